From an optimization exercise on the open Yosys and OpenROAD flow, aimed at small area and a short achievable clock period; shortcuts taken in it are not production practice.
RTL that was checked went through simulation tests only; none was proved equivalent to the original.
The runs stand in the order in which they began. Some may have run side by side, so a run need not build on the results above it, and the first need not be the original design.
Some runs may be left out. An edit can pass the tests and still lose a function that they never use.
Only the layout flow was run in runs 2 to 9, 15, 16, 22, 27 and 28; the RTL was not checked for function there.
No activity file was given, so power comes from the tool's default toggle rates.

==> design/flow/design.v <==
module ALU(
           input[63:0] A,
	   input[63:0] B,   
           input[3:0] OPERATION, 
           output[63:0] Out,  
	   output Z  
    );
    reg [63:0] Result;
    assign Out = Result;  
    assign Z = (Result == 64'd0);
    always @(A or B or OPERATION)
    begin
        case(OPERATION)
        	4'b0000:  
           		Result = A & B ; 
        	4'b0001:  
          		Result = A | B ;
        	4'b0010:  
           		Result = A + B;
        	4'b0110:  
           		Result = A-B;
        	4'b0111:  
           		Result = B;
         	4'b1100:  
			Result = ~(A | B);
		4'b0101 : 
			Result = -A-B;
          	default: Result = A + B ; 
        endcase
    end
endmodule
module ALU_top(
    input             clk,
    input      [63:0] A,
    input      [63:0] B,
    input      [3:0]  OPERATION,
    output reg [63:0] Out,
    output reg        Z
);
    reg [63:0] a_q, b_q;
    reg [3:0]  op_q;
    wire [63:0] alu_out;
    wire        alu_z;
    always @(posedge clk) begin
        a_q  <= A;
        b_q  <= B;
        op_q <= OPERATION;
        Out  <= alu_out;
        Z    <= alu_z;
    end
    ALU alu(.A(a_q), .B(b_q), .OPERATION(op_q), .Out(alu_out), .Z(alu_z));
endmodule
==> design/flow/run.sh <==
#!/bin/bash
# synth_recipe.tcl (not shown) runs the flow's synth.tcl, then flattens the netlist and writes it again
# the make line also repeats each setting of config.mk as NAME=value (left out here)
make -C /OpenROAD-flow-scripts/flow DESIGN_CONFIG=/design/flow/config.mk WORK_HOME=/design/flow/orfs CLKGATE_MAP_FILE= SYNTH_SCRIPT=/design/flow/synth_recipe.tcl finish
==> design/flow/config.mk <==
export PLATFORM = sky130hd
export DESIGN_NAME = ALU_top
export DESIGN_NICKNAME = ALU_top
export VERILOG_FILES = /design/flow/design.v
export SDC_FILE = /design/flow/constraint.sdc
export NUM_CORES = 4
export LEC_CHECK = 0
export CAP_MARGIN = 20
export CORE_MARGIN = 2
export CORE_UTILIZATION = 40
export SLEW_MARGIN = 20
==> design/flow/constraint.sdc <==
create_clock -name core_clock -period 6.5 [get_ports {clk}]
set_input_delay 1.3000 -clock core_clock [delete_from_list [all_inputs] [get_ports {clk}]]
set_output_delay 1.3000 -clock core_clock [all_outputs]
set_load 0.01 [all_outputs]
==> impl_metrics.py, run 1 <==
metrics = {
    "status": {
        "outcome": "timing/DRC/antenna clean",
    },
    "cells_and_area": {
        "drive_above_1_share_pct": 5.08,
        "nNetsFinal": 2915,
        "fin_area_um2": 21700,
        "layoutNonFillerInstCount": 3138,
        "post-route-util_pct": 47.7,
        "area_growth_pct": 18.0,
        "diodes": 0,
    },
    "route": {
        "viasPerCell": 6.17,
        "drt_wl_total_um": 79800,
        "post-route-drc-count": 0,
        "drt.antenna.violating_nets": 0,
        "dr.first_iter.drc_count": 2077,
        "routedWlPerCell_um": 25.4,
        "first_pass_iters": 6,
        "vias": 19400,
    },
    "synth": {
        "synth_edf_count": 0,
        "ys_seq_area_share_pct": 21.5,
        "ys_types": 81,
        "async_flop_share_pct": 0,
        "yosysWarnings": 2,
        "syn_inst": 2393,
        "synth_area_um2": 18400,
        "synth_top_flop_cell": "dfxtp_1",
        "avgSynthCellArea_um2": 7.67,
        "syn-num-nets": 2783,
        "ys_seq_elements": 197,
    },
    "clock_network": {
        "clockBufferDepth": 2,
        "numCtsBuffers": 17,
        "cts_hold_buf": 0,
        "h-tree-depth": 4,
        "cts_root_buf": "clkbuf_16",
        "clock_latency_ns": 0.52,
        "clkTransAtPathRegs_ns": 0.08,
        "cts_tree": "yes",
        "cts_num_sinks": 197,
    },
    "die": {
        "die_area_um2": 47600,
        "die_x_um": 218,
        "ios": 198,
        "core_area_um2": 45400,
        "die_height_um": 218,
        "start_util_pct": 40.5,
        "row_count": 78,
    },
    "power_and_ir_drop": {
        "cellPowerDensity_nw_per_um2": 221,
        "p_int_mw": 2.89,
        "seq_power_share_pct": 30.6,
        "p_sw_mw": 1.90,
        "peakVddDrop_v": 0.000209,
        "leakagePower_nw": 9.18,
        "switching_share_pct": 39.6,
        "pwr-share-clk_pct": 24.9,
        "p_comb_share_pct": 44.5,
    },
    "sta": {
        "setup_violations": 0,
        "fin_crit_ns": 6.21,
        "fmax_mhz": 161,
        "setup_ws_ns": 0.292,
        "drv_slew": 0,
        "finalHoldViolCount": 0,
        "rsz0062_at_grt": "false",
        "fin_skew_ns": 0.0190,
        "fin_tns_setup_ns": 0,
        "slew_headroom_pct": 28.4,
        "tightest_slew_ns": 1.07,
        "min_period_over_period_pct": 95.5,
    },
    "worst_setup_path": {
        "crit_start": "b_q[10]",
        "crit_path_max_incr_delay_ns": 0.59,
        "rr_startpoint": "b_q[10]",
        "end_kind": "register",
        "critPathMaxFanout": 9,
        "required_ns": 6.93,
        "critPathLaunchType": "register",
        "arrival_ns": 6.64,
        "criticalPathCategory": "register to register",
        "crit_chain": "or4_1 > nor4_1 > and3_2 > and3_1 > and3_2 > a31oi_1 > xnor2_1 > ha_1 > a21oi_1 > o21ai_0 > nor3_1 > o21ai_0 > and2_1 > o21a_1 > mux2_2 > o211ai_1 > nor4_2 > and4_1 > nand4_1 > nor4_2",
        "slowest_stage": "nor4_2",
    },
    "global_routing": {
        "antenna_found_initial": 3,
        "grtUsageTotal_pct": 33.0,
        "grt_max_degree": 46,
        "grt_pass1_vias": 18400,
        "grt-ovfl-total": 0,
        "grt_pass1_wl_um": 117000,
    },
    "job": {
        "cap_viol_max_count": 0,
    },
    "placed_design": {
        "dpl.hpwl_um": 64300,
        "dp_cells": 3106,
        "port_buffers": 197,
        "place_worst_setup_slack_ns": -0.131,
        "routabilityCongestion": 1.01,
        "placed_area_um2": 21000,
    },
    "worst_hold_path": {
        "worstHoldStart": "b_q[12]",
        "hold_path.class": "register to register",
    },
}
-- final timing paths --
path | to | slack (ns) | cells after the start
setup / recovery | Z | 0.29 | 20
hold / removal | Out[12] | 0.68 | 2
setup reg to reg | Z | 0.29 | 20
hold reg to reg | Out[12] | 0.68 | 2
-- placed cells by master (no fill, tap or decap), drive strengths merged, types with 9 or more instances in the layout --
| master | instances |
|---|---|
| nand3 | 50 |
| nor4 | 28 |
| inv | 168 |
| xor2 | 33 |
| a211oi | 16 |
| nor2b | 17 |
| and2 | 21 |
| clkbuf | 22 |
| o211ai | 33 |
| a221oi | 26 |
| or2 | 10 |
| a31oi | 33 |
| a21oi | 208 |
| or3 | 17 |
| o31ai | 21 |
| o21a | 21 |
| o22ai | 13 |
| dfxtp | 197 |
| o2111ai | 16 |
| clkdlybuf4s50 | 197 |
| mux2i | 12 |
| nand2b | 14 |
| nand4 | 68 |
| a211o | 10 |
| a221o | 11 |
| o21ai | 148 |
| buf | 51 |
| or4 | 9 |
| a22oi | 41 |
| nor3 | 42 |
| o221ai | 18 |
| a21o | 61 |
| nand2 | 227 |
| xnor2 | 113 |
| nor2 | 148 |
| and3 | 22 |
| ha | 255 |
| o21bai | 17 |
-- per-stage QoR --
stage / power, mW / hold slack [ns]
6_report: 4.79 / 0.678
2_1_floorplan: 2.67 / 0.521
4_1_cts: 4.76 / 0.661
5_1_grt: 5.00 / 0.718
3_5_place_dp: 3.55 / 0.650
3_3_place_gp: 3.56 / 0.633
-- critical path, delay by kind of cell, from the launching register on --
family | cells | cell delay (ns)
xor+xnor | 1 | 0.14
simple gates | 11 | 3.74
fa+ha+maj | 1 | 0.42
flops | 1 | 0.34
mux | 1 | 0.26
compound gates | 6 | 1.22
-- power by group through the flow --
stage               sequential, mW  clock, mW  combinational, mW
global placement              1.49          0               2.06
CTS                           1.46       1.23               2.07
finish                        1.47       1.19               2.13
global route                  1.48       1.26               2.27
floorplan                     1.50          0               1.17
detailed placement            1.49          0               2.06
-- area by class of cell --
cell class	instances	area, um2
flip-flops and latches	197	3940
repair buffers	248	2370
clock inverters	10	165
well taps	600	751
fillers	4557	23700
clock buffers	22	484
inverters	165	619
multi-input cells	1896	13300
-- sequential cells by signal, indices dropped and copies added, names as in the netlist --
signal / count
a_q: 64
Out: 64
b_q: 64
op_q: 4
Z: 1
-- cells by family after synthesis --
logic type	share of synthesized area, %
AOI/OAI and AO/OA	28.1
and+or+nand+nor	18.8
buffers and inverters	6.29
adders and majority gates	17.6
DFF	21.5
xor gates and xnor gates	6.97
muxes	0.838
-- repair_timing --
item | CTS | global route
cloned | 0 | 0
gates resized for setup | 1 | 12
endpoints found under the setup margin | 1 | 1
buffers inserted | 0 | 0
pin swaps | 0 | 0
-- synthesized netlist by cell type (18+ instances only) --
cell / count / area share (%)
a21o_1: 61 / 2.5
a21oi_1: 205 / 5.6
a221oi_1: 22 / 1.0
a22oi_1: 41 / 1.7
a31oi_1: 33 / 1.1
and2_1: 21 / 0.72
and3_1: 22 / 0.75
clkbuf_1: 111 / 2.3
dfxtp_1: 197 / 21
ha_1: 255 / 17
inv_1: 165 / 3.4
nand2_1: 227 / 4.6
nand3_1: 50 / 1.4
nand4_1: 68 / 2.3
nor2_1: 148 / 3.0
nor3_1: 42 / 1.1
nor4_1: 27 / 0.92
o211ai_1: 33 / 1.3
o21a_1: 21 / 0.86
o21ai_0: 147 / 4.0
o221ai_1: 18 / 0.86
o31ai_1: 21 / 0.86
xnor2_1: 113 / 5.4
xor2_1: 33 / 1.6
-- metal layers --
layer  part of all wire (%)  track usage [%]
met1                     45             45.4
met2                     43             50.3
met3                    8.5             6.29
met4                    3.7             13.4
met5                  0.028                0
==> inputs of run 2 (changes only) <==
==> design/flow/design.v (replaced) <==
module ALU_pre #(parameter K = 4) (
    input  [63:0]       A,
    input  [63:0]       B,
    input  [3:0]        OPERATION,
    output [63:0]       S,       
    output [64/K-2:0]   G        
);
    localparam NB = 64 / K;
    wire op_and  = (OPERATION == 4'b0000);
    wire op_or   = (OPERATION == 4'b0001);
    wire op_pass = (OPERATION == 4'b0111);
    wire op_nor  = (OPERATION == 4'b1100);
    wire op_sub  = (OPERATION == 4'b0110);
    wire op_neg  = (OPERATION == 4'b0101);
    wire logic_op = op_and | op_or | op_pass | op_nor;
    wire [63:0] L = ({64{op_and}}  & (A & B))
                  | ({64{op_or}}   & (A | B))
                  | ({64{op_pass}} & B)
                  | ({64{op_nor}}  & ~(A | B));
    wire [63:0] An = A ^ B ^ 64'd1;
    wire [63:0] Bn = {~(A[62:1] | B[62:1]), ~(A[0] & B[0]), 1'b0};
    wire [63:0] X = logic_op ? L : (op_neg ? An : A);
    wire [63:0] Y = logic_op ? 64'd0 : (op_neg ? Bn : (op_sub ? ~B : B));
    wire cin = op_sub | op_neg;
    genvar j;
    generate
        for (j = 0; j < NB; j = j + 1) begin : blk
            wire [K:0] sum;
            if (j == 0) begin : b0
                assign sum = X[K-1:0] + Y[K-1:0] + cin;
            end else begin : bj
                assign sum = X[j*K +: K] + Y[j*K +: K];
            end
            assign S[j*K +: K] = sum[K-1:0];
            if (j < NB - 1) begin : g
                assign G[j] = sum[K];
            end
        end
    endgenerate
endmodule
module ALU_post #(parameter K = 4) (
    input  [63:0]       S,
    input  [64/K-2:0]   G,
    output [63:0]       Out,
    output              Z
);
    localparam NB = 64 / K;
    wire [NB-1:0] P, Zb;
    wire [NB-1:0] c;    
    genvar j, l;
    generate
        for (j = 0; j < NB; j = j + 1) begin : bp
            assign P[j]  = &S[j*K +: K];
            assign Zb[j] = ~|S[j*K +: K];
        end
    endgenerate
    localparam LV = (NB <= 2) ? 1 : $clog2(NB - 1) + 1;
    wire [NB-2:0] gg [0:LV];
    wire [NB-2:0] pp [0:LV];
    assign gg[0] = G;
    assign pp[0] = P[NB-2:0];
    generate
        for (l = 0; l < LV; l = l + 1) begin : lvl
            for (j = 0; j < NB - 1; j = j + 1) begin : node
                if (j >= (1 << l)) begin : comb
                    assign gg[l+1][j] = gg[l][j] | (pp[l][j] & gg[l][j - (1 << l)]);
                    assign pp[l+1][j] = pp[l][j] & pp[l][j - (1 << l)];
                end else begin : pass
                    assign gg[l+1][j] = gg[l][j];
                    assign pp[l+1][j] = pp[l][j];
                end
            end
        end
    endgenerate
    assign c = {gg[LV], 1'b0};
    wire [NB-1:0] zblk;
    generate
        for (j = 0; j < NB; j = j + 1) begin : inc
            assign Out[j*K +: K] = S[j*K +: K] + c[j];
            assign zblk[j] = c[j] ? P[j] : Zb[j];
        end
    endgenerate
    assign Z = &zblk;
endmodule
module ALU_top(
    input             clk,
    input      [63:0] A,
    input      [63:0] B,
    input      [3:0]  OPERATION,
    output reg [63:0] Out,
    output reg        Z
);
    localparam K = 4;
    wire [63:0]     s_d;
    wire [64/K-2:0] g_d;
    reg  [63:0]     s_q;
    reg  [64/K-2:0] g_q;
    wire [63:0]     alu_out;
    wire            alu_z;
    ALU_pre  #(.K(K)) pre (.A(A), .B(B), .OPERATION(OPERATION), .S(s_d), .G(g_d));
    ALU_post #(.K(K)) post(.S(s_q), .G(g_q), .Out(alu_out), .Z(alu_z));
    always @(posedge clk) begin
        s_q <= s_d;
        g_q <= g_d;
        Out <= alu_out;
        Z   <= alu_z;
    end
endmodule
==> run 2 against run 1 <==
Net effect: still clean; total power is 14% lower; routed wire length down 53%; cell area shrank 28%; sequential share of layout area up 0.22 points; critical endpoint is now g_q[9]; highest routed layer unchanged.
==> impl_metrics.py, run 2 <==
metrics = {
    "power_and_ir_drop": {
        "p_total_mw": 4.10,
        "leakagePower_nw": 7.25,
        "cellPowerDensity_nw_per_um2": 262,
        "peakVddDrop_v": 0.000196,
    },
    "clock_network": {
        "post_cts_buffers": 0,
        "cts_tree": "yes",
        "numCtsBuffers": 17,
        "cts_root_buf": "clkbuf_16",
        "cts_hold_buf": 0,
        "h-tree-depth": 4,
        "clockBufferDepth": 2,
        "clkTransAtPathRegs_ns": 0.07,
        "clock_latency_ns": 0.44,
        "cts_num_sinks": 144,
        "cts_resized": 0,
    },
    "sta": {
        "setup_violations": 0,
        "fin_crit_ns": 4.49,
        "drv_slew": 0,
        "tightest_slew_ns": 0.909,
        "slew_headroom_pct": 39.2,
        "hold_ws_ns": 0.356,
        "finalHoldViolCount": 0,
        "fin_tns_setup_ns": 0,
        "setup_ws_ns": 2.01,
        "fmax_mhz": 223,
        "min_period_over_period_pct": 69.0,
        "rsz0062_at_grt": "false",
        "fin_skew_ns": 0.0128,
    },
    "placed_design": {
        "routabilityCongestion": 0.848,
        "place_worst_setup_slack_ns": 1.58,
        "port_buffers": 197,
        "dpl.hpwl_um": 27300,
    },
    "synth": {
        "async_flop_share_pct": 0,
        "synth_edf_count": 0,
        "ys_seq_area_share_pct": 22.7,
        "yosys-top-cells-count": "ha_1, inv_1, nor2_1",
        "synth_area_leader_cell": "dfxtp_1",
        "ys_seq_elements": 144,
        "ys_types": 65,
        "syn-num-nets": 1947,
        "syn_inst": 1577,
        "avgSynthCellArea_um2": 8.06,
        "synth_area_leaders": "dfxtp_1, ha_1, xnor2_1",
        "synth_most_common_cell": "ha_1",
        "synth_top_flop_cell": "dfxtp_1",
        "synth_area_um2": 12700,
        "netlist.area_leader.share_pct": 22.7,
        "yosysWarnings": 2,
    },
    "worst_setup_path": {
        "r2r-end": "Z",
        "slowest_stage": "or2_4",
        "crit_path_max_incr_delay_ns": 0.66,
        "arrival_ns": 4.81,
        "critPathLaunchType": "input pin",
        "required_ns": 6.83,
        "end_kind": "register",
        "crit_chain": "clkdlybuf4s50_1 > nor2b_1 > and3_2 > or2_4 > buf_4 > a21oi_1 > ha_1 > fa_1 > a21o_1 > a21o_1",
        "crit_top_cell": "a21o_1",
        "rr_startpoint": "s_q[6]",
        "critical-path-top-delay-family": "simple AND/OR/NAND/NOR gates",
        "ff2ff_path_depth": 8,
        "cp.buffers_inverters": 2,
        "critPathMaxFanout": 63,
        "rrSetupSlack_ns": 3.43,
        "criticalPathCategory": "input pin to register",
    },
    "cells_and_area": {
        "drive_above_1_share_pct": 4.21,
        "reg_top3": "Out (64), s_q (64), g_q (15)",
        "final_cell_mix": "ha_1, clkdlybuf4s50_1, inv_1",
        "post-route-util_pct": 49.9,
        "area_growth_pct": 23.2,
        "nNetsFinal": 2092,
        "mostFrequentLayoutCell": "ha_1",
    },
    "die": {
        "die_x_um": 182,
        "die_area_um2": 33200,
        "die_height_um": 182,
        "row_count": 65,
        "start_util_pct": 40.5,
        "ios": 198,
        "core_area_um2": 31400,
    },
    "route": {
        "routedWlPerCell_um": 17.4,
        "first_pass_iters": 5,
        "drt.antenna.violating_nets": 0,
        "dr.first_iter.drc_count": 771,
        "post-route-drc-count": 0,
        "drt_wl_total_um": 37200,
        "viasPerCell": 5.33,
        "vias": 11400,
    },
    "job": {
        "cap_viol_max_count": 0,
    },
    "worst_hold_path": {
        "hold_path.class": "register to register",
        "worstHoldStart": "s_q[1]",
        "hold_depth": 0,
        "worstHoldEndpoint": "Out[1]",
    },
    "global_routing": {
        "grt_max_degree": 108,
        "grt_pass1_vias": 11100,
        "antenna_found_initial": 6,
        "grt-ovfl-total": 0,
        "grt_pass1_wl_um": 59500,
        "grtUsageTotal_pct": 22.6,
    },
    "status": {
        "outcome": "timing/DRC/antenna clean",
    },
}
## run 2: cell count changes after synthesis, moves of 47 or more
| cell | change |
|---|---|
| clkbuf_1 | -47 |
| nand2_1 | -97 |
| nand4_1 | -62 |
| dfxtp_1 | -53 |
| o21ai_0 | -127 |
| a21oi_1 | -55 |
## run 2: how the worst max path moves through the flow
| stage | startpoint | endpoint | cells after the start |
|---|---|---|---|
| 3_5_place_dp | OPERATION[2] | g_q[9] | 10 |
| 6_report | OPERATION[2] | g_q[9] | 10 |
| 4_1_cts | OPERATION[2] | g_q[9] | 10 |
| 5_1_grt | OPERATION[3] | g_q[3] | 13 |
| 2_1_floorplan | OPERATION[1] | g_q[10] | 14 |
| 3_3_place_gp | OPERATION[2] | g_q[9] | 10 |
## run 2: cell families (layout without fill, tap and decap cells)
family	count (synthesis)	after routing	share of synthesized area (%)
simple gates	439	439	16.7
fa+ha+maj	237	237	24.3
flops	144	144	22.7
buf+inv	266	424	7.98
other cells	0	3	0
mux	6	6	0.483
compound gates	358	358	19.1
xor+xnor	127	127	8.76
## run 2: layer usage
layer,vias to the layer above,track usage [%],share of wire [%]
met5,-,0,0.10
met4,6,5.42,1.2
met3,33,4.55,6.7
met2,306,37.7,46
met1,5339,29.8,46
li1,5717,-,-
## run 2: power breakdown
group	total [mW]	internal, mW	switching [mW]
combinational	1.63	0.871	0.758
clock	0.976	0.540	0.436
sequential	1.50	1.26	0.238
## run 2: final cells by class
type | count | area [um2]
clock inverters | 14 | 145
well taps | 402 | 503
fillers | 3015 | 15700
clock buffers | 18 | 429
multi-input cells | 1167 | 8850
diodes | 3 | 7.51
repair buffers | 212 | 2160
inverters | 180 | 676
flip-flops and latches | 144 | 2880
## run 2: per-stage QoR
step | cell area, um2 | cells
final | 15700 | 2140
after global routing | 15600 | 2138
after CTS | 15600 | 2137
after detailed placement | 15100 | 2105
after global placement | 15100 | 2105
after floorplan | 12700 | 1577
==> inputs of run 3 (changes only) <==
--- a/design/flow/design.v
+++ b/design/flow/design.v
@@ -24,14 +24,19 @@
     wire cin = op_sub | op_neg;
-    genvar j;
+    wire [63:0] p = X ^ Y;
+    wire [63:0] g = X & Y;
+    genvar j, i;
     generate
         for (j = 0; j < NB; j = j + 1) begin : blk
-            wire [K:0] sum;
+            wire [K:0] c;    
             if (j == 0) begin : b0
-                assign sum = X[K-1:0] + Y[K-1:0] + cin;
+                assign c[0] = cin;
             end else begin : bj
-                assign sum = X[j*K +: K] + Y[j*K +: K];
+                assign c[0] = 1'b0;
             end
-            assign S[j*K +: K] = sum[K-1:0];
-            if (j < NB - 1) begin : g
-                assign G[j] = sum[K];
+            for (i = 0; i < K; i = i + 1) begin : bt
+                assign c[i+1] = g[j*K+i] | (p[j*K+i] & c[i]);
+                assign S[j*K+i] = p[j*K+i] ^ c[i];
+            end
+            if (j < NB - 1) begin : gout
+                assign G[j] = c[K];
             end
@@ -49,3 +54,3 @@
     wire [NB-1:0] c;    
-    genvar j, l;
+    genvar j, l, i;
     generate
@@ -56,13 +61,15 @@
     endgenerate
-    localparam LV = (NB <= 2) ? 1 : $clog2(NB - 1) + 1;
-    wire [NB-2:0] gg [0:LV];
-    wire [NB-2:0] pp [0:LV];
+    localparam N = NB - 1;
+    localparam LV = (N <= 1) ? 1 : $clog2(N);
+    wire [N-1:0] gg [0:LV];
+    wire [N-1:0] pp [0:LV];
     assign gg[0] = G;
-    assign pp[0] = P[NB-2:0];
+    assign pp[0] = P[N-1:0];
     generate
         for (l = 0; l < LV; l = l + 1) begin : lvl
-            for (j = 0; j < NB - 1; j = j + 1) begin : node
-                if (j >= (1 << l)) begin : comb
-                    assign gg[l+1][j] = gg[l][j] | (pp[l][j] & gg[l][j - (1 << l)]);
-                    assign pp[l+1][j] = pp[l][j] & pp[l][j - (1 << l)];
+            for (j = 0; j < N; j = j + 1) begin : node
+                if ((j >> l) & 1) begin : comb
+                    localparam integer SRC = ((j >> l) << l) - 1;
+                    assign gg[l+1][j] = gg[l][j] | (pp[l][j] & gg[l][SRC]);
+                    assign pp[l+1][j] = pp[l][j] & pp[l][SRC];
                 end else begin : pass
@@ -78,3 +85,9 @@
         for (j = 0; j < NB; j = j + 1) begin : inc
-            assign Out[j*K +: K] = S[j*K +: K] + c[j];
+            for (i = 0; i < K; i = i + 1) begin : bt
+                if (i == 0) begin : b0
+                    assign Out[j*K] = S[j*K] ^ c[j];
+                end else begin : bi
+                    assign Out[j*K+i] = S[j*K+i] ^ (c[j] & (&S[j*K +: i]));
+                end
+            end
             assign zblk[j] = c[j] ? P[j] : Zb[j];
==> run 3 against run 2 <==
Net effect: global-route usage down 1.1 points; cell area down 4.8%; maximum frequency down 9.2%; largest power group is now sequential cells; core utilization up 0.82 points; register-to-register slack better by 0.20 ns; clock power up 8%; critical path depth up 2; first-iteration DRC count down 20%; via count down 9.2%; synthesized area down 6.5%; flip-flop and latch count unchanged.
==> impl_metrics.py, run 3 <==
metrics = {
    "synth": {
        "yosysWarnings": 2,
        "ys_types": 62,
        "synth_area_um2": 11900,
        "synth_top_flop_cell": "dfxtp_1",
        "synthSimpleGateAreaFrac_pct": 12.7,
        "synth_mux_area_share_pct": 0.263,
        "synthAdderAreaFrac_pct": 24.7,
        "synth_xor_xnor_area_share_pct": 8.26,
        "syn-num-nets": 1753,
        "async_flop_share_pct": 0,
        "synth_compound_area_share_pct": 20.8,
        "ys_seq_area_share_pct": 24.3,
        "syn_inst": 1414,
        "synth_area_leader_cell": "dfxtp_1",
        "synth_edf_count": 0,
        "synth_most_common_cell": "inv_1",
        "synth_top_family_by_area": "adder cells",
        "netlist.area_leader.share_pct": 24.3,
        "yosys-top-cells-count": "inv_1, nand2_1, ha_1",
        "synth_area_leaders": "dfxtp_1, ha_1, fa_1",
        "ys_seq_elements": 144,
        "avgSynthCellArea_um2": 8.40,
    },
    "placed_design": {
        "dpl.hpwl_um": 23000,
        "routabilityCongestion": 0.793,
        "port_buffers": 197,
        "dp_cells": 1937,
        "place_worst_setup_slack_ns": 1.12,
    },
    "sta": {
        "fin_tns_setup_ns": 0,
        "finalHoldViolCount": 0,
        "fin_crit_ns": 4.94,
        "fin_skew_ns": 0.0140,
        "min_period_over_period_pct": 76.0,
        "rsz0062_at_grt": "false",
        "fmax_mhz": 202,
        "tightest_slew_ns": 0.844,
        "setup_ws_ns": 1.56,
        "slew_headroom_pct": 43.7,
        "drv_slew": 0,
        "setup_violations": 0,
        "hold_ws_ns": 0.378,
    },
    "clock_network": {
        "clkTransAtPathRegs_ns": 0.06,
        "numCtsBuffers": 17,
        "cts_num_sinks": 144,
        "clock_latency_ns": 0.43,
        "cts_hold_buf": 0,
        "cts_root_buf": "clkbuf_16",
        "h-tree-depth": 4,
        "post_cts_buffers": 0,
        "clockBufferDepth": 2,
        "cts_resized": 0,
        "cts_tree": "yes",
    },
    "die": {
        "die_height_um": 176,
        "core_area_um2": 29400,
        "die_x_um": 176,
        "ios": 198,
        "start_util_pct": 40.4,
        "die_area_um2": 31100,
        "row_count": 63,
    },
    "status": {
        "outcome": "timing/DRC/antenna clean",
    },
    "worst_setup_path": {
        "crit_path_max_incr_delay_ns": 0.61,
        "crit_top_cell": "fa_1",
        "crit_chain": "clkdlybuf4s50_1 > nor2b_1 > and3_2 > buf_12 > a22oi_1 > o2111ai_1 > o21ai_0 > fa_1 > fa_1 > fa_1 > fa_1 > inv_1",
        "required_ns": 6.83,
        "criticalPathCategory": "input pin to register",
        "arrival_ns": 5.27,
        "slowest_stage": "clkdlybuf4s50_1",
        "critical-path-top-delay-family": "adder cells",
        "cp.buffers_inverters": 3,
        "end_kind": "register",
        "critPathMaxFanout": 64,
        "critPathLaunchType": "input pin",
    },
    "cells_and_area": {
        "mostFrequentLayoutCell": "inv_1",
        "area_growth_pct": 25.4,
        "regArea_um2": 2880,
        "nNetsFinal": 1905,
        "multi_input_area_um2": 7990,
        "final_cell_mix": "inv_1, clkdlybuf4s50_1, nand2_1",
        "nFillCells": 2769,
        "drive_above_1_share_pct": 4.69,
        "layoutNonFillerInstCount": 1970,
        "post-route-util_pct": 50.7,
        "reg_top3": "Out (64), s_q (64), g_q (15)",
    },
    "power_and_ir_drop": {
        "seq_power_share_pct": 37.4,
        "cellPowerDensity_nw_per_um2": 264,
        "p_int_mw": 2.63,
        "peakVddDrop_v": 0.000156,
        "p_sw_mw": 1.31,
        "switching_share_pct": 33.3,
        "p_comb_share_pct": 35.8,
        "leakagePower_nw": 6.63,
        "pwr-share-clk_pct": 26.8,
    },
    "route": {
        "viasPerCell": 5.26,
        "routedWlPerCell_um": 16.6,
        "first_pass_iters": 5,
        "drt_wl_total_um": 32700,
        "dr.first_iter.drc_count": 615,
        "post-route-drc-count": 0,
        "vias": 10400,
        "drt.antenna.violating_nets": 0,
    },
    "global_routing": {
        "grtUsageTotal_pct": 21.4,
        "grt_max_degree": 75,
        "grt_pass1_vias": 10000,
        "antenna_found_initial": 3,
        "grt-ovfl-total": 0,
        "grt_pass1_wl_um": 52500,
    },
    "worst_hold_path": {
        "hold_path.class": "register to register",
    },
    "job": {
        "cap_viol_max_count": 0,
    },
}
-- run 3: changes by cell type after synthesis, sizes merged, moves of 31 or more --
cell / before / now
a21oi: 151 / 11
a221oi: 51 / 1
and3: 51 / 7
fa: 17 / 48
ha: 220 / 158
nand2: 130 / 173
nor2: 156 / 77
o211ai: 14 / 69
o21ai: 22 / 78
-- run 3: logic make-up (layout without fill, tap and decap cells) --
group	count (synthesis)	after routing
AO/OA/AOI/OAI	335	335
XOR/XNOR	112	112
adder cells (fa/ha/maj)	206	206
buffers and inverters	280	445
flip-flops	144	144
multiplexers	3	3
other	0	1
AND/OR/NAND/NOR	334	334
-- run 3: power groups by stage --
stage          combinational [mW]  sequential (mW)  clock, mW
4_1_cts                      1.43             1.47       1.09
3_5_place_dp                 1.42             1.49          0
2_1_floorplan               0.624             1.55          0
3_3_place_gp                 1.41             1.49          0
5_1_grt                      1.57             1.51       1.13
6_report                     1.41             1.47       1.05
-- run 3: worst paths after layout --
path                                   start      to  slack [ns]  depth (start not counted)
worst min-delay path                  s_q[2]  Out[2]        0.38                          0
worst max-delay path            OPERATION[2]  s_q[3]        1.56                         12
worst min register to register        s_q[2]  Out[2]        0.38                          0
worst max register to register       s_q[18]       Z        3.63                          8
-- run 3: metal layers --
metal | up-vias | share of wire [%] | track usage, %
met5 | - | 0.083 | 0
met4 | 4 | 2.1 | 6.20
met3 | 45 | 5.3 | 4.50
met2 | 252 | 47 | 35.4
met1 | 4885 | 46 | 28.3
li1 | 5171 | - | -
-- run 3: area by class of cell --
class,instances,share of cell area (%)
diodes,1,0.0168
multi-input cells,990,53.6
clock buffers,19,2.91
well taps,390,3.27
inverters,200,5.04
clock inverters,13,1.20
repair buffers,213,14.6
flip-flops and latches,144,19.3
-- run 3: per-stage QoR --
| step | instance area (um2) | power (mW) |
|---|---|---|
| 4_1_cts | 14900 | 3.99 |
| 5_1_grt | 14900 | 4.22 |
| 6_report | 14900 | 3.93 |
| 3_3_place_gp | 14300 | 2.90 |
| 2_1_floorplan | 11900 | 2.17 |
| 3_5_place_dp | 14300 | 2.91 |
-- run 3: worst reg2reg max path: cells and delay by family (launching register included) --
| kind | cells | cell delay, ns |
|---|---|---|
| DFF | 1 | 0.34 |
| and+or+nand+nor | 4 | 1.11 |
| AOI/OAI and AO/OA | 4 | 1.28 |
==> inputs of run 4 (changes only) <==
--- a/design/flow/config.mk
+++ b/design/flow/config.mk
@@ -7,2 +7,3 @@
 export LEC_CHECK = 0
+export ABC_CLOCK_PERIOD_IN_PS = 1500
 export CAP_MARGIN = 20
@@ -10,2 +11,3 @@
 export CORE_UTILIZATION = 40
+export SETUP_SLACK_MARGIN = 4.0
 export SLEW_MARGIN = 20
==> run 4 against run 3 <==
Net effect: still clean on timing, DRC and antenna; flip-flop and latch count did not move; worst setup slack gained 1.2 ns; die area did not move; clock power is 7% lower; worst hold slack got worse by 0.017 ns; critical endpoint is now s_q[15]; largest cell class unchanged; largest power group is now combinational cells; highest routed layer unchanged.
==> impl_metrics.py, run 4 <==
metrics = {
    "sta": {
        "tightest_slew_ns": 0.720,
        "fmax_mhz": 268,
        "finalHoldViolCount": 0,
        "slew_headroom_pct": 51.8,
        "fin_tns_setup_ns": 0,
        "setup_ws_ns": 2.77,
        "setup_violations": 0,
        "rsz0062_at_grt": "true",
        "fin_crit_ns": 3.73,
        "fin_skew_ns": 0.0118,
        "drv_slew": 0,
        "min_period_over_period_pct": 57.3,
    },
    "synth": {
        "synth_most_common_cell": "inv_1",
        "syn-num-nets": 1753,
        "async_flop_share_pct": 0,
        "ys_seq_area_share_pct": 24.3,
        "yosysWarnings": 2,
        "synth_top_flop_cell": "dfxtp_1",
        "ys_types": 62,
        "ys_seq_elements": 144,
        "synth_area_leader_cell": "dfxtp_1",
        "yosys-top-cells-count": "inv_1, nand2_1, ha_1",
        "netlist.area_leader.share_pct": 24.3,
        "syn_inst": 1414,
        "avgSynthCellArea_um2": 8.40,
        "synth_area_leaders": "dfxtp_1, ha_1, fa_1",
        "synth_area_um2": 11900,
        "synth_edf_count": 0,
    },
    "die": {
        "ios": 198,
        "die_height_um": 176,
        "die_x_um": 176,
        "core_area_um2": 29400,
        "start_util_pct": 40.4,
        "row_count": 63,
        "die_area_um2": 31100,
    },
    "worst_setup_path": {
        "crit_path_max_incr_delay_ns": 0.53,
        "required_ns": 6.83,
        "arrival_ns": 4.06,
        "r2r-end": "Z",
        "crit_chain": "buf_12 > nor2b_4 > nand2_2 > nor2_4 > buf_4 > buf_4 > buf_12 > buf_16 > buf_4 > xnor2_1 > a211oi_2 > fa_2 > inv_2 > fa_2 > fa_2 > inv_1",
        "rr_startpoint": "s_q[16]",
        "path_depth": 16,
        "cp.buffers_inverters": 8,
        "end_kind": "register",
        "critical-path-top-delay-family": "adder cells",
        "critPathMaxFanout": 8,
        "rrSetupSlack_ns": 3.91,
        "critPathLaunchType": "input pin",
        "slowest_stage": "fa_2",
        "ff2ff_path_depth": 9,
        "criticalPathCategory": "input pin to register",
    },
    "route": {
        "vias": 11900,
        "viasPerCell": 5.58,
        "routedWlPerCell_um": 21.0,
        "first_pass_iters": 7,
        "drt.antenna.violating_nets": 0,
        "wl_met1_um": 18800,
        "wl_met2_um": 21000,
        "highest_layer": "met5",
        "dr.first_iter.drc_count": 924,
        "drt_wl_total_um": 44700,
        "post-route-drc-count": 0,
        "wl_met3_um": 3330,
    },
    "clock_network": {
        "clkTransAtPathRegs_ns": 0.07,
        "cts_tree": "yes",
        "cts_root_buf": "clkbuf_16",
        "numCtsBuffers": 17,
        "clock_latency_ns": 0.44,
        "cts_num_sinks": 144,
        "clockBufferDepth": 2,
        "cts_hold_buf": 0,
        "h-tree-depth": 4,
    },
    "worst_hold_path": {
        "hold_path.class": "register to register",
        "worstHoldEndpoint": "Out[2]",
        "worstHoldStart": "s_q[2]",
        "hold_depth": 0,
    },
    "cells_and_area": {
        "nFillCells": 2446,
        "nNetsFinal": 2060,
        "reg_top3": "Out (64), s_q (64), g_q (15)",
        "area_growth_pct": 53.3,
        "mostFrequentLayoutCell": "nand2_1",
        "final_cell_mix": "nand2_1, inv_1, ha_1",
        "drive_above_1_share_pct": 26.7,
    },
    "global_routing": {
        "grt_pass1_wl_um": 66600,
        "grt_pass1_vias": 11600,
        "grtUsageTotal_pct": 28.1,
        "grt-ovfl-total": 0,
        "grt_max_degree": 47,
        "antenna_found_initial": 4,
    },
    "job": {
        "cap_viol_max_count": 0,
    },
    "placed_design": {
        "place_worst_setup_slack_ns": 1.09,
        "port_buffers": 197,
        "dpl.hpwl_um": 23900,
        "routabilityCongestion": 0.845,
    },
    "power_and_ir_drop": {
        "peakVddDrop_v": 0.000156,
        "cellPowerDensity_nw_per_um2": 224,
        "leakagePower_nw": 8.03,
    },
    "status": {
        "outcome": "timing/DRC/antenna clean",
    },
}
run 4: cell counts after synthesis:
No cell type changed its count.
run 4: logic make-up after synthesis:
family | count (synthesis) | synth area share, %
fa+ha+maj | 206 | 24.7
flops | 144 | 24.3
simple gates | 334 | 12.7
xor+xnor | 112 | 8.26
compound gates | 335 | 20.8
buf+inv | 280 | 8.91
mux | 3 | 0.263
run 4: how the worst max path moves through the flow:
stage / start / endpoint / slack (ns)
floorplan: OPERATION[0] / s_q[3] / 2.47
global placement: OPERATION[2] / s_q[35] / 1.19
detailed placement: OPERATION[2] / s_q[47] / 1.09
CTS: OPERATION[2] / s_q[3] / 2.88
global route: OPERATION[2] / s_q[15] / 2.66
finish: OPERATION[2] / s_q[15] / 2.77
run 4: routing by layer:
metal  vias up  track usage [%]
met1      5696             37.1
met2       532             46.4
met5         -                0
met3       108             4.76
li1       5524                -
met4         4             9.75
run 4: worst reg2reg max path, cell delays in order, from the launching register on:
cell and delay, ns:
dfxtp_2 0.33, and4_4 0.20, and2_4 0.15, and4_4 0.22, buf_6 0.14, o211ai_4 0.21, a21boi_2 0.12, o21a_4 0.28
or4_4 0.53, a2111oi_4 0.31
run 4: layout make-up:
cell class	instances	area [um2]	area share (%)
clock inverter	14	121	0.667
antenna	2	5.00	0.0275
sequential	144	2900	15.9
tap	390	488	2.68
multi-input combinational	995	9400	51.6
timing repair buffer	363	4110	22.6
clock buffer	18	429	2.36
inverter	200	751	4.12
run 4: report_power, final:
group	switching [mW]	internal, mW	leakage (nW)
clock	0.474	0.502	0.267
combinational	0.816	0.820	6.55
sequential	0.222	1.25	1.21
run 4: stage by stage:
stage                     total power [mW]  hold slack [ns]  util, %  instances  area, um2
after floorplan                       2.18            0.331        -       1414      12100
after global placement                2.90            0.339     49.0       1941      14400
after detailed placement              2.92            0.348     49.0       1941      14400
after CTS                             3.99            0.360     59.8       2088      17600
after global routing                  4.31            0.379     61.9       2125      18200
final                                 4.08            0.361     61.9       2126      18200
run 4: timing repair:
item | in CTS | in global routing
setup buffers | 93 | 35
gates cloned | 22 | 1
gates resized for setup | 405 | 68
endpoints found under the setup margin | 149 | 85
endpoints found under the hold margin | 0 | 0
pin swaps | 121 | 63
==> inputs of run 5 (changes only) <==
--- a/design/flow/design.v
+++ b/design/flow/design.v
@@ -14,14 +14,18 @@
     wire op_neg  = (OPERATION == 4'b0101);
-    wire logic_op = op_and | op_or | op_pass | op_nor;
-    wire [63:0] L = ({64{op_and}}  & (A & B))
-                  | ({64{op_or}}   & (A | B))
-                  | ({64{op_pass}} & B)
-                  | ({64{op_nor}}  & ~(A | B));
-    wire [63:0] An = A ^ B ^ 64'd1;
-    wire [63:0] Bn = {~(A[62:1] | B[62:1]), ~(A[0] & B[0]), 1'b0};
-    wire [63:0] X = logic_op ? L : (op_neg ? An : A);
-    wire [63:0] Y = logic_op ? 64'd0 : (op_neg ? Bn : (op_sub ? ~B : B));
+    wire op_add  = ~(op_and | op_or | op_pass | op_nor | op_sub | op_neg);
     wire cin = op_sub | op_neg;
-    wire [63:0] p = X ^ Y;
-    wire [63:0] g = X & Y;
+    wire p00 = op_sub | op_nor;
+    wire p01 = op_add | op_or | op_pass;
+    wire p10 = op_add | op_or;
+    wire p11 = op_sub | op_and | op_or | op_pass;
+    wire g10 = op_sub;
+    wire g11 = op_add;
+    wire [63:0] x  = A ^ B;
+    wire [63:0] xn = {x[63:1], ~x[0]};                   
+    wire [63:0] tp = {A[62:1] | B[62:1], A[0] & B[0], 1'b1};   
+    wire [63:0] p = (A & B & {64{p11}}) | (A & ~B & {64{p10}})
+                  | (~A & B & {64{p01}}) | (~A & ~B & {64{p00}})
+                  | ({64{op_neg}} & ~(xn ^ tp));
+    wire [63:0] g = (A & B & {64{g11}}) | (A & ~B & {64{g10}})
+                  | ({64{op_neg}} & xn & ~tp);
     genvar j, i;
@@ -48,7 +52,6 @@
     input  [64/K-2:0]   G,
-    output [63:0]       Out,
-    output              Z
+    output [63:0]       Out
 );
     localparam NB = 64 / K;
-    wire [NB-1:0] P, Zb;
+    wire [NB-1:0] P;
     wire [NB-1:0] c;    
@@ -57,15 +60,13 @@
         for (j = 0; j < NB; j = j + 1) begin : bp
-            assign P[j]  = &S[j*K +: K];
-            assign Zb[j] = ~|S[j*K +: K];
+            assign P[j] = &S[j*K +: K];
         end
     endgenerate
-    localparam N = NB - 1;
-    localparam LV = (N <= 1) ? 1 : $clog2(N);
-    wire [N-1:0] gg [0:LV];
-    wire [N-1:0] pp [0:LV];
-    assign gg[0] = G;
-    assign pp[0] = P[N-1:0];
+    localparam LV = $clog2(NB);
+    wire [NB-1:0] gg [0:LV];
+    wire [NB-1:0] pp [0:LV];
+    assign gg[0] = {G, 1'b0};
+    assign pp[0] = {P[NB-2:0], 1'b0};
     generate
         for (l = 0; l < LV; l = l + 1) begin : lvl
-            for (j = 0; j < N; j = j + 1) begin : node
+            for (j = 0; j < NB; j = j + 1) begin : node
                 if ((j >> l) & 1) begin : comb
@@ -81,4 +82,3 @@
     endgenerate
-    assign c = {gg[LV], 1'b0};
-    wire [NB-1:0] zblk;
+    assign c = gg[LV];
     generate
@@ -92,6 +92,4 @@
             end
-            assign zblk[j] = c[j] ? P[j] : Zb[j];
         end
     endgenerate
-    assign Z = &zblk;
 endmodule
@@ -103,3 +101,3 @@
     output reg [63:0] Out,
-    output reg        Z
+    output            Z
 );
@@ -111,11 +109,10 @@
     wire [63:0]     alu_out;
-    wire            alu_z;
     ALU_pre  #(.K(K)) pre (.A(A), .B(B), .OPERATION(OPERATION), .S(s_d), .G(g_d));
-    ALU_post #(.K(K)) post(.S(s_q), .G(g_q), .Out(alu_out), .Z(alu_z));
+    ALU_post #(.K(K)) post(.S(s_q), .G(g_q), .Out(alu_out));
     always @(posedge clk) begin
-        s_q <= s_d;
-        g_q <= g_d;
-        Out <= alu_out;
-        Z   <= alu_z;
+        s_q  <= s_d;
+        g_q  <= g_d;
+        Out  <= alu_out;
     end
+    assign Z = ~|Out;
 endmodule
==> design/flow/flow/run.sh (new file) <==
#!/bin/bash
# The standard layout (standard.sh), with three changes to synthesis and
# placement. Registers and their names are the standard synthesis's.
#  - abc maps the logic with flow/abc.script, an area-first script; the
#    resizer then sizes the critical paths;
#  - full/half adder cells are not extracted (abc maps that logic too);
#  - the port buffers start as buf_1 cells (the resizer sizes them up where
#    timing needs it).
# Each tool's output goes to flow.log; ORFS keeps its own logs under orfs/.
set -euo pipefail
W=$PWD
export ADDER_MAP_FILE=
export BUFFER_PORTS_ARGS="-buffer_cell sky130_fd_sc_hd__buf_1"
{
  head -n 1 synth_recipe.tcl
  cat <<EOT
proc abc {args} {
  set i [lsearch -exact \$args -script]
  if {\$i >= 0} { lset args [expr {\$i + 1}] $W/flow/abc.script }
  yosys abc {*}\$args
}
EOT
  tail -n +2 synth_recipe.tcl
} > my_synth.tcl
sed "s#SYNTH_SCRIPT=[^ ]*#SYNTH_SCRIPT=$W/my_synth.tcl#" standard.sh > my_standard.sh
grep -q "SYNTH_SCRIPT=$W/my_synth.tcl" my_standard.sh
bash my_standard.sh > flow.log 2>&1
==> design/flow/flow/abc.script (new file) <==
strash
dc2
dch -f
map -a
topo
==> design/flow/standard.sh (new file) <==
#!/bin/bash
# synth_recipe.tcl (not shown) runs the flow's synth.tcl, then flattens the netlist and writes it again
# the make line also repeats each setting of config.mk as NAME=value (left out here)
make -C /OpenROAD-flow-scripts/flow DESIGN_CONFIG=/design/flow/config.mk WORK_HOME=/design/flow/orfs CLKGATE_MAP_FILE= SYNTH_SCRIPT=/design/flow/synth_recipe.tcl "${@:-finish}"
--- a/design/flow/config.mk
+++ b/design/flow/config.mk
@@ -7,3 +7,2 @@
 export LEC_CHECK = 0
-export ABC_CLOCK_PERIOD_IN_PS = 1500
 export CAP_MARGIN = 20
@@ -11,3 +10,3 @@
 export CORE_UTILIZATION = 40
-export SETUP_SLACK_MARGIN = 4.0
+export SETUP_SLACK_MARGIN = 3.5
 export SLEW_MARGIN = 20
removed: design/flow/run.sh
==> run 5 against run 4 <==
Net effect: still clean; cell area decreased by 24%; clock skew fell by 0.0014 ns; maximum frequency shrank 39%; non-clock buffer count grew 12; critical path type is now register to register; largest cell class unchanged; highest routed layer is now met4.
==> impl_metrics.py, run 5 <==
metrics = {
    "route": {
        "viasPerCell": 5.66,
        "drt.antenna.violating_nets": 0,
        "drt_wl_total_um": 34600,
        "first_pass_iters": 6,
        "post-route-drc-count": 0,
        "vias": 11500,
        "dr.first_iter.drc_count": 751,
        "routedWlPerCell_um": 17.1,
    },
    "sta": {
        "rsz0062_at_grt": "true",
        "finalHoldViolCount": 0,
        "fin_crit_ns": 6.16,
        "fin_skew_ns": 0.0104,
        "setup_violations": 0,
        "tightest_slew_ns": 0.677,
        "min_period_over_period_pct": 94.7,
        "slew_headroom_pct": 53.7,
        "fmax_mhz": 162,
        "drv_slew": 0,
    },
    "die": {
        "ios": 198,
        "core_area_um2": 22600,
        "die_area_um2": 24300,
        "die_x_um": 156,
        "start_util_pct": 40.7,
        "row_count": 55,
        "die_height_um": 156,
    },
    "power_and_ir_drop": {
        "cellPowerDensity_nw_per_um2": 240,
        "peakVddDrop_v": 0.000147,
        "leakagePower_nw": 5.45,
        "p_total_mw": 3.32,
    },
    "synth": {
        "synth_area_leaders": "dfxtp_1, nand2_1, xor2_1",
        "yosysWarnings": 2,
        "syn_inst": 1332,
        "ys_seq_area_share_pct": 31.0,
        "synth_most_common_cell": "nand2_1",
        "netlist.area_leader.share_pct": 31.0,
        "async_flop_share_pct": 0,
        "syn-num-nets": 1465,
        "ys_types": 28,
        "synth_edf_count": 0,
        "yosys-top-cells-count": "nand2_1, nor2_1, clkinv_1",
        "synth_area_um2": 9220,
        "synth_top_flop_cell": "dfxtp_1",
        "ys_seq_elements": 143,
        "avgSynthCellArea_um2": 6.92,
        "synth_area_leader_cell": "dfxtp_1",
    },
    "worst_setup_path": {
        "slowest_stage": "dfxtp_2",
        "critPathLaunchType": "register",
        "end_kind": "register",
        "criticalPathCategory": "register to register",
        "critPathMaxFanout": 3,
        "crit_path_max_incr_delay_ns": 0.35,
        "required_ns": 6.82,
        "arrival_ns": 6.47,
    },
    "placed_design": {
        "dpl.hpwl_um": 20400,
        "routabilityCongestion": 0.881,
        "dp_cells": 1856,
        "port_buffers": 197,
    },
    "global_routing": {
        "grt_pass1_wl_um": 52100,
        "grtUsageTotal_pct": 27.0,
        "grt_pass1_vias": 10400,
        "grt-ovfl-total": 0,
        "antenna_found_initial": 2,
        "grt_max_degree": 75,
    },
    "cells_and_area": {
        "final_cell_mix": "nand2_1, buf_1, nor2_1",
        "layoutNonFillerInstCount": 2028,
        "nFillCells": 2038,
        "reg_top3": "Out (64), s_q (64), g_q (15)",
        "area_growth_pct": 50.1,
        "nNetsFinal": 1861,
        "drive_above_1_share_pct": 21.4,
        "multi_input_area_um2": 6870,
        "regArea_um2": 2870,
        "mostFrequentLayoutCell": "nand2_1",
    },
    "job": {
        "cap_viol_max_count": 0,
    },
    "clock_network": {
        "h-tree-depth": 4,
        "cts_root_buf": "clkbuf_16",
        "clkTransAtPathRegs_ns": 0.06,
        "cts_num_sinks": 143,
        "numCtsBuffers": 17,
        "cts_hold_buf": 0,
        "clock_latency_ns": 0.42,
        "cts_tree": "yes",
        "clockBufferDepth": 2,
    },
    "status": {
        "outcome": "timing/DRC/antenna clean",
    },
    "worst_hold_path": {
        "hold_path.class": "register to register",
    },
}
[run 5: cell count changes after synthesis, sizes merged, moves of 63 or more]
cell / delta
ha: -158
clkinv: +162
xnor2: -88
xor2: +70
inv: -200
clkbuf: -63
nand3: +89
nand2: +70
nor2: +89
[run 5: where the power goes]
group / leakage [nW] / switching [mW] / internal, mW / total, mW
Sequential: 1.20 / 0.158 / 1.09 / 1.25
Combinational: 3.98 / 0.606 / 0.491 / 1.10
Clock: 0.274 / 0.400 / 0.571 / 0.971
Total: 5.45 / 1.16 / 2.15 / 3.32
[run 5: through the flow]
stage / hold WS [ns] / TNS, ns / utilization [%] / setup WS (ns) / area (um2)
after CTS: 0.327 / 0 / 58.7 / 0.322 / 13300
after global routing: 0.336 / -0.0277 / 61.2 / -0.0277 / 13800
after global placement: 0.311 / -0.501 / 49.2 / -0.222 / 11100
after detailed placement: 0.312 / -0.717 / 49.2 / -0.271 / 11100
after floorplan: 0.310 / -35.11 / - / -0.945 / 9670
final: 0.327 / 0 / 61.2 / 0.341 / 13800
[run 5: area by class of cell]
class                      count  share of cell area, %
timing repair inverter         1                  0.117
timing repair buffer         375                   17.9
clock buffer                  18                   3.10
antenna                        2                 0.0361
tap                          285                   2.58
clock inverter                14                   1.13
multi-input combinational   1028                   49.6
inverter                     162                   4.82
sequential                   143                   20.7
[run 5: path summary, 6_finish.rpt]
| check | slack, ns | start | cells after the start | to |
|---|---|---|---|---|
| worst max register to register | 0.34 | s_q[4] | 46 | Out[63] |
| worst max-delay path | 0.34 | s_q[4] | 46 | Out[63] |
| worst min register to register | 0.33 | s_q[1] | 0 | Out[1] |
| worst min-delay path | 0.33 | s_q[1] | 0 | Out[1] |
[run 5: repair_timing]
action                     CTS  global route
gates resized for setup    147            47
pin swaps                   86            64
setup endpoints to repair  117            84
setup buffers               90            42
gates cloned                 5             1
[run 5: worst max-delay path: cells and delay by family, from the launching register on]
kind                   cells  cell delay, ns
AO/OA/AOI/OAI             14            1.69
AND/OR/NAND/NOR           30            3.86
XOR/XNOR                   1            0.11
flip-flops                 1            0.35
buffers and inverters      1            0.07
[run 5: cells by family after synthesis]
logic type | Yosys count | synth area share, %
xor+xnor | 94 | 8.93
flops | 143 | 31.0
compound gates | 328 | 25.3
buf+inv | 162 | 6.59
simple gates | 605 | 28.1
[run 5: layer usage]
layer	share of wire (%)	global-route usage [%]	vias to the layer above
met5	0	0	-
met4	4.2	11.6	0
met3	8.2	4.86	110
met2	46	44.7	464
met1	41	34.6	5276
li1	-	-	5623
==> inputs of run 6 (changes only) <==
--- a/design/flow/config.mk
+++ b/design/flow/config.mk
@@ -10,3 +10,2 @@
 export CORE_UTILIZATION = 40
-export SETUP_SLACK_MARGIN = 3.5
 export SLEW_MARGIN = 20
==> run 6 against run 5 <==
Net effect: synthesized cell count unchanged; register-to-register slack got worse by 0.18 ns; count of clock-buffer cells in the layout decreased by 1; flip-flop and latch count unchanged; largest cell class unchanged.
==> impl_metrics.py, run 6 <==
metrics = {
    "synth": {
        "ys_seq_area_share_pct": 31.0,
        "syn-num-nets": 1465,
        "synth_area_leaders": "dfxtp_1, nand2_1, xor2_1",
        "yosys-top-cells-count": "nand2_1, nor2_1, clkinv_1",
        "ys_seq_elements": 143,
        "yosysWarnings": 2,
        "synth_top_flop_cell": "dfxtp_1",
        "async_flop_share_pct": 0,
        "syn_inst": 1332,
        "synth_edf_count": 0,
        "netlist.area_leader.share_pct": 31.0,
        "synth_area_leader_cell": "dfxtp_1",
        "synth_most_common_cell": "nand2_1",
        "avgSynthCellArea_um2": 6.92,
        "synth_area_um2": 9220,
        "ys_types": 28,
    },
    "power_and_ir_drop": {
        "cellPowerDensity_nw_per_um2": 254,
        "p_total_mw": 3.02,
        "leakagePower_nw": 4.58,
        "peakVddDrop_v": 0.000136,
    },
    "worst_setup_path": {
        "end_kind": "register",
        "slowest_stage": "dfxtp_2",
        "ff2ff_path_depth": 46,
        "r2r-end": "Out[63]",
        "critPathLaunchType": "register",
        "rrSetupSlack_ns": 0.16,
        "critical-path-top-delay-family": "simple AND/OR/NAND/NOR gates",
        "critPathMaxFanout": 3,
        "required_ns": 6.81,
        "arrival_ns": 6.65,
        "criticalPathCategory": "register to register",
        "cp.buffers_inverters": 1,
        "crit_path_max_incr_delay_ns": 0.35,
        "rr_startpoint": "s_q[4]",
        "path_depth": 46,
    },
    "sta": {
        "setup_ws_ns": 0.163,
        "rsz0062_at_grt": "true",
        "fmax_mhz": 158,
        "tightest_slew_ns": 0.759,
        "fin_crit_ns": 6.34,
        "finalHoldViolCount": 0,
        "fin_skew_ns": 0.0103,
        "drv_slew": 0,
        "min_period_over_period_pct": 97.5,
        "setup_violations": 0,
        "slew_headroom_pct": 48.1,
        "fin_tns_setup_ns": 0,
        "hold_ws_ns": 0.332,
    },
    "clock_network": {
        "clkTransAtPathRegs_ns": 0.06,
        "clock_latency_ns": 0.43,
        "clockBufferDepth": 2,
        "cts_tree": "yes",
        "numCtsBuffers": 17,
        "cts_root_buf": "clkbuf_16",
        "cts_num_sinks": 143,
        "h-tree-depth": 4,
    },
    "die": {
        "ios": 198,
        "die_area_um2": 24300,
        "die_x_um": 156,
        "row_count": 55,
        "start_util_pct": 40.7,
        "core_area_um2": 22600,
        "die_height_um": 156,
    },
    "global_routing": {
        "grt_pass1_vias": 9795,
        "grt-ovfl-total": 0,
        "antenna_found_initial": 2,
        "grt_max_degree": 56,
        "grt_pass1_wl_um": 47500,
        "grtUsageTotal_pct": 24.3,
    },
    "job": {
        "cap_viol_max_count": 0,
    },
    "cells_and_area": {
        "reg_top3": "Out (64), s_q (64), g_q (15)",
        "drive_above_1_share_pct": 10.8,
        "fin_area_um2": 11900,
        "final_cell_mix": "nand2_1, buf_1, nor2_1",
        "area_growth_pct": 28.9,
        "nFillCells": 2279,
        "nNetsFinal": 1746,
        "mostFrequentLayoutCell": "nand2_1",
        "diodes": 0,
    },
    "route": {
        "drt.antenna.violating_nets": 0,
        "routedWlPerCell_um": 15.6,
        "vias": 10700,
        "wl_met2_um": 14100,
        "viasPerCell": 5.61,
        "post-route-drc-count": 0,
        "first_pass_iters": 5,
        "highest_layer": "met5",
        "drt_wl_total_um": 29900,
        "wl_met3_um": 2010,
        "wl_met1_um": 13000,
        "dr.first_iter.drc_count": 548,
    },
    "placed_design": {
        "port_buffers": 197,
        "routabilityCongestion": 0.857,
        "place_worst_setup_slack_ns": -0.274,
        "placed_area_um2": 11100,
        "dpl.hpwl_um": 20800,
    },
    "worst_hold_path": {
        "worstHoldStart": "s_q[1]",
        "worstHoldEndpoint": "Out[1]",
        "hold_path.class": "register to register",
        "hold_depth": 0,
    },
    "status": {
        "outcome": "timing/DRC/antenna clean",
    },
}
run 6: cell counts after synthesis:
Identical to the previous run, type by type.
run 6: worst register-to-register path, delay by kind of cell, from the launching register on:
| family | cells | cell delay (ns) |
|---|---|---|
| simple gates | 30 | 3.85 |
| compound gates | 14 | 1.83 |
| flops | 1 | 0.35 |
| xor+xnor | 1 | 0.11 |
| buf+inv | 1 | 0.07 |
run 6: through the flow:
step | std cells | util [%]
after floorplan | 1332 | -
after global placement | 1856 | 49.2
after detailed placement | 1856 | 49.2
after CTS | 1894 | 51.9
after global routing | 1911 | 52.5
final | 1911 | 52.5
run 6: how the worst max path moves through the flow:
| stage | from | endpoint | slack, ns |
|---|---|---|---|
| 6_report | s_q[4] | Out[63] | 0.16 |
| 5_1_grt | s_q[5] | Out[63] | -0.19 |
| 2_1_floorplan | OPERATION[2] | g_q[0] | -0.95 |
| 3_3_place_gp | s_q[5] | Out[63] | -0.19 |
| 3_5_place_dp | s_q[5] | Out[63] | -0.27 |
| 4_1_cts | s_q[5] | Out[63] | 0.02 |
run 6: report_power, final:
group | switching [mW] | internal [mW] | leakage [nW] | total [mW]
clock network | 0.434 | 0.509 | 0.277 | 0.943
registers | 0.140 | 1.09 | 1.20 | 1.23
logic | 0.515 | 0.332 | 3.10 | 0.847
total | 1.09 | 1.93 | 4.58 | 3.02
run 6: layout make-up:
cell class	count	area (um2)	share of cell area, %
Clock inverter	15	145	1.22
Timing Repair Buffer	262	1250	10.5
Tap cell	285	357	3.00
Inverter	162	637	5.36
Clock buffer	17	425	3.58
Multi-Input combinational cell	1027	6200	52.2
Sequential cell	143	2870	24.1
run 6: per-layer routing:
metal,vias to the layer above,GRT usage (%)
li1,5395,-
met1,4865,30.3
met2,388,41.6
met3,63,4.28
met4,4,10.1
met5,-,0
run 6: cell families after synthesis:
kind of cell	Yosys count	synth area share, %
AO/OA/AOI/OAI	328	25.3
AND/OR/NAND/NOR	605	28.1
buffers and inverters	162	6.59
XOR/XNOR	94	8.93
flip-flops	143	31.0
run 6: timing repair:
action	4_1_cts	5_1_grt
buffers inserted	6	17
resized for setup	1	2
hold buffers	0	0
pin swaps	15	29
endpoints found under the setup margin	4	4
==> inputs of run 7 (changes only) <==
==> design/flow/design.v (replaced) <==
module ALU_operands (
    input  [63:0] A,
    input  [63:0] B,
    input  [3:0]  OPERATION,
    output [63:0] X,
    output [63:0] Y,
    output        cin
);
    wire op_and  = (OPERATION == 4'b0000);
    wire op_or   = (OPERATION == 4'b0001);
    wire op_pass = (OPERATION == 4'b0111);
    wire op_nor  = (OPERATION == 4'b1100);
    wire op_sub  = (OPERATION == 4'b0110);
    wire op_neg  = (OPERATION == 4'b0101);
    wire op_add  = ~(op_and | op_or | op_pass | op_nor | op_sub | op_neg);
    assign cin = op_sub | op_neg;
    wire x00 = op_nor;
    wire x01 = op_or | op_pass | op_neg;
    wire x10 = op_add | op_sub | op_or | op_neg;
    wire x11 = op_add | op_sub | op_and | op_or | op_pass;
    wire [63:0] Xr = (A & B & {64{x11}}) | (A & ~B & {64{x10}})
                   | (~A & B & {64{x01}}) | (~A & ~B & {64{x00}});
    assign X = {Xr[63:1], Xr[0] ^ op_neg};
    wire [63:0] tn = {~(A[62:1] | B[62:1]), ~(A[0] & B[0]), 1'b0};
    assign Y = ({64{op_add}} & B) | ({64{op_sub}} & ~B) | ({64{op_neg}} & tn);
endmodule
module ALU_add (
    input  [63:0] X,
    input  [63:0] Y,
    input         cin,
    output [63:0] Out
);
    wire [63:0] p = X ^ Y;
    wire [63:0] g0 = X & Y;
    wire [63:0] g = {g0[63:1], g0[0] | (p[0] & cin)};
    localparam LV = 6;
    wire [63:0] gg [0:LV];
    wire [63:0] pp [0:LV];
    assign gg[0] = g;
    assign pp[0] = p;
    genvar l, j;
    generate
        for (l = 0; l < LV; l = l + 1) begin : lvl
            for (j = 0; j < 64; j = j + 1) begin : node
                if ((j >> l) & 1) begin : comb
                    localparam integer SRC = ((j >> l) << l) - 1;
                    assign gg[l+1][j] = gg[l][j] | (pp[l][j] & gg[l][SRC]);
                    assign pp[l+1][j] = pp[l][j] & pp[l][SRC];
                end else begin : pass
                    assign gg[l+1][j] = gg[l][j];
                    assign pp[l+1][j] = pp[l][j];
                end
            end
        end
    endgenerate
    assign Out = p ^ {gg[LV][62:0], cin};
endmodule
module ALU_top(
    input             clk,
    input      [63:0] A,
    input      [63:0] B,
    input      [3:0]  OPERATION,
    output reg [63:0] Out,
    output            Z
);
    wire [63:0] x_d, y_d;
    wire        cin_d;
    reg  [63:0] x_q, y_q;
    reg         cin_q;
    wire [63:0] alu_out;
    ALU_operands ops(.A(A), .B(B), .OPERATION(OPERATION), .X(x_d), .Y(y_d), .cin(cin_d));
    ALU_add      add(.X(x_q), .Y(y_q), .cin(cin_q), .Out(alu_out));
    always @(posedge clk) begin
        x_q   <= x_d;
        y_q   <= y_d;
        cin_q <= cin_d;
        Out   <= alu_out;
    end
    assign Z = ~|Out;
endmodule
==> design/flow/flow/abc.script (replaced) <==
strash
dch
map
topo
buffer
upsize
dnsize
==> run 7 against run 6 <==
Net effect: routed wire length grew 19%; cell area grew 12%; global-route usage is 1.0 points lower; still clean on timing, DRC and antenna; total power up 22%; sequential power up 23%; register-to-register slack improved by 3.5 ns; worst hold slack improved by 0.17 ns; synthesized area up 26%; critical endpoint is now x_q[53]; via count up 14%.
==> impl_metrics.py, run 7 <==
metrics = {
    "die": {
        "row_count": 62,
        "die_area_um2": 30400,
        "ios": 198,
        "core_area_um2": 28600,
        "die_height_um": 174,
        "die_x_um": 174,
        "start_util_pct": 40.6,
    },
    "worst_setup_path": {
        "crit_top_cell": "nand3_2",
        "required_ns": 6.78,
        "critPathMaxFanout": 66,
        "crit_path_max_incr_delay_ns": 0.87,
        "end_kind": "register",
        "rrSetupSlack_ns": 3.70,
        "criticalPathCategory": "input pin to register",
        "ff2ff_path_depth": 11,
        "critPathLaunchType": "input pin",
        "crit_chain": "buf_1 > nor2_1 > nand3_2 > buf_4 > nand3_2 > buf_4 > nand3_2 > inv_1 > a21oi_1 > o21ai_0 > o311ai_0",
        "slowest_stage": "inv_1",
        "arrival_ns": 4.27,
    },
    "synth": {
        "ys_seq_area_share_pct": 33.2,
        "syn_inst": 1701,
        "ys_types": 55,
        "netlist.area_leader.share_pct": 33.2,
        "synth_edf_count": 0,
        "synth_area_um2": 11600,
        "ys_seq_elements": 193,
        "syn-num-nets": 1834,
        "synth_area_leaders": "dfxtp_1, nand2_1, inv_1",
        "async_flop_share_pct": 0,
        "yosys-top-cells-count": "nand2_1, inv_1, dfxtp_1",
        "synth_area_leader_cell": "dfxtp_1",
        "synth_most_common_cell": "nand2_1",
        "avgSynthCellArea_um2": 6.83,
        "yosysWarnings": 2,
        "synth_top_flop_cell": "dfxtp_1",
    },
    "worst_hold_path": {
        "hold_depth": 1,
        "hold_path.class": "register to register",
    },
    "placed_design": {
        "placed_area_um2": 12700,
        "routabilityCongestion": 0.928,
        "dp_cells": 2234,
        "dpl.hpwl_um": 25900,
        "port_buffers": 197,
    },
    "global_routing": {
        "antenna_found_initial": 3,
        "grt_max_degree": 67,
        "grt_pass1_vias": 11400,
        "grt-ovfl-total": 0,
        "grtUsageTotal_pct": 23.3,
        "grt_pass1_wl_um": 56800,
    },
    "power_and_ir_drop": {
        "peakVddDrop_v": 0.000137,
        "cellPowerDensity_nw_per_um2": 278,
        "leakagePower_nw": 5.71,
    },
    "clock_network": {
        "clock_latency_ns": 0.44,
        "post_cts_buffers": 0,
        "cts_root_buf": "clkbuf_16",
        "numCtsBuffers": 17,
        "cts_resized": 0,
        "clkTransAtPathRegs_ns": 0.08,
        "clockBufferDepth": 2,
        "cts_num_sinks": 193,
        "h-tree-depth": 4,
        "cts_tree": "yes",
        "cts_hold_buf": 0,
    },
    "route": {
        "viasPerCell": 5.38,
        "first_pass_iters": 6,
        "post-route-drc-count": 0,
        "drt_wl_total_um": 35600,
        "routedWlPerCell_um": 15.7,
        "drt.antenna.violating_nets": 0,
        "dr.first_iter.drc_count": 1062,
        "vias": 12200,
    },
    "cells_and_area": {
        "nNetsFinal": 2002,
        "mostFrequentLayoutCell": "nand2_1",
        "reg_top3": "Out (64), x_q (64), y_q (64)",
        "drive_above_1_share_pct": 6.54,
        "layoutNonFillerInstCount": 2267,
        "fin_area_um2": 13300,
        "area_growth_pct": 14.3,
        "final_cell_mix": "nand2_1, inv_1, buf_1",
    },
    "sta": {
        "finalHoldViolCount": 0,
        "fmax_mhz": 250,
        "rsz0062_at_grt": "false",
        "fin_tns_setup_ns": 0,
        "tightest_slew_ns": 1.15,
        "min_period_over_period_pct": 61.5,
        "fin_crit_ns": 4.00,
        "drv_slew": 0,
        "slew_headroom_pct": 23.6,
        "setup_violations": 0,
        "fin_skew_ns": 0.0117,
    },
    "status": {
        "outcome": "timing/DRC/antenna clean",
    },
    "job": {
        "cap_viol_max_count": 0,
    },
}
==> run 7: final timing paths <==
check / startpoint / end
hold / removal: cin_q / Out[0]
setup reg to reg: x_q[8] / Out[62]
hold reg to reg: cin_q / Out[0]
setup / recovery: OPERATION[0] / x_q[53]
==> run 7: metal layers <==
metal	GRT usage (%)	share of wire, %
met2	39.8	47
met4	8.23	2.6
met1	29.3	44
met5	0	0.070
met3	4.59	6.7
==> run 7: power by group <==
part	internal, mW	leakage (nW)	total, mW	switching, mW
Combinational	0.366	3.79	1.11	0.740
Clock	0.551	0.294	1.07	0.524
Sequential	1.40	1.63	1.51	0.118
==> run 7: cell type report <==
class	instances	area, um2
antenna	1	2.50
clock buffer	17	425
clock inverter	15	171
fill	2944	15300
inverter	265	995
multi-input combinational	1186	6520
sequential	193	3860
tap	384	480
timing repair buffer	206	827
==> run 7: cell families (layout without fill, tap and decap cells) <==
logic type             count (synthesis)  in the layout  synth area share, %
AND/OR/NAND/NOR                      638            638                 25.0
AO/OA/AOI/OAI                        522            522                 28.8
other                                  0              1                    0
flip-flops                           193            193                 33.2
XOR/XNOR                              26             26                 1.96
buffers and inverters                322            503                 11.0
==> run 7: per-stage QoR <==
stage	utilization (%)	setup slack, ns	total power, mW	hold slack (ns)
global placement	44.2	2.16	2.61	0.478
CTS	46.4	2.53	3.72	0.500
finish	46.4	2.50	3.69	0.497
floorplan	-	3.73	2.28	0.431
global route	46.4	2.27	3.92	0.518
detailed placement	44.3	2.07	2.64	0.486
==> run 7: critical path, delay by kind of cell <==
| family | cells | cell delay [ns] |
|---|---|---|
| buffers and inverters | 4 | 1.99 |
| AOI/OAI and AO/OA | 3 | 0.42 |
| and+or+nand+nor | 4 | 0.52 |
==> inputs of run 8 (changes only) <==
--- a/design/flow/config.mk
+++ b/design/flow/config.mk
@@ -10,2 +10,3 @@
 export CORE_UTILIZATION = 40
+export SETUP_SLACK_MARGIN = 3.3
 export SLEW_MARGIN = 20
==> run 8 against run 7 <==
Net effect: count of clock-buffer cells in the layout unchanged; clock power about the same; largest power group unchanged; register-to-register slack about the same; cell count increased by 0.57%; synthesized cell count unchanged; sequential power about the same; critical endpoint is now Z; critical path type is now register to primary output; die area unchanged; core utilization increased by 1.2 points; sequential share of layout area decreased by 0.69 points; global-route usage increased by 0.62 points; synthesized area unchanged; maximum frequency increased by 24%.
==> impl_metrics.py, run 8 <==
metrics = {
    "cells_and_area": {
        "fin_area_um2": 13600,
        "drive_above_1_share_pct": 8.07,
        "final_cell_mix": "nand2_1, inv_1, buf_1",
        "nNetsFinal": 2015,
        "multi_input_area_um2": 6650,
        "area_growth_pct": 17.2,
        "regArea_um2": 3870,
        "post-route-util_pct": 47.6,
        "reg_top3": "Out (64), x_q (64), y_q (64)",
        "mostFrequentLayoutCell": "nand2_1",
        "nFillCells": 2918,
    },
    "power_and_ir_drop": {
        "peakVddDrop_v": 0.000138,
        "cellPowerDensity_nw_per_um2": 276,
        "leakagePower_nw": 5.82,
        "p_total_mw": 3.77,
    },
    "clock_network": {
        "h-tree-depth": 4,
        "clockBufferDepth": 2,
        "cts_tree": "yes",
        "clock_latency_ns": 0.44,
        "clkTransAtPathRegs_ns": 0.08,
        "cts_num_sinks": 193,
        "cts_hold_buf": 0,
        "cts_root_buf": "clkbuf_16",
        "numCtsBuffers": 17,
    },
    "synth": {
        "synthSimpleGateAreaFrac_pct": 25.0,
        "ys_seq_elements": 193,
        "ys_seq_area_share_pct": 33.2,
        "synth_edf_count": 0,
        "synth_area_leaders": "dfxtp_1, nand2_1, inv_1",
        "synth_top_family_by_area": "compound AO/OA/AOI/OAI gates",
        "synth_top_flop_cell": "dfxtp_1",
        "avgSynthCellArea_um2": 6.83,
        "ys_types": 55,
        "yosys-top-cells-count": "nand2_1, inv_1, dfxtp_1",
        "synthAdderAreaFrac_pct": 0,
        "async_flop_share_pct": 0,
        "synth_area_leader_cell": "dfxtp_1",
        "netlist.area_leader.share_pct": 33.2,
        "syn-num-nets": 1834,
        "synth_most_common_cell": "nand2_1",
        "syn_inst": 1701,
        "synth_mux_area_share_pct": 0,
        "synth_compound_area_share_pct": 28.8,
        "synth_xor_xnor_area_share_pct": 1.96,
        "synth_area_um2": 11600,
        "yosysWarnings": 2,
    },
    "die": {
        "die_x_um": 174,
        "die_height_um": 174,
        "ios": 198,
        "die_area_um2": 30400,
        "core_area_um2": 28600,
        "start_util_pct": 40.6,
        "row_count": 62,
    },
    "sta": {
        "fin_skew_ns": 0.0120,
        "drv_slew": 0,
        "tightest_slew_ns": 0.814,
        "slew_headroom_pct": 45.7,
        "fin_crit_ns": 3.23,
        "min_period_over_period_pct": 49.7,
        "hold_ws_ns": 0.506,
        "fmax_mhz": 310,
        "finalHoldViolCount": 0,
        "setup_violations": 0,
        "rsz0062_at_grt": "true",
        "fin_tns_setup_ns": 0,
    },
    "worst_setup_path": {
        "critPathMaxFanout": 2,
        "critPathLaunchType": "register",
        "crit_chain": "nor4_4 > nand4_1 > nor4_1 > buf_2",
        "arrival_ns": 1.93,
        "criticalPathCategory": "register to primary output",
        "end_kind": "primary output",
        "crit_path_max_incr_delay_ns": 0.37,
        "slowest_stage": "dfxtp_1",
        "rrSetupSlack_ns": 3.69,
        "required_ns": 5.20,
        "cp.buffers_inverters": 1,
        "critical-path-top-delay-family": "simple AND/OR/NAND/NOR gates",
    },
    "placed_design": {
        "dpl.hpwl_um": 25900,
        "placed_area_um2": 12700,
        "port_buffers": 197,
        "routabilityCongestion": 0.928,
    },
    "route": {
        "post-route-drc-count": 0,
        "drt_wl_total_um": 37700,
        "viasPerCell": 5.39,
        "dr.first_iter.drc_count": 1170,
        "first_pass_iters": 5,
        "drt.antenna.violating_nets": 0,
        "vias": 12300,
        "routedWlPerCell_um": 16.5,
    },
    "global_routing": {
        "grt_pass1_wl_um": 58100,
        "antenna_found_initial": 3,
        "grt-ovfl-total": 0,
        "grt_pass1_vias": 11500,
        "grt_max_degree": 67,
        "grtUsageTotal_pct": 23.9,
    },
    "job": {
        "cap_viol_max_count": 0,
    },
    "status": {
        "outcome": "timing/DRC/antenna clean",
    },
    "worst_hold_path": {
        "hold_path.class": "register to register",
    },
}
[run 8: cell counts after synthesis]
Identical to the previous run, type by type.
[run 8: stage by stage]
step                setup slack, ns  std cells
floorplan                      3.73       1701
global placement               2.16       2233
detailed placement             2.07       2234
CTS                            3.24       2274
global route                   3.16       2279
finish                         3.27       2280
[run 8: repair_timing]
action	in CTS	in global routing
buffers inserted	5	2
resized for setup	25	16
cloned	3	3
endpoints found under the setup margin	65	64
pin swaps	6	7
[run 8: final timing paths]
path	to	depth (start not counted)	startpoint
worst max-delay path	Z	4	Out[0]
worst min-delay path	Out[0]	1	cin_q
worst max register to register	Out[62]	11	x_q[8]
worst min register to register	Out[0]	1	cin_q
[run 8: cell type report]
type	instances	share of cell area [%]
Antenna cell	1	0.0184
Timing Repair inverter	1	0.0551
Inverter	265	7.38
Clock buffer	17	3.12
Timing Repair Buffer	216	7.43
Tap cell	384	3.53
Clock inverter	15	1.26
Sequential cell	193	28.4
Multi-Input combinational cell	1188	48.8
[run 8: worst reg2reg max path, cell delays in order (launching register included)]
cell and delay (ns):
dfxtp_1 0.32, nand2_1 0.10, inv_1 0.05, nor2_1 0.19, nand2_1 0.11, nor2_1 0.21, nand4_1 0.18, o21bai_4 0.54
a21oi_4 0.34, buf_16 0.26, o211ai_1 0.19, nand2_1 0.16
[run 8: per-layer routing]
layer	routed length, um	up-vias	global-route usage (%)	part of all wire [%]
li1	-	6201	-	-
met1	16600	5605	29.8	44
met2	17500	415	41.0	46
met3	2700	69	4.92	7.2
met4	914	4	8.26	2.4
met5	25	-	0	0.066
[run 8: logic make-up (layout without fill, tap and decap cells)]
group                     Yosys count  after routing
and+or+nand+nor                   638            639
AOI/OAI and AO/OA                 522            523
buffers and inverters             322            514
DFF                               193            193
xor gates and xnor gates           26             26
other                               0              1
[run 8: power by group]
part           internal, mW  switching [mW]
clock                 0.551           0.528
sequential             1.40           0.137
combinational         0.392           0.760
==> inputs of run 9 (changes only) <==
--- a/design/flow/config.mk
+++ b/design/flow/config.mk
@@ -10,3 +10,3 @@
 export CORE_UTILIZATION = 40
-export SETUP_SLACK_MARGIN = 3.3
+export SETUP_SLACK_MARGIN = 4.0
 export SLEW_MARGIN = 20
==> run 9 against run 8 <==
Net effect: non-clock buffer count up 42; cell count up 2.1%; synthesized area unchanged; sequential share of layout area down 1.6 points; worst hold slack worse by 0.034 ns; synthesized cell count unchanged; critical endpoint unchanged; largest cell class unchanged; largest power group unchanged.
==> impl_metrics.py, run 9 <==
metrics = {
    "cells_and_area": {
        "multi_input_area_um2": 6920,
        "post-route-util_pct": 50.3,
        "drive_above_1_share_pct": 12.5,
        "final_cell_mix": "nand2_1, inv_1, dfxtp_1, buf_1, a21oi_1",
        "nNetsFinal": 2062,
        "reg_top3": "Out (64), x_q (64), y_q (64)",
        "area_growth_pct": 24.0,
        "nFillCells": 2841,
        "regArea_um2": 3860,
        "mostFrequentLayoutCell": "nand2_1",
        "fin_area_um2": 14400,
    },
    "worst_setup_path": {
        "criticalPathCategory": "register to primary output",
        "critPathMaxFanout": 2,
        "required_ns": 5.20,
        "critPathLaunchType": "register",
        "end_kind": "primary output",
        "arrival_ns": 2.00,
    },
    "clock_network": {
        "cts_root_buf": "clkbuf_16",
        "numCtsBuffers": 17,
        "clkTransAtPathRegs_ns": 0.07,
        "clockBufferDepth": 2,
        "cts_hold_buf": 0,
        "h-tree-depth": 4,
        "clock_latency_ns": 0.45,
        "cts_num_sinks": 193,
        "cts_tree": "yes",
    },
    "synth": {
        "syn_inst": 1701,
        "yosysWarnings": 2,
        "synth_mux_area_share_pct": 0,
        "synthSimpleGateAreaFrac_pct": 25.0,
        "ys_seq_elements": 193,
        "avgSynthCellArea_um2": 6.83,
        "synth_edf_count": 0,
        "netlist.area_leader.share_pct": 33.2,
        "synth_most_common_cell": "nand2_1",
        "synth_area_leaders": "dfxtp_1, nand2_1, inv_1",
        "synth_area_um2": 11600,
        "ys_seq_area_share_pct": 33.2,
        "synth_area_leader_cell": "dfxtp_1",
        "ys_types": 55,
        "syn-num-nets": 1834,
        "synth_compound_area_share_pct": 28.8,
        "synthAdderAreaFrac_pct": 0,
        "synth_top_flop_cell": "dfxtp_1",
        "yosys-top-cells-count": "nand2_1, inv_1, dfxtp_1",
        "async_flop_share_pct": 0,
        "synth_xor_xnor_area_share_pct": 1.96,
        "synth_top_family_by_area": "compound AO/OA/AOI/OAI gates",
    },
    "die": {
        "die_area_um2": 30400,
        "ios": 198,
        "start_util_pct": 40.6,
        "die_x_um": 174,
        "core_area_um2": 28600,
        "row_count": 62,
        "die_height_um": 174,
    },
    "worst_hold_path": {
        "hold_path.class": "register to register",
    },
    "global_routing": {
        "grt_pass1_wl_um": 61100,
        "antenna_found_initial": 3,
        "grt_max_degree": 66,
        "grt_pass1_vias": 11500,
        "grt-ovfl-total": 0,
        "grtUsageTotal_pct": 25.5,
    },
    "sta": {
        "fin_tns_setup_ns": 0,
        "drv_slew": 0,
        "fin_crit_ns": 3.30,
        "finalHoldViolCount": 0,
        "rsz0062_at_grt": "true",
        "fmax_mhz": 303,
        "min_period_over_period_pct": 50.8,
        "setup_violations": 0,
        "fin_skew_ns": 0.0130,
        "tightest_slew_ns": 0.684,
        "slew_headroom_pct": 54.4,
    },
    "placed_design": {
        "placed_area_um2": 12700,
        "routabilityCongestion": 0.931,
        "port_buffers": 197,
        "dpl.hpwl_um": 26100,
    },
    "route": {
        "post-route-drc-count": 0,
        "drt.antenna.violating_nets": 0,
        "drt_wl_total_um": 39800,
        "vias": 12600,
        "first_pass_iters": 6,
        "routedWlPerCell_um": 17.1,
        "viasPerCell": 5.43,
        "dr.first_iter.drc_count": 938,
    },
    "power_and_ir_drop": {
        "cellPowerDensity_nw_per_um2": 264,
        "peakVddDrop_v": 0.000159,
        "leakagePower_nw": 6.16,
    },
    "status": {
        "outcome": "timing/DRC/antenna clean",
    },
    "job": {
        "cap_viol_max_count": 0,
    },
}
==> run 9: power by group <==
part           leakage [nW]  internal, mW  switching (mW)
clock network         0.257         0.509           0.501
logic                  4.28         0.455           0.808
registers              1.63          1.40           0.129
total                  6.16          2.36            1.44
==> run 9: cell type report <==
type / instances / area share, %
multi-input cells: 1191 / 48.0
well taps: 384 / 3.34
inverters: 265 / 7.14
clock inverters: 12 / 0.703
repair buffers: 258 / 10.6
repair inverters: 3 / 0.191
diodes: 3 / 0.0521
clock buffers: 20 / 3.10
flip-flops and latches: 193 / 26.8
==> run 9: routing by layer <==
metal  global-route usage [%]  routed length [um]  up-vias
li1                         -                   -     6314
met1                     33.6               17700     5794
met2                     41.7               18300      464
met3                     4.44                2670       74
met4                     9.80                1100        2
met5                        0                  11        -
==> run 9: critical path: stages (launching register included) <==
cell and delay [ns]:
dfxtp_1 0.31, nor4_1 0.34, nand4_1 0.46, nor4_2 0.27
buf_2 0.17
==> run 9: worst paths after layout <==
kind	end	startpoint	slack [ns]	cells after the start
min	Out[0]	cin_q	0.47	1
min reg2reg	Out[0]	cin_q	0.47	1
max reg2reg	Out[63]	x_q[32]	4.07	10
max	Z	Out[21]	3.20	4
==> run 9: timing repair <==
item,CTS,global route
setup endpoints to repair,161,154
gates resized for setup,59,71
pin swaps,15,31
buffers inserted,25,22
gates cloned,13,1
==> run 9: cell families (layout without fill, tap and decap cells) <==
group	Yosys count	count (layout)
other	0	3
AO/OA/AOI/OAI	522	524
AND/OR/NAND/NOR	638	641
XOR/XNOR	26	26
buffers and inverters	322	558
flip-flops	193	193
==> run 9: metrics by stage <==
| stage | worst slack, ns | power (mW) | instances | hold slack (ns) |
|---|---|---|---|---|
| floorplan | 3.91 | 2.30 | 1701 | 0.431 |
| global placement | 1.79 | 2.62 | 2232 | 0.470 |
| detailed placement | 1.72 | 2.64 | 2233 | 0.470 |
| CTS | 3.21 | 3.76 | 2303 | 0.479 |
| global route | 3.16 | 4.02 | 2328 | 0.488 |
| finish | 3.20 | 3.80 | 2329 | 0.472 |
==> inputs of run 10 (changes only) <==
--- a/design/flow/design.v
+++ b/design/flow/design.v
@@ -30,3 +30,4 @@
     input         cin,
-    output [63:0] Out
+    output [63:0] Out,
+    output        Z
 );
@@ -56,2 +57,4 @@
     assign Out = p ^ {gg[LV][62:0], cin};
+    wire [63:0] t = X | Y;
+    assign Z = &(p ~^ {t[62:0], cin});
 endmodule
@@ -63,3 +66,3 @@
     output reg [63:0] Out,
-    output            Z
+    output reg        Z
 );
@@ -70,4 +73,5 @@
     wire [63:0] alu_out;
+    wire        alu_z;
     ALU_operands ops(.A(A), .B(B), .OPERATION(OPERATION), .X(x_d), .Y(y_d), .cin(cin_d));
-    ALU_add      add(.X(x_q), .Y(y_q), .cin(cin_q), .Out(alu_out));
+    ALU_add      add(.X(x_q), .Y(y_q), .cin(cin_q), .Out(alu_out), .Z(alu_z));
     always @(posedge clk) begin
@@ -77,4 +81,4 @@
         Out   <= alu_out;
+        Z     <= alu_z;
     end
-    assign Z = ~|Out;
 endmodule
==> design/flow/flow/abc.script (replaced) <==
strash
dc2
dch -f
map -a
topo
--- a/design/flow/config.mk
+++ b/design/flow/config.mk
@@ -10,3 +10,3 @@
 export CORE_UTILIZATION = 40
-export SETUP_SLACK_MARGIN = 4.0
+export SETUP_SLACK_MARGIN = 4.2
 export SLEW_MARGIN = 20
==> run 10 against run 9 <==
Net effect: now fails the layout checks on negative setup slack; register-to-register slack worse by 6.5 ns; cell area increased by 15%; critical endpoint is now Out[28]; total power grew 21%; synthesized cell count decreased by 16%.
==> impl_metrics.py, run 10 <==
metrics = {
    "placed_design": {
        "dpl.hpwl_um": 24500,
        "placed_area_um2": 12100,
        "routabilityCongestion": 0.908,
        "place_worst_setup_slack_ns": -1.99,
        "port_buffers": 197,
    },
    "status": {
        "outcome": "failed layout checks",
        "check.faults": "negative setup slack",
    },
    "worst_setup_path": {
        "critPathLaunchType": "register",
        "crit_path_max_incr_delay_ns": 0.33,
        "end_kind": "register",
        "criticalPathCategory": "register to register",
        "slowest_stage": "dfxtp_2",
        "required_ns": 6.82,
        "crit_top_cell": "buf_4",
        "critPathMaxFanout": 2,
        "arrival_ns": 9.24,
        "rr_startpoint": "y_q[0]",
        "crit_start": "y_q[0]",
    },
    "route": {
        "dr.first_iter.drc_count": 1258,
        "drt_wl_total_um": 46500,
        "viasPerCell": 5.55,
        "routedWlPerCell_um": 20.5,
        "first_pass_iters": 5,
        "drt.antenna.violating_nets": 0,
        "vias": 12600,
        "post-route-drc-count": 0,
    },
    "synth": {
        "netlist.area_leader.share_pct": 38.6,
        "synth_area_leaders": "dfxtp_1, nor2_1, clkinv_1",
        "syn-num-nets": 1554,
        "synth_compound_area_share_pct": 23.5,
        "ys_seq_area_share_pct": 38.6,
        "synth_area_leader_cell": "dfxtp_1",
        "synth_top_flop_cell": "dfxtp_1",
        "yosysWarnings": 2,
        "yosys-top-cells-count": "nor2_1, clkinv_1, dfxtp_1",
        "avgSynthCellArea_um2": 7.08,
        "synth_edf_count": 0,
        "syn_inst": 1421,
        "synthSimpleGateAreaFrac_pct": 22.7,
        "ys_types": 31,
        "synth_most_common_cell": "nor2_1",
        "synth_mux_area_share_pct": 0,
        "synth_xor_xnor_area_share_pct": 6.79,
        "ys_seq_elements": 194,
        "async_flop_share_pct": 0,
        "synthAdderAreaFrac_pct": 0,
        "synth_top_family_by_area": "compound AO/OA/AOI/OAI gates",
        "synth_area_um2": 10100,
    },
    "sta": {
        "tightest_slew_ns": 0.779,
        "fmax_mhz": 112,
        "finalHoldViolCount": 0,
        "setup_violations": 35,
        "fin_tns_setup_ns": -51.66,
        "slew_headroom_pct": 46.7,
        "fin_skew_ns": 0.0197,
        "rsz0062_at_grt": "true",
        "drv_slew": 0,
        "fin_crit_ns": 8.92,
        "setup_ws_ns": -2.42,
        "min_period_over_period_pct": 137,
    },
    "cells_and_area": {
        "mostFrequentLayoutCell": "nor2_1",
        "area_growth_pct": 64.2,
        "reg_top3": "Out (64), x_q (64), y_q (64)",
        "nNetsFinal": 2055,
        "drive_above_1_share_pct": 31.8,
        "fin_area_um2": 16500,
        "final_cell_mix": "nor2_1, clkinv_1, buf_1",
    },
    "global_routing": {
        "grt-ovfl-total": 0,
        "grt_max_degree": 65,
        "grt_pass1_vias": 11300,
        "grtUsageTotal_pct": 31.1,
        "grt_pass1_wl_um": 62300,
        "antenna_found_initial": 2,
    },
    "die": {
        "die_area_um2": 26400,
        "start_util_pct": 40.3,
        "die_height_um": 163,
        "core_area_um2": 25000,
        "ios": 198,
        "die_x_um": 163,
        "row_count": 58,
    },
    "job": {
        "cap_viol_max_count": 0,
    },
    "clock_network": {
        "cts_tree": "yes",
        "cts_num_sinks": 194,
        "cts_root_buf": "clkbuf_16",
        "clock_latency_ns": 0.45,
        "h-tree-depth": 4,
        "clkTransAtPathRegs_ns": 0.08,
        "numCtsBuffers": 17,
        "clockBufferDepth": 2,
    },
    "power_and_ir_drop": {
        "cellPowerDensity_nw_per_um2": 278,
        "leakagePower_nw": 6.41,
        "peakVddDrop_v": 0.000168,
        "p_total_mw": 4.59,
    },
    "worst_hold_path": {
        "hold_path.class": "register to register",
        "worstHoldStart": "x_q[63]",
    },
}
run 10: critical path: cells and delay by family (launching register included):
kind,cells,cell delay [ns]
simple gates,31,2.93
buf+inv,27,3.35
compound gates,21,2.13
flops,1,0.33
run 10: layout make-up:
cell class / count / area [um2]
Sequential cell: 194 / 3890
Multi-Input combinational cell: 1005 / 6980
Fill cell: 1993 / 8450
Timing Repair inverter: 2 / 50.0
Antenna cell: 2 / 5.00
Clock inverter: 11 / 126
Clock buffer: 21 / 460
Timing Repair Buffer: 477 / 3660
Tap cell: 330 / 413
Inverter: 225 / 938
run 10: final timing paths:
kind / end / slack [ns] / cells after the start
worst min-delay path: Out[63] / 0.63 / 2
worst max register to register: Out[28] / -2.42 / 79
worst max-delay path: Out[28] / -2.42 / 79
worst min register to register: Out[63] / 0.63 / 2
run 10: power breakdown:
group / total, mW / internal [mW] / switching (mW)
combinational: 1.98 / 0.875 / 1.10
sequential: 1.52 / 1.42 / 0.0955
clock: 1.10 / 0.592 / 0.506
run 10: per-stage QoR:
stage          utilization (%)  hold WS, ns  cells
6_report                  66.1        0.627   2267
3_5_place_dp              48.6        0.609   2040
4_1_cts                   60.1        0.604   2219
5_1_grt                   66.1        0.654   2266
2_1_floorplan                -        0.447   1421
3_3_place_gp              48.6        0.602   2040
run 10: logic make-up after synthesis:
kind of cell,count (synthesis)
DFF,194
and+or+nand+nor,535
xor gates and xnor gates,78
AOI/OAI and AO/OA,389
buffers and inverters,225
run 10: per-layer routing:
layer	vias up	part of all wire, %	GRT usage [%]
met3	172	9.0	6.39
met1	5870	38	38.2
met4	0	5.4	13.8
met5	-	0	0
li1	5825	-	-
met2	715	48	52.9
run 10: timing repair:
| item | CTS | global route |
|---|---|---|
| setup buffers | 135 | 39 |
| endpoints found under the hold margin | 0 | 0 |
| gates resized for setup | 224 | 242 |
| hold buffers | 0 | 0 |
| pin swaps | 103 | 120 |
| endpoints found under the setup margin | 182 | 187 |
| cloned | 12 | 7 |
==> inputs of run 11 (changes only) <==
==> design/flow/flow/abc.script (replaced) <==
strash
dch
map
topo
buffer
upsize
dnsize
--- a/design/flow/config.mk
+++ b/design/flow/config.mk
@@ -10,3 +10,3 @@
 export CORE_UTILIZATION = 40
-export SETUP_SLACK_MARGIN = 4.2
+export SETUP_SLACK_MARGIN = 3.6
 export SLEW_MARGIN = 20
==> run 11 against run 10 <==
Net effect: now clean on timing, DRC and antenna; sequential share of layout area up 4.3 points; clock power decreased by 7%; first-iteration DRC count up 6.3%; largest cell class unchanged.
==> impl_metrics.py, run 11 <==
metrics = {
    "sta": {
        "drv_slew": 0,
        "rsz0062_at_grt": "true",
        "fmax_mhz": 348,
        "min_period_over_period_pct": 44.2,
        "slew_headroom_pct": 43.7,
        "fin_tns_setup_ns": 0,
        "finalHoldViolCount": 0,
        "hold_ws_ns": 0.629,
        "fin_skew_ns": 0.0169,
        "tightest_slew_ns": 0.844,
        "fin_crit_ns": 2.87,
        "setup_violations": 0,
    },
    "cells_and_area": {
        "fin_area_um2": 13900,
        "reg_top3": "Out (64), x_q (64), y_q (64)",
        "diodes": 0,
        "nNetsFinal": 2117,
        "final_cell_mix": "inv_1, nand2_1, a21oi_1",
        "nFillCells": 3035,
        "area_growth_pct": 16.4,
        "drive_above_1_share_pct": 5.51,
    },
    "placed_design": {
        "dpl.hpwl_um": 29400,
        "routabilityCongestion": 0.895,
        "port_buffers": 197,
        "placed_area_um2": 13100,
    },
    "job": {
        "cap_viol_max_count": 0,
    },
    "synth": {
        "netlist.area_leader.share_pct": 32.4,
        "synth_edf_count": 0,
        "ys_types": 48,
        "synth_area_leader_cell": "dfxtp_1",
        "yosysWarnings": 2,
        "async_flop_share_pct": 0,
        "avgSynthCellArea_um2": 6.66,
        "synth_area_leaders": "dfxtp_1, inv_1, nand2_1",
        "ys_seq_area_share_pct": 32.4,
        "synth_top_flop_cell": "dfxtp_1",
        "synth_area_um2": 12000,
        "yosys-top-cells-count": "inv_1, nand2_1, a21oi_1",
        "ys_seq_elements": 194,
        "syn-num-nets": 1931,
        "syn_inst": 1798,
    },
    "global_routing": {
        "grt-ovfl-total": 0,
        "grt_use_met2_pct": 41.3,
        "grt_pass1_wl_um": 62600,
        "antenna_found_initial": 1,
        "grtUsageMet1_pct": 34.7,
        "grtUsageTotal_pct": 25.4,
        "grt_pass1_vias": 11600,
        "busiest_layer": "met2",
        "grt_max_degree": 66,
        "use_met3_pct": 3.54,
    },
    "clock_network": {
        "h-tree-depth": 4,
        "cts_num_sinks": 194,
        "clockBufferDepth": 2,
        "clkTransAtPathRegs_ns": 0.07,
        "numCtsBuffers": 17,
        "cts_root_buf": "clkbuf_16",
        "cts_tree": "yes",
        "clock_latency_ns": 0.46,
    },
    "die": {
        "core_area_um2": 29600,
        "ios": 198,
        "start_util_pct": 40.5,
        "row_count": 63,
        "die_x_um": 177,
        "die_height_um": 177,
        "die_area_um2": 31300,
    },
    "worst_setup_path": {
        "critPathMaxFanout": 18,
        "critical-path-top-delay-family": "buffers and inverters",
        "slowest_stage": "o31ai_1",
        "required_ns": 6.87,
        "criticalPathCategory": "input pin to register",
        "crit_path_max_incr_delay_ns": 0.32,
        "critPathLaunchType": "input pin",
        "crit_chain": "buf_2 > inv_1 > nor2_1 > a21oi_2 > nand3_4 > buf_12 > nand3_2 > clkinv_4 > o31ai_1 > xor2_1",
        "arrival_ns": 3.24,
        "end_kind": "register",
        "cp.buffers_inverters": 4,
    },
    "route": {
        "drt_wl_total_um": 41500,
        "dr.first_iter.drc_count": 1337,
        "vias": 12900,
        "viasPerCell": 5.40,
        "post-route-drc-count": 0,
        "routedWlPerCell_um": 17.4,
        "drt.antenna.violating_nets": 0,
        "first_pass_iters": 7,
    },
    "worst_hold_path": {
        "hold_path.class": "register to register",
    },
    "power_and_ir_drop": {
        "peakVddDrop_v": 0.000167,
        "leakagePower_nw": 6.13,
        "cellPowerDensity_nw_per_um2": 275,
    },
    "status": {
        "outcome": "timing/DRC/antenna clean",
    },
}
## run 11: routing by layer
metal	routed length, um	share of wire [%]
met1	18400	44
met2	18900	45
met3	2900	7.0
met4	1310	3.2
met5	9	0.022
## run 11: layout make-up
| type | instances | area (um2) | area share (%) |
|---|---|---|---|
| timing repair buffer | 221 | 1050 | 7.55 |
| multi-input combinational | 1257 | 6860 | 49.2 |
| inverter | 293 | 1110 | 7.95 |
| sequential | 194 | 3880 | 27.9 |
| tap | 390 | 488 | 3.50 |
| clock buffer | 17 | 425 | 3.05 |
| clock inverter | 15 | 121 | 0.871 |
## run 11: what timing repair did
action                     CTS  global route
buffers inserted             4             9
hold buffers                 0             0
pin swaps                    3             3
gates cloned                 3             3
resized for setup           15            16
setup endpoints to repair  104            93
## run 11: worst paths after layout
kind	depth (start not counted)	start	to	slack, ns
min reg2reg	3	y_q[38]	Out[38]	0.63
max	10	OPERATION[0]	x_q[0]	3.63
max reg2reg	11	x_q[13]	Out[34]	3.76
min	3	y_q[38]	Out[38]	0.63
## run 11: logic make-up after synthesis
logic type      share of synthesized area, %
simple gates                            23.2
buf+inv                                 11.4
xor+xnor                                5.78
compound gates                          27.2
flops                                   32.4
## run 11: stage by stage
step | power [mW] | setup slack [ns] | instances | utilization, %
finish | 3.84 | 3.63 | 2387 | 47.2
global route | 4.06 | 3.54 | 2387 | 47.2
CTS | 3.81 | 3.60 | 2375 | 46.4
detailed placement | 2.77 | 2.10 | 2336 | 44.2
global placement | 2.75 | 2.22 | 2336 | 44.2
floorplan | 2.33 | 3.73 | 1798 | -
## run 11: report_power, final
group / leakage, nW / internal [mW] / total (mW) / switching (mW)
logic: 4.23 / 0.421 / 1.33 / 0.909
clock network: 0.265 / 0.501 / 1.02 / 0.523
registers: 1.63 / 1.40 / 1.48 / 0.0836
## run 11: worst register-to-register path, stage by stage, from the launching register on
cell	delay [ns]
dfxtp_1	0.35
nor2_1	0.33
a21oi_1	0.14
a311oi_1	0.29
o21ai_0	0.12
o21bai_4	0.19
buf_12	0.16
buf_4	0.14
a21oi_4	0.54
o22ai_1	0.15
nand2_1	0.09
nand2_1	0.09
==> inputs of run 12 (changes only) <==
--- a/design/flow/config.mk
+++ b/design/flow/config.mk
@@ -10,3 +10,3 @@
 export CORE_UTILIZATION = 40
-export SETUP_SLACK_MARGIN = 3.6
+export SETUP_SLACK_MARGIN = 4.2
 export SLEW_MARGIN = 20
==> run 12 against run 11 <==
Net effect: still clean on timing, DRC and antenna; largest power group is now combinational cells; maximum frequency rose by 13%; worst setup slack improved by 0.33 ns; cell area increased by 16%; highest routed layer unchanged; critical path depth is 3 higher; register-to-register slack improved by 0.45 ns.
==> impl_metrics.py, run 12 <==
metrics = {
    "power_and_ir_drop": {
        "p_comb_share_pct": 39.5,
        "p_int_mw": 2.47,
        "peakVddDrop_v": 0.000194,
        "p_sw_mw": 1.70,
        "p_total_mw": 4.17,
        "seq_power_share_pct": 35.7,
        "pwr-share-clk_pct": 24.9,
        "switching_share_pct": 40.8,
        "leakagePower_nw": 6.92,
        "cellPowerDensity_nw_per_um2": 258,
    },
    "route": {
        "vias": 14000,
        "first_pass_iters": 8,
        "post-route-drc-count": 0,
        "routedWlPerCell_um": 20.2,
        "viasPerCell": 5.64,
        "drt_wl_total_um": 50100,
        "drt.antenna.violating_nets": 0,
        "dr.first_iter.drc_count": 1877,
    },
    "synth": {
        "avgSynthCellArea_um2": 6.66,
        "async_flop_share_pct": 0,
        "ys_seq_elements": 194,
        "synth_area_leaders": "dfxtp_1, inv_1, nand2_1",
        "netlist.area_leader.share_pct": 32.4,
        "yosysWarnings": 2,
        "syn_inst": 1798,
        "ys_seq_area_share_pct": 32.4,
        "synth_area_leader_cell": "dfxtp_1",
        "ys_types": 48,
        "synth_top_flop_cell": "dfxtp_1",
        "syn-num-nets": 1931,
        "yosys-top-cells-count": "inv_1, nand2_1, a21oi_1",
        "synth_edf_count": 0,
        "synth_area_um2": 12000,
    },
    "placed_design": {
        "routabilityCongestion": 0.883,
        "dpl.hpwl_um": 29200,
        "port_buffers": 197,
        "place_worst_setup_slack_ns": 1.68,
    },
    "worst_setup_path": {
        "crit_path_max_incr_delay_ns": 0.18,
        "ff2ff_path_depth": 11,
        "rrSetupSlack_ns": 4.21,
        "slowest_stage": "buf_6",
        "required_ns": 6.83,
        "critPathLaunchType": "input pin",
        "rr_startpoint": "x_q[21]",
        "crit_top_cell": "nor2_4",
        "crit_chain": "buf_8 > nor2_4 > nand2_4 > nor2_4 > buf_12 > nor2_4 > nand3_4 > buf_12 > nand3_4 > buf_6 > a22oi_2 > o31ai_4 > xor2_1",
        "criticalPathCategory": "input pin to register",
        "critPathMaxFanout": 7,
        "end_kind": "register",
        "arrival_ns": 2.88,
        "r2r-end": "Out[51]",
    },
    "status": {
        "outcome": "timing/DRC/antenna clean",
    },
    "cells_and_area": {
        "post-route-util_pct": 54.7,
        "nFillCells": 2823,
        "drive_above_1_share_pct": 18.0,
        "nNetsFinal": 2204,
        "mostFrequentLayoutCell": "inv_1",
        "regArea_um2": 3900,
        "reg_top3": "Out (64), x_q (64), y_q (64)",
        "multi_input_area_um2": 7820,
        "area_growth_pct": 34.9,
        "final_cell_mix": "inv_1, nand2_1, buf_1",
    },
    "job": {
        "cap_viol_max_count": 0,
    },
    "clock_network": {
        "clockBufferDepth": 2,
        "cts_hold_buf": 0,
        "cts_tree": "yes",
        "h-tree-depth": 4,
        "cts_num_sinks": 194,
        "clkTransAtPathRegs_ns": 0.08,
        "numCtsBuffers": 17,
        "clock_latency_ns": 0.46,
        "cts_root_buf": "clkbuf_16",
    },
    "global_routing": {
        "grt_pass1_vias": 12200,
        "grt_max_degree": 36,
        "grt_pass1_wl_um": 69600,
        "grtUsageTotal_pct": 29.3,
        "grt-ovfl-total": 0,
        "antenna_found_initial": 2,
    },
    "die": {
        "core_area_um2": 29600,
        "die_x_um": 177,
        "row_count": 63,
        "ios": 198,
        "die_area_um2": 31300,
        "start_util_pct": 40.5,
        "die_height_um": 177,
    },
    "sta": {
        "rsz0062_at_grt": "true",
        "setup_violations": 0,
        "fin_crit_ns": 2.55,
        "min_period_over_period_pct": 39.2,
        "fin_tns_setup_ns": 0,
        "hold_ws_ns": 0.603,
        "slew_headroom_pct": 56.3,
        "drv_slew": 0,
        "fin_skew_ns": 0.0166,
        "fmax_mhz": 392,
        "tightest_slew_ns": 0.652,
        "finalHoldViolCount": 0,
        "setup_ws_ns": 3.95,
    },
    "worst_hold_path": {
        "hold_depth": 3,
        "hold_path.class": "register to register",
        "worstHoldEndpoint": "Out[21]",
        "worstHoldStart": "y_q[20]",
    },
}
## run 12: cell counts after synthesis
No cell type changed its count.
## run 12: cell type report
class	instances	area share, %
antenna	1	0.0155
clock buffer	18	2.66
clock inverter	14	0.751
inverter	293	7.22
multi-input combinational	1260	48.4
sequential	194	24.1
tap	390	3.02
timing repair buffer	301	13.3
timing repair inverter	4	0.488
## run 12: per-layer routing
layer  part of all wire (%)  GRT usage (%)
met1                     42           39.3
met2                     44           46.4
met3                    9.1           4.55
met4                    4.9           13.1
met5                  0.024              0
## run 12: what timing repair did
item | CTS | global route
buffers inserted | 45 | 33
gates resized for setup | 113 | 215
pin swaps | 27 | 66
cloned | 18 | 11
setup endpoints to repair | 165 | 169
## run 12: critical path: cells and delay by family
kind	cells	cell delay, ns
buf+inv	4	0.52
xor+xnor	1	0.16
compound gates	2	0.27
simple gates	6	0.63
## run 12: through the flow
step | area, um2 | std cells
floorplan | 12200 | 1798
global placement | 13100 | 2335
detailed placement | 13100 | 2335
CTS | 14900 | 2430
global route | 16200 | 2474
finish | 16200 | 2475
## run 12: cell families (layout without fill, tap and decap cells)
family	count (synthesis)	count (layout)	synth area share [%]
and+or+nand+nor	640	642	23.2
buffers and inverters	350	630	11.4
xor gates and xnor gates	79	79	5.78
other	0	1	0
DFF	194	194	32.4
AOI/OAI and AO/OA	535	539	27.2
## run 12: power by group through the flow
stage	clock network [mW]	logic (mW)	registers, mW
after floorplan	0	0.792	1.56
after global placement	0	1.26	1.51
after detailed placement	0	1.27	1.51
after CTS	1.04	1.44	1.48
after global routing	1.09	1.77	1.51
final	1.04	1.65	1.49
## run 12: how the worst max path moves through the flow
stage          depth (start not counted)  slack [ns]      end         start
5_1_grt                               13        3.89   x_q[0]  OPERATION[1]
4_1_cts                               13        4.08   x_q[0]  OPERATION[3]
6_report                              13        3.95   x_q[0]  OPERATION[1]
3_5_place_dp                          11        1.68  x_q[19]  OPERATION[0]
3_3_place_gp                          12        1.78  x_q[14]  OPERATION[1]
2_1_floorplan                         11        4.00  x_q[32]  OPERATION[2]
==> inputs of run 13 (changes only) <==
--- a/design/flow/config.mk
+++ b/design/flow/config.mk
@@ -10,3 +10,5 @@
 export CORE_UTILIZATION = 40
-export SETUP_SLACK_MARGIN = 4.2
+export SETUP_SLACK_MARGIN = 3.7
 export SLEW_MARGIN = 20
+export SYNTH_HIERARCHICAL = 1
+export SYNTH_MINIMUM_KEEP_SIZE = 0
==> run 13 against run 12 <==
Net effect: worst hold slack worse by 0.0073 ns; global-route usage decreased by 2.9 points; routed wire length down 16%; cell count is 3.8% lower; synthesized area fell by 1.5%; non-clock buffer count shrank 79; flip-flop and latch count unchanged; clock skew is essentially flat; die area down 1.5%.
==> impl_metrics.py, run 13 <==
metrics = {
    "status": {
        "outcome": "timing/DRC/antenna clean",
    },
    "sta": {
        "rsz0062_at_grt": "true",
        "fin_crit_ns": 2.74,
        "min_period_over_period_pct": 42.2,
        "drv_slew": 0,
        "tightest_slew_ns": 0.990,
        "setup_violations": 0,
        "fmax_mhz": 365,
        "fin_skew_ns": 0.0165,
        "finalHoldViolCount": 0,
        "slew_headroom_pct": 33.9,
        "fin_tns_setup_ns": 0,
    },
    "cells_and_area": {
        "layoutNonFillerInstCount": 2380,
        "post-route-util_pct": 47.6,
        "drive_above_1_share_pct": 5.07,
        "nNetsFinal": 2113,
        "reg_top3": "Out (64), x_q (64), y_q (64)",
        "final_cell_mix": "nand2_1, nor2_1, inv_1",
        "mostFrequentLayoutCell": "nand2_1",
        "area_growth_pct": 16.6,
        "nFillCells": 3059,
    },
    "synth": {
        "yosys-top-cells-count": "nand2_1, nor2_1, inv_1",
        "syn-num-nets": 1925,
        "synth_area_um2": 11800,
        "avgSynthCellArea_um2": 6.58,
        "ys_types": 50,
        "synth_area_leader_cell": "dfxtp_1",
        "async_flop_share_pct": 0,
        "synth_edf_count": 0,
        "syn_inst": 1792,
        "ys_seq_area_share_pct": 32.9,
        "ys_seq_elements": 194,
        "yosysWarnings": 8,
        "synth_most_common_cell": "nand2_1",
        "synth_area_leaders": "dfxtp_1, nand2_1, o21ai_0",
        "netlist.area_leader.share_pct": 32.9,
        "synth_top_flop_cell": "dfxtp_1",
    },
    "clock_network": {
        "clkTransAtPathRegs_ns": 0.08,
        "clock_latency_ns": 0.45,
        "clockBufferDepth": 2,
        "cts_num_sinks": 194,
        "cts_hold_buf": 0,
        "cts_root_buf": "clkbuf_16",
        "h-tree-depth": 4,
        "numCtsBuffers": 17,
        "cts_tree": "yes",
    },
    "placed_design": {
        "routabilityCongestion": 0.887,
        "dp_cells": 2325,
        "dpl.hpwl_um": 29900,
        "port_buffers": 197,
    },
    "job": {
        "cap_viol_max_count": 0,
    },
    "route": {
        "drt.antenna.violating_nets": 0,
        "vias": 12900,
        "first_pass_iters": 5,
        "dr.first_iter.drc_count": 1363,
        "drt_wl_total_um": 42000,
        "viasPerCell": 5.43,
        "post-route-drc-count": 0,
        "routedWlPerCell_um": 17.6,
    },
    "die": {
        "start_util_pct": 40.9,
        "die_x_um": 176,
        "core_area_um2": 28900,
        "die_height_um": 176,
        "row_count": 62,
        "ios": 198,
        "die_area_um2": 30900,
    },
    "global_routing": {
        "grt_max_degree": 66,
        "grtUsageTotal_pct": 26.4,
        "antenna_found_initial": 5,
        "grt_pass1_wl_um": 63200,
        "grt_pass1_vias": 11500,
        "grt-ovfl-total": 0,
    },
    "worst_setup_path": {
        "ff2ff_path_depth": 9,
        "timing.critical_path.to": "x_q[45]",
        "rrSetupSlack_ns": 3.90,
        "critPathMaxFanout": 50,
        "r2r-end": "Out[57]",
        "rr_startpoint": "x_q[35]",
        "required_ns": 6.86,
        "critPathLaunchType": "input pin",
        "crit_start": "OPERATION[0]",
        "criticalPathCategory": "input pin to register",
        "end_kind": "register",
        "arrival_ns": 3.10,
    },
    "worst_hold_path": {
        "hold_path.class": "register to register",
    },
    "power_and_ir_drop": {
        "peakVddDrop_v": 0.000177,
        "cellPowerDensity_nw_per_um2": 288,
        "leakagePower_nw": 6.12,
    },
}
==> run 13: power by group <==
group | internal, mW | switching (mW)
clock network | 0.619 | 0.516
registers | 1.41 | 0.0894
logic | 0.423 | 0.908
==> run 13: kinds of logic (layout without fill, tap and decap cells) <==
kind of cell | after synthesis | count (layout) | synth area share (%)
compound gates | 541 | 541 | 26.9
flops | 194 | 194 | 32.9
buf+inv | 300 | 497 | 10.1
other cells | 0 | 3 | 0
simple gates | 679 | 683 | 24.3
xor+xnor | 78 | 78 | 5.79
==> run 13: worst max-delay path, cell delays in order <==
cell and delay (ns):
buf_2 0.19, nor2_2 0.08, nand3_2 0.08, buf_12 0.28, nand4_1 0.23, buf_4 0.20
buf_4 0.13, nand4_4 0.12, buf_8 0.26, nor2_1 0.08, o22ai_1 0.14
==> run 13: metrics by stage <==
stage	instance area, um2	power, mW	setup WS (ns)	hold WS, ns
3_5_place_dp	12900	2.79	2.14	0.556
5_1_grt	13700	4.17	3.66	0.623
3_3_place_gp	12800	2.77	2.25	0.547
4_1_cts	13600	3.94	3.73	0.581
2_1_floorplan	11800	2.34	4.04	0.462
6_report	13700	3.96	3.76	0.596
==> run 13: area by class of cell <==
| type | count | area [um2] | share of cell area [%] |
|---|---|---|---|
| Multi-Input combinational cell | 1302 | 6850 | 49.8 |
| Sequential cell | 194 | 3880 | 28.3 |
| Timing Repair Buffer | 222 | 992 | 7.22 |
| Inverter | 243 | 915 | 6.65 |
| Tap cell | 384 | 480 | 3.50 |
| Clock buffer | 17 | 425 | 3.09 |
| Clock inverter | 15 | 196 | 1.43 |
| Antenna cell | 3 | 7.51 | 0.0546 |
==> run 13: worst min path at each step <==
stage,from,endpoint,slack [ns],depth (start not counted)
6_report,cin_q,Out[0],0.60,2
5_1_grt,cin_q,Out[0],0.62,2
4_1_cts,cin_q,Out[0],0.58,2
3_5_place_dp,cin_q,Out[0],0.56,2
3_3_place_gp,cin_q,Out[0],0.55,2
2_1_floorplan,cin_q,Out[0],0.46,2
==> run 13: what timing repair did <==
action / in CTS / in global routing
gates resized for setup: 14 / 9
setup endpoints to repair: 132 / 105
pin swaps: 4 / 3
buffers inserted: 5 / 11
gates cloned: 4 / 0
==> run 13: routing by layer <==
metal	vias up	GRT usage [%]	part of all wire (%)
li1	6437	-	-
met5	-	0	0.060
met2	517	43.1	46
met1	5916	36.0	45
met3	60	4.31	7.5
met4	4	7.44	2.3
==> run 13: modules after synthesis, one instance, submodules excluded <==
module        times used  cells  flops+latches  area, um2
ALU_add                1    934              0       4720
ALU_top                1    194            194       3880
ALU_operands           1    664              0       3190
==> inputs of run 14 (changes only) <==
==> design/flow/flow/run.sh (replaced) <==
#!/bin/bash
# The standard layout (standard.sh), with these changes to synthesis and
# placement. Registers and their names are the standard synthesis's.
#  - synthesis keeps the modules apart (SYNTH_HIERARCHICAL in config.mk) and
#    abc maps each module with its own script, flow/abc_<module>.script
#    (flow/abc.script for any other module), each with its own delay target;
#    the design is flattened afterwards as in the standard synthesis;
#  - full/half adder cells are not extracted (abc maps that logic too);
#  - the port buffers start as buf_1 cells (the resizer sizes them up where
#    timing needs it).
# make's output goes to flow.log; ORFS keeps each step's log under orfs/logs.
set -euo pipefail
W=$PWD
export ADDER_MAP_FILE=
export BUFFER_PORTS_ARGS="-buffer_cell sky130_fd_sc_hd__buf_1"
{
  head -n 1 synth_recipe.tcl
  cat <<EOT
proc abc {args} {
  set i [lsearch -exact \$args -script]
  set mods [split [string trim [tee -q -s result.string select -list-mod =*]] "\n"]
  set done {}
  foreach f [glob -nocomplain $W/flow/abc_*.script] {
    set m [string range [file rootname [file tail \$f]] 4 end]
    if {[lsearch -exact \$mods \$m] < 0} { continue }
    set a \$args
    lset a [expr {\$i + 1}] \$f
    yosys abc {*}\$a =\$m
    lappend done \$m
  }
  set rest [list]
  foreach m \$mods { if {[lsearch -exact \$done \$m] < 0} { lappend rest =\$m } }
  if {[llength \$rest]} {
    set a \$args
    lset a [expr {\$i + 1}] $W/flow/abc.script
    yosys abc {*}\$a {*}\$rest
  }
}
EOT
  tail -n +2 synth_recipe.tcl
} > my_synth.tcl
sed "s#SYNTH_SCRIPT=[^ ]*#SYNTH_SCRIPT=$W/my_synth.tcl#" standard.sh > my_standard.sh
grep -q "SYNTH_SCRIPT=$W/my_synth.tcl" my_standard.sh
bash my_standard.sh > flow.log 2>&1
==> design/flow/flow/abc_ALU_add.script (new file) <==
strash
dch
map -D 2000
topo
buffer
upsize -D 2000
dnsize -D 2000
==> design/flow/flow/abc_ALU_operands.script (new file) <==
strash
dch
map -D 1200
topo
buffer
upsize -D 1200
dnsize -D 1200
==> run 14 against run 13 <==
Net effect: via count is 15% lower; first-iteration DRC count is 33% lower; global-route usage is 3.1 points lower; still clean; synthesized cell count is 12% lower; flip-flop and latch count stayed put; highest routed layer is now met4; critical path depth is 3 higher.
==> impl_metrics.py, run 14 <==
metrics = {
    "status": {
        "outcome": "timing/DRC/antenna clean",
    },
    "cells_and_area": {
        "mostFrequentLayoutCell": "inv_1",
        "multi_input_area_um2": 6210,
        "regArea_um2": 3880,
        "final_cell_mix": "inv_1, buf_1, dfxtp_1",
        "area_growth_pct": 21.7,
        "drive_above_1_share_pct": 7.80,
        "reg_top3": "Out (64), x_q (64), y_q (64)",
        "nNetsFinal": 1915,
        "nFillCells": 2675,
    },
    "power_and_ir_drop": {
        "cellPowerDensity_nw_per_um2": 290,
        "switching_share_pct": 37.7,
        "p_int_mw": 2.39,
        "peakVddDrop_v": 0.000180,
        "seq_power_share_pct": 39.6,
        "leakagePower_nw": 5.75,
        "p_comb_share_pct": 33.9,
        "pwr-share-clk_pct": 26.5,
        "p_total_mw": 3.83,
        "p_sw_mw": 1.45,
    },
    "synth": {
        "yosys-top-cells-count": "inv_1, nor2_1, dfxtp_1",
        "ys_types": 42,
        "synth_top_flop_cell": "dfxtp_1",
        "synth_area_leaders": "dfxtp_1, inv_1, xor2_1",
        "syn-num-nets": 1711,
        "synth_area_um2": 10900,
        "synth_area_leader_cell": "dfxtp_1",
        "ys_seq_area_share_pct": 35.7,
        "ys_seq_elements": 194,
        "synth_edf_count": 0,
        "async_flop_share_pct": 0,
        "syn_inst": 1578,
        "netlist.area_leader.share_pct": 35.7,
        "yosysWarnings": 436,
        "avgSynthCellArea_um2": 6.89,
        "synth_most_common_cell": "inv_1",
    },
    "die": {
        "start_util_pct": 40.6,
        "die_height_um": 169,
        "die_x_um": 169,
        "ios": 198,
        "row_count": 60,
        "die_area_um2": 28500,
        "core_area_um2": 26800,
    },
    "route": {
        "first_pass_iters": 8,
        "vias": 11000,
        "drt_wl_total_um": 35900,
        "routedWlPerCell_um": 16.8,
        "drt.antenna.violating_nets": 0,
        "dr.first_iter.drc_count": 908,
        "post-route-drc-count": 0,
        "viasPerCell": 5.13,
    },
    "clock_network": {
        "numCtsBuffers": 17,
        "cts_num_sinks": 194,
        "h-tree-depth": 4,
        "clkTransAtPathRegs_ns": 0.07,
        "cts_tree": "yes",
        "cts_root_buf": "clkbuf_16",
        "clockBufferDepth": 2,
        "clock_latency_ns": 0.44,
    },
    "sta": {
        "rsz0062_at_grt": "true",
        "fin_crit_ns": 2.71,
        "min_period_over_period_pct": 41.7,
        "fin_tns_setup_ns": 0,
        "tightest_slew_ns": 0.550,
        "fmax_mhz": 369,
        "fin_skew_ns": 0.0123,
        "drv_slew": 0,
        "hold_ws_ns": 0.563,
        "setup_violations": 0,
        "slew_headroom_pct": 63.2,
        "finalHoldViolCount": 0,
    },
    "global_routing": {
        "antenna_found_initial": 1,
        "grt_pass1_wl_um": 51400,
        "grtUsageTotal_pct": 23.3,
        "grt_max_degree": 65,
        "grt-ovfl-total": 0,
        "grt_pass1_vias": 9676,
    },
    "worst_hold_path": {
        "hold_depth": 2,
        "worstHoldEndpoint": "Out[0]",
        "hold_path.class": "register to register",
        "worstHoldStart": "cin_q",
    },
    "worst_setup_path": {
        "critical-path-top-delay-family": "compound AO/OA/AOI/OAI gates",
        "rrSetupSlack_ns": 3.79,
        "crit_path_max_incr_delay_ns": 0.33,
        "crit_chain": "inv_1 > nor2_1 > nor2_2 > inv_1 > nor3_1 > a221oi_2 > o221a_2 > inv_1 > a31oi_4 > nand2_4 > buf_4 > buf_4 > a221oi_1 > xnor2_1",
        "ff2ff_path_depth": 14,
        "critPathMaxFanout": 9,
        "arrival_ns": 3.06,
        "crit_top_cell": "inv_1",
        "end_kind": "register",
        "r2r-end": "Out[43]",
        "criticalPathCategory": "register to register",
        "critPathLaunchType": "register",
        "rr_startpoint": "y_q[18]",
        "cp.buffers_inverters": 5,
        "slowest_stage": "dfxtp_1",
        "required_ns": 6.85,
    },
    "placed_design": {
        "routabilityCongestion": 0.862,
        "dpl.hpwl_um": 24000,
        "port_buffers": 197,
    },
    "job": {
        "cap_viol_max_count": 0,
    },
}
run 14: cell types whose count changed in the layout (fill, tap and decap cells not counted), sizes merged, moves of 21 or more:
cell and change:
xor2 +31, o22ai -82, and2 +21, o211ai +27, nand2 -90, nor2 -55, nor3 -33, nand3 +32
run 14: worst max-delay path by stage:
stage,slack (ns),start,endpoint,cells after the start
final,3.79,y_q[18],Out[43],14
after global routing,3.57,x_q[12],Out[53],12
after CTS,3.69,y_q[33],Out[61],14
after detailed placement,2.43,OPERATION[0],x_q[56],10
after global placement,2.52,OPERATION[0],x_q[29],10
after floorplan,4.00,OPERATION[0],x_q[13],7
run 14: per-stage QoR:
step	area (um2)	util [%]	cells	setup WS [ns]
final	13200	49.4	2137	3.79
after global routing	13200	49.4	2136	3.57
after CTS	12800	47.7	2119	3.69
after detailed placement	11900	44.5	2077	2.43
after global placement	11900	44.5	2077	2.52
after floorplan	10900	-	1578	4.00
run 14: Yosys stat by module (local to each module, per instance):
module | cells inside | copies in the design
ALU_add | 679 | 1
ALU_top | 194 | 1
ALU_operands | 705 | 1
run 14: area by class of cell:
cell class | count | area share [%]
clock buffers | 18 | 3.32
multi-input cells | 1099 | 47.0
diodes | 1 | 0.0189
repair buffers | 231 | 9.25
clock inverters | 14 | 0.927
flip-flops and latches | 194 | 29.4
inverters | 239 | 6.93
well taps | 341 | 3.22
run 14: logic make-up (layout without fill, tap and decap cells):
group | after synthesis | count (layout) | synth area share [%]
AO/OA/AOI/OAI | 432 | 432 | 22.6
buffers and inverters | 286 | 502 | 10.2
XOR/XNOR | 122 | 122 | 9.83
flip-flops | 194 | 194 | 35.7
other | 0 | 1 | 0
AND/OR/NAND/NOR | 544 | 545 | 21.6
run 14: worst register-to-register path, delay by kind of cell, from the launching register on:
| family | cells | cell delay [ns] |
|---|---|---|
| AOI/OAI and AO/OA | 4 | 1.03 |
| buffers and inverters | 5 | 0.54 |
| and+or+nand+nor | 4 | 0.53 |
| DFF | 1 | 0.33 |
| xor gates and xnor gates | 1 | 0.19 |
run 14: layer usage:
| metal | up-vias | routed length (um) | track usage, % |
|---|---|---|---|
| met5 | - | 0 | 0 |
| met4 | 0 | 860 | 6.93 |
| met3 | 53 | 2530 | 5.05 |
| met2 | 405 | 16600 | 37.9 |
| met1 | 4868 | 15900 | 31.1 |
| li1 | 5632 | - | - |
run 14: power by group through the flow:
stage | combinational (mW) | sequential, mW | clock, mW
after CTS | 1.22 | 1.52 | 1.03
after floorplan | 0.689 | 1.62 | 0
after global routing | 1.41 | 1.54 | 1.08
after global placement | 1.16 | 1.54 | 0
final | 1.30 | 1.52 | 1.01
after detailed placement | 1.17 | 1.55 | 0
run 14: what timing repair did:
| action | CTS | global route |
|---|---|---|
| setup endpoints to repair | 160 | 100 |
| hold buffers | 0 | 0 |
| gates resized for setup | 38 | 59 |
| pin swaps | 6 | 14 |
| cloned | 4 | 4 |
| buffers inserted | 6 | 13 |
==> inputs of run 15 (changes only) <==
--- a/design/flow/design.v
+++ b/design/flow/design.v
@@ -57,4 +57,3 @@
     assign Out = p ^ {gg[LV][62:0], cin};
-    wire [63:0] t = X | Y;
-    assign Z = &(p ~^ {t[62:0], cin});
+    assign Z = ~|Out;
 endmodule
==> design/flow/flow/run.sh (replaced) <==
#!/bin/bash
# The standard layout (standard.sh), with three changes to synthesis and
# placement. Registers and their names are the standard synthesis's.
#  - abc maps the logic with flow/abc.script, an area-first script; the
#    resizer then sizes the critical paths;
#  - full/half adder cells are not extracted (abc maps that logic too);
#  - the port buffers start as buf_1 cells (the resizer sizes them up where
#    timing needs it).
# Each tool's output goes to flow.log; ORFS keeps its own logs under orfs/.
set -euo pipefail
W=$PWD
export ADDER_MAP_FILE=
export BUFFER_PORTS_ARGS="-buffer_cell sky130_fd_sc_hd__buf_1"
{
  head -n 1 synth_recipe.tcl
  cat <<EOT
proc abc {args} {
  set i [lsearch -exact \$args -script]
  if {\$i >= 0} { lset args [expr {\$i + 1}] $W/flow/abc.script }
  yosys abc {*}\$args
}
EOT
  tail -n +2 synth_recipe.tcl
} > my_synth.tcl
sed "s#SYNTH_SCRIPT=[^ ]*#SYNTH_SCRIPT=$W/my_synth.tcl#" standard.sh > my_standard.sh
grep -q "SYNTH_SCRIPT=$W/my_synth.tcl" my_standard.sh
bash my_standard.sh > flow.log 2>&1
removed: design/flow/flow/abc_ALU_add.script
removed: design/flow/flow/abc_ALU_operands.script
==> run 15 against run 14 <==
Net effect: non-clock buffer count increased by 17; die area up 6.7%; via count grew 19%; critical endpoint is now Z; highest routed layer unchanged.
==> impl_metrics.py, run 15 <==
metrics = {
    "status": {
        "outcome": "timing/DRC/antenna clean",
    },
    "synth": {
        "synth_most_common_cell": "nand2_1",
        "synth_area_leaders": "dfxtp_1, o21ai_0, nand2_1",
        "synth_top_flop_cell": "dfxtp_1",
        "synth_area_um2": 11600,
        "synth_edf_count": 0,
        "ys_seq_elements": 194,
        "async_flop_share_pct": 0,
        "synth_area_leader_cell": "dfxtp_1",
        "ys_seq_area_share_pct": 33.4,
        "yosys-top-cells-count": "nand2_1, nor2_1, inv_1",
        "netlist.area_leader.share_pct": 33.4,
        "ys_types": 61,
        "yosysWarnings": 8,
        "syn_inst": 1764,
        "syn-num-nets": 1897,
        "avgSynthCellArea_um2": 6.58,
    },
    "cells_and_area": {
        "mostFrequentLayoutCell": "nand2_1",
        "layoutNonFillerInstCount": 2381,
        "area_growth_pct": 22.1,
        "nFillCells": 2954,
        "fin_area_um2": 14200,
        "final_cell_mix": "nand2_1, nor2_1, inv_1",
        "nNetsFinal": 2116,
        "reg_top3": "Out (64), x_q (64), y_q (64)",
        "drive_above_1_share_pct": 10.5,
    },
    "worst_setup_path": {
        "critical-path-top-delay-family": "simple AND/OR/NAND/NOR gates",
        "cp.buffers_inverters": 2,
        "required_ns": 6.87,
        "slowest_stage": "nand4_1",
        "rr_startpoint": "x_q[6]",
        "crit_start": "x_q[6]",
        "critPathMaxFanout": 8,
        "crit_chain": "nand2_2 > nand4_1 > nor3_4 > a21oi_4 > buf_8 > buf_6 > o211ai_1 > nand4_1 > nor3_2 > nand4_1 > nor3_2 > nand4_1 > nor2_1",
        "critPathLaunchType": "register",
        "criticalPathCategory": "register to register",
        "crit_top_cell": "nand4_1",
        "crit_path_max_incr_delay_ns": 0.45,
        "end_kind": "register",
        "arrival_ns": 3.41,
    },
    "power_and_ir_drop": {
        "cellPowerDensity_nw_per_um2": 280,
        "peakVddDrop_v": 0.000181,
        "leakagePower_nw": 6.14,
        "p_total_mw": 3.96,
    },
    "global_routing": {
        "grt_pass1_wl_um": 59700,
        "antenna_found_initial": 3,
        "grt_max_degree": 67,
        "grt_pass1_vias": 11900,
        "grt-ovfl-total": 0,
        "grtUsageTotal_pct": 24.6,
    },
    "clock_network": {
        "numCtsBuffers": 17,
        "h-tree-depth": 4,
        "cts_root_buf": "clkbuf_16",
        "cts_tree": "yes",
        "clockBufferDepth": 2,
        "cts_hold_buf": 0,
        "clock_latency_ns": 0.45,
        "clkTransAtPathRegs_ns": 0.08,
        "cts_num_sinks": 194,
    },
    "die": {
        "die_x_um": 174,
        "die_area_um2": 30400,
        "ios": 198,
        "start_util_pct": 40.6,
        "row_count": 62,
        "core_area_um2": 28600,
        "die_height_um": 174,
    },
    "sta": {
        "setup_violations": 0,
        "slew_headroom_pct": 35.0,
        "fin_tns_setup_ns": 0,
        "fin_crit_ns": 3.04,
        "setup_ws_ns": 3.46,
        "min_period_over_period_pct": 46.8,
        "drv_slew": 0,
        "fmax_mhz": 329,
        "finalHoldViolCount": 0,
        "rsz0062_at_grt": "true",
        "fin_skew_ns": 0.0155,
        "tightest_slew_ns": 0.974,
    },
    "route": {
        "vias": 13100,
        "drt.antenna.violating_nets": 0,
        "first_pass_iters": 5,
        "drt_wl_total_um": 40000,
        "post-route-drc-count": 0,
        "routedWlPerCell_um": 16.8,
        "dr.first_iter.drc_count": 1102,
        "viasPerCell": 5.49,
    },
    "worst_hold_path": {
        "worstHoldStart": "x_q[1]",
        "hold_path.class": "register to register",
    },
    "job": {
        "cap_viol_max_count": 0,
    },
    "placed_design": {
        "place_worst_setup_slack_ns": 2.23,
        "dpl.hpwl_um": 26900,
        "dp_cells": 2300,
        "port_buffers": 197,
        "placed_area_um2": 12600,
        "routabilityCongestion": 0.913,
    },
}
==> run 15: cell types whose count changed in the layout (fill, tap and decap cells not counted), moves of 17 or more <==
cell	previous run	this run
nor3_1	6	46
o21ai_1	142	31
nand2_1	174	261
inv_1	235	209
o211ai_1	65	31
nand3_1	77	60
xnor2_1	26	2
o21ai_0	71	205
xor2_1	95	0
nor2_1	181	253
o22ai_1	1	58
a21oi_1	107	86
==> run 15: stage by stage <==
step	hold WS, ns	util (%)
after floorplan	0.505	-
after global placement	0.568	44.2
after CTS	0.605	47.9
after detailed placement	0.586	44.2
after global routing	0.631	49.5
final	0.606	49.5
==> run 15: path summary, 6_finish.rpt <==
check	to	slack [ns]	depth (start not counted)
worst min register to register	Out[1]	0.61	3
worst max-delay path	Z	3.46	13
worst max register to register	Z	3.46	13
worst min-delay path	Out[1]	0.61	3
==> run 15: cell families after synthesis <==
group | share of synthesized area, %
AO/OA/AOI/OAI | 27.3
AND/OR/NAND/NOR | 29.7
buffers and inverters | 9.49
flip-flops | 33.4
XOR/XNOR | 0.151
==> run 15: worst min-delay path: stages, from the launching register on <==
cell and delay (ns):
dfxtp_2 0.33, nor2_1 0.07, o21ai_0 0.10, nand2_1 0.08
==> run 15: metal layers <==
metal	track usage [%]	vias up	part of all wire, %
li1	-	6499	-
met1	32.1	5958	44
met2	39.6	546	45
met3	4.35	80	8.1
met4	11.4	0	3.6
met5	0	-	0
==> run 15: layout make-up <==
cell class | instances | area [um2] | area share, %
Antenna cell | 1 | 2.50 | 0.0176
Clock buffer | 17 | 425 | 3.00
Clock inverter | 15 | 193 | 1.36
Inverter | 219 | 825 | 5.81
Multi-Input combinational cell | 1303 | 7010 | 49.5
Sequential cell | 194 | 3900 | 27.5
Tap cell | 384 | 480 | 3.39
Timing Repair Buffer | 248 | 1340 | 9.48
==> run 15: timing repair <==
item	in CTS	in global routing
hold endpoints to repair	0	0
gates cloned	5	4
resized for setup	47	62
pin swaps	21	37
buffers inserted	17	22
endpoints found under the setup margin	129	107
==> run 15: power by group <==
part	total, mW	switching, mW	leakage, nW	internal [mW]
Sequential	1.47	0.0769	1.64	1.39
Combinational	1.37	0.888	4.21	0.485
Clock	1.12	0.533	0.301	0.589
Total	3.96	1.50	6.14	2.47
==> run 15: Yosys stat by module (local to each module, per instance) <==
module / cells / times used
ALU_operands: 664 / 1
ALU_add: 906 / 1
ALU_top: 194 / 1
==> inputs of run 16 (changes only) <==
--- a/design/flow/design.v
+++ b/design/flow/design.v
@@ -36,11 +36,31 @@
     wire [63:0] g = {g0[63:1], g0[0] | (p[0] & cin)};
-    localparam LV = 6;
-    wire [63:0] gg [0:LV];
-    wire [63:0] pp [0:LV];
-    assign gg[0] = g;
-    assign pp[0] = p;
-    genvar l, j;
+    localparam K = 4;
+    localparam NB = 64 / K;
+    wire [NB-1:0] bg, bp;      
+    wire [64:0] c;             
+    genvar l, j, i;
+    generate
+        for (j = 0; j < NB; j = j + 1) begin : blk
+            wire [K:0] gi, pi;     
+            assign gi[0] = 1'b0;
+            assign pi[0] = 1'b1;
+            for (i = 0; i < K; i = i + 1) begin : bt
+                assign gi[i+1] = g[j*K+i] | (p[j*K+i] & gi[i]);
+                assign pi[i+1] = p[j*K+i] & pi[i];
+                if (i > 0) begin : cin_i
+                    assign c[j*K+i] = gi[i] | (pi[i] & c[j*K]);
+                end
+            end
+            assign bg[j] = gi[K];
+            assign bp[j] = pi[K];
+        end
+    endgenerate
+    localparam LV = $clog2(NB);
+    wire [NB-1:0] gg [0:LV];
+    wire [NB-1:0] pp [0:LV];
+    assign gg[0] = bg;
+    assign pp[0] = bp;
     generate
         for (l = 0; l < LV; l = l + 1) begin : lvl
-            for (j = 0; j < 64; j = j + 1) begin : node
+            for (j = 0; j < NB; j = j + 1) begin : node
                 if ((j >> l) & 1) begin : comb
@@ -55,5 +75,11 @@
         end
+        for (j = 1; j < NB; j = j + 1) begin : bc
+            assign c[j*K] = gg[LV][j-1];
+        end
     endgenerate
-    assign Out = p ^ {gg[LV][62:0], cin};
-    assign Z = ~|Out;
+    assign c[0] = 1'b0;     
+    assign c[64] = 1'b0;
+    assign Out = p ^ {c[63:1], cin};
+    wire [63:0] t = X | Y;
+    assign Z = &(p ~^ {t[62:0], cin});
 endmodule
==> design/flow/flow/run.sh (replaced) <==
#!/bin/bash
# The standard layout (standard.sh), with these changes to synthesis and
# placement. Registers and their names are the standard synthesis's.
#  - synthesis keeps the modules apart (SYNTH_HIERARCHICAL in config.mk) and
#    abc maps each module with its own script, flow/abc_<module>.script
#    (flow/abc.script for any other module), each with its own delay target;
#    the design is flattened afterwards as in the standard synthesis;
#  - full/half adder cells are not extracted (abc maps that logic too);
#  - the port buffers start as buf_1 cells (the resizer sizes them up where
#    timing needs it).
# make's output goes to flow.log; ORFS keeps each step's log under orfs/logs.
set -euo pipefail
W=$PWD
export ADDER_MAP_FILE=
export BUFFER_PORTS_ARGS="-buffer_cell sky130_fd_sc_hd__buf_1"
{
  head -n 1 synth_recipe.tcl
  cat <<EOT
proc abc {args} {
  set i [lsearch -exact \$args -script]
  set mods [split [string trim [tee -q -s result.string select -list-mod =*]] "\n"]
  set done {}
  foreach f [glob -nocomplain $W/flow/abc_*.script] {
    set m [string range [file rootname [file tail \$f]] 4 end]
    if {[lsearch -exact \$mods \$m] < 0} { continue }
    set a \$args
    lset a [expr {\$i + 1}] \$f
    yosys abc {*}\$a =\$m
    lappend done \$m
  }
  set rest [list]
  foreach m \$mods { if {[lsearch -exact \$done \$m] < 0} { lappend rest =\$m } }
  if {[llength \$rest]} {
    set a \$args
    lset a [expr {\$i + 1}] $W/flow/abc.script
    yosys abc {*}\$a {*}\$rest
  }
}
EOT
  tail -n +2 synth_recipe.tcl
} > my_synth.tcl
sed "s#SYNTH_SCRIPT=[^ ]*#SYNTH_SCRIPT=$W/my_synth.tcl#" standard.sh > my_standard.sh
grep -q "SYNTH_SCRIPT=$W/my_synth.tcl" my_standard.sh
bash my_standard.sh > flow.log 2>&1
==> design/flow/flow/abc_ALU_add.script (new file) <==
strash
dch
map -D 2000
topo
buffer
upsize -D 2000
dnsize -D 2000
==> design/flow/flow/abc_ALU_operands.script (new file) <==
strash
dch
map -D 1200
topo
buffer
upsize -D 1200
dnsize -D 1200
==> run 16 against run 15 <==
Net effect: critical path depth grew 2; highest routed layer unchanged; first-iteration DRC count fell by 8.5%; clock power barely moved; largest power group unchanged.
==> impl_metrics.py, run 16 <==
metrics = {
    "synth": {
        "synth_edf_count": 0,
        "synth_most_common_cell": "inv_1",
        "synth_area_leader_cell": "dfxtp_1",
        "syn_inst": 1510,
        "ys_types": 45,
        "synth_area_um2": 10600,
        "syn-num-nets": 1643,
        "yosys-top-cells-count": "inv_1, nor2_1, dfxtp_1",
        "synth_top_flop_cell": "dfxtp_1",
        "ys_seq_elements": 194,
        "async_flop_share_pct": 0,
        "synth_area_leaders": "dfxtp_1, inv_1, xor2_1",
        "netlist.area_leader.share_pct": 36.6,
        "ys_seq_area_share_pct": 36.6,
        "yosysWarnings": 436,
        "avgSynthCellArea_um2": 7.03,
    },
    "cells_and_area": {
        "final_cell_mix": "inv_1, buf_1, dfxtp_1",
        "area_growth_pct": 23.5,
        "multi_input_area_um2": 6150,
        "diodes": 0,
        "reg_top3": "Out (64), x_q (64), y_q (64)",
        "regArea_um2": 3890,
        "drive_above_1_share_pct": 10.2,
        "post-route-util_pct": 50.3,
        "nNetsFinal": 1862,
        "mostFrequentLayoutCell": "inv_1",
        "nFillCells": 2599,
    },
    "global_routing": {
        "grt-ovfl-total": 0,
        "grtUsageTotal_pct": 23.8,
        "grt_pass1_wl_um": 52100,
        "antenna_found_initial": 0,
        "grt_pass1_vias": 9639,
        "grt_max_degree": 66,
    },
    "route": {
        "post-route-drc-count": 0,
        "dr.first_iter.drc_count": 1008,
        "routedWlPerCell_um": 17.2,
        "vias": 10700,
        "viasPerCell": 5.16,
        "drt.antenna.violating_nets": 0,
        "first_pass_iters": 6,
        "drt_wl_total_um": 35700,
    },
    "die": {
        "ios": 198,
        "row_count": 59,
        "start_util_pct": 40.7,
        "die_area_um2": 27900,
        "core_area_um2": 26100,
        "die_height_um": 167,
        "die_x_um": 167,
    },
    "worst_hold_path": {
        "worstHoldEndpoint": "Out[13]",
        "hold_path.class": "register to register",
        "worstHoldStart": "y_q[12]",
        "hold_depth": 3,
    },
    "worst_setup_path": {
        "critPathMaxFanout": 4,
        "criticalPathCategory": "register to register",
        "critical-path-top-delay-family": "simple AND/OR/NAND/NOR gates",
        "ff2ff_path_depth": 15,
        "rrSetupSlack_ns": 3.68,
        "critPathLaunchType": "register",
        "crit_path_max_incr_delay_ns": 0.35,
        "rr_startpoint": "x_q[33]",
        "required_ns": 6.81,
        "crit_chain": "nand2_1 > inv_1 > nor2_2 > nand2_1 > nor2_1 > nand2_1 > nor2_1 > inv_1 > nor3_2 > inv_1 > nor3_4 > a31oi_2 > buf_6 > o311ai_4 > xnor2_2",
        "crit_start": "x_q[33]",
        "cp.buffers_inverters": 4,
        "arrival_ns": 3.13,
        "end_kind": "register",
        "slowest_stage": "dfxtp_2",
        "r2r-end": "Out[63]",
    },
    "sta": {
        "setup_ws_ns": 3.68,
        "tightest_slew_ns": 0.594,
        "setup_violations": 0,
        "drv_slew": 0,
        "fin_skew_ns": 0.0117,
        "min_period_over_period_pct": 43.4,
        "finalHoldViolCount": 0,
        "fin_crit_ns": 2.82,
        "hold_ws_ns": 0.583,
        "rsz0062_at_grt": "true",
        "fmax_mhz": 355,
        "fin_tns_setup_ns": 0,
        "slew_headroom_pct": 60.4,
    },
    "power_and_ir_drop": {
        "cellPowerDensity_nw_per_um2": 297,
        "peakVddDrop_v": 0.000196,
        "leakagePower_nw": 5.62,
        "p_total_mw": 3.90,
    },
    "clock_network": {
        "cts_root_buf": "clkbuf_16",
        "cts_tree": "yes",
        "numCtsBuffers": 17,
        "clockBufferDepth": 2,
        "clock_latency_ns": 0.44,
        "cts_num_sinks": 194,
        "clkTransAtPathRegs_ns": 0.08,
        "h-tree-depth": 4,
    },
    "placed_design": {
        "port_buffers": 197,
        "dpl.hpwl_um": 23800,
        "routabilityCongestion": 0.907,
        "place_worst_setup_slack_ns": 2.22,
    },
    "status": {
        "outcome": "timing/DRC/antenna clean",
    },
    "job": {
        "cap_viol_max_count": 0,
    },
}
==> run 16: power by group <==
part | total [mW] | internal [mW] | switching [mW]
sequential | 1.52 | 1.44 | 0.0839
clock | 1.09 | 0.587 | 0.499
combinational | 1.29 | 0.452 | 0.839
total | 3.90 | 2.47 | 1.42
==> run 16: final cells by class <==
cell class	instances	share of cell area, %
clock buffers	20	3.41
clock inverters	12	1.11
inverters	211	6.20
multi-input cells	1062	46.9
flip-flops and latches	194	29.7
well taps	335	3.20
repair buffers	242	9.42
repair inverters	1	0.0382
==> run 16: how the worst max path moves through the flow <==
| stage | depth (start not counted) | to |
|---|---|---|
| 3_5_place_dp | 10 | x_q[0] |
| 6_report | 15 | Out[63] |
| 2_1_floorplan | 7 | x_q[13] |
| 4_1_cts | 11 | x_q[0] |
| 3_3_place_gp | 10 | x_q[0] |
| 5_1_grt | 15 | Out[63] |
==> run 16: timing repair <==
item / in CTS / in global routing
gates resized for setup: 36 / 92
gates cloned: 4 / 3
buffers inserted: 14 / 20
endpoints found under the setup margin: 146 / 143
pin swaps: 7 / 33
hold buffers: 0 / 0
==> run 16: cell families after synthesis <==
| family | after synthesis | synth area share, % |
|---|---|---|
| buffers and inverters | 257 | 9.36 |
| AND/OR/NAND/NOR | 532 | 21.9 |
| XOR/XNOR | 108 | 8.91 |
| flip-flops | 194 | 36.6 |
| AO/OA/AOI/OAI | 419 | 23.3 |
==> run 16: per-layer routing <==
| metal | vias up | wire (um) | track usage, % |
|---|---|---|---|
| li1 | 5467 | - | - |
| met5 | - | 0 | 0 |
| met3 | 56 | 2500 | 4.11 |
| met2 | 407 | 16100 | 38.8 |
| met1 | 4779 | 16100 | 32.2 |
| met4 | 0 | 1090 | 7.42 |
==> run 16: through the flow <==
| step | area [um2] | instances |
|---|---|---|
| after floorplan | 10600 | 1510 |
| after global placement | 11700 | 2004 |
| after detailed placement | 11700 | 2004 |
| after CTS | 12600 | 2054 |
| after global routing | 13100 | 2077 |
| final | 13100 | 2077 |
==> run 16: per-module statistics from Yosys, one instance, submodules excluded <==
| module | cells | flops+latches | copies in the design |
|---|---|---|---|
| ALU_operands | 705 | 0 | 1 |
| ALU_add | 611 | 0 | 1 |
| ALU_top | 194 | 194 | 1 |
==> run 16: tightest hold or removal path: stages (launching register included) <==
cell and delay (ns):
dfxtp_1 0.33, nand2_1 0.06, nand2_1 0.08, xor2_1 0.07
==> inputs of run 17 (changes only) <==
==> design/flow/design.v (replaced) <==
module ALU_decode (
    input  [3:0] OPERATION,
    output [3:0] xt,         
    output [3:0] xt0,        
    output       y_b,        
    output       y_nb,       
    output       y_c,        
    output       cin
);
    wire op_and  = (OPERATION == 4'b0000);
    wire op_or   = (OPERATION == 4'b0001);
    wire op_pass = (OPERATION == 4'b0111);
    wire op_nor  = (OPERATION == 4'b1100);
    wire op_sub  = (OPERATION == 4'b0110);
    wire op_neg  = (OPERATION == 4'b0101);
    wire op_add  = ~(op_and | op_or | op_pass | op_nor | op_sub | op_neg);
    assign xt[0]  = op_nor;
    assign xt[1]  = op_or | op_pass | op_neg;
    assign xt[2]  = op_add | op_sub | op_or | op_neg;
    assign xt[3]  = op_add | op_sub | op_and | op_or | op_pass;
    assign xt0[0] = op_nor | op_neg;
    assign xt0[1] = op_or | op_pass;
    assign xt0[2] = op_add | op_sub | op_or;
    assign xt0[3] = op_add | op_sub | op_and | op_or | op_pass | op_neg;
    assign y_b  = op_add;
    assign y_nb = op_sub;
    assign y_c  = op_neg;
    assign cin  = op_sub | op_neg;
endmodule
module ALU_slice (
    input        a,
    input        b,
    input        c,
    input  [3:0] xt,
    input        y_b,
    input        y_nb,
    input        y_c,
    output       x,
    output       y
);
    assign x = b ? (a ? xt[3] : xt[1]) : (a ? xt[2] : xt[0]);
    assign y = (y_b & b) | (y_nb & ~b) | (y_c & c);
endmodule
module ALU_operands (
    input  [63:0] A,
    input  [63:0] B,
    input  [3:0]  OPERATION,
    output [63:0] X,
    output [63:0] Y,
    output        cin
);
    wire [3:0] xt, xt0;
    wire y_b, y_nb, y_c;
    ALU_decode dec(.OPERATION(OPERATION), .xt(xt), .xt0(xt0), .y_b(y_b), .y_nb(y_nb),
                   .y_c(y_c), .cin(cin));
    wire [63:0] c = {~(A[62:1] | B[62:1]), ~(A[0] & B[0]), 1'b0};
    genvar i;
    generate
        for (i = 0; i < 64; i = i + 1) begin : sl
            ALU_slice s(.a(A[i]), .b(B[i]), .c(c[i]), .xt(i == 0 ? xt0 : xt),
                        .y_b(y_b), .y_nb(y_nb), .y_c(y_c), .x(X[i]), .y(Y[i]));
        end
    endgenerate
endmodule
module ALU_add (
    input  [63:0] X,
    input  [63:0] Y,
    input         cin,
    output [63:0] Out,
    output        Z
);
    wire [63:0] p = X ^ Y;
    wire [63:0] g0 = X & Y;
    wire [63:0] g = {g0[63:1], g0[0] | (p[0] & cin)};
    localparam LV = 6;
    wire [63:0] gg [0:LV];
    wire [63:0] pp [0:LV];
    assign gg[0] = g;
    assign pp[0] = p;
    genvar l, j;
    generate
        for (l = 0; l < LV; l = l + 1) begin : lvl
            for (j = 0; j < 64; j = j + 1) begin : node
                if ((j >> l) & 1) begin : comb
                    localparam integer SRC = ((j >> l) << l) - 1;
                    assign gg[l+1][j] = gg[l][j] | (pp[l][j] & gg[l][SRC]);
                    assign pp[l+1][j] = pp[l][j] & pp[l][SRC];
                end else begin : pass
                    assign gg[l+1][j] = gg[l][j];
                    assign pp[l+1][j] = pp[l][j];
                end
            end
        end
    endgenerate
    assign Out = p ^ {gg[LV][62:0], cin};
    wire [63:0] t = X | Y;
    assign Z = &(p ~^ {t[62:0], cin});
endmodule
module ALU_top(
    input             clk,
    input      [63:0] A,
    input      [63:0] B,
    input      [3:0]  OPERATION,
    output reg [63:0] Out,
    output reg        Z
);
    wire [63:0] x_d, y_d;
    wire        cin_d;
    reg  [63:0] x_q, y_q;
    reg         cin_q;
    wire [63:0] alu_out;
    wire        alu_z;
    ALU_operands ops(.A(A), .B(B), .OPERATION(OPERATION), .X(x_d), .Y(y_d), .cin(cin_d));
    ALU_add      add(.X(x_q), .Y(y_q), .cin(cin_q), .Out(alu_out), .Z(alu_z));
    always @(posedge clk) begin
        x_q   <= x_d;
        y_q   <= y_d;
        cin_q <= cin_d;
        Out   <= alu_out;
        Z     <= alu_z;
    end
endmodule
==> design/flow/flow/abc_ALU_decode.script (new file) <==
strash
dch
map -D 300
topo
buffer
upsize -D 300
dnsize -D 300
==> design/flow/flow/abc_ALU_slice.script (new file) <==
&get -n
&st
&dch
&nf -a
&put
--- a/design/flow/config.mk
+++ b/design/flow/config.mk
@@ -9,3 +9,4 @@
 export CORE_MARGIN = 2
-export CORE_UTILIZATION = 40
+export CORE_UTILIZATION = 50
+export CTS_BUF_LIST = sky130_fd_sc_hd__clkbuf_8
 export SETUP_SLACK_MARGIN = 3.7
==> run 17 against run 16 <==
Net effect: global-route usage is 4.0 points higher; die area decreased by 21%; maximum frequency up 3.6%; critical path type is now input pin to register; critical endpoint is now x_q[30].
==> impl_metrics.py, run 17 <==
metrics = {
    "route": {
        "drt_wl_total_um": 30900,
        "drt.antenna.violating_nets": 0,
        "routedWlPerCell_um": 17.7,
        "post-route-drc-count": 0,
        "viasPerCell": 5.38,
        "dr.first_iter.drc_count": 612,
        "vias": 9369,
        "first_pass_iters": 5,
    },
    "placed_design": {
        "routabilityCongestion": 0.864,
        "dp_cells": 1694,
        "dpl.hpwl_um": 20500,
        "port_buffers": 197,
    },
    "synth": {
        "ys_seq_area_share_pct": 37.3,
        "syn-num-nets": 1356,
        "ys_types": 46,
        "synth_edf_count": 0,
        "synth_area_leader_cell": "dfxtp_1",
        "avgSynthCellArea_um2": 8.50,
        "async_flop_share_pct": 0,
        "synth_area_um2": 10400,
        "synth_most_common_cell": "nor2_1",
        "synth_top_flop_cell": "dfxtp_1",
        "syn_inst": 1223,
        "netlist.area_leader.share_pct": 37.3,
        "ys_seq_elements": 194,
        "yosysWarnings": 436,
        "synth_area_leaders": "dfxtp_1, mux4_2, nor2_1",
        "yosys-top-cells-count": "nor2_1, dfxtp_1, inv_1",
    },
    "cells_and_area": {
        "post-route-util_pct": 61.0,
        "mostFrequentLayoutCell": "nor2_1",
        "nNetsFinal": 1590,
        "layoutNonFillerInstCount": 1740,
        "reg_top3": "Out (64), x_q (64), y_q (64)",
        "area_growth_pct": 19.1,
        "final_cell_mix": "nor2_1, buf_1, dfxtp_1",
        "diodes": 0,
        "drive_above_1_share_pct": 12.7,
        "nFillCells": 1902,
    },
    "worst_setup_path": {
        "critPathLaunchType": "input pin",
        "crit_path_max_incr_delay_ns": 0.57,
        "crit_chain": "buf_1 > nand3_2 > nand2_4 > clkinvlp_4 > mux4_2",
        "arrival_ns": 3.07,
        "critical-path-top-delay-family": "buffers and inverters",
        "critPathMaxFanout": 14,
        "criticalPathCategory": "input pin to register",
        "rrSetupSlack_ns": 3.82,
        "required_ns": 6.85,
        "end_kind": "register",
        "ff2ff_path_depth": 12,
        "r2r-end": "Out[54]",
        "rr_startpoint": "x_q[19]",
        "slowest_stage": "mux4_2",
        "cp.buffers_inverters": 2,
    },
    "sta": {
        "hold_ws_ns": 0.614,
        "tightest_slew_ns": 0.845,
        "slew_headroom_pct": 43.7,
        "fin_tns_setup_ns": 0,
        "rsz0062_at_grt": "true",
        "drv_slew": 0,
        "fmax_mhz": 368,
        "finalHoldViolCount": 0,
        "min_period_over_period_pct": 41.9,
        "fin_crit_ns": 2.72,
        "fin_skew_ns": 0.0147,
        "setup_violations": 0,
    },
    "global_routing": {
        "grt_max_degree": 65,
        "grt_pass1_vias": 8784,
        "antenna_found_initial": 0,
        "grtUsageTotal_pct": 27.8,
        "grt_pass1_wl_um": 46900,
        "grt-ovfl-total": 0,
    },
    "worst_hold_path": {
        "hold_depth": 2,
        "worstHoldEndpoint": "Out[0]",
        "hold_path.class": "register to register",
        "worstHoldStart": "cin_q",
    },
    "job": {
        "cap_viol_max_count": 0,
    },
    "die": {
        "die_x_um": 148,
        "row_count": 52,
        "die_height_um": 148,
        "die_area_um2": 22000,
        "core_area_um2": 20300,
        "start_util_pct": 51.2,
        "ios": 198,
    },
    "clock_network": {
        "cts_num_sinks": 194,
        "numCtsBuffers": 17,
        "clock_latency_ns": 0.48,
        "h-tree-depth": 4,
        "cts_tree": "yes",
        "clockBufferDepth": 2,
        "cts_hold_buf": 0,
        "cts_root_buf": "clkbuf_8",
        "clkTransAtPathRegs_ns": 0.09,
    },
    "power_and_ir_drop": {
        "leakagePower_nw": 4.97,
        "cellPowerDensity_nw_per_um2": 286,
        "peakVddDrop_v": 0.000137,
    },
    "status": {
        "outcome": "timing/DRC/antenna clean",
    },
}
-- run 17: cell types whose count changed in the layout (fill, tap and decap cells not counted), moves of 43 or more --
cell,delta
o21ai_1,-145
nor2_1,+43
nand3_1,-53
o211ai_1,-64
a21oi_1,-53
mux4_2,+64
inv_1,-99
a22oi_1,+59
nand2_1,-90
clkinv_1,+64
-- run 17: worst max path at each step --
stage,slack (ns),endpoint,start,cells after the start
after floorplan,3.10,x_q[10],OPERATION[3],5
after global placement,2.77,x_q[60],OPERATION[3],7
after detailed placement,2.70,y_q[34],OPERATION[3],8
after CTS,3.38,y_q[34],OPERATION[3],8
after global routing,3.65,Out[61],x_q[48],17
final,3.78,x_q[30],OPERATION[2],5
-- run 17: final cells by class --
type                            instances  area [um2]  area share [%]
Sequential cell                       194        3880            31.4
Timing Repair inverter                  1        7.51          0.0606
Timing Repair Buffer                  214         888            7.17
Tap cell                              270         338            2.73
Clock inverter                         14         188            1.52
Multi-Input combinational cell        853        6140            49.6
Inverter                              176         687            5.55
Clock buffer                           18         248            2.00
-- run 17: power by group --
group          switching (mW)  total, mW  internal [mW]
clock                   0.438      0.867          0.429
sequential             0.0902       1.51           1.42
combinational           0.737       1.17          0.428
-- run 17: cell families (layout without fill, tap and decap cells) --
kind of cell | after synthesis | count (layout) | share of synthesized area (%)
AND/OR/NAND/NOR | 423 | 426 | 17.5
AO/OA/AOI/OAI | 241 | 241 | 14.5
flip-flops | 194 | 194 | 37.3
buffers and inverters | 179 | 423 | 6.52
XOR/XNOR | 121 | 121 | 10.2
multiplexers | 64 | 64 | 13.9
other | 1 | 1 | 0.0361
-- run 17: layer usage --
layer | wire length, um | vias to the layer above | global-route usage, %
met2 | 14200 | 317 | 45.4
li1 | - | 4665 | -
met3 | 2320 | 37 | 4.88
met4 | 629 | 0 | 8.10
met1 | 13700 | 4350 | 38.2
met5 | 0 | - | 0
-- run 17: per-stage QoR --
step / setup WS (ns) / total power, mW / area, um2
after floorplan: 3.10 / 2.24 / 10400
after global placement: 2.77 / 2.62 / 11600
after detailed placement: 2.70 / 2.63 / 11600
after CTS: 3.38 / 3.51 / 12100
after global routing: 3.65 / 3.74 / 12400
final: 3.78 / 3.55 / 12400
-- run 17: repair_timing --
action,4_1_cts,5_1_grt
buffers inserted,3,7
endpoints found under the setup margin,159,161
gates resized for setup,13,61
cloned,3,1
pin swaps,2,12
-- run 17: modules after synthesis (local to each module, per instance) --
module        flip-flops and latches  area [um2]  cells
ALU_decode                         0         156     30
ALU_top                          194        3880    194
ALU_operands                       0         240     64
ALU_add                            0        3640    679
ALU_slice                          0        38.8      4
-- run 17: worst reg2reg max path, cell delays in order (launching register included) --
cell	delay, ns
dfxtp_1	0.35
inv_1	0.05
nor2_1	0.27
nor2_1	0.17
a221oi_2	0.39
o221a_2	0.25
inv_1	0.08
a31oi_4	0.22
nand2_4	0.10
inv_4	0.14
nor4_1	0.06
a311oi_1	0.31
xor2_1	0.21
==> inputs of run 18 (changes only) <==
--- a/design/flow/config.mk
+++ b/design/flow/config.mk
@@ -9,5 +9,4 @@
 export CORE_MARGIN = 2
-export CORE_UTILIZATION = 50
-export CTS_BUF_LIST = sky130_fd_sc_hd__clkbuf_8
-export SETUP_SLACK_MARGIN = 3.7
+export CORE_UTILIZATION = 40
+export SETUP_SLACK_MARGIN = 3.4
 export SLEW_MARGIN = 20
==> run 18 against run 17 <==
Net effect: still clean; first-iteration DRC count grew 4.4%; sequential power barely moved; clock power rose by 23%; register-to-register slack worse by 0.18 ns; die area grew 24%; total power is 4.1% higher; largest power group unchanged.
==> impl_metrics.py, run 18 <==
metrics = {
    "worst_setup_path": {
        "crit_start": "y_q[5]",
        "arrival_ns": 3.19,
        "slowest_stage": "dfxtp_1",
        "crit_top_cell": "nor2_1",
        "rr_startpoint": "y_q[5]",
        "critPathLaunchType": "register",
        "crit_chain": "nor2_1 > nor2_1 > a21oi_1 > nor3_1 > a211oi_1 > nand2_2 > nand3_1 > nand3_4 > nand4_1 > nand2_1 > buf_8 > inv_2 > nor4_2 > a2111oi_2 > xor2_1",
        "crit_path_max_incr_delay_ns": 0.30,
        "criticalPathCategory": "register to register",
        "end_kind": "register",
        "critPathMaxFanout": 24,
        "required_ns": 6.83,
    },
    "cells_and_area": {
        "area_growth_pct": 18.3,
        "mostFrequentLayoutCell": "nor2_1",
        "regArea_um2": 3880,
        "nFillCells": 2562,
        "fin_area_um2": 12300,
        "drive_above_1_share_pct": 9.63,
        "multi_input_area_um2": 5930,
        "nNetsFinal": 1577,
        "final_cell_mix": "nor2_1, buf_1, dfxtp_1",
        "diodes": 0,
        "reg_top3": "Out (64), x_q (64), y_q (64)",
    },
    "power_and_ir_drop": {
        "p_comb_share_pct": 30.2,
        "p_sw_mw": 1.25,
        "p_int_mw": 2.44,
        "leakagePower_nw": 4.94,
        "switching_share_pct": 33.9,
        "seq_power_share_pct": 40.8,
        "p_total_mw": 3.69,
        "peakVddDrop_v": 0.000161,
        "cellPowerDensity_nw_per_um2": 300,
        "pwr-share-clk_pct": 29.0,
    },
    "sta": {
        "fmax_mhz": 350,
        "setup_violations": 0,
        "rsz0062_at_grt": "false",
        "min_period_over_period_pct": 44.0,
        "fin_skew_ns": 0.00919,
        "drv_slew": 0,
        "hold_ws_ns": 0.608,
        "tightest_slew_ns": 0.972,
        "finalHoldViolCount": 0,
        "fin_crit_ns": 2.86,
        "slew_headroom_pct": 35.2,
        "fin_tns_setup_ns": 0,
    },
    "route": {
        "viasPerCell": 5.18,
        "vias": 9272,
        "drt.antenna.violating_nets": 0,
        "dr.first_iter.drc_count": 639,
        "drt_wl_total_um": 29900,
        "routedWlPerCell_um": 16.7,
        "first_pass_iters": 5,
        "post-route-drc-count": 0,
    },
    "synth": {
        "yosys-top-cells-count": "nor2_1, dfxtp_1, inv_1",
        "async_flop_share_pct": 0,
        "yosysWarnings": 436,
        "ys_types": 46,
        "synth_area_leaders": "dfxtp_1, mux4_2, nor2_1",
        "ys_seq_elements": 194,
        "synth_area_leader_cell": "dfxtp_1",
        "syn_inst": 1223,
        "synth_edf_count": 0,
        "ys_seq_area_share_pct": 37.3,
        "synth_area_um2": 10400,
        "syn-num-nets": 1356,
        "netlist.area_leader.share_pct": 37.3,
        "synth_top_flop_cell": "dfxtp_1",
        "avgSynthCellArea_um2": 8.50,
        "synth_most_common_cell": "nor2_1",
    },
    "clock_network": {
        "cts_root_buf": "clkbuf_16",
        "cts_tree": "yes",
        "post_cts_buffers": 0,
        "cts_num_sinks": 194,
        "clkTransAtPathRegs_ns": 0.07,
        "numCtsBuffers": 17,
        "clock_latency_ns": 0.43,
        "cts_hold_buf": 0,
        "h-tree-depth": 4,
        "clockBufferDepth": 2,
    },
    "placed_design": {
        "routabilityCongestion": 0.832,
        "placed_area_um2": 11600,
        "dpl.hpwl_um": 21000,
        "port_buffers": 197,
    },
    "global_routing": {
        "grt_max_degree": 65,
        "grt_pass1_vias": 8639,
        "antenna_found_initial": 2,
        "grt-ovfl-total": 0,
        "grtUsageTotal_pct": 21.9,
        "grt_pass1_wl_um": 45500,
    },
    "die": {
        "ios": 198,
        "row_count": 59,
        "die_height_um": 165,
        "core_area_um2": 25800,
        "start_util_pct": 40.4,
        "die_x_um": 165,
        "die_area_um2": 27300,
    },
    "worst_hold_path": {
        "hold_path.class": "register to register",
        "worstHoldStart": "y_q[2]",
    },
    "job": {
        "cap_viol_max_count": 0,
    },
    "status": {
        "outcome": "timing/DRC/antenna clean",
    },
}
run 18: cell types whose count changed in the layout (fill, tap and decap cells not counted), sizes merged:
cell,previous run,this run
bufinv,4,3
clkinv,68,70
nor2,255,253
clkinvlp,4,2
nand2,78,77
inv,115,111
buf,213,205
run 18: worst paths after layout:
kind,endpoint,slack [ns],cells after the start
max,Out[53],3.64,15
min,Out[3],0.61,3
min reg2reg,Out[3],0.61,3
max reg2reg,Out[53],3.64,15
run 18: kinds of logic (layout without fill, tap and decap cells):
group / after synthesis / in the layout / share of synthesized area, %
buf+inv: 179 / 410 / 6.52
other cells: 1 / 1 / 0.0361
flops: 194 / 194 / 37.3
simple gates: 423 / 423 / 17.5
compound gates: 241 / 241 / 14.5
mux: 64 / 64 / 13.9
xor+xnor: 121 / 121 / 10.2
run 18: layer usage:
| layer | wire length [um] | vias to the layer above | track usage, % | share of wire, % |
|---|---|---|---|---|
| met2 | 14100 | 280 | 36.6 | 47 |
| met1 | 13000 | 4318 | 28.6 | 44 |
| met3 | 2090 | 40 | 4.40 | 7.0 |
| li1 | - | 4632 | - | - |
| met5 | 13 | - | 0 | 0.044 |
| met4 | 611 | 2 | 6.96 | 2.0 |
run 18: per-module statistics from Yosys, one instance, submodules excluded:
| module | area, um2 | flops+latches | cells inside |
|---|---|---|---|
| ALU_top | 3880 | 194 | 194 |
| ALU_add | 3640 | 0 | 679 |
| ALU_operands | 240 | 0 | 64 |
| ALU_decode | 156 | 0 | 30 |
| ALU_slice | 38.8 | 0 | 4 |
run 18: power groups by stage:
stage               clock network, mW  logic [mW]  registers [mW]
global route                     1.13        1.24            1.53
floorplan                           0       0.643            1.60
global placement                    0        1.09            1.53
CTS                              1.09        1.11            1.51
detailed placement                  0        1.10            1.53
finish                           1.07        1.12            1.51
run 18: layout make-up:
class                      count  area share, %
tap                          335           3.41
clock buffer                  19           3.60
clock inverter                10           1.12
timing repair buffer         205           6.56
inverter                     176           5.48
multi-input combinational    850           48.2
sequential                   194           31.6
run 18: metrics by stage:
stage               instances  setup slack [ns]  utilization [%]
CTS                      1789              3.47             47.5
global placement         1760              3.35             45.2
global route             1789              3.41             47.7
detailed placement       1760              3.28             45.2
floorplan                1223              3.10                -
finish                   1789              3.64             47.7
run 18: critical path: cells and delay by family, from the launching register on:
family	cells	cell delay [ns]
simple gates	9	1.07
compound gates	3	0.69
buf+inv	2	0.38
flops	1	0.30
xor+xnor	1	0.30
run 18: repair_timing:
item | in CTS | in global routing
resized for setup | 2 | 16
endpoints found under the setup margin | 1 | 15
cloned | 0 | 0
pin swaps | 0 | 1
==> inputs of run 19 (changes only) <==
--- a/design/flow/config.mk
+++ b/design/flow/config.mk
@@ -10,3 +10,3 @@
 export CORE_UTILIZATION = 40
-export SETUP_SLACK_MARGIN = 3.4
+export SETUP_SLACK_MARGIN = 3.7
 export SLEW_MARGIN = 20
==> run 19 against run 18 <==
Net effect: synthesized cell count unchanged; largest cell class unchanged; critical path depth increased by 3; sequential power about the same; register-to-register slack improved by 0.19 ns.
==> impl_metrics.py, run 19 <==
metrics = {
    "sta": {
        "setup_violations": 0,
        "fin_tns_setup_ns": 0,
        "fin_crit_ns": 2.67,
        "setup_ws_ns": 3.83,
        "drv_slew": 0,
        "fin_skew_ns": 0.0112,
        "min_period_over_period_pct": 41.1,
        "slew_headroom_pct": 42.2,
        "finalHoldViolCount": 0,
        "fmax_mhz": 375,
        "hold_ws_ns": 0.612,
        "rsz0062_at_grt": "true",
        "tightest_slew_ns": 0.866,
    },
    "global_routing": {
        "grt_pass1_vias": 8639,
        "grt_max_degree": 65,
        "grt_pass1_wl_um": 45500,
        "grtUsageTotal_pct": 22.0,
        "grt-ovfl-total": 0,
        "antenna_found_initial": 2,
    },
    "synth": {
        "synth_area_um2": 10400,
        "ys_seq_area_share_pct": 37.3,
        "ys_types": 46,
        "synth_edf_count": 0,
        "avgSynthCellArea_um2": 8.50,
        "async_flop_share_pct": 0,
        "ys_seq_elements": 194,
        "synth_area_leaders": "dfxtp_1, mux4_2, nor2_1",
        "synth_top_flop_cell": "dfxtp_1",
        "syn_inst": 1223,
        "syn-num-nets": 1356,
        "synth_area_leader_cell": "dfxtp_1",
        "netlist.area_leader.share_pct": 37.3,
        "yosysWarnings": 436,
        "synth_most_common_cell": "nor2_1",
        "yosys-top-cells-count": "nor2_1, dfxtp_1, inv_1",
    },
    "job": {
        "cap_viol_max_count": 0,
    },
    "worst_setup_path": {
        "crit_top_cell": "inv_1",
        "criticalPathCategory": "register to register",
        "cp.buffers_inverters": 6,
        "critical-path-top-delay-family": "simple AND/OR/NAND/NOR gates",
        "slowest_stage": "dfxtp_2",
        "critPathMaxFanout": 12,
        "required_ns": 6.83,
        "crit_chain": "inv_1 > nor2_2 > nor2_1 > inv_1 > nor2_1 > inv_1 > nor2_1 > a211oi_1 > inv_1 > a21oi_2 > nand3_4 > nand4_1 > nand2_2 > buf_12 > inv_6 > nor4_2 > a2111oi_2 > xor2_1",
        "end_kind": "register",
        "arrival_ns": 3.00,
        "crit_path_max_incr_delay_ns": 0.35,
        "critPathLaunchType": "register",
    },
    "placed_design": {
        "port_buffers": 197,
        "place_worst_setup_slack_ns": 3.28,
        "dpl.hpwl_um": 21000,
        "routabilityCongestion": 0.832,
    },
    "clock_network": {
        "clockBufferDepth": 2,
        "numCtsBuffers": 17,
        "clock_latency_ns": 0.44,
        "cts_tree": "yes",
        "cts_root_buf": "clkbuf_16",
        "cts_hold_buf": 0,
        "cts_num_sinks": 194,
        "h-tree-depth": 4,
        "clkTransAtPathRegs_ns": 0.07,
    },
    "power_and_ir_drop": {
        "p_total_mw": 3.74,
        "peakVddDrop_v": 0.000163,
        "leakagePower_nw": 5.01,
        "cellPowerDensity_nw_per_um2": 299,
    },
    "cells_and_area": {
        "post-route-util_pct": 48.6,
        "diodes": 0,
        "drive_above_1_share_pct": 12.3,
        "final_cell_mix": "nor2_1, buf_1, dfxtp_1",
        "nNetsFinal": 1585,
        "area_growth_pct": 20.5,
        "nFillCells": 2534,
        "mostFrequentLayoutCell": "nor2_1",
        "reg_top3": "Out (64), x_q (64), y_q (64)",
    },
    "worst_hold_path": {
        "hold_path.class": "register to register",
    },
    "route": {
        "viasPerCell": 5.17,
        "first_pass_iters": 5,
        "routedWlPerCell_um": 16.8,
        "vias": 9287,
        "dr.first_iter.drc_count": 559,
        "drt_wl_total_um": 30300,
        "post-route-drc-count": 0,
        "drt.antenna.violating_nets": 0,
    },
    "die": {
        "start_util_pct": 40.4,
        "die_height_um": 165,
        "die_area_um2": 27300,
        "core_area_um2": 25800,
        "row_count": 59,
        "die_x_um": 165,
        "ios": 198,
    },
    "status": {
        "outcome": "timing/DRC/antenna clean",
    },
}
## run 19: cell counts after synthesis
Identical to the previous run, type by type.
## run 19: worst paths after layout
kind              depth (start not counted)       to    start  slack, ns
setup / recovery                         18  Out[53]  y_q[11]       3.83
hold / removal                            3   Out[3]   y_q[2]       0.61
setup reg to reg                         18  Out[53]  y_q[11]       3.83
hold reg to reg                           3   Out[3]   y_q[2]       0.61
## run 19: cell families (layout without fill, tap and decap cells)
group                  after synthesis  after routing  synth area share, %
multiplexers                        64             64                 13.9
AO/OA/AOI/OAI                      241            241                 14.5
AND/OR/NAND/NOR                    423            423                 17.5
XOR/XNOR                           121            121                 10.2
other                                1              1               0.0361
flip-flops                         194            194                 37.3
buffers and inverters              179            418                 6.52
## run 19: layout make-up
type	instances	area, um2	share of cell area [%]
inverter	176	679	5.42
tap	335	419	3.35
timing repair buffer	213	905	7.22
sequential	194	3890	31.0
clock buffer	19	443	3.54
multi-input combinational	850	6060	48.4
clock inverter	10	138	1.10
## run 19: worst min-delay path, cell delays in order (launching register included)
cell,delay [ns]
dfxtp_1,0.33
nand2_1,0.07
o21ai_0,0.09
xor2_1,0.08
## run 19: stage by stage
| stage | cell area [um2] | instances |
|---|---|---|
| 4_1_cts | 12300 | 1789 |
| 2_1_floorplan | 10400 | 1223 |
| 6_report | 12500 | 1797 |
| 3_3_place_gp | 11600 | 1760 |
| 3_5_place_dp | 11600 | 1760 |
| 5_1_grt | 12500 | 1797 |
## run 19: per-module statistics from Yosys (local to each module, per instance)
module,cells inside,copies in the design
ALU_add,679,1
ALU_operands,64,1
ALU_slice,4,64
ALU_decode,30,1
ALU_top,194,1
## run 19: routing by layer
| layer | wire, um | up-vias | global-route usage (%) |
|---|---|---|---|
| met5 | 13 | - | 0 |
| met4 | 690 | 2 | 6.96 |
| met3 | 2050 | 43 | 4.40 |
| met2 | 14400 | 281 | 36.6 |
| met1 | 13100 | 4307 | 28.6 |
| li1 | - | 4654 | - |
## run 19: timing repair
item	4_1_cts	5_1_grt
setup buffers	0	7
gates cloned	0	1
pin swaps	1	12
setup endpoints to repair	16	156
gates resized for setup	13	51
## run 19: where the power goes
group / switching (mW) / total (mW) / internal (mW)
combinational: 0.730 / 1.16 / 0.434
clock: 0.461 / 1.07 / 0.608
sequential: 0.0845 / 1.51 / 1.42
==> inputs of run 20 (changes only) <==
--- a/design/flow/config.mk
+++ b/design/flow/config.mk
@@ -10,3 +10,3 @@
 export CORE_UTILIZATION = 40
-export SETUP_SLACK_MARGIN = 3.7
+export SETUP_SLACK_MARGIN = 4.0
 export SLEW_MARGIN = 20
==> run 20 against run 19 <==
Net effect: register-to-register slack improved by 0.11 ns; non-clock buffer count increased by 45; worst setup slack improved by 0.11 ns; via count increased by 6.4%; die area unchanged; routed wire length increased by 13%; synthesized cell count unchanged; clock power decreased by 7%; core utilization increased by 4.1 points; critical path type unchanged; critical endpoint is now Out[51]; highest routed layer is now met4.
==> impl_metrics.py, run 20 <==
metrics = {
    "cells_and_area": {
        "layoutNonFillerInstCount": 1849,
        "area_growth_pct": 30.7,
        "reg_top3": "Out (64), x_q (64), y_q (64)",
        "nFillCells": 2456,
        "drive_above_1_share_pct": 26.0,
        "final_cell_mix": "buf_1, dfxtp_1, nor2_1",
        "nNetsFinal": 1633,
        "multi_input_area_um2": 6640,
        "fin_area_um2": 13600,
        "regArea_um2": 3900,
        "mostFrequentLayoutCell": "buf_1",
    },
    "die": {
        "die_height_um": 165,
        "core_area_um2": 25800,
        "row_count": 59,
        "die_x_um": 165,
        "ios": 198,
        "start_util_pct": 40.4,
        "die_area_um2": 27300,
    },
    "worst_setup_path": {
        "rr_startpoint": "x_q[36]",
        "crit_top_cell": "nor2_4",
        "r2r-end": "Out[51]",
        "ff2ff_path_depth": 12,
        "criticalPathCategory": "register to register",
        "crit_chain": "and2_1 > nor2_2 > nand2_1 > inv_1 > nand3_4 > nor3_4 > inv_2 > nor2_4 > nand4_1 > nor2_4 > a31oi_1 > xnor2_1",
        "critPathMaxFanout": 5,
        "crit_path_max_incr_delay_ns": 0.31,
        "slowest_stage": "dfxtp_1",
        "arrival_ns": 2.89,
        "required_ns": 6.83,
        "end_kind": "register",
        "rrSetupSlack_ns": 3.94,
        "critPathLaunchType": "register",
    },
    "global_routing": {
        "grtUsageTotal_pct": 23.5,
        "grt-ovfl-total": 0,
        "grt_pass1_wl_um": 48700,
        "grt_pass1_vias": 9276,
        "antenna_found_initial": 1,
        "grt_max_degree": 65,
    },
    "power_and_ir_drop": {
        "leakagePower_nw": 5.37,
        "cellPowerDensity_nw_per_um2": 284,
        "peakVddDrop_v": 0.000153,
    },
    "worst_hold_path": {
        "worstHoldStart": "cin_q",
        "hold_depth": 2,
        "worstHoldEndpoint": "Out[0]",
        "hold_path.class": "register to register",
    },
    "job": {
        "cap_viol_max_count": 0,
    },
    "synth": {
        "synth_area_leaders": "dfxtp_1, mux4_2, nor2_1",
        "synth_area_leader_cell": "dfxtp_1",
        "async_flop_share_pct": 0,
        "syn-num-nets": 1356,
        "synth_top_flop_cell": "dfxtp_1",
        "synth_area_um2": 10400,
        "synthSimpleGateAreaFrac_pct": 17.5,
        "ys_seq_area_share_pct": 37.3,
        "avgSynthCellArea_um2": 8.50,
        "synthAdderAreaFrac_pct": 0,
        "ys_seq_elements": 194,
        "yosysWarnings": 436,
        "syn_inst": 1223,
        "synth_mux_area_share_pct": 13.9,
        "ys_types": 46,
        "synth_most_common_cell": "nor2_1",
        "yosys-top-cells-count": "nor2_1, dfxtp_1, inv_1",
        "synth_compound_area_share_pct": 14.5,
        "synth_edf_count": 0,
        "synth_top_family_by_area": "simple AND/OR/NAND/NOR gates",
        "synth_xor_xnor_area_share_pct": 10.2,
        "netlist.area_leader.share_pct": 37.3,
    },
    "sta": {
        "setup_violations": 0,
        "min_period_over_period_pct": 39.3,
        "fin_skew_ns": 0.0101,
        "rsz0062_at_grt": "true",
        "slew_headroom_pct": 58.3,
        "drv_slew": 0,
        "fin_crit_ns": 2.56,
        "tightest_slew_ns": 0.620,
        "fin_tns_setup_ns": 0,
        "fmax_mhz": 391,
        "finalHoldViolCount": 0,
    },
    "clock_network": {
        "cts_num_sinks": 194,
        "clkTransAtPathRegs_ns": 0.07,
        "clockBufferDepth": 2,
        "numCtsBuffers": 17,
        "h-tree-depth": 4,
        "cts_root_buf": "clkbuf_16",
        "cts_tree": "yes",
        "clock_latency_ns": 0.43,
    },
    "placed_design": {
        "dpl.hpwl_um": 21700,
        "placed_area_um2": 11700,
        "dp_cells": 1759,
        "routabilityCongestion": 0.819,
        "port_buffers": 197,
    },
    "route": {
        "first_pass_iters": 5,
        "drt_wl_total_um": 34300,
        "drt.antenna.violating_nets": 0,
        "post-route-drc-count": 0,
        "routedWlPerCell_um": 18.5,
        "vias": 9881,
        "viasPerCell": 5.34,
        "dr.first_iter.drc_count": 723,
    },
    "status": {
        "outcome": "timing/DRC/antenna clean",
    },
}
run 20: cell types whose count changed in the layout (fill, tap and decap cells not counted), moves of 35 or more:
cell | before | now
clkinv_1 | 64 | 14
nor2_1 | 221 | 180
clkinv_2 | 4 | 53
o21ai_1 | 1 | 64
o21ai_0 | 86 | 20
buf_4 | 10 | 45
run 20: metrics by stage:
step	util (%)	setup slack, ns	hold WS (ns)	power [mW]
global route	52.7	3.83	0.621	4.05
global placement	45.6	2.95	0.555	2.63
CTS	49.3	3.90	0.569	3.70
finish	52.7	3.94	0.626	3.85
floorplan	-	3.10	0.464	2.25
detailed placement	45.6	2.88	0.543	2.65
run 20: Yosys stat by module, one instance, submodules excluded:
module	flip-flops and latches	copies in the design	cell area, um2	cells
ALU_decode	0	1	156	30
ALU_operands	0	1	240	64
ALU_slice	0	64	38.8	4
ALU_top	194	1	3880	194
ALU_add	0	1	3640	679
run 20: worst max-delay path: cells and delay by family (launching register included):
family | cells | cell delay [ns]
AOI/OAI and AO/OA | 1 | 0.14
xor gates and xnor gates | 1 | 0.26
buffers and inverters | 2 | 0.27
DFF | 1 | 0.31
and+or+nand+nor | 8 | 1.48
run 20: cell families (layout without fill, tap and decap cells):
logic type / count (synthesis) / count (layout)
simple gates: 423 / 424
compound gates: 241 / 241
flops: 194 / 194
buf+inv: 179 / 468
xor+xnor: 121 / 121
mux: 64 / 64
other cells: 1 / 2
run 20: worst max-delay path by stage:
stage                     endpoint  cells past startpoint  slack, ns          from
after global placement     y_q[44]                      7       2.95  OPERATION[2]
after CTS                  Out[55]                     11       3.90       y_q[25]
final                      Out[51]                     12       3.94       x_q[36]
after global routing       Out[51]                     15       3.83       y_q[32]
after floorplan            x_q[10]                      5       3.10  OPERATION[3]
after detailed placement   y_q[47]                      7       2.88  OPERATION[2]
run 20: cell type report:
| cell class | count | share of cell area (%) |
|---|---|---|
| multi-input cells | 851 | 48.9 |
| flip-flops and latches | 194 | 28.7 |
| repair buffers | 258 | 9.67 |
| inverters | 176 | 5.53 |
| clock buffers | 24 | 3.62 |
| well taps | 335 | 3.08 |
| clock inverters | 8 | 0.396 |
| repair inverters | 2 | 0.111 |
| diodes | 1 | 0.0184 |
run 20: per-layer routing:
metal / global-route usage [%] / wire (um) / vias to the layer above
li1: - / - / 4748
met1: 30.8 / 14600 / 4730
met2: 39.9 / 16700 / 351
met3: 4.12 / 2140 / 52
met4: 6.80 / 780 / 0
met5: 0 / 0 / -
run 20: repair_timing:
action                                  4_1_cts  5_1_grt
gates cloned                                  3        3
buffers inserted                             17       34
hold buffers                                  0        0
resized for setup                            75      169
endpoints found under the setup margin      167      126
hold endpoints to repair                      0        0
pin swaps                                    12       45
run 20: power breakdown:
part	leakage [nW]	switching [mW]	internal [mW]	total (mW)
combinational	3.47	0.826	0.511	1.34
sequential	1.64	0.0947	1.43	1.52
clock	0.258	0.466	0.530	0.996
==> inputs of run 21 (changes only) <==
==> design/flow/flow/abc_ALU_add.script (replaced) <==
strash
dch
map -D 2400
topo
buffer
upsize -D 2400
dnsize -D 2400
--- a/design/flow/config.mk
+++ b/design/flow/config.mk
@@ -10,3 +10,3 @@
 export CORE_UTILIZATION = 40
-export SETUP_SLACK_MARGIN = 4.0
+export SETUP_SLACK_MARGIN = 3.7
 export SLEW_MARGIN = 20
==> run 21 against run 20 <==
Net effect: first-iteration DRC count decreased by 5.4%; die area decreased by 0.40%; critical path type unchanged; flip-flop and latch count unchanged; cell area decreased by 6.5%; sequential share of layout area increased by 2.0 points; still clean; worst setup slack got worse by 0.18 ns; largest power group unchanged; highest routed layer is now met5; core utilization decreased by 2.6 points; clock skew decreased by 0.0014 ns; maximum frequency decreased by 6.7%.
==> impl_metrics.py, run 21 <==
metrics = {
    "worst_setup_path": {
        "cp.buffers_inverters": 5,
        "required_ns": 6.86,
        "end_kind": "register",
        "crit_top_cell": "inv_1",
        "arrival_ns": 3.10,
        "critPathMaxFanout": 7,
        "crit_path_max_incr_delay_ns": 0.33,
        "slowest_stage": "dfxtp_2",
        "critical-path-top-delay-family": "compound AO/OA/AOI/OAI gates",
        "crit_chain": "nor2_2 > nor2_4 > inv_1 > nor2_1 > inv_1 > nor2_2 > a211oi_2 > inv_1 > a21oi_1 > nand2_1 > a31oi_4 > inv_2 > nand4_1 > nand2_4 > clkinvlp_4 > nor4_2 > a2111oi_2 > xor2_1",
        "critPathLaunchType": "register",
        "criticalPathCategory": "register to register",
    },
    "global_routing": {
        "antenna_found_initial": 3,
        "grt_pass1_wl_um": 46300,
        "grt_max_degree": 65,
        "grtUsageTotal_pct": 22.2,
        "grt_pass1_vias": 8763,
        "grt-ovfl-total": 0,
    },
    "cells_and_area": {
        "drive_above_1_share_pct": 14.2,
        "nFillCells": 2448,
        "mostFrequentLayoutCell": "nor2_1",
        "reg_top3": "Out (64), x_q (64), y_q (64)",
        "regArea_um2": 3890,
        "fin_area_um2": 12700,
        "area_growth_pct": 22.7,
        "multi_input_area_um2": 6170,
        "final_cell_mix": "nor2_1, buf_1, dfxtp_1",
        "post-route-util_pct": 50.2,
        "nNetsFinal": 1595,
    },
    "synth": {
        "syn_inst": 1224,
        "avgSynthCellArea_um2": 8.46,
        "synth_most_common_cell": "nor2_1",
        "ys_seq_elements": 194,
        "synth_area_um2": 10400,
        "synth_top_flop_cell": "dfxtp_1",
        "netlist.area_leader.share_pct": 37.5,
        "async_flop_share_pct": 0,
        "yosysWarnings": 436,
        "ys_seq_area_share_pct": 37.5,
        "synth_edf_count": 0,
        "yosys-top-cells-count": "nor2_1, dfxtp_1, inv_1",
        "ys_types": 40,
        "syn-num-nets": 1357,
        "synth_area_leaders": "dfxtp_1, mux4_2, nor2_1",
        "synth_area_leader_cell": "dfxtp_1",
    },
    "route": {
        "dr.first_iter.drc_count": 684,
        "drt.antenna.violating_nets": 0,
        "first_pass_iters": 5,
        "viasPerCell": 5.20,
        "routedWlPerCell_um": 17.0,
        "vias": 9401,
        "post-route-drc-count": 0,
        "drt_wl_total_um": 30800,
    },
    "power_and_ir_drop": {
        "peakVddDrop_v": 0.000148,
        "cellPowerDensity_nw_per_um2": 297,
        "leakagePower_nw": 5.07,
    },
    "clock_network": {
        "numCtsBuffers": 17,
        "cts_num_sinks": 194,
        "clock_latency_ns": 0.43,
        "cts_tree": "yes",
        "cts_hold_buf": 0,
        "clkTransAtPathRegs_ns": 0.07,
        "cts_root_buf": "clkbuf_16",
        "clockBufferDepth": 2,
        "h-tree-depth": 4,
    },
    "placed_design": {
        "routabilityCongestion": 0.881,
        "port_buffers": 197,
        "placed_area_um2": 11600,
        "place_worst_setup_slack_ns": 2.88,
        "dpl.hpwl_um": 21200,
    },
    "sta": {
        "slew_headroom_pct": 50.0,
        "setup_violations": 0,
        "fmax_mhz": 365,
        "setup_ws_ns": 3.76,
        "hold_ws_ns": 0.564,
        "tightest_slew_ns": 0.750,
        "drv_slew": 0,
        "finalHoldViolCount": 0,
        "fin_crit_ns": 2.74,
        "min_period_over_period_pct": 42.1,
        "rsz0062_at_grt": "true",
        "fin_tns_setup_ns": 0,
        "fin_skew_ns": 0.00874,
    },
    "die": {
        "die_x_um": 165,
        "ios": 198,
        "row_count": 58,
        "start_util_pct": 40.9,
        "die_area_um2": 27200,
        "core_area_um2": 25300,
        "die_height_um": 165,
    },
    "status": {
        "outcome": "timing/DRC/antenna clean",
    },
    "worst_hold_path": {
        "hold_path.class": "register to register",
    },
    "job": {
        "cap_viol_max_count": 0,
    },
}
==> run 21: cell families (layout without fill, tap and decap cells) <==
kind of cell              count (synthesis)  count (layout)  synth area share, %
xor gates and xnor gates                121             121                 10.2
other                                     1               3               0.0362
muxes                                    64              64                 13.9
buffers and inverters                   184             433                 6.71
AOI/OAI and AO/OA                       244             244                 14.5
and+or+nand+nor                         416             418                 17.1
DFF                                     194             194                 37.5
==> run 21: final timing paths <==
| check | startpoint | to | slack [ns] | cells after the start |
|---|---|---|---|---|
| hold / removal | cin_q | Out[0] | 0.56 | 2 |
| setup reg to reg | y_q[10] | Out[53] | 3.76 | 18 |
| setup / recovery | y_q[10] | Out[53] | 3.76 | 18 |
| hold reg to reg | cin_q | Out[0] | 0.56 | 2 |
==> run 21: what timing repair did <==
item                       4_1_cts  5_1_grt
cloned                           2        0
pin swaps                        4       15
buffers inserted                 4       10
setup endpoints to repair       78      161
gates resized for setup         33       77
==> run 21: tightest hold or removal path: cells and delay by family, from the launching register on <==
| kind | cells | cell delay, ns |
|---|---|---|
| flip-flops | 1 | 0.31 |
| XOR/XNOR | 1 | 0.12 |
| buffers and inverters | 1 | 0.07 |
==> run 21: per-module statistics from Yosys, one instance, submodules excluded <==
module	cells inside	times used	cell area, um2
ALU_slice	4	64	38.8
ALU_decode	30	1	156
ALU_add	680	1	3590
ALU_top	194	1	3880
ALU_operands	64	1	240
==> run 21: per-stage QoR <==
step | total power [mW] | cells
finish | 3.77 | 1807
global route | 3.97 | 1805
CTS | 3.73 | 1795
detailed placement | 2.63 | 1757
global placement | 2.62 | 1757
floorplan | 2.23 | 1224
==> run 21: layout make-up <==
class,instances,share of cell area [%]
well taps,330,3.25
inverters,181,5.53
clock buffers,21,3.62
diodes,2,0.0394
repair buffers,220,7.31
clock inverters,11,1.00
flip-flops and latches,194,30.6
multi-input cells,848,48.6
==> run 21: per-layer routing <==
metal	vias up	global-route usage (%)	part of all wire, %
met3	48	3.79	5.9
met1	4394	29.3	44
met4	2	7.27	2.6
met5	-	0	0.052
li1	4676	-	-
met2	281	37.0	48
==> run 21: where the power goes <==
part | internal (mW) | switching (mW) | leakage (nW)
Combinational | 0.438 | 0.758 | 3.15
Clock | 0.590 | 0.471 | 0.280
Sequential | 1.42 | 0.0861 | 1.64
Total | 2.45 | 1.31 | 5.07
==> inputs of run 22 (changes only) <==
--- a/design/flow/design.v
+++ b/design/flow/design.v
@@ -75,17 +75,16 @@
     localparam LV = 6;
-    wire [63:0] gg [0:LV];
-    wire [63:0] pp [0:LV];
-    assign gg[0] = g;
-    assign pp[0] = p;
+    wire [63:0] ug [0:LV];
+    wire [63:0] up [0:LV];
+    assign ug[0] = g;
+    assign up[0] = p;
     genvar l, j;
     generate
-        for (l = 0; l < LV; l = l + 1) begin : lvl
-            for (j = 0; j < 64; j = j + 1) begin : node
-                if ((j >> l) & 1) begin : comb
-                    localparam integer SRC = ((j >> l) << l) - 1;
-                    assign gg[l+1][j] = gg[l][j] | (pp[l][j] & gg[l][SRC]);
-                    assign pp[l+1][j] = pp[l][j] & pp[l][SRC];
+        for (l = 0; l < LV; l = l + 1) begin : ul
+            for (j = 0; j < 64; j = j + 1) begin : un
+                if ((j % (1 << (l + 1))) == (1 << (l + 1)) - 1) begin : comb
+                    assign ug[l+1][j] = ug[l][j] | (up[l][j] & ug[l][j - (1 << l)]);
+                    assign up[l+1][j] = up[l][j] & up[l][j - (1 << l)];
                 end else begin : pass
-                    assign gg[l+1][j] = gg[l][j];
-                    assign pp[l+1][j] = pp[l][j];
+                    assign ug[l+1][j] = ug[l][j];
+                    assign up[l+1][j] = up[l][j];
                 end
@@ -94,3 +93,16 @@
     endgenerate
-    assign Out = p ^ {gg[LV][62:0], cin};
+    wire [63:0] dg [0:LV];
+    assign dg[LV] = ug[LV];
+    generate
+        for (l = LV - 1; l >= 0; l = l - 1) begin : dl
+            for (j = 0; j < 64; j = j + 1) begin : dn
+                if (j >= (1 << (l + 1)) && (j % (1 << (l + 1))) == (1 << l) - 1) begin : comb
+                    assign dg[l][j] = dg[l+1][j] | (up[l][j] & dg[l+1][j - (1 << l)]);
+                end else begin : pass
+                    assign dg[l][j] = dg[l+1][j];
+                end
+            end
+        end
+    endgenerate
+    assign Out = p ^ {dg[0][62:0], cin};
     wire [63:0] t = X | Y;
==> design/flow/flow/abc_ALU_add.script (replaced) <==
strash
dch
map -D 2000
topo
buffer
upsize -D 2000
dnsize -D 2000
==> run 22 against run 21 <==
Net effect: maximum frequency down 3.0%; global-route usage down 0.85 points; count of clock-buffer cells in the layout rose by 3; largest cell class unchanged; non-clock buffer count up 11; still clean on timing, DRC and antenna; critical endpoint is now Out[47].
==> impl_metrics.py, run 22 <==
metrics = {
    "global_routing": {
        "grt-ovfl-total": 0,
        "grtUsageTotal_pct": 21.3,
        "busiest_layer": "met2",
        "grt_max_degree": 65,
        "use_met3_pct": 4.16,
        "grt_pass1_vias": 8092,
        "grt_use_met2_pct": 35.3,
        "grtUsageMet1_pct": 28.6,
        "antenna_found_initial": 0,
        "grt_pass1_wl_um": 43100,
    },
    "job": {
        "cap_viol_max_count": 0,
    },
    "worst_setup_path": {
        "critPathLaunchType": "register",
        "crit_start": "x_q[6]",
        "rr_startpoint": "x_q[6]",
        "criticalPathCategory": "register to register",
        "timing.critical_path.to": "Out[47]",
        "required_ns": 6.81,
        "critPathMaxFanout": 3,
        "path_depth": 14,
        "critical-path-top-delay-family": "compound AO/OA/AOI/OAI gates",
        "arrival_ns": 3.13,
        "slowest_stage": "dfxtp_2",
        "ff2ff_path_depth": 14,
        "r2r-end": "Out[47]",
        "end_kind": "register",
        "rrSetupSlack_ns": 3.68,
        "crit_path_max_incr_delay_ns": 0.33,
        "cp.buffers_inverters": 1,
        "crit_chain": "and2_4 > maj3_2 > a31o_4 > a41oi_4 > o2111ai_4 > a31oi_4 > buf_6 > o21bai_4 > a21oi_2 > nor2_2 > nor2_2 > o21ai_2 > a21oi_2 > xnor2_1",
    },
    "power_and_ir_drop": {
        "p_int_mw": 2.48,
        "p_sw_mw": 1.25,
        "leakagePower_nw": 4.90,
        "pwr-share-clk_pct": 28.1,
        "p_total_mw": 3.73,
        "seq_power_share_pct": 40.4,
        "peakVddDrop_v": 0.000136,
        "switching_share_pct": 33.5,
        "cellPowerDensity_nw_per_um2": 300,
        "p_comb_share_pct": 31.5,
    },
    "sta": {
        "setup_violations": 0,
        "hold_ws_ns": 0.528,
        "rsz0062_at_grt": "true",
        "fin_crit_ns": 2.82,
        "fmax_mhz": 354,
        "fin_tns_setup_ns": 0,
        "drv_slew": 0,
        "fin_skew_ns": 0.00911,
        "min_period_over_period_pct": 43.4,
        "finalHoldViolCount": 0,
        "tightest_slew_ns": 0.760,
        "slew_headroom_pct": 49.4,
    },
    "cells_and_area": {
        "drive_above_1_share_pct": 16.6,
        "mostFrequentLayoutCell": "buf_1",
        "reg_top3": "Out (64), x_q (64), y_q (64)",
        "nNetsFinal": 1501,
        "layoutNonFillerInstCount": 1711,
        "fin_area_um2": 12400,
        "area_growth_pct": 22.9,
        "nFillCells": 2451,
        "final_cell_mix": "buf_1, dfxtp_1, nor2_1",
        "diodes": 0,
    },
    "placed_design": {
        "port_buffers": 197,
        "dpl.hpwl_um": 20100,
        "dp_cells": 1652,
        "routabilityCongestion": 0.830,
        "placed_area_um2": 11400,
    },
    "synth": {
        "yosysWarnings": 436,
        "async_flop_share_pct": 0,
        "yosys-top-cells-count": "nor2_1, dfxtp_1, xor2_1",
        "ys_seq_elements": 194,
        "synth_edf_count": 0,
        "avgSynthCellArea_um2": 9.03,
        "synth_area_leaders": "dfxtp_1, mux4_2, nor2_1",
        "ys_seq_area_share_pct": 38.4,
        "synth_area_um2": 10100,
        "syn_inst": 1120,
        "ys_types": 54,
        "synth_most_common_cell": "nor2_1",
        "netlist.area_leader.share_pct": 38.4,
        "synth_top_flop_cell": "dfxtp_1",
        "synth_area_leader_cell": "dfxtp_1",
        "syn-num-nets": 1253,
    },
    "route": {
        "drt_wl_total_um": 28700,
        "viasPerCell": 5.05,
        "routedWlPerCell_um": 16.8,
        "vias": 8648,
        "dr.first_iter.drc_count": 512,
        "post-route-drc-count": 0,
        "first_pass_iters": 4,
        "drt.antenna.violating_nets": 0,
    },
    "die": {
        "ios": 198,
        "die_area_um2": 26600,
        "row_count": 58,
        "start_util_pct": 40.4,
        "die_height_um": 163,
        "die_x_um": 163,
        "core_area_um2": 25000,
    },
    "status": {
        "outcome": "timing/DRC/antenna clean",
    },
    "clock_network": {
        "clockBufferDepth": 2,
        "cts_tree": "yes",
        "numCtsBuffers": 17,
        "clock_latency_ns": 0.43,
        "cts_num_sinks": 194,
        "clkTransAtPathRegs_ns": 0.07,
        "cts_root_buf": "clkbuf_16",
        "h-tree-depth": 4,
    },
    "worst_hold_path": {
        "hold_path.class": "register to register",
    },
}
run 22: cell count changes after synthesis, moves of 7 or more:
cell / change
a21oi_1: -10
nand3_1: -9
xor2_1: -8
xnor2_1: +12
a31oi_1: -9
nand2_1: +13
inv_1: -50
nor2_1: -43
or2_2: +7
o21ai_0: -16
run 22: kinds of logic after synthesis:
family / count (synthesis) / synth area share [%]
adders and majority gates: 1 / 0.111
muxes: 64 / 14.2
DFF: 194 / 38.4
buffers and inverters: 132 / 4.93
AOI/OAI and AO/OA: 213 / 14.5
xor gates and xnor gates: 126 / 11.0
other: 1 / 0.0371
and+or+nand+nor: 389 / 16.8
run 22: repair_timing:
item                                    CTS  global route
hold buffers                              0             0
pin swaps                                19            21
hold endpoints to repair                  0             0
resized for setup                        32            48
endpoints found under the setup margin  124           157
gates cloned                              0             0
setup buffers                            15            12
run 22: final cells by class:
| cell class | instances | area [um2] | area share, % |
|---|---|---|---|
| flip-flops and latches | 194 | 3890 | 31.3 |
| multi-input cells | 794 | 6040 | 48.5 |
| inverters | 130 | 504 | 4.05 |
| clock buffers | 24 | 472 | 3.79 |
| repair buffers | 231 | 1020 | 8.22 |
| clock inverters | 8 | 103 | 0.825 |
| well taps | 330 | 413 | 3.32 |
run 22: worst min path at each step:
stage,from,to,cells after the start
2_1_floorplan,cin_q,Out[0],1
3_3_place_gp,cin_q,Out[0],1
3_5_place_dp,cin_q,Out[0],1
4_1_cts,cin_q,Out[0],1
5_1_grt,cin_q,Out[0],1
6_report,cin_q,Out[0],1
run 22: stage by stage:
stage	setup slack [ns]	utilization (%)
after global routing	3.53	49.7
after global placement	3.06	45.4
after detailed placement	3.04	45.4
after CTS	3.57	48.6
final	3.68	49.7
after floorplan	3.10	-
run 22: power by group through the flow:
stage | registers [mW] | logic (mW) | clock network [mW]
finish | 1.51 | 1.17 | 1.05
floorplan | 1.60 | 0.635 | 0
global placement | 1.53 | 1.07 | 0
global route | 1.53 | 1.28 | 1.12
detailed placement | 1.53 | 1.08 | 0
CTS | 1.51 | 1.13 | 1.06
run 22: modules after synthesis (local to each module, per instance):
module        area [um2]  cells  flops+latches
ALU_operands         240     64              0
ALU_slice           38.8      4              0
ALU_add             3350    576              0
ALU_decode           156     30              0
ALU_top             3880    194            194
run 22: layer usage:
layer,vias to the layer above,share of wire (%)
met5,-,0
met2,238,48
met1,4044,44
met4,0,1.9
li1,4336,-
met3,30,6.1
==> inputs of run 23 (changes only) <==
--- a/design/flow/design.v
+++ b/design/flow/design.v
@@ -75,16 +75,17 @@
     localparam LV = 6;
-    wire [63:0] ug [0:LV];
-    wire [63:0] up [0:LV];
-    assign ug[0] = g;
-    assign up[0] = p;
+    wire [63:0] gg [0:LV];
+    wire [63:0] pp [0:LV];
+    assign gg[0] = g;
+    assign pp[0] = p;
     genvar l, j;
     generate
-        for (l = 0; l < LV; l = l + 1) begin : ul
-            for (j = 0; j < 64; j = j + 1) begin : un
-                if ((j % (1 << (l + 1))) == (1 << (l + 1)) - 1) begin : comb
-                    assign ug[l+1][j] = ug[l][j] | (up[l][j] & ug[l][j - (1 << l)]);
-                    assign up[l+1][j] = up[l][j] & up[l][j - (1 << l)];
+        for (l = 0; l < LV; l = l + 1) begin : lvl
+            for (j = 0; j < 64; j = j + 1) begin : node
+                if ((j >> l) & 1) begin : comb
+                    localparam integer SRC = ((j >> l) << l) - 1;
+                    assign gg[l+1][j] = gg[l][j] | (pp[l][j] & gg[l][SRC]);
+                    assign pp[l+1][j] = pp[l][j] & pp[l][SRC];
                 end else begin : pass
-                    assign ug[l+1][j] = ug[l][j];
-                    assign up[l+1][j] = up[l][j];
+                    assign gg[l+1][j] = gg[l][j];
+                    assign pp[l+1][j] = pp[l][j];
                 end
@@ -93,16 +94,3 @@
     endgenerate
-    wire [63:0] dg [0:LV];
-    assign dg[LV] = ug[LV];
-    generate
-        for (l = LV - 1; l >= 0; l = l - 1) begin : dl
-            for (j = 0; j < 64; j = j + 1) begin : dn
-                if (j >= (1 << (l + 1)) && (j % (1 << (l + 1))) == (1 << l) - 1) begin : comb
-                    assign dg[l][j] = dg[l+1][j] | (up[l][j] & dg[l+1][j - (1 << l)]);
-                end else begin : pass
-                    assign dg[l][j] = dg[l+1][j];
-                end
-            end
-        end
-    endgenerate
-    assign Out = p ^ {dg[0][62:0], cin};
+    assign Out = p ^ {gg[LV][62:0], cin};
     wire [63:0] t = X | Y;
--- a/design/flow/config.mk
+++ b/design/flow/config.mk
@@ -10,2 +10,3 @@
 export CORE_UTILIZATION = 40
+export CTS_BUF_LIST = sky130_fd_sc_hd__clkbuf_8
 export SETUP_SLACK_MARGIN = 3.7
==> run 23 against run 22 <==
Net effect: still clean; non-clock buffer count shrank 15; synthesized cell count grew 9.2%; maximum frequency grew 3.8%; clock skew grew 0.0056 ns; clock power shrank 23%; synthesized area grew 2.8%; cell area shrank 0.55%; worst setup slack gained 0.10 ns; global-route usage grew 0.54 points; routed wire length grew 5.5%; highest routed layer is now met5.
==> impl_metrics.py, run 23 <==
metrics = {
    "synth": {
        "yosysWarnings": 436,
        "synth_area_leader_cell": "dfxtp_1",
        "syn-num-nets": 1356,
        "synth_top_flop_cell": "dfxtp_1",
        "synth_area_leaders": "dfxtp_1, mux4_2, nor2_1",
        "synth_most_common_cell": "nor2_1",
        "ys_types": 46,
        "synth_area_um2": 10400,
        "ys_seq_elements": 194,
        "ys_seq_area_share_pct": 37.3,
        "yosys-top-cells-count": "nor2_1, dfxtp_1, inv_1",
        "netlist.area_leader.share_pct": 37.3,
        "async_flop_share_pct": 0,
        "syn_inst": 1223,
        "synth_edf_count": 0,
        "avgSynthCellArea_um2": 8.50,
    },
    "sta": {
        "fmax_mhz": 368,
        "fin_crit_ns": 2.72,
        "setup_ws_ns": 3.78,
        "drv_slew": 0,
        "setup_violations": 0,
        "slew_headroom_pct": 43.6,
        "finalHoldViolCount": 0,
        "fin_skew_ns": 0.0147,
        "fin_tns_setup_ns": 0,
        "rsz0062_at_grt": "true",
        "min_period_over_period_pct": 41.9,
        "tightest_slew_ns": 0.846,
    },
    "global_routing": {
        "grtUsageTotal_pct": 21.9,
        "grt_pass1_wl_um": 45400,
        "grt-ovfl-total": 0,
        "grt_pass1_vias": 8539,
        "grt_max_degree": 65,
        "antenna_found_initial": 1,
    },
    "worst_setup_path": {
        "end_kind": "register",
        "cp.buffers_inverters": 4,
        "arrival_ns": 3.09,
        "criticalPathCategory": "register to register",
        "crit_path_max_incr_delay_ns": 0.34,
        "critPathMaxFanout": 12,
        "ff2ff_path_depth": 15,
        "required_ns": 6.87,
        "critPathLaunchType": "register",
        "slowest_stage": "a2111oi_2",
        "critical-path-top-delay-family": "compound AO/OA/AOI/OAI gates",
        "crit_chain": "nor2_1 > inv_1 > o21ai_0 > nor2_1 > a211oi_1 > inv_1 > a21oi_2 > nand3_4 > nand4_1 > nand2_2 > buf_12 > inv_8 > nor4_2 > a2111oi_2 > xor2_1",
        "path_depth": 15,
    },
    "die": {
        "start_util_pct": 40.4,
        "core_area_um2": 25800,
        "die_x_um": 165,
        "die_area_um2": 27300,
        "ios": 198,
        "row_count": 59,
        "die_height_um": 165,
    },
    "cells_and_area": {
        "final_cell_mix": "nor2_1, buf_1, dfxtp_1",
        "nFillCells": 2565,
        "diodes": 0,
        "drive_above_1_share_pct": 12.6,
        "nNetsFinal": 1588,
        "mostFrequentLayoutCell": "nor2_1",
        "reg_top3": "Out (64), x_q (64), y_q (64)",
        "area_growth_pct": 19.0,
    },
    "route": {
        "first_pass_iters": 5,
        "dr.first_iter.drc_count": 663,
        "vias": 9321,
        "routedWlPerCell_um": 16.8,
        "post-route-drc-count": 0,
        "drt.antenna.violating_nets": 0,
        "viasPerCell": 5.18,
        "drt_wl_total_um": 30300,
    },
    "clock_network": {
        "cts_root_buf": "clkbuf_8",
        "clock_latency_ns": 0.47,
        "clkTransAtPathRegs_ns": 0.10,
        "cts_hold_buf": 0,
        "h-tree-depth": 4,
        "cts_num_sinks": 194,
        "numCtsBuffers": 17,
        "cts_tree": "yes",
        "clockBufferDepth": 2,
    },
    "placed_design": {
        "port_buffers": 197,
        "place_worst_setup_slack_ns": 3.28,
        "routabilityCongestion": 0.832,
        "dpl.hpwl_um": 21000,
    },
    "power_and_ir_drop": {
        "leakagePower_nw": 4.94,
        "p_total_mw": 3.49,
        "cellPowerDensity_nw_per_um2": 282,
        "peakVddDrop_v": 0.000125,
    },
    "job": {
        "cap_viol_max_count": 0,
    },
    "status": {
        "outcome": "timing/DRC/antenna clean",
    },
    "worst_hold_path": {
        "hold_path.class": "register to register",
        "hold_depth": 3,
    },
}
-- run 23: cell count changes after synthesis, sizes merged, moves of 9 or more --
cell and delta:
nand2 -11, nand3 +9, xnor2 -12, inv +46, nor2 +40, o21ai +9
-- run 23: kinds of logic (layout without fill, tap and decap cells) --
kind of cell	count (synthesis)	in the layout	synth area share (%)
and+or+nand+nor	423	423	17.5
buffers and inverters	179	421	6.52
AOI/OAI and AO/OA	241	241	14.5
xor gates and xnor gates	121	121	10.2
DFF	194	194	37.3
muxes	64	64	13.9
other	1	1	0.0361
-- run 23: worst register-to-register path, stage by stage (launching register included) --
cell and delay, ns:
dfxtp_1 0.32, nor2_1 0.30, inv_1 0.07, o21ai_0 0.12, nor2_1 0.08, a211oi_1 0.16
inv_1 0.09, a21oi_2 0.18, nand3_4 0.14, nand4_1 0.12, nand2_2 0.09, buf_12 0.17
inv_8 0.10, nor4_2 0.05, a2111oi_2 0.34, xor2_1 0.30
-- run 23: worst paths after layout --
kind / startpoint / end / slack, ns
min: y_q[2] / Out[3] / 0.61
max: y_q[9] / Out[53] / 3.78
min reg2reg: y_q[2] / Out[3] / 0.61
max reg2reg: y_q[9] / Out[53] / 3.78
-- run 23: final cells by class --
type | count | area, um2 | share of cell area [%]
Multi-Input combinational cell | 850 | 6070 | 49.1
Sequential cell | 194 | 3890 | 31.4
Timing Repair Buffer | 216 | 920 | 7.43
Inverter | 176 | 682 | 5.51
Tap cell | 335 | 419 | 3.39
Clock buffer | 18 | 248 | 2.00
Clock inverter | 11 | 141 | 1.14
-- run 23: per-stage QoR --
stage	area, um2	hold WS, ns	std cells	utilization (%)
floorplan	10400	0.464	1223	-
global placement	11600	0.587	1760	45.2
detailed placement	11600	0.590	1760	45.2
CTS	12100	0.606	1789	46.9
global route	12400	0.638	1800	48.0
finish	12400	0.608	1800	48.0
-- run 23: repair_timing --
action	in CTS	in global routing
gates resized for setup	13	53
pin swaps	1	13
setup buffers	0	10
endpoints found under the setup margin	16	92
cloned	0	1
-- run 23: power by group --
part / switching [mW] / internal (mW) / leakage, nW / total [mW]
clock: 0.429 / 0.382 / 0.197 / 0.811
sequential: 0.0850 / 1.42 / 1.63 / 1.51
combinational: 0.732 / 0.437 / 3.11 / 1.17
total: 1.25 / 2.24 / 4.94 / 3.49
-- run 23: per-module statistics from Yosys (local to each module, per instance) --
module	area (um2)	cells	times used
ALU_add	3640	679	1
ALU_decode	156	30	1
ALU_operands	240	64	1
ALU_slice	38.8	4	64
ALU_top	3880	194	1
-- run 23: per-layer routing --
layer / GRT usage [%] / up-vias / share of wire, %
met1: 29.1 / 4353 / 44
met4: 6.40 / 2 / 2.1
met2: 36.1 / 275 / 47
li1: - / 4653 / -
met5: 0 / - / 0.043
met3: 4.32 / 38 / 6.2
==> inputs of run 24 (changes only) <==
--- a/design/flow/config.mk
+++ b/design/flow/config.mk
@@ -10,4 +10,3 @@
 export CORE_UTILIZATION = 40
-export CTS_BUF_LIST = sky130_fd_sc_hd__clkbuf_8
-export SETUP_SLACK_MARGIN = 3.7
+export SETUP_SLACK_MARGIN = 3.8
 export SLEW_MARGIN = 20
==> run 24 against run 23 <==
Net effect: non-clock buffer count up 5; combinational power about the same; maximum frequency up 0.80%; die area unchanged; flip-flop and latch count unchanged; worst hold slack about the same; core utilization up 1.4 points; cell area up 2.9%; via count up 0.63%; critical endpoint unchanged; highest routed layer unchanged.
==> impl_metrics.py, run 24 <==
metrics = {
    "synth": {
        "netlist.area_leader.share_pct": 37.3,
        "ys_seq_elements": 194,
        "synthSimpleGateAreaFrac_pct": 17.5,
        "synth_area_leader_cell": "dfxtp_1",
        "synth_top_flop_cell": "dfxtp_1",
        "synth_xor_xnor_area_share_pct": 10.2,
        "async_flop_share_pct": 0,
        "ys_seq_area_share_pct": 37.3,
        "synth_edf_count": 0,
        "yosys-top-cells-count": "nor2_1, dfxtp_1, inv_1",
        "syn-num-nets": 1356,
        "synth_mux_area_share_pct": 13.9,
        "synthAdderAreaFrac_pct": 0,
        "synth_most_common_cell": "nor2_1",
        "synth_compound_area_share_pct": 14.5,
        "synth_area_um2": 10400,
        "ys_types": 46,
        "yosysWarnings": 436,
        "synth_area_leaders": "dfxtp_1, mux4_2, nor2_1",
        "avgSynthCellArea_um2": 8.50,
        "syn_inst": 1223,
        "synth_top_family_by_area": "simple AND/OR/NAND/NOR gates",
    },
    "route": {
        "routedWlPerCell_um": 17.0,
        "first_pass_iters": 5,
        "dr.first_iter.drc_count": 635,
        "post-route-drc-count": 0,
        "vias": 9380,
        "viasPerCell": 5.20,
        "drt.antenna.violating_nets": 0,
        "drt_wl_total_um": 30700,
    },
    "clock_network": {
        "cts_num_sinks": 194,
        "clkTransAtPathRegs_ns": 0.07,
        "cts_root_buf": "clkbuf_16",
        "numCtsBuffers": 17,
        "cts_tree": "yes",
        "clockBufferDepth": 2,
        "clock_latency_ns": 0.44,
        "h-tree-depth": 4,
    },
    "placed_design": {
        "routabilityCongestion": 0.832,
        "dpl.hpwl_um": 21000,
        "placed_area_um2": 11600,
        "port_buffers": 197,
    },
    "worst_setup_path": {
        "ff2ff_path_depth": 12,
        "arrival_ns": 3.02,
        "critPathMaxFanout": 9,
        "crit_top_cell": "nor2_1",
        "rr_startpoint": "y_q[19]",
        "slowest_stage": "a221oi_2",
        "critPathLaunchType": "register",
        "end_kind": "register",
        "crit_start": "y_q[19]",
        "crit_path_max_incr_delay_ns": 0.35,
        "rrSetupSlack_ns": 3.80,
        "r2r-end": "Out[53]",
        "required_ns": 6.82,
        "crit_chain": "nor2_1 > nor2_1 > a221oi_2 > o221a_2 > inv_1 > a31oi_1 > nand2_2 > buf_12 > clkinv_8 > nor4_2 > a2111oi_2 > xor2_1",
        "criticalPathCategory": "register to register",
    },
    "die": {
        "start_util_pct": 40.4,
        "row_count": 59,
        "core_area_um2": 25800,
        "die_height_um": 165,
        "die_area_um2": 27300,
        "die_x_um": 165,
        "ios": 198,
    },
    "cells_and_area": {
        "fin_area_um2": 12700,
        "reg_top3": "Out (64), x_q (64), y_q (64)",
        "area_growth_pct": 22.4,
        "final_cell_mix": "nor2_1, buf_1, dfxtp_1",
        "diodes": 0,
        "mostFrequentLayoutCell": "nor2_1",
        "nNetsFinal": 1593,
        "drive_above_1_share_pct": 14.4,
    },
    "global_routing": {
        "grt_pass1_wl_um": 45800,
        "antenna_found_initial": 2,
        "grtUsageTotal_pct": 22.1,
        "grt-ovfl-total": 0,
        "grt_max_degree": 65,
        "grt_pass1_vias": 8699,
    },
    "sta": {
        "setup_violations": 0,
        "drv_slew": 0,
        "slew_headroom_pct": 42.0,
        "fin_tns_setup_ns": 0,
        "fmax_mhz": 370,
        "fin_skew_ns": 0.0220,
        "finalHoldViolCount": 0,
        "rsz0062_at_grt": "true",
        "fin_crit_ns": 2.70,
        "min_period_over_period_pct": 41.5,
        "tightest_slew_ns": 0.870,
    },
    "worst_hold_path": {
        "hold_depth": 3,
        "worstHoldStart": "y_q[2]",
        "hold_path.class": "register to register",
        "worstHoldEndpoint": "Out[3]",
    },
    "power_and_ir_drop": {
        "cellPowerDensity_nw_per_um2": 297,
        "leakagePower_nw": 5.07,
        "peakVddDrop_v": 0.000157,
    },
    "status": {
        "outcome": "timing/DRC/antenna clean",
    },
    "job": {
        "cap_viol_max_count": 0,
    },
}
[run 24: report_power, final]
part | internal (mW) | switching [mW] | total, mW
sequential | 1.42 | 0.0849 | 1.51
combinational | 0.449 | 0.746 | 1.19
clock | 0.608 | 0.462 | 1.07
total | 2.48 | 1.29 | 3.77
[run 24: per-stage QoR]
stage | utilization, % | hold WS (ns) | setup WS, ns | instances | power [mW]
after global routing | 49.4 | 0.635 | 3.68 | 1805 | 3.98
after floorplan | - | 0.464 | 3.10 | 1223 | 2.24
after global placement | 45.2 | 0.587 | 3.35 | 1760 | 2.62
after detailed placement | 45.2 | 0.590 | 3.28 | 1760 | 2.63
final | 49.4 | 0.609 | 3.80 | 1805 | 3.77
after CTS | 47.9 | 0.605 | 3.76 | 1791 | 3.73
[run 24: logic make-up after synthesis]
logic type,Yosys count
other,1
muxes,64
buffers and inverters,179
and+or+nand+nor,423
xor gates and xnor gates,121
AOI/OAI and AO/OA,241
DFF,194
[run 24: worst max path at each step]
stage | to | cells past startpoint
global placement | y_q[39] | 8
CTS | Out[53] | 13
finish | Out[53] | 12
floorplan | x_q[10] | 5
global route | Out[53] | 15
detailed placement | y_q[50] | 8
[run 24: routing by layer]
metal / share of wire [%] / wire length (um) / global-route usage [%] / vias up
met3: 6.9 / 2130 / 4.47 / 37
met5: 0.042 / 13 / 0 / -
li1: - / - / - / 4671
met2: 48 / 14900 / 37.0 / 286
met4: 2.1 / 634 / 7.00 / 2
met1: 43 / 13100 / 28.6 / 4384
[run 24: critical path: cells and delay by family, from the launching register on]
kind	cells	cell delay (ns)
buffers and inverters	3	0.27
DFF	1	0.32
and+or+nand+nor	4	0.61
AOI/OAI and AO/OA	4	1.08
xor gates and xnor gates	1	0.30
[run 24: timing repair]
action,CTS,global route
resized for setup,29,74
pin swaps,4,23
setup endpoints to repair,108,103
cloned,0,1
hold buffers,0,0
buffers inserted,2,13
[run 24: area by class of cell]
cell class	instances	area (um2)
tap	335	419
fill	2513	13000
inverter	176	689
multi-input combinational	850	6180
timing repair buffer	221	970
clock inverter	10	138
clock buffer	19	443
sequential	194	3890
[run 24: Yosys stat by module (local to each module, per instance)]
module        cells inside  times used  area (um2)
ALU_add                679           1        3640
ALU_slice                4          64        38.8
ALU_operands            64           1         240
ALU_top                194           1        3880
ALU_decode              30           1         156
==> inputs of run 25 (changes only) <==
==> design/flow/flow/abc_ALU_add.script (replaced) <==
strash
dch
map -D 1700
topo
buffer
upsize -D 1700
dnsize -D 1700
--- a/design/flow/config.mk
+++ b/design/flow/config.mk
@@ -10,3 +10,3 @@
 export CORE_UTILIZATION = 40
-export SETUP_SLACK_MARGIN = 3.8
+export SETUP_SLACK_MARGIN = 3.7
 export SLEW_MARGIN = 20
==> run 25 against run 24 <==
Net effect: still clean; core utilization shrank 1.6 points; via count grew 0.90%; largest cell class unchanged; sequential power about the same; global-route usage is 0.16 points lower; largest power group unchanged.
==> impl_metrics.py, run 25 <==
metrics = {
    "status": {
        "outcome": "timing/DRC/antenna clean",
    },
    "worst_setup_path": {
        "rr_startpoint": "y_q[1]",
        "required_ns": 6.81,
        "crit_chain": "buf_1 > inv_6 > nand4_4 > nand2_2 > clkinvlp_4 > buf_6 > mux4_2",
        "ff2ff_path_depth": 11,
        "criticalPathCategory": "input pin to register",
        "critPathMaxFanout": 51,
        "end_kind": "register",
        "rrSetupSlack_ns": 3.87,
        "arrival_ns": 3.00,
        "critPathLaunchType": "input pin",
        "crit_path_max_incr_delay_ns": 0.52,
        "slowest_stage": "mux4_2",
        "r2r-end": "Out[61]",
    },
    "die": {
        "die_height_um": 168,
        "die_x_um": 168,
        "core_area_um2": 26700,
        "row_count": 60,
        "die_area_um2": 28400,
        "start_util_pct": 40.4,
        "ios": 198,
    },
    "sta": {
        "fin_crit_ns": 2.70,
        "slew_headroom_pct": 48.8,
        "drv_slew": 0,
        "rsz0062_at_grt": "false",
        "tightest_slew_ns": 0.768,
        "fin_skew_ns": 0.0120,
        "setup_violations": 0,
        "fin_tns_setup_ns": 0,
        "min_period_over_period_pct": 41.5,
        "setup_ws_ns": 3.80,
        "fmax_mhz": 371,
        "finalHoldViolCount": 0,
    },
    "synth": {
        "synth_xor_xnor_area_share_pct": 9.80,
        "async_flop_share_pct": 0,
        "ys_seq_area_share_pct": 35.9,
        "synth_area_um2": 10800,
        "avgSynthCellArea_um2": 8.79,
        "syn-num-nets": 1363,
        "synth_mux_area_share_pct": 13.3,
        "synth_most_common_cell": "nor2_1",
        "ys_types": 62,
        "synth_top_family_by_area": "simple AND/OR/NAND/NOR gates",
        "synth_compound_area_share_pct": 15.8,
        "synth_top_flop_cell": "dfxtp_1",
        "yosysWarnings": 436,
        "synth_area_leaders": "dfxtp_1, mux4_2, nor2_1",
        "synthAdderAreaFrac_pct": 0,
        "netlist.area_leader.share_pct": 35.9,
        "synthSimpleGateAreaFrac_pct": 18.5,
        "ys_seq_elements": 194,
        "yosys-top-cells-count": "nor2_1, dfxtp_1, inv_1",
        "synth_area_leader_cell": "dfxtp_1",
        "syn_inst": 1230,
        "synth_edf_count": 0,
    },
    "clock_network": {
        "cts_tree": "yes",
        "clockBufferDepth": 2,
        "clkTransAtPathRegs_ns": 0.07,
        "cts_root_buf": "clkbuf_16",
        "cts_hold_buf": 0,
        "h-tree-depth": 4,
        "cts_num_sinks": 194,
        "numCtsBuffers": 17,
        "clock_latency_ns": 0.43,
    },
    "cells_and_area": {
        "drive_above_1_share_pct": 14.3,
        "nNetsFinal": 1590,
        "fin_area_um2": 12800,
        "diodes": 0,
        "mostFrequentLayoutCell": "nor2_1",
        "final_cell_mix": "nor2_1, buf_1, dfxtp_1",
        "area_growth_pct": 18.1,
        "reg_top3": "Out (64), x_q (64), y_q (64)",
        "layoutNonFillerInstCount": 1811,
    },
    "worst_hold_path": {
        "hold_path.class": "register to register",
        "worstHoldStart": "cin_q",
        "hold_depth": 2,
        "worstHoldEndpoint": "Out[0]",
    },
    "route": {
        "viasPerCell": 5.23,
        "routedWlPerCell_um": 17.4,
        "drt_wl_total_um": 31500,
        "vias": 9464,
        "first_pass_iters": 5,
        "drt.antenna.violating_nets": 0,
        "dr.first_iter.drc_count": 650,
        "post-route-drc-count": 0,
    },
    "global_routing": {
        "grt_pass1_vias": 8886,
        "grtUsageTotal_pct": 21.9,
        "grt_pass1_wl_um": 47700,
        "grt_max_degree": 65,
        "grt-ovfl-total": 0,
        "antenna_found_initial": 0,
    },
    "placed_design": {
        "dpl.hpwl_um": 22300,
        "place_worst_setup_slack_ns": 2.81,
        "port_buffers": 197,
        "placed_area_um2": 12100,
        "dp_cells": 1770,
        "routabilityCongestion": 0.866,
    },
    "job": {
        "cap_viol_max_count": 0,
    },
    "power_and_ir_drop": {
        "leakagePower_nw": 5.09,
        "peakVddDrop_v": 0.000152,
        "cellPowerDensity_nw_per_um2": 300,
        "p_total_mw": 3.83,
    },
}
-- run 25: cell types whose count changed after synthesis, sizes merged, moves of 4 or more --
cell and delta:
nor2 -19, o211ai +7, nand2 +21, or2 +6
and2 -6, nand4 -4, a31oi +4, nand3 -7
xor2 -11, o21bai +4, xnor2 +11
-- run 25: worst max path at each step --
stage                 start       to  slack [ns]  cells past startpoint
2_1_floorplan  OPERATION[3]  x_q[10]        3.10                      5
3_3_place_gp   OPERATION[3]  y_q[44]        2.81                      8
3_5_place_dp   OPERATION[3]  x_q[26]        2.81                      5
4_1_cts        OPERATION[1]  y_q[43]        3.75                      8
5_1_grt             x_q[49]  Out[63]        3.70                     13
6_report       OPERATION[1]  x_q[58]        3.80                      7
-- run 25: stage by stage --
step,hold slack (ns),util (%)
global route,0.632,47.8
detailed placement,0.587,45.1
global placement,0.584,45.0
floorplan,0.490,-
CTS,0.595,47.5
finish,0.611,47.8
-- run 25: layer usage --
metal,GRT usage [%],vias up,wire (um)
li1,-,4659,-
met1,29.7,4435,14300
met2,35.3,332,14400
met3,4.28,38,2180
met4,6.93,0,651
met5,0,-,0
-- run 25: layout make-up --
type	count	area, um2
Timing Repair Buffer	212	886
Clock inverter	8	124
Clock buffer	24	502
Timing Repair inverter	1	7.51
Sequential cell	194	3880
Fill cell	2623	14000
Inverter	178	689
Multi-Input combinational cell	853	6250
Tap cell	341	427
-- run 25: kinds of logic after synthesis --
group | count (synthesis)
AOI/OAI and AO/OA | 255
xor gates and xnor gates | 121
buffers and inverters | 184
DFF | 194
muxes | 64
other | 1
and+or+nand+nor | 411
-- run 25: worst max-delay path, delay by kind of cell --
| kind | cells | cell delay, ns |
|---|---|---|
| buffers and inverters | 4 | 0.69 |
| AND/OR/NAND/NOR | 2 | 0.46 |
| multiplexers | 1 | 0.52 |
-- run 25: power breakdown --
part	internal (mW)	switching (mW)
Sequential	1.42	0.0887
Combinational	0.440	0.755
Clock	0.658	0.468
-- run 25: repair_timing --
action	CTS	global route
setup endpoints to repair	84	116
cloned	1	1
resized for setup	5	4
pin swaps	0	2
setup buffers	1	6
-- run 25: Yosys stat by module (local to each module, per instance) --
module | flops+latches | cell area, um2 | cells inside | copies in the design
ALU_top | 194 | 3880 | 194 | 1
ALU_decode | 0 | 156 | 30 | 1
ALU_slice | 0 | 38.8 | 4 | 64
ALU_add | 0 | 4050 | 686 | 1
ALU_operands | 0 | 240 | 64 | 1
==> inputs of run 26 (changes only) <==
==> design/flow/flow/abc_ALU_add.script (replaced) <==
strash
dch
map -D 2000
topo
buffer
upsize -D 2000
dnsize -D 2000
--- a/design/flow/config.mk
+++ b/design/flow/config.mk
@@ -10,2 +10,3 @@
 export CORE_UTILIZATION = 40
+export PLACE_DENSITY = 0.75
 export SETUP_SLACK_MARGIN = 3.7
==> run 26 against run 25 <==
Net effect: clock skew fell by 0.0012 ns; maximum frequency fell by 0.30%; cell count rose by 0.33%; highest routed layer is now met5; non-clock buffer count rose by 16; clock power fell by 12%; synthesized area fell by 3.8%; sequential power barely moved; total power fell by 3.6%; first-iteration DRC count rose by 2.6%; largest cell class unchanged; worst setup slack got worse by 0.0081 ns.
==> impl_metrics.py, run 26 <==
metrics = {
    "status": {
        "outcome": "timing/DRC/antenna clean",
    },
    "route": {
        "vias": 9711,
        "viasPerCell": 5.34,
        "dr.first_iter.drc_count": 667,
        "routedWlPerCell_um": 17.5,
        "first_pass_iters": 5,
        "drt_wl_total_um": 31700,
        "post-route-drc-count": 0,
        "drt.antenna.violating_nets": 0,
    },
    "global_routing": {
        "antenna_found_initial": 1,
        "grtUsageTotal_pct": 22.5,
        "grt-ovfl-total": 0,
        "grt_pass1_wl_um": 46700,
        "grt_max_degree": 65,
        "grt_pass1_vias": 8946,
    },
    "worst_setup_path": {
        "ff2ff_path_depth": 15,
        "required_ns": 6.81,
        "critPathMaxFanout": 34,
        "criticalPathCategory": "input pin to register",
        "critPathLaunchType": "input pin",
        "end_kind": "register",
        "arrival_ns": 3.01,
    },
    "synth": {
        "syn-num-nets": 1356,
        "ys_seq_elements": 194,
        "netlist.area_leader.share_pct": 37.3,
        "synth_area_leader_cell": "dfxtp_1",
        "synth_most_common_cell": "nor2_1",
        "synth_top_flop_cell": "dfxtp_1",
        "ys_seq_area_share_pct": 37.3,
        "avgSynthCellArea_um2": 8.50,
        "ys_types": 46,
        "synth_area_um2": 10400,
        "syn_inst": 1223,
        "synth_edf_count": 0,
        "yosys-top-cells-count": "nor2_1, dfxtp_1, inv_1",
        "synth_area_leaders": "dfxtp_1, mux4_2, nor2_1",
        "async_flop_share_pct": 0,
        "yosysWarnings": 436,
    },
    "cells_and_area": {
        "reg_top3": "Out (64), x_q (64), y_q (64)",
        "mostFrequentLayoutCell": "nor2_1",
        "area_growth_pct": 21.7,
        "nNetsFinal": 1603,
        "diodes": 0,
        "final_cell_mix": "nor2_1, buf_1, dfxtp_1",
        "drive_above_1_share_pct": 13.3,
    },
    "sta": {
        "tightest_slew_ns": 0.946,
        "slew_headroom_pct": 36.8,
        "fin_skew_ns": 0.0108,
        "fmax_mhz": 370,
        "drv_slew": 0,
        "rsz0062_at_grt": "true",
        "setup_violations": 0,
        "fin_tns_setup_ns": 0,
        "fin_crit_ns": 2.70,
        "min_period_over_period_pct": 41.6,
        "finalHoldViolCount": 0,
    },
    "clock_network": {
        "cts_root_buf": "clkbuf_16",
        "numCtsBuffers": 17,
        "clock_latency_ns": 0.44,
        "cts_tree": "yes",
        "cts_num_sinks": 194,
        "clockBufferDepth": 2,
        "cts_hold_buf": 0,
        "h-tree-depth": 4,
        "clkTransAtPathRegs_ns": 0.07,
    },
    "power_and_ir_drop": {
        "cellPowerDensity_nw_per_um2": 292,
        "leakagePower_nw": 5.07,
        "p_total_mw": 3.69,
        "peakVddDrop_v": 0.000155,
    },
    "placed_design": {
        "port_buffers": 197,
        "routabilityCongestion": 0.857,
        "dpl.hpwl_um": 22100,
    },
    "job": {
        "cap_viol_max_count": 0,
    },
    "die": {
        "die_area_um2": 27300,
        "ios": 198,
        "start_util_pct": 40.4,
        "die_height_um": 165,
        "core_area_um2": 25800,
        "row_count": 59,
        "die_x_um": 165,
    },
    "worst_hold_path": {
        "hold_depth": 2,
        "hold_path.class": "register to register",
    },
}
-- run 26: cell types whose count changed after synthesis, moves of 7 or more --
cell	change
nor2_1	+43
nor2_2	-12
nand2_1	-11
nor2_4	-11
o21ai_0	+11
xnor2_1	-11
xor2_1	+11
and2_1	+9
o21ai_1	-9
nand2_2	-8
nand3_1	+7
-- run 26: repair_timing --
item                                    in CTS  in global routing
resized for setup                           16                 48
endpoints found under the hold margin        0                  0
pin swaps                                    2                 12
buffers inserted                             5                 18
endpoints found under the setup margin     125                105
cloned                                       3                  0
-- run 26: final cells by class --
| class | count | area (um2) |
|---|---|---|
| fill | 2465 | 13100 |
| clock buffer | 21 | 470 |
| timing repair inverter | 1 | 7.51 |
| tap | 335 | 419 |
| clock inverter | 10 | 78.8 |
| multi-input combinational | 852 | 6100 |
| inverter | 176 | 684 |
| sequential | 194 | 3880 |
| timing repair buffer | 228 | 1010 |
-- run 26: modules after synthesis, one instance, submodules excluded --
module        copies in the design  cells inside
ALU_decode                       1            30
ALU_top                          1           194
ALU_operands                     1            64
ALU_slice                       64             4
ALU_add                          1           679
-- run 26: final timing paths --
kind | startpoint | endpoint | slack [ns]
worst max-delay path | OPERATION[1] | x_q[24] | 3.80
worst min-delay path | cin_q | Out[0] | 0.60
worst max register to register | x_q[1] | Out[63] | 3.83
worst min register to register | cin_q | Out[0] | 0.60
-- run 26: through the flow --
stage	util (%)	setup slack (ns)	hold WS (ns)	cell area [um2]	instances
final	49.1	3.80	0.605	12700	1817
after global routing	49.1	3.60	0.626	12700	1817
after CTS	47.8	3.70	0.591	12300	1799
after detailed placement	45.2	2.83	0.574	11600	1760
after global placement	45.2	2.95	0.570	11600	1760
after floorplan	-	3.10	0.464	10400	1223
-- run 26: power breakdown --
group / switching, mW / internal, mW / total [mW]
Sequential: 0.0923 / 1.42 / 1.52
Combinational: 0.750 / 0.436 / 1.19
Clock: 0.470 / 0.522 / 0.992
Total: 1.31 / 2.38 / 3.69
-- run 26: routing by layer --
| layer | part of all wire, % | GRT usage, % |
|---|---|---|
| met4 | 2.8 | 7.98 |
| met2 | 48 | 38.1 |
| met5 | 0.035 | 0 |
| met1 | 42 | 29.1 |
| met3 | 7.1 | 3.82 |
-- run 26: logic make-up after synthesis --
| logic type | Yosys count | share of synthesized area, % |
|---|---|---|
| compound gates | 241 | 14.5 |
| simple gates | 423 | 17.5 |
| other cells | 1 | 0.0361 |
| mux | 64 | 13.9 |
| buf+inv | 179 | 6.52 |
| xor+xnor | 121 | 10.2 |
| flops | 194 | 37.3 |
-- run 26: critical path: stages --
cell,delay [ns]
buf_1,0.16
nor2_1,0.16
nand3_2,0.14
nand2_4,0.17
clkinvlp_4,0.12
buf_12,0.15
buf_4,0.26
mux4_2,0.52
==> inputs of run 27 (changes only) <==
--- a/design/flow/design.v
+++ b/design/flow/design.v
@@ -68,4 +68,3 @@
     input         cin,
-    output [63:0] Out,
-    output        Z
+    output [63:0] Out
 );
@@ -95,4 +94,2 @@
     assign Out = p ^ {gg[LV][62:0], cin};
-    wire [63:0] t = X | Y;
-    assign Z = &(p ~^ {t[62:0], cin});
 endmodule
@@ -104,3 +101,3 @@
     output reg [63:0] Out,
-    output reg        Z
+    output            Z
 );
@@ -111,5 +108,4 @@
     wire [63:0] alu_out;
-    wire        alu_z;
     ALU_operands ops(.A(A), .B(B), .OPERATION(OPERATION), .X(x_d), .Y(y_d), .cin(cin_d));
-    ALU_add      add(.X(x_q), .Y(y_q), .cin(cin_q), .Out(alu_out), .Z(alu_z));
+    ALU_add      add(.X(x_q), .Y(y_q), .cin(cin_q), .Out(alu_out));
     always @(posedge clk) begin
@@ -119,4 +115,4 @@
         Out   <= alu_out;
-        Z     <= alu_z;
     end
+    assign Z = ~|Out;
 endmodule
--- a/design/flow/config.mk
+++ b/design/flow/config.mk
@@ -10,3 +10,2 @@
 export CORE_UTILIZATION = 40
-export PLACE_DENSITY = 0.75
 export SETUP_SLACK_MARGIN = 3.7
==> run 27 against run 26 <==
Net effect: still clean; synthesized cell count decreased by 4.3%; worst setup slack worse by 0.24 ns; cell count down 3.2%; count of clock-buffer cells in the layout fell by 4; non-clock buffer count is the same; largest power group unchanged.
==> impl_metrics.py, run 27 <==
metrics = {
    "placed_design": {
        "dpl.hpwl_um": 18200,
        "place_worst_setup_slack_ns": 3.07,
        "port_buffers": 197,
        "placed_area_um2": 11200,
        "dp_cells": 1693,
        "routabilityCongestion": 0.862,
    },
    "synth": {
        "synth_area_leader_cell": "dfxtp_1",
        "ys_types": 55,
        "synth_area_um2": 10000,
        "syn_inst": 1170,
        "yosysWarnings": 436,
        "synth_edf_count": 0,
        "synth_most_common_cell": "nor2_1",
        "synth_top_flop_cell": "dfxtp_1",
        "syn-num-nets": 1303,
        "synth_area_leaders": "dfxtp_1, mux4_2, nor2_1",
        "netlist.area_leader.share_pct": 38.7,
        "ys_seq_elements": 193,
        "ys_seq_area_share_pct": 38.7,
        "async_flop_share_pct": 0,
        "avgSynthCellArea_um2": 8.54,
        "yosys-top-cells-count": "nor2_1, dfxtp_1, inv_1",
    },
    "sta": {
        "drv_slew": 0,
        "rsz0062_at_grt": "true",
        "fin_crit_ns": 2.94,
        "hold_ws_ns": 0.495,
        "finalHoldViolCount": 0,
        "tightest_slew_ns": 0.681,
        "fmax_mhz": 340,
        "fin_skew_ns": 0.0140,
        "setup_violations": 0,
        "slew_headroom_pct": 54.6,
        "min_period_over_period_pct": 45.3,
        "fin_tns_setup_ns": 0,
        "setup_ws_ns": 3.56,
    },
    "route": {
        "vias": 8730,
        "drt.antenna.violating_nets": 0,
        "post-route-drc-count": 0,
        "dr.first_iter.drc_count": 387,
        "viasPerCell": 4.96,
        "first_pass_iters": 5,
        "drt_wl_total_um": 25900,
        "routedWlPerCell_um": 14.7,
    },
    "die": {
        "die_area_um2": 26300,
        "die_x_um": 162,
        "ios": 198,
        "die_height_um": 162,
        "start_util_pct": 40.9,
        "core_area_um2": 24500,
        "row_count": 57,
    },
    "global_routing": {
        "antenna_found_initial": 7,
        "grt_pass1_wl_um": 41000,
        "grt_pass1_vias": 8246,
        "grt_max_degree": 65,
        "grt-ovfl-total": 0,
        "grtUsageTotal_pct": 19.6,
    },
    "worst_hold_path": {
        "hold_depth": 1,
        "hold_path.class": "register to register",
        "worstHoldStart": "cin_q",
    },
    "worst_setup_path": {
        "crit_chain": "nor2_2 > nand4_1 > nor2_2 > nand2_1 > nor2_1 > buf_2",
        "ff2ff_path_depth": 16,
        "criticalPathCategory": "register to primary output",
        "arrival_ns": 1.64,
        "crit_path_max_incr_delay_ns": 0.33,
        "critPathLaunchType": "register",
        "timing.critical_path.to": "Z",
        "end_kind": "primary output",
        "critPathMaxFanout": 2,
        "slowest_stage": "dfxtp_1",
        "crit_top_cell": "nor2_2",
        "rrSetupSlack_ns": 3.78,
        "rr_startpoint": "y_q[0]",
        "crit_start": "Out[35]",
        "required_ns": 5.20,
        "r2r-end": "Out[50]",
    },
    "status": {
        "outcome": "timing/DRC/antenna clean",
    },
    "clock_network": {
        "cts_tree": "yes",
        "clkTransAtPathRegs_ns": 0.08,
        "clock_latency_ns": 0.43,
        "h-tree-depth": 4,
        "clockBufferDepth": 2,
        "cts_hold_buf": 0,
        "cts_root_buf": "clkbuf_16",
        "numCtsBuffers": 17,
        "cts_num_sinks": 193,
    },
    "cells_and_area": {
        "nNetsFinal": 1550,
        "nFillCells": 2394,
        "mostFrequentLayoutCell": "nor2_1",
        "final_cell_mix": "nor2_1, buf_1, dfxtp_1",
        "regArea_um2": 3870,
        "reg_top3": "Out (64), x_q (64), y_q (64)",
        "area_growth_pct": 22.6,
        "layoutNonFillerInstCount": 1759,
        "fin_area_um2": 12300,
        "drive_above_1_share_pct": 15.4,
        "post-route-util_pct": 50.1,
        "multi_input_area_um2": 5740,
    },
    "power_and_ir_drop": {
        "p_total_mw": 3.64,
        "peakVddDrop_v": 0.000125,
        "cellPowerDensity_nw_per_um2": 297,
        "leakagePower_nw": 4.88,
    },
    "job": {
        "cap_viol_max_count": 0,
    },
}
-- run 27: cell types whose count changed in the layout (fill, tap and decap cells not counted), sizes merged, moves of 7 or more --
| cell | before | now |
|---|---|---|
| xor2 | 94 | 43 |
| nor3 | 9 | 19 |
| nand4 | 24 | 13 |
| nand3 | 20 | 11 |
| a21oi | 46 | 39 |
| nand2 | 78 | 91 |
| inv | 113 | 106 |
| nor2 | 254 | 269 |
-- run 27: cells by family after synthesis --
group,Yosys count,synth area share [%]
AO/OA/AOI/OAI,239,15.8
XOR/XNOR,69,6.05
buffers and inverters,167,6.58
flip-flops,193,38.7
multiplexers,64,14.4
other,1,0.0375
AND/OR/NAND/NOR,437,18.5
-- run 27: Yosys stat by module (local to each module, per instance) --
| module | area, um2 | cells inside |
|---|---|---|
| ALU_top | 4060 | 238 |
| ALU_operands | 240 | 64 |
| ALU_decode | 156 | 30 |
| ALU_add | 3060 | 582 |
| ALU_slice | 38.8 | 4 |
-- run 27: worst min-delay path by stage --
stage	to
floorplan	Out[0]
CTS	Out[0]
detailed placement	Out[0]
global route	Out[0]
finish	Out[0]
global placement	Out[0]
-- run 27: power by group --
| group | switching [mW] | internal, mW | total (mW) |
|---|---|---|---|
| Combinational | 0.621 | 0.432 | 1.05 |
| Clock | 0.486 | 0.540 | 1.03 |
| Sequential | 0.136 | 1.42 | 1.56 |
| Total | 1.24 | 2.40 | 3.64 |
-- run 27: repair_timing --
item / CTS / global route
endpoints found under the setup margin: 80 / 135
setup buffers: 2 / 23
pin swaps: 6 / 21
gates cloned: 1 / 3
endpoints found under the hold margin: 0 / 0
gates resized for setup: 18 / 57
-- run 27: area by class of cell --
| type | count | area share (%) |
|---|---|---|
| Antenna cell | 5 | 0.102 |
| Clock inverter | 15 | 1.21 |
| Timing Repair inverter | 2 | 0.143 |
| Inverter | 163 | 5.22 |
| Tap cell | 324 | 3.31 |
| Clock buffer | 17 | 3.47 |
| Timing Repair Buffer | 228 | 8.14 |
| Multi-Input combinational cell | 812 | 46.8 |
| Sequential cell | 193 | 31.6 |
-- run 27: metal layers --
metal,global-route usage (%),vias up,part of all wire (%)
met5,0,-,0.17
met4,7.12,6,2.2
met3,4.67,44,5.3
met2,33.8,194,50
met1,23.8,3979,43
li1,-,4507,-
-- run 27: worst max-delay path: cells and delay by family, from the launching register on --
| kind | cells | cell delay [ns] |
|---|---|---|
| buffers and inverters | 1 | 0.13 |
| AND/OR/NAND/NOR | 5 | 0.75 |
| flip-flops | 1 | 0.33 |
==> inputs of run 28 (changes only) <==
--- a/design/flow/config.mk
+++ b/design/flow/config.mk
@@ -10,2 +10,3 @@
 export CORE_UTILIZATION = 40
+export CTS_BUF_LIST = sky130_fd_sc_hd__clkbuf_8
 export SETUP_SLACK_MARGIN = 3.7
==> run 28 against run 27 <==
Net effect: clock skew increased by 0.0054 ns; still clean on timing, DRC and antenna; synthesized cell count unchanged; cell count increased by 0.23%; worst hold slack improved by 0.0026 ns; sequential power about the same; total power decreased by 6.5%; synthesized area unchanged; via count increased by 0.53%; register-to-register slack about the same; die area unchanged; worst setup slack got worse by 0.056 ns.
==> impl_metrics.py, run 28 <==
metrics = {
    "global_routing": {
        "grt_max_degree": 65,
        "grt_pass1_vias": 8282,
        "grt_pass1_wl_um": 40700,
        "grtUsageTotal_pct": 19.4,
        "grt-ovfl-total": 0,
        "antenna_found_initial": 7,
    },
    "synth": {
        "netlist.area_leader.share_pct": 38.7,
        "synth_edf_count": 0,
        "yosys-top-cells-count": "nor2_1, dfxtp_1, inv_1",
        "syn-num-nets": 1303,
        "ys_types": 55,
        "synth_most_common_cell": "nor2_1",
        "synth_area_leader_cell": "dfxtp_1",
        "synth_top_flop_cell": "dfxtp_1",
        "ys_seq_area_share_pct": 38.7,
        "synth_area_um2": 10000,
        "async_flop_share_pct": 0,
        "ys_seq_elements": 193,
        "avgSynthCellArea_um2": 8.54,
        "synth_area_leaders": "dfxtp_1, mux4_2, nor2_1",
        "syn_inst": 1170,
        "yosysWarnings": 436,
    },
    "cells_and_area": {
        "nFillCells": 2408,
        "drive_above_1_share_pct": 16.0,
        "reg_top3": "Out (64), x_q (64), y_q (64)",
        "nNetsFinal": 1554,
        "mostFrequentLayoutCell": "nor2_1",
        "final_cell_mix": "nor2_1, buf_1, dfxtp_1",
        "area_growth_pct": 22.0,
    },
    "clock_network": {
        "cts_root_buf": "clkbuf_8",
        "clockBufferDepth": 2,
        "numCtsBuffers": 17,
        "clock_latency_ns": 0.48,
        "clkTransAtPathRegs_ns": 0.11,
        "cts_hold_buf": 0,
        "cts_num_sinks": 193,
        "h-tree-depth": 4,
        "cts_tree": "yes",
    },
    "worst_hold_path": {
        "hold_path.class": "register to register",
    },
    "placed_design": {
        "routabilityCongestion": 0.862,
        "dpl.hpwl_um": 18200,
        "port_buffers": 197,
    },
    "power_and_ir_drop": {
        "seq_power_share_pct": 45.7,
        "p_int_mw": 2.18,
        "peakVddDrop_v": 0.000158,
        "p_total_mw": 3.40,
        "p_comb_share_pct": 31.6,
        "switching_share_pct": 36.0,
        "leakagePower_nw": 4.84,
        "pwr-share-clk_pct": 22.6,
        "p_sw_mw": 1.23,
        "cellPowerDensity_nw_per_um2": 279,
    },
    "die": {
        "ios": 198,
        "start_util_pct": 40.9,
        "die_area_um2": 26300,
        "core_area_um2": 24500,
        "die_x_um": 162,
        "die_height_um": 162,
        "row_count": 57,
    },
    "sta": {
        "drv_slew": 0,
        "fin_tns_setup_ns": 0,
        "fmax_mhz": 333,
        "finalHoldViolCount": 0,
        "fin_crit_ns": 3.00,
        "setup_violations": 0,
        "slew_headroom_pct": 54.7,
        "rsz0062_at_grt": "true",
        "min_period_over_period_pct": 46.2,
        "fin_skew_ns": 0.0194,
        "tightest_slew_ns": 0.679,
        "hold_ws_ns": 0.498,
    },
    "route": {
        "routedWlPerCell_um": 14.9,
        "first_pass_iters": 5,
        "viasPerCell": 4.98,
        "drt_wl_total_um": 26200,
        "vias": 8776,
        "dr.first_iter.drc_count": 390,
        "post-route-drc-count": 0,
        "drt.antenna.violating_nets": 0,
    },
    "status": {
        "outcome": "timing/DRC/antenna clean",
    },
    "worst_setup_path": {
        "arrival_ns": 1.70,
        "criticalPathCategory": "register to primary output",
        "critPathMaxFanout": 2,
        "end_kind": "primary output",
        "required_ns": 5.20,
        "critPathLaunchType": "register",
    },
    "job": {
        "cap_viol_max_count": 0,
    },
}
==> run 28: path summary, 6_finish.rpt <==
path | from | to | slack, ns | cells past startpoint
worst max-delay path | Out[35] | Z | 3.50 | 6
worst min-delay path | cin_q | Out[0] | 0.50 | 1
worst max register to register | x_q[48] | Out[61] | 3.78 | 19
worst min register to register | cin_q | Out[0] | 0.50 | 1
==> run 28: cell type report <==
cell class | count | area, um2 | share of cell area [%]
multi-input cells | 812 | 5830 | 47.8
well taps | 324 | 405 | 3.32
repair buffers | 232 | 1040 | 8.49
clock inverters | 15 | 149 | 1.22
inverters | 163 | 639 | 5.24
repair inverters | 2 | 20.0 | 0.164
diodes | 5 | 12.5 | 0.103
flip-flops and latches | 193 | 3870 | 31.7
clock buffers | 17 | 234 | 1.92
==> run 28: repair_timing <==
action,in CTS,in global routing
gates resized for setup,18,69
endpoints found under the setup margin,79,91
pin swaps,5,27
gates cloned,0,4
buffers inserted,2,26
==> run 28: per-module statistics from Yosys, one instance, submodules excluded <==
module        area, um2  flops+latches  copies in the design
ALU_top            4060            193                     1
ALU_decode          156              0                     1
ALU_slice          38.8              0                    64
ALU_operands        240              0                     1
ALU_add            3060              0                     1
==> run 28: metrics by stage <==
step           instances  util, %  instance area, um2  worst slack, ns
6_report            1763     49.9               12200             3.50
5_1_grt             1759     49.8               12200             3.41
4_1_cts             1727     47.6               11600             3.45
3_5_place_dp        1693     45.7               11200             3.07
3_3_place_gp        1693     45.7               11200             3.14
2_1_floorplan       1170        -               10000             3.10
==> run 28: power by group through the flow <==
stage / clock [mW] / sequential, mW / combinational (mW)
2_1_floorplan: 0 / 1.62 / 0.597
3_3_place_gp: 0 / 1.58 / 0.959
3_5_place_dp: 0 / 1.58 / 0.971
4_1_cts: 0.796 / 1.56 / 0.986
5_1_grt: 0.840 / 1.59 / 1.19
6_report: 0.770 / 1.56 / 1.08
==> run 28: logic make-up (layout without fill, tap and decap cells) <==
| kind of cell | Yosys count | in the layout | synth area share, % |
|---|---|---|---|
| buf+inv | 167 | 429 | 6.58 |
| flops | 193 | 193 | 38.7 |
| other cells | 1 | 6 | 0.0375 |
| mux | 64 | 64 | 14.4 |
| xor+xnor | 69 | 69 | 6.05 |
| compound gates | 239 | 239 | 15.8 |
| simple gates | 437 | 439 | 18.5 |
==> run 28: per-layer routing <==
| layer | part of all wire [%] | track usage, % | vias to the layer above |
|---|---|---|---|
| met4 | 2.6 | 7.88 | 6 |
| li1 | - | - | 4516 |
| met1 | 43 | 23.5 | 4026 |
| met2 | 50 | 33.4 | 177 |
| met3 | 4.8 | 4.24 | 51 |
| met5 | 0.17 | 0 | - |
==> run 28: critical path, cell delays in order (launching register included) <==
cell and delay (ns):
dfxtp_1 0.34, nor2_2 0.18, nand4_1 0.14, nor2_2 0.17, nand2_1 0.15, nor2_1 0.12, buf_2 0.13

==> separate check: timing with driven ports <==
The results above use ideal ports. As a check the final layouts listed here were re-extracted and re-timed, cells and wires unchanged. Step 1: set_driving_cell puts a clkbuf_16 on clk and a buf_2 on each other input, an assumption about the parent block. Step 2, shift: input delay + t, output delay - t, t = (earliest + latest rising clock arrival at the registers) / 2. This alone moves slack from input paths to output paths. Slacks: ideal / step 1 / step 2; pairs: ideal / step 1.
run	t (ns)	slack for setup (ns)	worst slew at a driven data input, ns
run 1	0.567	0.292 / 0.292 / 0.292	0.06
run 2	0.484	2.015 / 2.040 / 1.556	0.11
run 3	0.475	1.560 / 1.583 / 1.108	0.08
run 4	0.490	2.774 / 2.767 / 2.277	0.08
run 5	0.463	0.341 / 0.341 / 0.341	0.08
run 6	0.468	0.163 / 0.163 / 0.163	0.08
run 7	0.487	2.504 / 2.534 / 2.047	0.07
run 8	0.487	3.270 / 3.220 / 2.968	0.07
run 9	0.490	3.197 / 3.146 / 3.509	0.08
run 10	0.493	-2.419 / -2.419 / -2.419	0.08
run 11	0.497	3.625 / 3.657 / 3.160	0.10
run 12	0.504	3.952 / 3.963 / 3.459	0.08
run 13	0.490	3.758 / 3.787 / 3.297	0.10
run 14	0.484	3.787 / 3.787 / 3.340	0.08
run 15	0.486	3.460 / 3.460 / 3.317	0.09
run 16	0.478	3.680 / 3.680 / 3.309	0.07
run 17	0.512	3.779 / 3.797 / 3.286	0.07
run 18	0.476	3.640 / 3.640 / 3.217	0.07
run 19	0.478	3.830 / 3.830 / 3.381	0.07
run 20	0.474	3.945 / 3.945 / 3.516	0.07
run 21	0.473	3.761 / 3.761 / 3.377	0.08
run 22	0.475	3.676 / 3.676 / 3.401	0.07
run 23	0.506	3.779 / 3.779 / 3.291	0.07
run 24	0.482	3.801 / 3.801 / 3.457	0.08
run 25	0.477	3.805 / 3.835 / 3.358	0.05
run 26	0.481	3.797 / 3.825 / 3.344	0.07
run 27	0.474	3.556 / 3.509 / 3.429	0.08
run 28	0.508	3.500 / 3.458 / 3.301	0.08
For run 4, which loses most, drivers alone change the setup slack by -0.007 ns; drivers and shift together by -0.497 ns.
